What follows belongs to an exercise in optimizing a design on an open flow for small area; a production flow would make more cautious choices.
Where RTL was checked, it was by simulation tests only, not by an equivalence proof against the original.
The runs stand in the order in which they began. Some may have run side by side, so a run need not build on the results above it, and the first need not be the original design.
The series may have gaps, and a smaller design here may also do less where the tests do not look.
For runs 3 to 6, only the layout was checked, not whether the RTL still works.
In run 16 the design's own scripts or RTL, not TritonCTS, make the clock network.
No driver is modelled on the clock port, so clock power and skew are understated where the tree is cut down; a real chip needs a root buffer or a tree.
No activity file was given, so power comes from the tool's default toggle rates.

<file path="flow/design.v">
module b12(
	       input            clock,
	       input            reset,
	       input            start,
	       input [3:0]      k,
	       output reg           nloss,
	       output reg [3:0]      nl,
	       output reg           speaker
	       );
   parameter RED = 0;
   parameter GREEN = 1;
   parameter YELLOW = 2;
   parameter BLUE = 3;
   parameter LED_ON = 1'b1;
   parameter LED_OFF = 1'b0;
   parameter PLAY_ON = 1;
   parameter PLAY_OFF = 0;
   parameter KEY_ON = 1;
   parameter NUM_KEY = 4;
   parameter COD_COLOR = 2;
   parameter COD_SOUND = 3;
   parameter SIZE_ADDRESS = 5;
   parameter SIZE_MEM = 2**SIZE_ADDRESS; 
   parameter COUNT_KEY = 33;
   parameter COUNT_SEQ = 33;
   parameter DEC_SEQ = 1;
   parameter COUNT_FIN = 8;
   parameter ERROR_TONE = 1;
   parameter RED_TONE = 2;
   parameter GREEN_TONE = 3;
   parameter YELLOW_TONE = 4;
   parameter BLUE_TONE = 5;
   parameter WIN_TONE = 6;
   reg [0:0]                     wr;
   reg [(SIZE_ADDRESS-1):0] address;
   reg [(COD_COLOR-1):0]    data_in;
   reg [(COD_COLOR-1):0]    data_out;
   reg [(COD_COLOR-1):0]    num;
   reg [(COD_SOUND-1):0]    sound;
   reg [0:0]                   play;
   reg [0:0] s;
   reg [2:0] counter;
   always @ (posedge clock )
   begin
	    if (reset)
	      begin
		     s = 0;
		     speaker <= 0;
		     counter = 0;
	      end
	    else
	      begin
		     if (play)
		       begin
			      case (sound)
				    0:
				      begin
					     if (counter > RED_TONE)  
					       begin
						      s = ~s;
						      counter = 0;
						      speaker <= s;
					       end
					     else
						   counter = counter + 1;
				      end
				    1:
				      begin
					     if (counter > GREEN_TONE)  
					       begin
						      s = ~s;
						      speaker <= s;
						      counter = 0;
					       end
					     else
						   counter = counter + 1;
				      end
				    2:
				      begin
					     if (counter > YELLOW_TONE)  
					       begin
						      s = ~s;
						      speaker <= s;
						      counter = 0;
					       end
					     else
						   counter = counter + 1;
				      end
				    3:
				      begin
					     if (counter > BLUE_TONE)  
					       begin
						      s = ~s;
						      speaker <= s;
						      counter = 0;
					       end
					     else
						   counter = counter + 1;
				      end
				    4:  
				      begin
					     if (counter > WIN_TONE)  
					       begin
						      s = ~s;
						      speaker <= s;
						      counter = 0;
					       end
					     else
						   counter = counter + 1;
				      end
				    5:  
				      begin
					     if (counter > ERROR_TONE)  
					       begin
						      s = ~s;
						      speaker <= s;
						      counter = 0;
					       end
					     else
						   counter = counter + 1;
				      end
				    default:
					  counter = 0;
			      endcase
		       end
		     else
		       begin
			      counter = 0;
			      speaker <= 0;
		       end
	      end
     end
   reg [(COD_COLOR-1):0]    count;
   always @ (posedge clock )
     begin
	    if (reset)
	      begin
		     count = 0;
		     num <= 0;
	      end
	    else    
	      begin
		     count = (count + 1) % (2**COD_COLOR) ;
		     num <= count;
	      end
     end
   reg [(COD_COLOR-1):0]    memory [0:(SIZE_MEM-1)];
   integer mar;
   always @ (posedge clock )
     begin
	    if (reset)
	      begin
		     data_out <= 0;
		     for(mar = 0; mar <= SIZE_MEM - 1; mar = mar + 1)
		       memory[mar] = 0;
	      end
	    else
	      begin
		     data_out <= memory[address];
		     if (wr)
			   memory[address] = data_in;
	      end
     end
   reg [4:0]                gamma;
   reg [(COD_COLOR-1):0]    ind;
   reg [(SIZE_ADDRESS-1):0] scan;
   reg [(SIZE_ADDRESS-1):0] max;
   reg [5:0]                timebase;
   reg [5:0]                count2;
   always @ (posedge clock )
     begin
	    if (reset)
	      begin
		     nloss <= LED_OFF;
		     nl <=  {4{LED_OFF}};
		     play <= PLAY_OFF;
		     wr <= 0;
		     scan = 0;
		     max = 0;
		     ind = 0;
		     timebase = 0;
		     count2 = 0;
		     sound <= 0;
		     address <= 0;
		     data_in <= 0;
		     gamma = 0;
	      end
	    else
	      begin
		     if (start == 1'b1)
			   gamma = 1;
             else
			   gamma = gamma;
		     case (gamma)
			   0: 
			     begin
				    gamma = 0;
			     end
			   1:  
			     begin
				    nloss <= LED_OFF;
				    nl <= {4{LED_OFF}};
				    play <= PLAY_OFF;
				    wr <= 0;
				    max = 0;
				    timebase = COUNT_SEQ;  
				    gamma = 2;
			     end
			   2:
			     begin
				    scan = 0;
				    wr <= 1;  
				    address <= max;  
				    data_in <= num;  
				    gamma = 3;
			     end
			   3:
			     begin
				    wr <= 0;  
				    address <= scan;
				    gamma = 4;
			     end
			   4:
			     begin
				    gamma = 5;
			     end
			   5:
			     begin
				    nl[data_out] <= LED_ON;
				    count2 = timebase;
				    play <= PLAY_ON;
				    sound <= {1'b0,data_out};
				    gamma = 6;
			     end
			   6:
			     begin
				    if (count2 == 0)
				      begin
					     nl <= {4{LED_OFF}};
					     play <= PLAY_OFF;
					     count2 = timebase;
					     gamma = 7;
				      end
				    else
				      begin
					     count2 = count2 - 1;
					     gamma = 6;
				      end
			     end
			   7:
			     begin
				    if (count2 == 0)
				      begin
					     if (scan != max)
					       begin
						      scan = scan + 1;
						      gamma = 3;
					       end
					     else
					       begin
						      scan = 0;
						      gamma = 8;
					       end
				      end
				    else
				      begin
					     count2 = count2 - 1;
					     gamma = 7;
				      end
			     end
			   8:
			     begin
				    count2 = COUNT_KEY;
				    address <= scan;
				    gamma = 9;
			     end
			   9:
			     begin
				    gamma = 10;
			     end
			   10:
			     begin
				    if (count2 == 0)
				      begin
					     nloss <= LED_ON;
					     max = 0;
					     gamma = 17;
				      end
				    else
				      begin
					     count2 = count2 - 1;
					     if (k[0] == KEY_ON)
					       begin
						      ind = 0;
						      sound <= 0;
						      play <= PLAY_ON;
						      count2 = timebase;
						      if (data_out == 0)
							    gamma = 11;
						      else
						        begin
							       nloss <= LED_ON;
							       gamma = 14;
						        end
					       end
					     else if (k[1] == KEY_ON)
					       begin
						      ind = 1;
						      sound <= 1;
						      play <= PLAY_ON;
						      count2 = timebase;
						      if (data_out == 1)
							    gamma = 11;
						      else
						        begin
							       nloss <= LED_ON;
							       gamma = 14;
						        end
					       end
					     else if (k[2] == KEY_ON)
					       begin
						      ind = 2;
						      sound <= 2;
						      play <= PLAY_ON;
						      count2 = timebase;
						      if (data_out == 2)
							    gamma = 11;
						      else
						        begin
							       nloss <= LED_ON;
							       gamma = 14;
						        end
					       end
					     else if (k[3] == KEY_ON)
					       begin
						      ind = 3;
						      sound <= 3;
						      play <= PLAY_ON;
						      count2 = timebase;
						      if (data_out == 3)
							    gamma = 11;
						      else
						        begin
							       nloss <= LED_ON;
							       gamma = 14;
						        end
					       end
					     else
						   gamma = 10;
				      end
			     end
			   11:
			     begin
				    nl[ind] <= LED_ON;
				    gamma = 12;
			     end
			   12:
			     begin
				    if (count2 == 0)
				      begin
					     nl <= {4{LED_OFF}};
					     play <= PLAY_OFF;
					     count2 = timebase;
					     gamma = 13;
				      end
				    else
				      begin
					     count2 = count2 - 1;
					     gamma = 12;
				      end
			     end
			   13:
			     begin
				    if (count2 == 0)
				      begin
					     if (scan != max)
					       begin
						      scan = scan + 1;
						      gamma = 8;
					       end
					     else if (max != (SIZE_MEM - 1))
					       begin
						      max = max + 1;
						      timebase = timebase - DEC_SEQ;
						      gamma = 2;
					       end
					     else
					       begin
						      play <= PLAY_ON;
						      sound <= 4;
						      count2 = COUNT_FIN;
						      gamma = 24;
					       end
				      end
				    else
				      begin
					     count2 = count2 - 1;
					     gamma = 13;
				      end
			     end
			   14:
			     begin
				    nl[ind] <= LED_ON;
				    gamma = 15;
			     end
			   15:
			     begin
				    if (count2 == 0)
				      begin
					     nl <= {4{LED_OFF}};
					     play <= PLAY_OFF;
					     count2 = timebase;
					     gamma = 16;
				      end
				    else
				      begin
					     count2 = count2 - 1;
					     gamma = 15;
				      end
			     end
			   16:
			     begin
				    if (count2 == 0)
				      begin
					     max = 0;
					     gamma = 17;
				      end
				    else
				      begin
					     count2 = count2 - 1;
					     gamma = 16;
				      end
			     end
			   17:
			     begin
				    address <= max;
				    gamma = 18;
			     end
			   18:
			     begin
				    gamma = 19;
			     end
			   19:
			     begin
				    nl[data_out] <= LED_ON;
				    play <= PLAY_ON;
				    sound <= {1'b0,data_out};
				    count2 = timebase;
				    gamma = 20;
			     end
			   20:
			     begin
				    if (count2 == 0)
				      begin
					     nl <= {4{LED_OFF}};
					     play <= PLAY_OFF;
					     count2 = timebase;
					     gamma = 21;
				      end
				    else
				      begin
					     count2 = count2 - 1;
					     gamma = 20;
				      end
			     end
			   21:
			     begin
				    if (count2 == 0)
				      begin
					     if (max != scan)
					       begin
						      max = max + 1;
						      gamma = 17;
					       end
					     else
					       begin
						      nl[data_out] <= LED_ON;
						      play <= PLAY_ON;
						      sound <= 5;
						      count2 = COUNT_FIN;
						      gamma = 22;
					       end
				      end
				    else
				      begin
					     count2 = count2 - 1;
					     gamma = 21;
				      end
			     end
			   22:
			     begin
				    if (count2==0)
				      begin
					     nl <= {4{LED_OFF}};
					     play <= PLAY_OFF;
					     count2 = COUNT_FIN;
					     gamma = 23;
				      end
				    else
				      begin
					     count2 = count2 - 1;
					     gamma = 22;
				      end
			     end
			   23:
			     begin
				    if (count2==0)
				      begin
					     nl[data_out] <= LED_ON;
					     play <= PLAY_ON;
					     sound <= 5;
					     count2 = COUNT_FIN;
					     gamma = 22;
				      end
				    else
				      begin
					     count2 = count2 - 1;
					     gamma = 23;
				      end
			     end
			   24:
			     begin
				    if (count2==0)
				      begin
					     nl <= {4{LED_ON}};
					     play <= PLAY_OFF;
					     count2 = COUNT_FIN;
					     gamma = 25;
				      end
				    else
				      begin
					     count2 = count2 - 1;
					     gamma = 24;
				      end
			     end
			   25:
			     begin
				    if (count2==0)
				      begin
					     nl <= {4{LED_OFF}};
					     play <= PLAY_ON;
					     sound <= 4;
					     count2 = COUNT_FIN;
					     gamma = 24;
				      end
				    else
				      begin
					     count2 = count2 - 1;
					     gamma = 25;
				      end
			     end
			   default:
				 gamma = 1;
		     endcase
	      end
     end
endmodule
</file>
<file path="flow/run.sh">
#!/bin/bash
# synth_recipe.tcl (not shown) runs the flow's synth.tcl, then flattens the netlist and writes it again
# the make line also repeats each setting of config.mk as NAME=value (left out here)
make -C /OpenROAD-flow-scripts/flow DESIGN_CONFIG=/design/flow/config.mk WORK_HOME=/design/flow/orfs CLKGATE_MAP_FILE= SYNTH_SCRIPT=/design/flow/synth_recipe.tcl finish
</file>
<file path="flow/config.mk">
export PLATFORM = sky130hd
export DESIGN_NAME = b12
export DESIGN_NICKNAME = b12
export VERILOG_FILES = /design/flow/design.v
export SDC_FILE = /design/flow/constraint.sdc
export NUM_CORES = 4
export LEC_CHECK = 0
export CAP_MARGIN = 20
export CORE_MARGIN = 2
export CORE_UTILIZATION = 40
export SLEW_MARGIN = 20
</file>
<file path="flow/constraint.sdc">
create_clock -name core_clock -period 5.0 [get_ports {clock}]
set_input_delay 1.0000 -clock core_clock [delete_from_list [all_inputs] [get_ports {clock}]]
set_output_delay 1.0000 -clock core_clock [all_outputs]
set_load 0.01 [all_outputs]
</file>
==> summary.txt, run 1 <==
- Clock-pin slew was measured on the worst setup and hold paths at about 0.060 ns.
- The CTS H-tree depth is 4.
- The die extent in x is between 100 and 150 um.
- Leaving out fill and tap cells, the most frequent cell in the layout is nand2_1.
- TritonCTS built the clock tree.
- For this block, the initial DRC count from the detailed router was ~720.
- Across the whole layout, storage elements account for between 2000 and 2500 sq um.
- The tree built by TritonCTS fans out to between 100 and 150 sinks.
- The total non-filler cell area in the finished layout is around 8100 sq um.
- The fill cell total of the finished layout is around 1.9k.
- The maximum number of pins on one net before global-route repair is 101.
- The number of global-route vias before repair is around 6.4k.
- In this run, CTS created clock tree buffers numbering 17.
- Global routing used about a fifth of the available tracks.
- The start-to-end type of the worst setup path is in2reg.
- The yosys synthesis warning count is 2.
- The wire length of the first global-routing pass is about 34000 um.
- Among all flip-flop cells after synthesis, the most frequent one is dfxtp_1.
- The starting density of the core is around 40%.
- The distinct cell type count after synthesis is 89.
- The shortest clock period the worst path allows after layout is approximately 3.5 ns.
- In this run the cell area of the synthesized design comes to between 7000 and 8000 sq um.
- The synthesis-to-layout area growth is 9.59%.
- The global placer's final weighted congestion is slightly above 0.9.
- The max-cap check violation count is 0.
- STA classifies the critical path startpoint as an input pin.
- The max-slew violation count is 0.
- In this run the tightest slew margin relative to its limit is roughly a quarter.
- Traced cell by cell, the critical path runs through clkdlybuf4s50_1, nor2b_1, nand2_1, o32a_1, nand4_1, mux2i_1, nor2_1.
- The count of nets after finishing is between 900 and 1k.
- Of all flip-flops after synthesis, the portion carrying an async set or reset was 0%.
- Counting flops and latches in the post-synthesis netlist gives 119.
- Cells with a size suffix above 1 make up roughly 8.8% of the layout.
- After detailed routing, the average wire length per cell comes to approximately 17 um.
- In this run, post-CTS hold repair placed 0 buffers.
- The top cell types in the final layout, fill and taps aside, are nand2_1, dfxtp_1, nor2_1, a21oi_1, o21ai_0.
- The slowest stage of the critical path is the clkdlybuf4s50_1 cell.
- The floorplan step defined a die boundary enclosing around 20000 sq um.
- In this run, placement finished with an instance count of ~1.2k.
- The initial antenna violation count is 0.
- After clock tree synthesis, the setup repair step added 0 buffers.
- Once detailed placement completed, the half-perimeter wirelength came to 13400 um.
- The transition at the pin with the smallest max-transition slack is between 1 and 1.5 ns.
- The number of DRC violations after detailed routing is 0.
- Counting every net in the synthesized netlist gives 989.
- The final sum of negative setup slack is 0 ns.
- The finished layout holds roughly 1.2k standard cells, fillers aside.
- 0 antenna diodes ended up in the layout.
- The design draws 2.26 mW.
- The cell chosen for the clock root is clkbuf_16.
- The worst setup path is captured at a flop.
- The ratio of routed vias to standard cells is ~5.9.
- The number of buffers and inverters on the critical path is 1.
- The run finished with no timing, DRC or antenna violations.
- After global routing the overflow that remains totals 0.
- The final number of setup-violating endpoints is 0.
- The floorplan has 49 rows.
- The leakage power of the design is approximately 2.6 nW.
- The cell area power density is between 200 and 300 nW/um^2.
- After layout, the worst path uses 69.6% of the clock period.
- The maximum clock insertion buffer count is 2.
- The total count of hold-check failures in the final report is 0.
- IR analysis of the VDD net gives a maximum drop of approximately 0.00026 V.
- The worst endpoint data arrival time is between 3 and 4 ns.
- Across all hold checks on the routed design, the worst slack comes to around 0.45 ns.
- By area the synthesized netlist is led by dfxtp_1, nand2_1, a21oi_1.
- Setup slack closes at approximately 1.5 ns.
- For the worst setup path, the data required time is between 5 and 6 ns.
- After synthesis, the largest area contributor takes up 32.3% of total cell area.
- The largest total area in the synthesized netlist belongs to dfxtp_1.
- The overall routed net length is just over 20000 um.
- The I/O pin count is 13.
- A synthesized cell averages about 7.6 sq um.
- Input and output buffers added on the ports amount to 12.
- The number of iterations in the first detailed-routing pass is 6.
- The detailed-route via count is ~6.9k.
- At the placement stage, the worst setup path has a slack of roughly 1.2 ns.
- The clock skew is between 0.01 and 0.015 ns.
- The count of flip-flops with a built-in enable after synthesis is 0.
- The number of resized instances in the post-cts repair step is 0.
- The post-detailed-placement cell area is between 7000 and 8000 sq um.
- The placeable core region is ~18000 sq um.
- The count of nets left with antenna violations once routing finished came out at 0.
- The die height is 140 um.
- The path category of the worst min-delay check is reg2reg.
- The part of the Yosys area used for sequential elements is 32.3%.
- The clock latency at the later pin of the worst-skew pair is between 0.4 and 0.5 ns.
- Among cell families on the critical path, the largest total delay comes from simple AND/OR/NAND/NOR gates.
- The share of the core filled with cells in the final layout is between 40% and 50%.
- The total area of multi-input combinational cells is about 4600 sq um.
- For this run, the top clock speed supported by timing is around 290 MHz.
- The largest driver fanout on the critical path is 22.
- Setup repair after global routing left no endpoint under its margin.
- Counting every instance in the synthesized netlist gives 974.
- In this design, the stage delay of the slowest critical-path cell is between 0.8 and 0.9 ns.
worst paths after layout:
| path | cells after the start | from | to | slack, ns |
|---|---|---|---|---|
| max | 7 | start | sound[2] | 1.52 |
| min | 2 | nl[2] | nl[2] | 0.45 |
| max reg2reg | 7 | gamma[0] | address[0] | 2.04 |
| min reg2reg | 2 | nl[2] | nl[2] | 0.45 |
layout make-up:
cell class | instances | area share, %
well taps | 229 | 3.54
flip-flops and latches | 119 | 29.4
multi-input cells | 757 | 56.3
repair buffers | 28 | 2.94
clock inverters | 9 | 1.30
clock buffers | 20 | 5.52
inverters | 20 | 0.928
routing by layer:
layer  routed length (um)  global-route usage (%)  up-vias
li1                     -                       -     3443
met5                    0                       0        -
met1                 9750                    29.6     3273
met2                 8890                    31.7      191
met4                  490                    8.11        0
met3                  977                    4.23       38
flip-flops by register name (all words and copies together) (netlist names):
register  count
memory       64
count2        6
timebase      6
address       5
gamma         5
max           5
scan          5
nl            4
counter       3
sound         3
data_in       2
data_out      2
ind           2
num           2
nloss         1
play          1
s             1
speaker       1
wr            1
power by group:
group	internal [mW]	switching, mW	total (mW)
Sequential	0.955	0.0149	0.970
Combinational	0.0392	0.0816	0.121
Clock	0.734	0.440	1.17
kinds of logic (layout without fill, tap and decap cells):
family | Yosys count | in the layout | share of synthesized area [%]
AOI/OAI and AO/OA | 278 | 278 | 24.7
DFF | 119 | 119 | 32.3
and+or+nand+nor | 407 | 407 | 27.1
muxes | 40 | 40 | 5.66
buffers and inverters | 98 | 77 | 6.00
adders and majority gates | 8 | 8 | 1.36
xor gates and xnor gates | 24 | 24 | 2.95
Yosys cell counts, types with 6 or more instances:
master / count
a211oi_1: 11
a21oi_1: 87
a221oi_1: 6
a22oi_1: 6
a31oi_1: 14
and2_1: 6
and3_1: 10
buf_2: 15
clkbuf_1: 48
dfxtp_1: 119
ha_1: 8
inv_1: 18
mux2_2: 9
mux2i_1: 29
nand2_1: 138
nand2b_1: 10
nand3_1: 58
nand3b_1: 6
nand4_1: 6
nor2_1: 89
nor2b_1: 25
nor3_1: 16
o21ai_0: 69
o2bb2ai_1: 7
o31ai_1: 8
or3_1: 6
xnor2_1: 10
xor2_1: 13
tightest hold or removal path, stage by stage (launching register included):
cell	delay, ns
dfxtp_1	0.31
nand2_1	0.05
o2bb2ai_1	0.05
==> run 2: changes to the inputs <==
==> flow/design.v (replaced) <==
module b12(
  input            clock,
  input            reset,
  input            start,
  input      [3:0] k,
  output reg       nloss,
  output reg [3:0] nl,
  output reg       speaker
);
  localparam [4:0]
    G0 = 5'd0,  G2 = 5'd1,  G3 = 5'd2,  G4 = 5'd3,  G5 = 5'd4,  G6 = 5'd5,
    G7 = 5'd6,  G8 = 5'd7,  G9 = 5'd8,  G10 = 5'd9, G10a = 5'd10, G11 = 5'd11,
    G12 = 5'd12, Ea = 5'd13, E0 = 5'd14, E1 = 5'd15, K0 = 5'd16, K1 = 5'd17,
    K2 = 5'd18, K3 = 5'd19, K4 = 5'd20, K5 = 5'd21, K6 = 5'd22, W0 = 5'd23,
    W1 = 5'd24;
  reg [4:0] st;
  reg [4:0] scan, mx, lvl;
  reg [5:0] cnt;
  reg [4:0] ph;
  reg [1:0] dout, din;
  reg [2:0] ctr;
  reg       s;
  reg [1:0] ring [0:31];
  wire cdone = (cnt == 6'd33);
  wire gphase = (st >= G3) && (st <= G12);
  wire [4:0] ridx = gphase ? scan : mx;
  wire [4:0] pidx = ridx - ph;
  wire [1:0] rdat = (gphase && scan == mx) ? din : ring[pidx];
  wire       kany = |k;
  wire [1:0] kidx = k[0] ? 2'd0 : k[1] ? 2'd1 : k[2] ? 2'd2 : 2'd3;
  integer i;
  always @(posedge clock) begin
    for (i = 0; i < 31; i = i + 1) ring[i] <= ring[i+1];
    ring[31] <= (gphase && ph == mx) ? din : ring[0];
  end
  always @(posedge clock) begin
    if (reset) ph <= 5'd0;
    else       ph <= ph + 5'd1;
  end
  always @(posedge clock) begin
    if (reset) begin
      st <= G0;
      scan <= 5'd0; mx <= 5'd0; lvl <= 5'd0; cnt <= 6'd0;
      dout <= 2'd0; din <= 2'd0;
    end else if (start) begin
      mx <= 5'd0; lvl <= 5'd0;
      st <= G2;
    end else begin
      case (st)
        G2: begin scan <= 5'd0; din <= ph[1:0]; st <= G3; end
        G3: st <= G4;
        G4: begin dout <= rdat; st <= G5; end
        G5: begin cnt <= {1'b0, lvl}; st <= G6; end
        G6: if (cdone) begin cnt <= {1'b0, lvl}; st <= G7; end
            else cnt <= cnt + 6'd1;
        G7: if (cdone) begin
              if (scan != mx) begin scan <= scan + 5'd1; st <= G3; end
              else begin scan <= 5'd0; st <= G8; end
            end else cnt <= cnt + 6'd1;
        G8: begin cnt <= 6'd0; st <= G9; end
        G9: begin dout <= rdat; st <= G10; end
        G10: if (cdone) begin mx <= 5'd0; st <= K0; end
             else if (kany) begin
               cnt <= {1'b0, lvl};
               dout <= kidx;
               st <= (dout == kidx) ? G10a : Ea;
             end else cnt <= cnt + 6'd1;
        G10a: st <= G11;
        G11: if (cdone) begin cnt <= {1'b0, lvl}; st <= G12; end
             else cnt <= cnt + 6'd1;
        G12: if (cdone) begin
               if (scan != mx) begin scan <= scan + 5'd1; st <= G8; end
               else if (mx != 5'd31) begin mx <= mx + 5'd1; lvl <= lvl + 5'd1; st <= G2; end
               else begin cnt <= 6'd25; st <= W0; end
             end else cnt <= cnt + 6'd1;
        Ea: st <= E0;
        E0: if (cdone) begin cnt <= {1'b0, lvl}; st <= E1; end
            else cnt <= cnt + 6'd1;
        E1: if (cdone) begin mx <= 5'd0; st <= K0; end
            else cnt <= cnt + 6'd1;
        K0: st <= K1;
        K1: begin dout <= rdat; st <= K2; end
        K2: begin cnt <= {1'b0, lvl}; st <= K3; end
        K3: if (cdone) begin cnt <= {1'b0, lvl}; st <= K4; end
            else cnt <= cnt + 6'd1;
        K4: if (cdone) begin
              if (mx != scan) begin mx <= mx + 5'd1; st <= K0; end
              else begin cnt <= 6'd25; st <= K5; end
            end else cnt <= cnt + 6'd1;
        K5: if (cdone) begin cnt <= 6'd25; st <= K6; end
            else cnt <= cnt + 6'd1;
        K6: if (cdone) begin cnt <= 6'd25; st <= K5; end
            else cnt <= cnt + 6'd1;
        W0: if (cdone) begin cnt <= 6'd25; st <= W1; end
            else cnt <= cnt + 6'd1;
        W1: if (cdone) begin cnt <= 6'd25; st <= W0; end
            else cnt <= cnt + 6'd1;
        default: st <= G0;
      endcase
    end
  end
  wire lit  = (st == G6) || (st == G11) || (st == E0) || (st == K3) || (st == K5);
  wire play = lit || (st == G10a) || (st == Ea) || (st == W0);
  wire [2:0] thr = (st == W0) ? 3'd6 : (st == K5) ? 3'd1 : {1'b0, dout} + 3'd2;
  always @(*) begin
    nloss = (st >= Ea) && (st <= K6);
    nl = (st == W1) ? 4'b1111 : lit ? (4'b0001 << dout) : 4'b0000;
  end
  always @(posedge clock) begin
    if (reset) begin
      s <= 1'b0; speaker <= 1'b0; ctr <= 3'd0;
    end else if (play) begin
      if (ctr > thr) begin s <= ~s; speaker <= ~s; ctr <= 3'd0; end
      else ctr <= ctr + 3'd1;
    end else begin
      ctr <= 3'd0; speaker <= 1'b0;
    end
  end
endmodule
==> summary.txt, run 2 <==
- The detailed placement HPWL is 9210 um.
- The number of buffers added to fix hold violations after cts is 0.
- The TritonCTS clock tree is done.
- The run finished with no timing, DRC or antenna violations.
- Sequential elements use 39.5% of the synthesized area.
- Counting flops with an async set or reset pin after synthesis yields a share of 0%.
- The synthesis-to-layout area growth is 10.4%.
- The total count of hold-check failures in the final report was 0.
- In the final layout, flip-flops and latches occupy roughly 2100 sq um.
- Using the TritonRoute via totals, the vias-per-cell ratio works out to between 5 and 6.
- For this configuration, the core starts out at a cell density of between 40% and 50%.
- The aggregate global-route resource usage is approximately a fifth.
- Sorting the synthesized cells by area gives the leading types as dfxtp_1, nor2_1, nand2_1.
- The congestion estimate from routability-driven global placement came to 0.869.
- Power spread over the standard cell area amounts to just over 300 nW/um^2.
- After clock tree synthesis, the setup repair step added 0 buffers.
- The maximum clock insertion buffer count is 2.
- Synthesis instantiated 67 different standard cells from the library.
- The worst endpoint data arrival time is between 4 and 5 ns.
- The die covers 14100 sq um.
- In this run, the number of DRC markers left after iteration 0 of detailed routing was roughly 470.
- The initial antenna violation count is 0.
- The H-tree was split into 3 levels.
- In this run, post-CTS repair resized a total of 0 instances.
- For the worst setup path, the data required time is 5.22 ns.
- Of all nets on the critical path, the largest fanout is 20.
- Dividing the detail-routed wire length by the instance count gives roughly 17 um.
- The I/O pin count is 13.
- The wire length of the first global-routing pass is around 22000 um.
- Summed over its instances, the top area cell type makes up between 30% and 40% of the synthesized netlist area.
- The number of clock sinks is 104.
- The clock latency at the later pin of the worst-skew pair is 0.35 ns.
- The max-cap check violation count is 0.
- Dividing the final minimum period by the clock period gives between 80% and 90%.
- The worst ir drop on vdd is between 0.00015 and 0.0002 V.
- The post-route netlist has between 6 and 7% of its cells at a drive strength greater than 1.
- Before CTS, the worst setup slack after placement is a little under 0.7 ns.
- Across the routed clock network, the largest skew measured is 0.00768 ns.
- In the layout the commonest cells are dfxtp_1, nor2_1, nand2_1, nand3_1, o21ai_0.
- The register clock-pin slew on the reported worst setup and hold paths is around 0.070 ns.
- Setup violations remaining at the end of the flow were counted as 0.
- Derived from the worst setup path, the maximum achievable clock frequency is around 230 MHz.
- STA classifies the critical path endpoint as a flop.
- The post-synthesis net count is 647.
- The most common cell after layout, fill and taps aside is dfxtp_1.
- The worst slew margin relative to its limit is a little over two fifths.
- In the post-route analysis, the smallest setup slack over all paths is ~0.63 ns.
- After floorplanning, the core was divided into just over 40 placement rows.
- The remaining antenna violation count after routing is 0.
- The detailed-route via count is between 4k and 5k.
- The number of global-route vias before repair was about 4.3k.
- The number of DRC violations after detailed routing is 0.
- The root buffer cell chosen for the clock tree is clkbuf_16.
- The register with the most flip-flops in the layout has 64 of them.
- For the pin with the worst max-slew slack, the measured transition is approximately 0.83 ns.
- Counting the fill cells in the layout gives approximately 1.3k.
- After routing, the total negative slack on setup checks comes to 0 ns.
- The mean area per synthesized cell is 8.45 sq um.
- The die extent in x is 119 um.
- The count of flip-flops with a built-in enable after synthesis is 0.
- The mapped netlist covers 5270 sq um.
- During placement, the flow inserted port buffers numbering 12.
- The shortest clock period the worst path allows after layout is around 4.4 ns.
- The synthesized design contains ~100 register bits.
- The core region is 12700 sq um.
- Synthesis produced 624 cells.
- The multi-input combinational cells in the finished layout cover a total of around 3000 sq um.
- Counting instances in the post-synthesis netlist gives the leading cell types as dfxtp_1, nor2_1, nand2_1, nand3_1, o21ai_0.
- After global routing the overflow that remains totals 0.
- The path category of the worst min-delay check is reg2reg.
- The synthesized design spends more area on one cell type than any other, namely dfxtp_1.
- For this run, the post-layout net count is ~640.
- The leakage power of the design is ~2.1 nW.
- The start-to-end type of the worst setup path is reg2reg.
- The reg2reg setup slack is about 0.63 ns.
- The cell with the most instances after synthesis is dfxtp_1.
- Setup repair after global routing left no endpoint under its margin.
- During synthesis, Yosys emitted a total of 2 warnings.
- TritonCTS created 9 clock buffers.
- The number of iterations in the first detailed-routing pass is 5.
- In this run the vertical extent of the chip is ~120 um.
- The max-slew violation count is 0.
- The most instantiated flip-flop cell in the synthesis netlist is dfxtp_1.
- The maximum number of pins on one net before global-route repair is 36.
- The overall routed net length is roughly 13000 um.
- The startpoint type of the worst setup path is a flop.
- The number of diodes added for antenna fixing is 0.
run 2: power breakdown:
group / total [mW] / switching, mW / internal, mW / leakage, nW
clock: 0.718 / 0.325 / 0.393 / 0.145
sequential: 0.845 / 0.00932 / 0.836 / 0.839
combinational: 0.237 / 0.159 / 0.0770 / 1.15
total: 1.80 / 0.494 / 1.31 / 2.14
run 2: area by class of cell:
cell class              count  share of cell area (%)
multi-input cells         463                    50.8
flip-flops and latches    104                    35.8
inverters                  19                    1.23
clock inverters             6                    1.38
clock buffers               9                    3.87
well taps                 172                    3.70
repair buffers             21                    3.22
run 2: critical path: stages (launching register included):
cell,delay (ns)
dfxtp_1,0.33
o211a_1,0.26
a211oi_4,0.40
mux2_2,0.39
ha_1,0.38
and3b_1,0.22
o21ai_0,0.46
and2_1,0.66
nor2_1,0.09
a32o_1,0.28
o32a_1,0.34
a2111oi_2,0.32
o22ai_1,0.11
run 2: logic make-up after synthesis:
| family | Yosys count | synth area share, % |
|---|---|---|
| compound gates | 146 | 18.8 |
| xor+xnor | 33 | 5.84 |
| fa+ha+maj | 17 | 4.13 |
| buf+inv | 57 | 4.51 |
| flops | 104 | 39.5 |
| mux | 23 | 4.58 |
| simple gates | 244 | 22.6 |
run 2: path summary, 6_finish.rpt:
check,depth (start not counted),start,end
setup / recovery,12,st[1],dout[0]
hold / removal,0,ring[28][0],ring[27][0]
setup reg to reg,12,st[1],dout[0]
hold reg to reg,0,ring[28][0],ring[27][0]
run 2: stage by stage:
stage	std cells	total power, mW	util (%)	instance area [sq um]	hold slack (ns)
3_5_place_dp	779	1.10	43.4	5520	0.334
5_1_grt	794	1.87	45.8	5820	0.354
4_1_cts	794	1.81	45.8	5820	0.352
6_report	794	1.80	45.8	5820	0.349
2_1_floorplan	624	1.04	-	5270	0.323
3_3_place_gp	779	1.09	43.3	5510	0.329
run 2: routing by layer:
layer / global-route usage (%) / vias up / routed length, um
met1: 27.8 / 2175 / 6580
met2: 28.0 / 167 / 5720
met3: 4.30 / 23 / 816
met5: 0 / - / 0
li1: - / 2244 / -
met4: 5.58 / 0 / 187
==> run 3: changes to the inputs <==
--- a/flow/design.v
+++ b/flow/design.v
@@ -25,5 +25,19 @@
   wire gphase = (st >= G3) && (st <= G12);
-  wire [4:0] ridx = gphase ? scan : mx;
-  wire [4:0] pidx = ridx - ph;
-  wire [1:0] rdat = (gphase && scan == mx) ? din : ring[pidx];
+  wire kphase = (st >= K0) && (st <= K6);
+  wire lphase = (st >= Ea) && (st <= E1);
+  wire adv    = (st == G5) || (st == G6) || (st == G7) || (st == G10a) ||
+                (st == G11) || (st == G12) || (st == G10) ||
+                (st == K2) || (st == K3) || (st == K4);
+  wire late   = (st == G10) && (cnt >= 6'd27);
+  wire [4:0] fsrc = kphase ? mx : scan;
+  wire [4:0] finc = fsrc + 5'd1;
+  wire last   = (scan == mx);
+  wire [4:0] nidx = (!kphase && last) ? 5'd0 : finc;
+  wire [4:0] fidx = (lphase || late || st == G2) ? 5'd0 : adv ? nidx : fsrc;
+  wire       hit  = (fidx[2:0] == ph[2:0]);
+  wire [1:0] tsel = fidx[4:3] - ph[4:3];
+  reg  [1:0] nxt;
+  always @(posedge clock)
+    if (hit) nxt <= ring[{tsel, 3'b000}];
+  wire [1:0] rdat = (gphase && last) ? din : nxt;
   wire       kany = |k;
@@ -56,4 +70,3 @@
         G7: if (cdone) begin
-              if (scan != mx) begin scan <= scan + 5'd1; st <= G3; end
-              else begin scan <= 5'd0; st <= G8; end
+              scan <= nidx; st <= last ? G8 : G3;
             end else cnt <= cnt + 6'd1;
@@ -71,3 +84,3 @@
         G12: if (cdone) begin
-               if (scan != mx) begin scan <= scan + 5'd1; st <= G8; end
+               if (!last) begin scan <= nidx; st <= G8; end
                else if (mx != 5'd31) begin mx <= mx + 5'd1; lvl <= lvl + 5'd1; st <= G2; end
@@ -86,3 +99,3 @@
         K4: if (cdone) begin
-              if (mx != scan) begin mx <= mx + 5'd1; st <= K0; end
+              if (!last) begin mx <= nidx; st <= K0; end
               else begin cnt <= 6'd25; st <= K5; end
--- a/flow/config.mk
+++ b/flow/config.mk
@@ -7,5 +7,7 @@
 export LEC_CHECK = 0
+export ABC_AREA = 1
 export CAP_MARGIN = 20
 export CORE_MARGIN = 2
-export CORE_UTILIZATION = 40
+export CORE_UTILIZATION = 65
+export CTS_BUF_LIST = sky130_fd_sc_hd__clkbuf_4 sky130_fd_sc_hd__clkbuf_8
 export SLEW_MARGIN = 20
==> summary.txt, run 3 <==
- The synthesis-to-layout area growth is 8.32%.
- The worst endpoint data arrival time is between 2 and 3 ns.
- The cell with the most instances after synthesis is dfxtp_1.
- Synthesis instantiated 46 different standard cells from the library.
- Data on the critical path is required at its endpoint by approximately 4.0 ns.
- The biggest area contributor in the post-synthesis netlist is dfxtp_1.
- The clock latency at the later pin of the worst-skew pair is 0.38 ns.
- The final sum of negative setup slack is 0 ns.
- The number of clock buffers added by TritonCTS is 9.
- The aggregate global-route resource usage is 31.4%.
- For this design, the slowest cell found on the critical path is dfxtp_1.
- The flip-flop count of the largest register after layout is between 60 and 70.
- Final hold analysis gives a worst-case slack of approximately 0.31 ns.
- In this run the worst path has a maximum fanout of 12.
- VDD sags by at most 0.000281 V.
- The commonest cells after synthesis are dfxtp_1, nand2_1, nor2_1, inv_1, a21oi_1.
- The core region is approximately 6800 sq um.
- The yosys synthesis warning count is 2.
- The most used flip-flop cell after synthesis is dfxtp_1.
- The startpoint type of the worst setup path is a flop.
- After detailed routing, the total wire length is ~11000 um.
- In this run the number of H-tree levels came out at 3.
- The starting density of the core is between 60% and 70%.
- Setup repair after global routing left no endpoint under its margin.
- Yosys mapped a number of flops with a built-in enable equal to 2.
- Walking the worst path, the cells encountered are inv_2, nand3_2, nor2_1, nor3_2, inv_1, nor2_1, o31ai_1, clkdlybuf4s50_1.
- The final route contains approximately 4k vias.
- The number of clock sinks is between 100 and 150.
- The TritonCTS clock tree is done.
- Once the clock tree was built, the setup fixing pass inserted 0 buffers.
- The shortest clock period the worst path allows after layout is ~3.7 ns.
- After synthesis the netlist holds a flip-flop and latch count of approximately 110.
- The worst pin sits at a relative slew slack of between 50% and 60%.
- Max-cap violations in this run came to 0.
- After global routing the overflow that remains totals 0.
- In the post-synthesis netlist, the biggest area contributors are dfxtp_1, nand2_1, nor2_1.
- The detailed router finished its first iteration with 332 violations.
- The number of antenna diodes in the final layout is 0.
- The number of iterations in the first detailed-routing pass is 5.
- The routed length per instance is between 15 and 20 um.
- For this run, design rule violations remaining after detail routing come to 0.
- In the layout the commonest cells are dfxtp_1, nand2_1, nor2_1, inv_1, a21oi_1.
- After clock tree synthesis, the repair step resized 0 gates.
- The path category of the worst min-delay check is reg2reg.
- Entering global routing, the biggest net connects 19 pins.
- After filler insertion, the fill cell instance count of the layout stands at approximately 520.
- The number of buffers added to fix hold violations after cts is 0.
- The setup path with the least slack is of type reg2out.
- The die extent in x is 87.3 um.
- The wire length of the first global-routing pass is 18300 um.
- The initial antenna violation count is 0.
- The number of nets handed over by synthesis was 587.
- Sequential elements use a little under half of the synthesized area.
- The part of the cycle the worst path needs is between 70 and 80%.
- Summing every instance area after synthesis gives around 4500 sq um.
- The leakage power of the design is slightly below 2 nW.
- The detail route stage leaves a number of antenna-violating nets equal to 0.
- The number of global-route vias before repair is between 3k and 4k.
- The number of buffers inserted by port buffering is 12.
- The final number of setup-violating endpoints is 0.
- The clock skew is roughly 0.022 ns.
- STA classifies the critical path endpoint as an output port.
- The async set or reset register ratio after synthesis is 0%.
- The floorplan step defined a die boundary enclosing between 7000 and 8000 sq um.
- The cell area power density is between 200 and 300 nW/um^2.
- The max-slew violation count came to 0.
- The global placer's final weighted congestion is roughly 1.
- The delay contributed by the slowest stage of the critical path is between 0.6 and 0.7 ns.
- The synthesized netlist cell count is roughly 570.
- The total count of hold-check failures in the final report is 0.
- The standard-cell row count is 30.
- In this run the vertical extent of the chip is 87.3 um.
- The library cell used most frequently in the layout, excluding fill and tap cells, is dfxtp_1.
- The root buffer cell chosen for the clock tree is clkbuf_8.
- The count of nets after finishing is roughly 610.
- The fraction of final layout cells sized beyond drive strength 1 is 9.49%.
- Derived from the worst setup path, the maximum achievable clock frequency is between 200 and 300 MHz.
- By instance count, the cell type seen most on the critical path is nor2_1.
- The run finished with no timing, DRC or antenna violations.
- Counting along the longest clock path gives a buffer depth of 2.
- The I/O pin count is 13.
- The transition at the pin with the smallest max-transition slack is roughly 0.73 ns.
- The detailed placement HPWL is 8210 um.
- Averaged over all synthesized cells, the footprint is around 7.9 sq um.
- After synthesis, the largest area contributor takes up about 46% of total cell area.
- The register clock-pin slew on the reported worst setup and hold paths is roughly 0.12 ns.
- The ratio of routed vias to standard cells is a little under 6.
## run 3: cell types whose count changed after synthesis, sizes merged, moves of 11 or more
cell	before	now
nand2	54	108
clkbuf	28	4
a21oi	32	48
mux2i	14	0
and3	11	0
nor2b	14	0
inv	19	72
## run 3: cell families after synthesis
group / count (synthesis) / synth area share [%]
and+or+nand+nor: 240 / 24.4
adders and majority gates: 12 / 3.33
buffers and inverters: 77 / 6.49
AOI/OAI and AO/OA: 114 / 14.5
xor gates and xnor gates: 19 / 3.69
DFF: 106 / 47.5
## run 3: critical path, delay by kind of cell, from the launching register on
| kind | cells | cell delay, ns |
|---|---|---|
| flip-flops | 1 | 0.63 |
| AO/OA/AOI/OAI | 1 | 0.11 |
| buffers and inverters | 3 | 0.75 |
| AND/OR/NAND/NOR | 4 | 0.85 |
## run 3: worst paths after layout
path / startpoint / end / slack, ns / cells after the start
max: st[4] / nl[1] / 1.29 / 8
min: ring[27][0] / ring[26][0] / 0.31 / 0
max reg2reg: st[0] / nxt[0] / 1.49 / 15
min reg2reg: ring[27][0] / ring[26][0] / 0.31 / 0
## run 3: layout make-up
class	count	area (sq um)	area share (%)
Inverter	72	273	5.58
Multi-Input combinational cell	385	2070	42.5
Tap cell	80	100	2.05
Clock inverter	6	51.3	1.05
Clock buffer	9	124	2.54
Timing Repair Buffer	12	120	2.46
Sequential cell	106	2140	43.9
## run 3: power by group
part           switching (mW)  internal (mW)  total [mW]
combinational          0.0335         0.0179      0.0515
sequential            0.00862          0.857       0.866
clock                   0.300          0.186       0.485
## run 3: per-layer routing
layer | global-route usage [%] | wire length, um
met5 | 0 | 0
met4 | 13.1 | 366
met3 | 5.59 | 516
met2 | 54.1 | 5660
met1 | 38.4 | 4820
## run 3: metrics by stage
step / total power [mW] / util (%) / setup WS [ns] / cells / cell area, sq um
5_1_grt: 1.44 / 72.3 / 1.04 / 670 / 4880
2_1_floorplan: 0.916 / - / 2.46 / 568 / 4510
3_5_place_dp: 0.935 / 69.7 / 1.73 / 655 / 4710
4_1_cts: 1.40 / 72.3 / 1.31 / 670 / 4880
3_3_place_gp: 0.932 / 69.7 / 1.81 / 655 / 4710
6_report: 1.40 / 72.3 / 1.29 / 670 / 4880
==> run 4: changes to the inputs <==
--- a/flow/config.mk
+++ b/flow/config.mk
@@ -10,4 +10,3 @@
 export CORE_MARGIN = 2
-export CORE_UTILIZATION = 65
-export CTS_BUF_LIST = sky130_fd_sc_hd__clkbuf_4 sky130_fd_sc_hd__clkbuf_8
+export CORE_UTILIZATION = 40
 export SLEW_MARGIN = 20
==> summary.txt, run 4 <==
- The number of buffers inserted by port buffering is 12.
- Counting every instance in the synthesized netlist gives about 570.
- The repair_antennas step left the layout with diodes totalling 0.
- Ranked by total cell area, the synthesized netlist is headed by dfxtp_1, nand2_1, nor2_1.
- The die is around 110 um tall.
- Along the worst path, the maximum fanout reaches 12.
- The die footprint is 12100 sq um.
- The fraction of final layout cells sized beyond drive strength 1 is between 9 and 10%.
- Yosys printed 2 warnings.
- The path class of the tightest hold or removal check is reg2reg.
- Clock-pin slew was measured on the worst setup and hold paths at approximately 0.080 ns.
- The total count of hold-check failures in the final report is 0.
- Sorting the synthesized cells by how often they occur yields dfxtp_1, nand2_1, nor2_1, inv_1, a21oi_1.
- The initial antenna violation count is 0.
- The worst slew margin relative to its limit is approximately 52%.
- After synthesis, the mean cell area works out to around 8 sq um.
- The remaining antenna violation count after routing is 0.
- The number of DRC markers in iteration 0 is 217.
- Setup repair after global routing left no endpoint under its margin.
- The worst path in the final design needs a cycle of 3.68 ns, including I/O delays and setup.
- The maximum clock insertion buffer count is 2.
- Timing would allow up to ~270 MHz.
- The transition at the pin with the smallest max-transition slack is around 0.72 ns.
- The part of the Yosys area used for sequential elements is between 40% and 50%.
- The finished layout holds ~730 standard cells, fillers aside.
- Yosys instantiated no cell more often than dfxtp_1.
- The leakage power of the design is slightly above 2 nW.
- The flow ran to the end and the layout has no timing, DRC or antenna violations.
- The number of global-route vias before repair is between 3k and 4k.
- In the finished design, the share of the clock period the worst path needs comes to 73.7%.
- The number of resized instances in the post-cts repair step is 0.
- The async set or reset register ratio after synthesis is 0%.
- The detailed-route via count is 3792.
- The starting density of the core is approximately 41%.
- The cell chosen for the clock root is clkbuf_16.
- The total CTS buffers is 9.
- The global routing stage identified its most utilized layer as met2.
- For this run, design rule violations remaining after detail routing come to 0.
- The I/O pin count is 13.
- The number of hold buffers added after CTS was 0.
- The most common cell after layout, fill and taps aside is dfxtp_1.
- The type of destination of the critical path is an output port.
- The global placer's final weighted congestion is approximately 0.94.
- The met3 usage is 3.82%.
- For this run, the slowest stage of the critical path takes approximately 0.61 ns.
- Net switching is about 23% of the power.
- The max-slew violation count is 0.
- The switching power summed over all nets is approximately 380 uW.
- The number of placed instances, taps included, is slightly above 700.
- The number of iterations in the first detailed-routing pass is 5.
- The leftover overflow at the end of global routing is 0.
- The aggregate global-route resource usage is between 10% and 20%.
- Combinational logic burns under 10% of the power.
- The worst endpoint data arrival time is roughly 2.7 ns.
- Summed over all instances, the cell type with the most area after synthesis is dfxtp_1.
- Counting every net in the synthesized netlist gives between 500 and 600.
- The TritonCTS clock tree is done.
- In the global route stage, met1 resource usage came out at between 20% and 30%.
- Walking the worst path, the cells encountered are inv_2, nand3_2, nor2_1, nor3_2, inv_1, nor2_1, o31ai_1, clkdlybuf4s50_1.
- The worst setup path is launched from a flop.
- The clock skew is approximately 0.0052 ns.
- The floorplan has 38 rows.
- The overall routed net length is about 11000 um.
- The die is between 100 and 150 um wide.
- The floorplan step defined a core boundary enclosing approximately 11000 sq um.
- The synthesis-to-layout area growth is 13.4%.
- The required time at the worst-slack endpoint is around 4.0 ns.
- For the worst-skew pair, the clock arrives at the later sink with an insertion delay of approximately 0.34 ns.
- CTS built an H-tree with a depth of 3.
- The maximum number of pins on one net before global-route repair is 21.
- Buffers added to address setup during post-CTS repair amount to 0.
- The power share of the clock group is 45.1%.
- Cell internal power was estimated by the tool at around 1.3 mW.
- Adding up every negative setup slack in the final design gives 0 ns.
- The wire length of the first global-routing pass is 17100 um.
- In this run, synthesis inferred 2 flip-flops with an integrated enable.
- In the layout the commonest cells are dfxtp_1, nand2_1, nor2_1, inv_1, a21oi_1.
- For met2 alone, demand over resource in global routing was 31.4%.
- The most instantiated flip-flop cell in the synthesis netlist is dfxtp_1.
- The max-cap check violation count is 0.
- Summed over its instances, the top area cell type makes up approximately 46% of the synthesized netlist area.
- Counting flops and latches in the post-synthesis netlist gives 106.
- Of the total power, registers draw 51.8%.
- The cell area power density is approximately 330 nW/um^2.
- The number of different library cells used by synthesis comes to 46.
- The detailed placement HPWL is 7970 um.
- The flip-flop count of the largest register after layout is 64.
- The tree built by TritonCTS fans out to between 100 and 150 sinks.
- The most numerous cell type found on the critical path is nor2_1.
- The ratio of routed vias to standard cells is between 5 and 6.
- For this design, the slowest cell found on the critical path is dfxtp_1.
- The filler cells instantiated in the layout total around 1.1k.
- The final number of setup-violating endpoints is 0.
- In the final routed layout, each cell accounts on average for approximately 15 um.
- The start-to-end type of the worst setup path is reg2out.
- In the final design database the tool counted between 600 and 700 nets.
- IR analysis of the VDD net gives a maximum drop of around 0.00025 V.
- The mapped netlist covers ~4500 sq um.
-- run 4: cell counts after synthesis --
Identical to the previous run, type by type.
-- run 4: kinds of logic after synthesis --
| group | after synthesis | synth area share [%] |
|---|---|---|
| DFF | 106 | 47.5 |
| adders and majority gates | 12 | 3.33 |
| AOI/OAI and AO/OA | 114 | 14.5 |
| buffers and inverters | 77 | 6.49 |
| xor gates and xnor gates | 19 | 3.69 |
| and+or+nand+nor | 240 | 24.4 |
-- run 4: cell type report --
cell class	instances	area (sq um)	share of cell area, %
clock buffers	10	239	4.67
inverters	72	273	5.33
flip-flops and latches	106	2140	41.9
clock inverters	6	91.3	1.79
repair buffers	12	120	2.35
multi-input cells	385	2070	40.6
well taps	140	175	3.42
-- run 4: power by group through the flow --
stage / combinational [mW] / clock, mW / sequential (mW)
after floorplan: 0.0352 / 0 / 0.881
after global placement: 0.0509 / 0 / 0.884
after detailed placement: 0.0514 / 0 / 0.884
after CTS: 0.0518 / 0.776 / 0.864
after global routing: 0.0579 / 0.804 / 0.865
final: 0.0522 / 0.753 / 0.864
-- run 4: worst paths after layout --
path                    from    endpoint  slack [ns]  depth (start not counted)
hold / removal    ring[6][0]  ring[5][0]        0.33                          0
hold reg to reg   ring[6][0]  ring[5][0]        0.33                          0
setup / recovery       st[4]       nl[0]        1.32                          8
setup reg to reg       st[0]      nxt[0]        1.84                         15
-- run 4: stage by stage --
| step | hold slack (ns) | utilization, % | setup WS, ns | area [sq um] | power, mW |
|---|---|---|---|---|---|
| after CTS | 0.330 | 46.8 | 1.29 | 5110 | 1.69 |
| after detailed placement | 0.312 | 43.8 | 1.68 | 4780 | 0.936 |
| final | 0.325 | 46.8 | 1.32 | 5110 | 1.67 |
| after global routing | 0.335 | 46.8 | 1.08 | 5110 | 1.73 |
| after global placement | 0.311 | 43.8 | 1.79 | 4780 | 0.935 |
| after floorplan | 0.310 | - | 2.46 | 4510 | 0.916 |
-- run 4: layer usage --
metal | share of wire [%] | vias to the layer above
met5 | 0 | -
met4 | 1.3 | 0
met3 | 3.5 | 10
met2 | 47 | 71
met1 | 48 | 1793
li1 | - | 1918
-- run 4: critical path, delay by kind of cell, from the launching register on --
| family | cells | cell delay, ns |
|---|---|---|
| AOI/OAI and AO/OA | 1 | 0.13 |
| buffers and inverters | 3 | 0.75 |
| and+or+nand+nor | 4 | 0.86 |
| DFF | 1 | 0.61 |
==> run 5: changes to the inputs <==
--- a/flow/config.mk
+++ b/flow/config.mk
@@ -10,3 +10,6 @@
 export CORE_MARGIN = 2
-export CORE_UTILIZATION = 40
+export CORE_UTILIZATION = 70
+export CTS_BUF_LIST = sky130_fd_sc_hd__clkbuf_16
+export CTS_CLUSTER_DIAMETER = 200
+export CTS_CLUSTER_SIZE = 50
 export SLEW_MARGIN = 20
==> summary.txt, run 5 <==
- The most used flip-flop cell after synthesis is dfxtp_1.
- Setup repair after global routing left no endpoint under its margin.
- Clock tree synthesis inserted a total of 9 buffers.
- The die extent in x is between 80 and 90 um.
- The initial antenna violation count was 0.
- The top cell types in the final layout, fill and taps aside, are dfxtp_1, nand2_1, nor2_1, inv_1, a21oi_1.
- The clock skew is roughly 0.0076 ns.
- In the global route stage, met2 resource usage came out at a little over half.
- The peak clock frequency supported by timing is around 270 MHz.
- For this design, the CTS-stage hold fixing added 0 buffers.
- The I/O pin count is 13.
- Post-CTS timing repair inserted 0 buffers for setup.
- The dominant cell type by area after synthesis is dfxtp_1.
- Setup violations remaining at the end of the flow were counted as 0.
- The overall routed net length is approximately 12000 um.
- In this run the remaining antenna-violating nets after routing total 0.
- The analysis attributes to net switching a power of 400 uW.
- The post-layout worst setup margin is roughly 1.3 ns.
- The cell area power density is around 330 nW/um^2.
- The type of destination of the critical path is an output port.
- For this block, the initial DRC count from the detailed router was 395.
- The worst hold path belongs to the class reg2reg.
- The number of antenna diodes in the final layout is 0.
- The max-slew violation count was 0.
- Post-CTS repair changed the size of 0 cells.
- After synthesis, the largest area contributor takes up a little under half of total cell area.
- The root buffer cell chosen for the clock tree is clkbuf_16.
- For this run, the total global-route usage over all layers was measured as 32.9%.
- The count of nets after finishing is around 600.
- Dividing the detail-routed via count by the number of cells gives 6.15.
- The worst endpoint data arrival time is approximately 2.7 ns.
- The leftover overflow at the end of global routing is 0.
- The yosys synthesis warning count is 2.
- The required time at the worst-slack endpoint is roughly 4.0 ns.
- For this run, global-route usage on met3 was measured as around 6.3%.
- The async set or reset register ratio after synthesis is 0%.
- The total non-filler cell area in the finished layout is ~5000 sq um.
- Subtracting the final worst setup slack from the clock period gives 3.69 ns.
- The startpoint type of the worst setup path is a flop.
- The count of state elements after synthesis is roughly 110.
- Summing all multi-input logic gate instances after layout gives just over 2000 sq um.
- In this run the cell area of the synthesized design comes to 4510 sq um.
- The worst setup path is of the reg2out kind.
- The tool flagged a number of max-cap violations equal to 0.
- The total count of hold-check failures in the final report is 0.
- The switching share of power is 24.4%.
- In this run the tightest slew margin relative to its limit is around 50%.
- The placeable core region is between 6000 and 7000 sq um.
- The synthesized netlist cell count is between 500 and 600.
- The commonest cells after synthesis are dfxtp_1, nand2_1, nor2_1, inv_1, a21oi_1.
- The power share of the clock group is a little over two fifths.
- The part of the Yosys area used for sequential elements is between 40% and 50%.
- Prior to clock tree synthesis, the placed netlist has a worst setup slack of around 1.7 ns.
- The sequential cell fraction of total power is between 50% and 60%.
- Relative to the synthesized area, the layout overhead comes to 11.4%.
- After legalization and detailed placement, the total HPWL measured slightly above 8000 um.
- After synthesis, the cell types taking the most area are dfxtp_1, nand2_1, nor2_1.
- Combinational logic burns 3.2% of the power.
- The count of flip-flops with a built-in enable after synthesis is 2.
- The number of global-route vias before repair is roughly 3.9k.
- Averaged over all synthesized cells, the footprint is approximately 7.9 sq um.
- Clock tree synthesis found a total of 106 sinks.
- The die covers a little over 7000 sq um.
- Measured in cells, the most critical reg-to-reg path has a length of 15.
- For the worst-skew pair, the clock arrives at the later sink with an insertion delay of around 0.35 ns.
- The global placer's final weighted congestion is 0.985.
- The global routing met1 resource utilization is between 40% and 50%.
- In this run the core area contains 29 standard-cell rows.
- At the pin with the least slew margin, the transition time is just over 0.7 ns.
- Registers take 2140 sq um.
- The routed length per instance is 17.3 um.
- In the final layout, the share of cells above drive strength 1 is 9.64%.
- The post-detailed-placement cell area is between 4000 and 5000 sq um.
- Internal power comes to roughly 1.2 mW.
- Along the worst hold path, the cell count comes to 0.
- The register with the most flip-flops in the layout has 64 of them.
- Counting distinct cell types in the post-synthesis netlist gives 46.
- The initial utilization of the core area, before any placement, comes to 71.8%.
- The detailed-route via count is roughly 4k.
- When the netlist entered floorplanning its net count stood at 587.
- The flow ran to the end and the layout has no timing, DRC or antenna violations.
- The layout has roughly 380 filler cells.
- After routing, the total negative slack on setup checks comes to 0 ns.
- The number of DRC violations after detailed routing is 0.
- The CTS H-tree depth is 3.
- The first detailed-routing pass ran for 6 iterations.
- The leakage power of the design is just over 2 nW.
- The cell with the most instances after synthesis is dfxtp_1.
- The TritonCTS clock tree is done.
- Leaving out fill and tap cells, the most frequent cell in the layout is dfxtp_1.
- The die height is 84.3 um.
- The final critical path takes up between 70% and 80% of the cycle.
- Across the VDD grid, the largest voltage drop is ~0.00032 V.
- The register clock-pin slew on the reported worst setup and hold paths is approximately 0.08 ns.
- The maximum clock insertion buffer count is 2.
- The share of the core filled with cells in the final layout is about four fifths.
- The maximum number of pins on one net before global-route repair is 23.
- The largest driver fanout on the critical path is 12.
- The number of buffers inserted by port buffering is 12.
- The wire length of the first global-routing pass is ~19000 um.
- The busiest metal layer after global routing is met2.
## run 5: kinds of logic after synthesis
| logic type | synth area share, % |
|---|---|
| flip-flops | 47.5 |
| buffers and inverters | 6.49 |
| adder cells (fa/ha/maj) | 3.33 |
| AND/OR/NAND/NOR | 24.4 |
| AO/OA/AOI/OAI | 14.5 |
| XOR/XNOR | 3.69 |
## run 5: worst max-delay path: stages, from the launching register on
cell	delay, ns
dfxtp_1	0.62
inv_2	0.19
nand3_2	0.22
nor2_1	0.10
nor3_2	0.27
inv_1	0.07
nor2_1	0.27
o31ai_1	0.11
clkdlybuf4s50_1	0.48
## run 5: path summary, 6_finish.rpt
kind	start	to	slack [ns]
min reg2reg	ring[25][0]	ring[24][0]	0.33
max	st[4]	nl[2]	1.31
min	ring[25][0]	ring[24][0]	0.33
max reg2reg	mx[3]	nxt[1]	1.57
## run 5: power groups by stage
stage	Combinational (mW)	Clock (mW)	Sequential, mW
final	0.0527	0.717	0.866
after global placement	0.0481	0	0.884
after detailed placement	0.0506	0	0.885
after floorplan	0.0352	0	0.881
after CTS	0.0513	0.720	0.865
after global routing	0.0574	0.750	0.866
## run 5: layout make-up
type	instances	share of cell area [%]
clock inverter	7	1.87
inverter	72	5.43
sequential	106	42.6
tap	77	1.92
timing repair buffer	12	2.39
clock buffer	9	4.48
multi-input combinational	385	41.3
## run 5: layer usage
| layer | vias up | wire length (um) | share of wire, % |
|---|---|---|---|
| li1 | 1929 | - | - |
| met1 | 1845 | 4590 | 40 |
| met2 | 266 | 5490 | 48 |
| met3 | 70 | 921 | 8.0 |
| met4 | 0 | 559 | 4.8 |
| met5 | - | 0 | 0 |
## run 5: through the flow
stage	power (mW)	instances	hold WS, ns
after floorplan	0.916	568	0.310
after global placement	0.932	652	0.311
after detailed placement	0.935	652	0.312
after CTS	1.64	668	0.330
after global routing	1.67	668	0.333
final	1.64	668	0.330
==> run 6: changes to the inputs <==
--- a/flow/config.mk
+++ b/flow/config.mk
@@ -10,6 +10,5 @@
 export CORE_MARGIN = 2
-export CORE_UTILIZATION = 70
-export CTS_BUF_LIST = sky130_fd_sc_hd__clkbuf_16
-export CTS_CLUSTER_DIAMETER = 200
-export CTS_CLUSTER_SIZE = 50
+export CORE_UTILIZATION = 80
+export CTS_BUF_LIST = sky130_fd_sc_hd__clkbuf_8
+export CTS_CLUSTER_SIZE = 30
 export SLEW_MARGIN = 20
==> summary.txt, run 6 <==
- The flow ran to the end and the layout has no timing, DRC or antenna violations.
- The async set or reset register ratio after synthesis is 0%.
- The flip-flop count of the largest register after layout is between 60 and 70.
- The count of nets after finishing is between 600 and 700.
- Counting flops with a built-in enable in the synthesized netlist gives 2.
- The total count of hold-check failures in the final report is 0.
- Measured against its own limit, the worst slew margin works out to 49.2%.
- The die extent in x is ~79 um.
- The number of DRC markers in iteration 0 is 605.
- The cell family contributing the most delay on the critical path is compound AO/OA/AOI/OAI gates.
- The combined flip-flop and latch cell area is ~2100 sq um.
- The signal on the critical path passes through nand3_2, o21ai_0, nand3_1, a31oi_1, o21ai_0, ha_1, xnor2_1, inv_1, nand2_1, nand2_1, nand3_1, nand4_1.
- The filler cells instantiated in the layout total around 240.
- The clock arrives with ~0.014 ns of skew.
- From bottom edge to top edge, the die measures 79.1 um.
- For the pin with the worst max-slew slack, the measured transition is between 0.7 and 0.8 ns.
- Of the synthesized area, sequential elements account for around 48%.
- Yosys printed 2 warnings.
- Setup repair after global routing left no endpoint under its margin.
- The number of clock sinks is ~110.
- The synthesized cell area is about 4500 sq um.
- The maximum number of pins on one net before global-route repair is 20.
- After synthesis, the netlist uses between 40 and 50 different library cells.
- The initialized floorplan defines 27 standard-cell rows.
- In the routed design, unresolved DRC markers number 0.
- The H-tree was split into 3 levels.
- The commonest cells after synthesis are dfxtp_1, nand2_1, nor2_1, inv_1, a21oi_1.
- The post-synthesis net count is 587.
- The global placer's final weighted congestion is 1.09.
- Summing all non-filler instances in the final layout gives an area of approximately 4900 sq um.
- The clock passes through at most 2 buffers.
- The source of the worst register-to-register timing path is st[4].
- Post-CTS repair changed the size of 0 cells.
- The delay contributed by the slowest stage of the critical path is about 0.67 ns.
- Timing would allow up to 262 MHz.
- The path category of the worst min-delay check is reg2reg.
- The aggregate global-route resource usage is a little over two fifths.
- Setup violations remaining at the end of the flow were counted as 0.
- The die covers 6250 sq um.
- The total CTS buffers is 9.
- Wires add up to roughly 13000 um.
- In this run the power density over the cells is between 200 and 300 nW/um^2.
- The number of hold buffers added after CTS was 0.
- The part of the cycle the worst path needs is between 70% and 80%.
- The first global-routing pass estimated 20300 um of wire.
- The shortest clock period the worst path allows after layout is roughly 3.8 ns.
- The endpoint identified for the worst register-to-register timing path is nxt[1].
- The largest driver fanout on the critical path is 12.
- The number of global-route vias before repair is about 4.1k.
- The worst hold path was traced through 0 stages.
- Clock latency on the worst-skew pair, taken at its later pin, is around 0.38 ns.
- The detail route stage leaves a number of antenna-violating nets equal to 0.
- After clock tree synthesis, the clock-pin slew on the worst setup and hold paths is about 0.11 ns.
- The type of destination of the critical path is a flop.
- Dividing the detail-routed via count by the number of cells gives around 6.6.
- The area growth from synthesis to layout is 8.82%.
- The leakage power of the design is between 2 and 2.5 nW.
- The total area of multi-input combinational cells is just over 2000 sq um.
- The synthesized netlist cell count is 568.
- The post-route netlist has under 10% of its cells at a drive strength greater than 1.
- The first TritonRoute pass finished after 7 iterations.
- The hold path startpoint is ring[28][0].
- The leftover overflow at the end of global routing is 0.
- The setup check on the worst reg-to-reg path leaves a slack of about 1.2 ns.
- The HPWL after detailed placement is 8260 um.
- STA classifies the critical path startpoint as a flop.
- The cell with the most instances after synthesis is dfxtp_1.
- The dominant cell type by area after synthesis is dfxtp_1.
- The initial antenna violation count is 0.
- Detailed routing inserted a total of roughly 4.4k vias.
- TritonCTS built the clock tree.
- The max-slew violation count is 0.
- A synthesized cell averages approximately 8 sq um.
- The max-cap check violation count is 0.
- Summed over its instances, the top area cell type makes up 46.2% of the synthesized netlist area.
- The required time at the worst-slack endpoint is slightly above 5 ns.
- The final sum of negative setup slack is 0 ns.
- The worst ir drop on vdd is 0.000370 V.
- The synthesized design contains between 100 and 150 register bits.
- Counting both buffers and inverters, the worst setup path holds a total of 1.
- The number of buffers inserted by port buffering is 12.
- The cell with the largest stage delay on the worst path is dfxtp_1.
- At the worst endpoint, the arrival time is just under 4 ns.
- Leaving out fill and tap cells, the most frequent cell in the layout is dfxtp_1.
- For this design the top-level I/O count stands at 13.
- The terminating pin of the worst hold path is ring[27][0].
- The most instantiated flip-flop cell in the synthesis netlist is dfxtp_1.
- Counting cells, the worst reg-to-reg path comes to 12.
- The initial utilization of the core area, before any placement, comes to between 80% and 90%.
- The core region is ~5500 sq um.
- The number of post-CTS setup repair buffers is 0.
- The library cells used most frequently in the layout, excluding fill and tap cells, are dfxtp_1, nand2_1, nor2_1, inv_1, a21oi_1.
- The cell chosen for the clock root is clkbuf_8.
- The critical path is of the reg2reg type.
- The routed length per instance is just under 20 um.
- By area the synthesized netlist is led by dfxtp_1, nand2_1, nor2_1.
- The number of diodes added for antenna fixing is 0.
- The post-detailed-placement cell area is approximately 4700 sq um.
[run 6: per-layer routing]
metal | part of all wire [%] | global-route usage (%) | up-vias
met2 | 47 | 73.0 | 363
met4 | 6.8 | 27.1 | 0
met3 | 10 | 8.52 | 120
met5 | 0 | 0 | -
li1 | - | - | 1925
met1 | 35 | 48.9 | 1953
[run 6: how the worst max path moves through the flow]
stage / from / to / slack (ns) / depth (start not counted)
6_report: st[4] / nxt[1] / 1.18 / 12
5_1_grt: st[4] / nl[1] / 1.06 / 8
4_1_cts: st[4] / nl[1] / 1.30 / 8
3_5_place_dp: st[0] / nxt[1] / 1.58 / 15
3_3_place_gp: st[4] / nl[0] / 1.89 / 8
2_1_floorplan: st[3] / nxt[0] / 2.46 / 14
[run 6: power by group]
group          switching, mW  internal, mW  leakage [nW]  total [mW]
sequential           0.00963         0.857         0.860       0.867
clock                  0.314         0.223         0.107       0.537
combinational         0.0373        0.0181          1.04      0.0554
[run 6: layout make-up]
class	count	area share, %
inverters	72	5.56
well taps	72	1.84
clock buffers	11	3.09
clock inverters	5	1.15
multi-input cells	385	42.3
flip-flops and latches	106	43.7
repair buffers	12	2.45
[run 6: kinds of logic after synthesis]
logic type / synth area share, %
AO/OA/AOI/OAI: 14.5
XOR/XNOR: 3.69
adder cells (fa/ha/maj): 3.33
buffers and inverters: 6.49
flip-flops: 47.5
AND/OR/NAND/NOR: 24.4
[run 6: stage by stage]
step	power (mW)	util, %	instances	hold WS [ns]	setup WS [ns]
3_3_place_gp	0.931	85.9	647	0.312	1.89
6_report	1.46	89.7	663	0.331	1.18
3_5_place_dp	0.936	85.9	647	0.314	1.58
4_1_cts	1.45	89.7	663	0.333	1.30
5_1_grt	1.49	89.7	663	0.338	1.06
2_1_floorplan	0.916	-	568	0.310	2.46
==> run 7: changes to the inputs <==
==> flow/design.v (replaced) <==
module b12(
  input            clock,
  input            reset,
  input            start,
  input      [3:0] k,
  output           nloss,
  output     [3:0] nl,
  output reg       speaker
);
  localparam [3:0]
    C_G0 = 4'd0,  C_G2 = 4'd1,  C_G3 = 4'd2,  C_G4 = 4'd3,  C_G5 = 4'd4,
    C_G8 = 4'd5,  C_G9 = 4'd6,
    C_G6 = 4'd8,  C_G11 = 4'd9, C_G10a = 4'd10, C_W0 = 4'd11,
    C_G7 = 4'd12, C_G12 = 4'd13, C_W1 = 4'd14, C_G10 = 4'd15;
  reg       L;           
  reg [3:0] c;           
  reg [4:0] scan, mx, lvl;
  reg [5:0] cnt;
  reg [4:0] ph;
  reg [1:0] dout, din, nxt;
  reg [2:0] ctr;
  reg       s;
  reg [1:0] ring [0:31];
  wire cdone = (cnt == 6'd33);
  wire last  = (scan == mx);
  wire sG2  = (c == C_G2),  sG5 = (c == C_G5), sG6 = (c == C_G6), sG7 = (c == C_G7);
  wire sG9  = (c == C_G9),  sG10 = (c == C_G10), sG10a = (c == C_G10a);
  wire sG11 = (c == C_G11), sG12 = (c == C_G12), sW0 = (c == C_W0), sW1 = (c == C_W1);
  wire       kany = |k;
  wire [1:0] kidx = k[0] ? 2'd0 : k[1] ? 2'd1 : k[2] ? 2'd2 : 2'd3;
  wire       key  = sG10 && !cdone && kany;
  wire [4:0] fsrc = L ? mx : scan;
  wire [4:0] finc = fsrc + 5'd1;
  wire adv  = sG5 || sG6 || sG7 || sG10a || sG11 || sG12 || sG10;
  wire zero = sG2 || (L && (sG10a || sG11 || sG12)) ||
              (sG10 && cnt >= 6'd27) || (!L && adv && last);
  wire [4:0] fidx = zero ? 5'd0 : adv ? finc : fsrc;
  integer i;
  always @(posedge clock) begin
    for (i = 0; i < 31; i = i + 1) ring[i] <= ring[i+1];
    ring[31] <= (!L && ph == mx) ? din : ring[0];
  end
  always @(posedge clock)
    if (fidx[2:0] == ph[2:0]) nxt <= ring[{fidx[4:3] - ph[4:3], 3'b000}];
  always @(posedge clock)
    if (reset) ph <= 5'd0;
    else       ph <= ph + 5'd1;
  wire [1:0] rdat = (!L && last) ? din : nxt;
  always @(posedge clock) begin
    if (sG5 || sG10a || (cdone && (sG6 || sG11)))   cnt <= {1'b0, lvl};
    else if (sG9)                                   cnt <= 6'd0;
    else if (cdone && (sG7 || sG12 || sW0 || sW1))  cnt <= 6'd25;
    else                                            cnt <= cnt + 6'd1;
    if (!c[3] && !sG5) dout <= rdat;
    else if (key)      dout <= kidx;
    if (sG2 || (cdone && !L && (sG7 || sG12))) scan <= fidx;
    if (start || (cdone && (sG10 || (L && sG12)))) mx <= 5'd0;
    else if (cdone && ((L && sG7) || (!L && sG12 && last))) mx <= finc;
    if (start) lvl <= 5'd0;
    else if (cdone && !L && sG12 && last) lvl <= finc;
    if (sG2) din <= ph[1:0];
  end
  always @(posedge clock) begin
    if (reset) begin
      L <= 1'b0; c <= C_G0;
    end else if (start) begin
      L <= 1'b0; c <= C_G2;
    end else begin
      if (sG10 && cdone) L <= 1'b1;
      else if (key)      L <= (dout != kidx);
      case (c)
        C_G0:   ;
        C_G2:   c <= C_G3;
        C_G3:   c <= C_G4;
        C_G4:   c <= C_G5;
        C_G5:   c <= C_G6;
        C_G6:   if (cdone) c <= C_G7;
        C_G7:   if (cdone) c <= !last ? C_G3 : L ? C_W0 : C_G8;
        C_G8:   c <= C_G9;
        C_G9:   c <= C_G10;
        C_G10:  if (cdone) c <= C_G3; else if (kany) c <= C_G10a;
        C_G10a: c <= C_G11;
        C_G11:  if (cdone) c <= C_G12;
        C_G12:  if (cdone) c <= L ? C_G3 : !last ? C_G8 : (mx != 5'd31) ? C_G2 : C_W0;
        C_W0:   if (cdone) c <= C_W1;
        C_W1:   if (cdone) c <= C_W0;
        default: c <= C_G0;
      endcase
    end
  end
  wire play = c[3] & ~c[2];
  wire lit  = sG6 || sG11 || (L && sW0);
  wire [2:0] thr = sW0 ? (L ? 3'd1 : 3'd6) : {1'b0, dout} + 3'd2;
  assign nloss = L;
  assign nl = (!L && sW1) ? 4'b1111 : lit ? (4'b0001 << dout) : 4'b0000;
  always @(posedge clock) begin
    if (reset) begin
      s <= 1'b0; speaker <= 1'b0;
    end else if (play && ctr > thr) begin
      s <= ~s; speaker <= ~s;
    end else if (!play)
      speaker <= 1'b0;
    if (play && !(ctr > thr)) ctr <= ctr + 3'd1;
    else                      ctr <= 3'd0;
  end
endmodule
--- a/flow/config.mk
+++ b/flow/config.mk
@@ -10,5 +10,3 @@
 export CORE_MARGIN = 2
-export CORE_UTILIZATION = 80
-export CTS_BUF_LIST = sky130_fd_sc_hd__clkbuf_8
-export CTS_CLUSTER_SIZE = 30
+export CORE_UTILIZATION = 70
 export SLEW_MARGIN = 20
==> summary.txt, run 7 <==
- The run finished with no timing, DRC or antenna violations.
- Cells fill about four fifths of the core in the end.
- The start-to-end type of the worst setup path is reg2out.
- The post-synthesis net count is 460.
- The synthesized netlist cell count is around 440.
- Across every metal layer, demand over resource in global routing totals ~29%.
- The clock latency at the later pin of the worst-skew pair is 0.38 ns.
- After detailed routing, the average wire length per cell comes to ~15 um.
- The area share of the leading cell type in the synthesized netlist is 46.7%.
- The path category of the worst min-delay check is reg2reg.
- The maximum number of pins on one net before global-route repair is 21.
- The number of clock sinks is about 110.
- In this run the count of I/O pins placed on the die edge is 13.
- The worst hold path passes through 0 cells.
- The detailed placement HPWL is approximately 6100 um.
- The number of buffers inserted by port buffering is 12.
- The detailed-route via count is 2964.
- The register with the most flip-flops in the layout has 64 of them.
- Summing the sequential cell areas from Yosys gives approximately 55% of the chip area.
- The placeable core region is between 5000 and 6000 sq um.
- Total power for the finished layout comes to between 1.5 and 2 mW.
- The total count of hold-check failures in the final report came to 0.
- The peak clock frequency supported by timing is 294 MHz.
- The number of different library cells used by synthesis comes to between 40 and 50.
- The total length of routed met3 wires is roughly 520 um.
- Summed over all cells, the static leakage comes to roughly 1.9 nW.
- The terminating pin of the worst hold path is ring[4][1].
- The instance count after placement with tap cells included is ~530.
- The yosys synthesis warning count is 2.
- The number of DRC violations after detailed routing is 0.
- The leftover overflow at the end of global routing is 0.
- Before CTS, the worst setup slack after placement is ~2.0 ns.
- After detailed placement, the total cell area comes to ~4300 sq um.
- The starting density of the core is between 70 and 80%.
- The finished cells cover between 4000 and 5000 sq um.
- Data on the critical path is required at its endpoint by around 4.0 ns.
- The wire length of the first global-routing pass is roughly 14000 um.
- The most common cell after layout, fill and taps aside is dfxtp_1.
- The repair_antennas step left the layout with diodes totalling 0.
- The top routing layer in use is met4.
- The worst setup path is launched from a flop.
- In this run, the number of DRC markers left after iteration 0 of detailed routing was ~280.
- The worst pin sits at a relative slew slack of about three fifths.
- Max-cap violations in this run came to 0.
- The die extent in x is 80.2 um.
- The H-tree generated during clock tree synthesis spans 3 levels.
- The routed design uses 3920 um of met2 wire.
- Setup repair after global routing left no endpoint under its margin.
- The die height is ~80 um.
- Measured in cells, the most critical reg-to-reg path has a length of 15.
- The standard-cell row count is 27.
- The first detailed-routing pass took 5 iterations.
- The startpoint identified for the worst hold timing path is ring[5][1].
- The die footprint is between 6000 and 7000 sq um.
- The number of global-route vias before repair is 2907.
- The max-slew violation count was 0.
- By count the netlist is led by dfxtp_1, nand2_1, inv_1, nor2_1.
- The synthesized cell area is ~4000 sq um.
- In the finished design, the share of the clock period the worst path needs comes to between 60% and 70%.
- The maximum clock insertion buffer count is 2.
- Counting flops with a built-in enable in the synthesized netlist gives 11.
- The transition at the pin with the smallest max-transition slack is 0.606 ns.
- In this run the power density over the cells is approximately 370 nW/um^2.
- For this design, the CTS-stage hold fixing added 0 buffers.
- The final sum of negative setup slack is 0 ns.
- The cell chosen for the clock root is clkbuf_8.
- Routability-driven placement finished with a final weighted congestion of around 1.
- The worst-case IR drop observed on VDD is 0.000467 V.
- TritonCTS built the clock tree.
- Post-CTS repair changed the size of 0 cells.
- The most instantiated flip-flop cell in the synthesis netlist is dfxtp_1.
- For the finished layout, the period the worst path requires is 3.40 ns.
- The post-layout worst setup margin is approximately 1.6 ns.
- Data on the critical path arrives at its endpoint at around 2.4 ns.
- The startpoint identified for the worst register-to-register timing path is L.
- STA classifies the critical path endpoint as an output port.
- The synthesized design contains between 100 and 150 register bits.
- By area the synthesized netlist is led by dfxtp_1, edfxtp_1, nand2_1.
- Averaged over all synthesized cells, the footprint is roughly 9.2 sq um.
- The remaining antenna violation count after routing is 0.
- The clock arrives with about 0.015 ns of skew.
- The fraction of final layout cells sized beyond drive strength 1 is roughly an eighth.
- dfxtp_1 is the most common cell in the netlist.
- Final hold analysis gives a worst-case slack of 0.330 ns.
- The total CTS buffers is 9.
- In the layout the commonest cells are dfxtp_1, nand2_1, inv_1, nor2_1.
- For this run, asynchronously set or reset flops after synthesis account for 0%.
- After detailed routing, the wire length on met1 is 3690 um.
- The synthesis-to-layout area growth is 9.38%.
- The reg2reg setup slack is ~2.1 ns.
- Clock-pin slew was measured on the worst setup and hold paths at 0.11 ns.
- The ratio of routed vias to standard cells is roughly 5.5.
- The final non-filler cell total is 542.
- The initial antenna violation count is 0.
- The endpoint identified for the worst register-to-register timing path is nxt[0].
- Setup violations remaining at the end of the flow were counted as 0.
- The biggest area contributor in the post-synthesis netlist is dfxtp_1.
- In this run the post-CTS setup repair buffer count came out at 0.
- The count of nets after finishing is 481.
- After detailed routing, the total wire length is between 8000 and 9000 um.
- The largest driver fanout on the critical path is 7.
## run 7: cell types whose count changed after synthesis, sizes merged, moves of 7 or more
cell | before | now
nand4 | 17 | 3
edfxtp | 2 | 11
dfxtp | 104 | 95
o21ai | 41 | 34
nand2 | 108 | 85
a21oi | 48 | 27
inv | 72 | 56
nor2 | 69 | 47
## run 7: power breakdown
group | internal [mW] | switching [mW]
combinational | 0.0510 | 0.0760
clock | 0.194 | 0.310
sequential | 0.952 | 0.0423
total | 1.20 | 0.429
## run 7: final cells by class
cell class | count | area, sq um
clock buffer | 10 | 128
clock inverter | 6 | 60.1
fill | 367 | 1120
inverter | 58 | 220
multi-input combinational | 278 | 1600
sequential | 106 | 2230
tap | 72 | 90.1
timing repair buffer | 12 | 120
## run 7: how the worst max path moves through the flow
stage / startpoint / to / slack [ns]
finish: c[1] / nl[0] / 1.60
global route: c[1] / nl[3] / 1.46
CTS: c[1] / nl[1] / 1.61
detailed placement: c[1] / nl[1] / 2.03
global placement: c[1] / nl[2] / 2.00
floorplan: L / nxt[0] / 2.47
## run 7: cells by family after synthesis
group                    share of synthesized area [%]
XOR/XNOR                                          3.23
flip-flops                                        54.9
adder cells (fa/ha/maj)                           2.77
AND/OR/NAND/NOR                                   21.7
buffers and inverters                             5.81
AO/OA/AOI/OAI                                     11.0
multiplexers                                     0.553
## run 7: routing by layer
metal | global-route usage, % | vias to the layer above
li1 | - | 1499
met1 | 35.9 | 1349
met2 | 47.9 | 101
met3 | 7.64 | 15
met4 | 10.2 | 0
met5 | 0 | -
## run 7: worst max-delay path, stage by stage, from the launching register on
cell	delay, ns
dfxtp_1	0.51
nand2_2	0.15
nor2_1	0.24
nand2_1	0.16
nand2_1	0.10
inv_1	0.07
o31ai_1	0.21
clkdlybuf4s50_1	0.59
==> run 8: changes to the inputs <==
--- a/flow/config.mk
+++ b/flow/config.mk
@@ -10,3 +10,4 @@
 export CORE_MARGIN = 2
-export CORE_UTILIZATION = 70
+export CORE_UTILIZATION = 75
+export CTS_BUF_LIST = sky130_fd_sc_hd__clkbuf_8
 export SLEW_MARGIN = 20
==> summary.txt, run 8 <==
- The clock latency at the later pin of the worst-skew pair is 0.37 ns.
- The Yosys step of the flow raised 2 warnings.
- In the synthesized netlist, the number of instances is roughly 440.
- The synthesized cell area is approximately 4100 sq um.
- For the pin with the worst max-slew slack, the measured transition is 0.602 ns.
- The run finished with no timing, DRC or antenna violations.
- In this run the horizontal extent of the chip is a little under 80 um.
- The standard-cell row count is 26.
- The fraction of final layout cells sized beyond drive strength 1 is between 10% and 20%.
- Summing all non-filler instances in the final layout gives an area of about 4500 sq um.
- The most common cell after layout, fill and taps aside is dfxtp_1.
- Once detailed placement completed, the half-perimeter wirelength came to 6570 um.
- The fill cell total of the finished layout is 260.
- The total length of routed met3 wires is 683 um.
- The clock skew is around 0.0063 ns.
- After global routing the overflow that remains totals 0.
- Buffers placed on the I/O ports in this run total 12.
- The remaining antenna violation count after routing is 0.
- The max-slew violation count is 0.
- The maximum number of pins on one net before global-route repair is 20.
- In this run the number of H-tree levels came out at 3.
- After synthesis, the most frequently instantiated cells are dfxtp_1, nand2_1, inv_1, nor2_1.
- The part of the cycle the worst path needs is 69.5%.
- The highest metal layer carrying signal wires in the routed design is met4.
- The part of the Yosys area used for sequential elements is approximately 55%.
- The number of antenna diodes in the final layout is 0.
- The initial antenna violation count is 0.
- The worst endpoint data arrival time is around 2.5 ns.
- The number of DRC violations after detailed routing is 0.
- The number of clock sinks is ~110.
- The share of the core filled with cells in the final layout is a little under nine tenths.
- The type of destination of the critical path is an output port.
- The detailed-route via count is roughly 3.2k.
- The final layout contains routed wiring with a total length of 9480 um.
- The ratio of routed vias to standard cells is roughly 6.0.
- The number of global-route vias before repair is around 3.2k.
- The total CTS buffers is 9.
- The maximum clock insertion buffer count is 2.
- The global placer's final weighted congestion is 1.01.
- The async set or reset register ratio after synthesis is 0%.
- The start point of the critical path is c[1].
- The shortest clock period the worst path allows after layout is approximately 3.5 ns.
- The synthesized design spends more area on one cell type than any other, namely dfxtp_1.
- The first routing iteration left approximately 380 violations.
- The library cells used most frequently in the layout, excluding fill and tap cells, are dfxtp_1, nand2_1, inv_1, nor2_1.
- For the worst setup path, the data required time is ~4 ns.
- The area share of the leading cell type in the synthesized netlist is roughly 47%.
- Across the run, the number of max-cap violations was 0.
- The final layout contains between 400 and 500 nets.
- The core region is roughly 5200 sq um.
- The worst ir drop on vdd is 0.000365 V.
- The TritonCTS clock tree is done.
- The aggregate global-route resource usage is around 33%.
- The leakage power of the design is 1.94 nW.
- The total count of hold-check failures in the final report is 0.
- The largest driver fanout on the critical path is 7.
- In this run the clock root is driven by a clkbuf_8.
- In this run, post-CTS hold repair placed 0 buffers.
- The final sum of negative setup slack is 0 ns.
- The number of post-CTS setup repair buffers is 0.
- The die is 77.7 um tall.
- The die footprint is slightly above 6000 sq um.
- In this run the critical register-to-register path is launched from L.
- The starting density of the core is between 70% and 80%.
- The termination of the worst setup path is nl[1].
- Setup repair after global routing left no endpoint under its margin.
- Dividing the detail-routed wire length by the instance count gives approximately 18 um.
- The path category of the worst min-delay check is reg2reg.
- The cell with the most instances after synthesis is dfxtp_1.
- STA classifies the critical path startpoint as a flop.
- The number of resized instances in the post-cts repair step is 0.
- The met2 wire length is approximately 4600 um.
- In this run the tightest slew margin relative to its limit is between 50% and 60%.
- The count of flip-flops with a built-in enable after synthesis is 11.
- The post-detailed-placement cell area is about 4300 sq um.
- The start-to-end type of the worst setup path is reg2out.
- Compared with the post-synthesis result, the final layout area differs by 9.81%.
- In this run the count of I/O pins placed on the die edge is 13.
- The distinct cell type count after synthesis is 43.
- For this block, wires on met1 add up to roughly 3700 um.
- The final number of setup-violating endpoints is 0.
- The flip-flop count of the largest register after layout is 64.
- The register clock-pin slew on the reported worst setup and hold paths is 0.10 ns.
- The peak clock frequency supported by timing is around 290 MHz.
- The worst register-to-register path ends at nxt[1].
- The post-synthesis net count is 460.
- The number of iterations in the first detailed-routing pass is 5.
- Among all flip-flop cells after synthesis, the most frequent one is dfxtp_1.
- In this run, synthesis produced a sequential element count of about 110.
- The mean area per synthesized cell is slightly above 9 sq um.
- Power spread over the standard cell area amounts to around 380 nW/um^2.
- The first global-routing pass estimated between 15000 and 20000 um of wire.
- Ranked by total cell area, the synthesized netlist is headed by dfxtp_1, edfxtp_1, nand2_1.
- The worst register-to-register path has a setup slack of between 1.5 and 2 ns.
- The number of cells on the worst reg-to-reg path is 14.
[run 8: cell count changes in the layout (fill, tap and decap cells not counted)]
cell       change
inv_6          +1
clkinv_4       -1
bufinv_16      +1
inv_8          -1
clkbuf_1       -1
clkinv_2       +1
[run 8: cell families after synthesis]
| kind of cell | count (synthesis) | synth area share (%) |
|---|---|---|
| buf+inv | 60 | 5.81 |
| xor+xnor | 15 | 3.23 |
| compound gates | 78 | 11.0 |
| fa+ha+maj | 9 | 2.77 |
| simple gates | 174 | 21.7 |
| flops | 106 | 54.9 |
| mux | 2 | 0.553 |
[run 8: routing by layer]
| layer | vias to the layer above | GRT usage [%] |
|---|---|---|
| li1 | 1494 | - |
| met4 | 0 | 18.8 |
| met2 | 197 | 57.1 |
| met3 | 59 | 5.93 |
| met5 | - | 0 |
| met1 | 1499 | 39.3 |
[run 8: how the worst min path moves through the flow]
stage	end	slack (ns)	depth (start not counted)	from
after global placement	ring[6][0]	0.31	0	ring[7][0]
after floorplan	ring[0][0]	0.31	0	ring[1][0]
after CTS	ring[6][1]	0.34	0	ring[7][1]
final	ring[5][0]	0.33	0	ring[6][0]
after detailed placement	ring[6][1]	0.31	0	ring[7][1]
after global routing	ring[22][1]	0.34	0	ring[23][1]
[run 8: final cells by class]
cell class | count | area, sq um | area share (%)
Clock buffer | 9 | 124 | 2.77
Multi-Input combinational cell | 278 | 1600 | 35.8
Clock inverter | 7 | 83.8 | 1.88
Inverter | 58 | 220 | 4.93
Sequential cell | 106 | 2230 | 50.0
Tap cell | 70 | 87.6 | 1.96
Timing Repair Buffer | 12 | 120 | 2.69
[run 8: critical path, stage by stage, from the launching register on]
cell	delay [ns]
dfxtp_1	0.51
nand2_2	0.16
nor2_1	0.26
nand2_1	0.17
nand2_1	0.10
inv_1	0.07
o31ai_1	0.25
clkdlybuf4s50_1	0.59
[run 8: where the power goes]
part	switching (mW)	total (mW)	internal (mW)	leakage [nW]
logic	0.0809	0.132	0.0512	0.937
clock network	0.304	0.545	0.241	0.108
registers	0.0480	1.00	0.952	0.895
total	0.433	1.68	1.24	1.94
[run 8: metrics by stage]
step                instances  total power [mW]  setup slack, ns  hold WS (ns)
detailed placement        524              1.14             1.95         0.314
finish                    540              1.68             1.52         0.335
floorplan                 444              1.09             2.47         0.310
global placement          524              1.13             1.99         0.310
global route              540              1.73             1.40         0.342
CTS                       540              1.68             1.54         0.339
==> run 9: changes to the inputs <==
--- a/flow/design.v
+++ b/flow/design.v
@@ -10,6 +10,6 @@
   localparam [3:0]
-    C_G0 = 4'd0,  C_G2 = 4'd1,  C_G3 = 4'd2,  C_G4 = 4'd3,  C_G5 = 4'd4,
-    C_G8 = 4'd5,  C_G9 = 4'd6,
-    C_G6 = 4'd8,  C_G11 = 4'd9, C_G10a = 4'd10, C_W0 = 4'd11,
-    C_G7 = 4'd12, C_G12 = 4'd13, C_W1 = 4'd14, C_G10 = 4'd15;
+    C_G0 = 4'd4,  C_G2 = 4'd3,  C_G3 = 4'd0,  C_G4 = 4'd9,  C_G5 = 4'd7,
+    C_G8 = 4'd2,  C_G9 = 4'd1,
+    C_G6 = 4'd5,  C_G11 = 4'd12, C_G10a = 4'd11, C_W0 = 4'd10,
+    C_G7 = 4'd13, C_G12 = 4'd8, C_W1 = 4'd14, C_G10 = 4'd15;
   reg       L;           
@@ -33,5 +33,4 @@
   wire [4:0] finc = fsrc + 5'd1;
-  wire adv  = sG5 || sG6 || sG7 || sG10a || sG11 || sG12 || sG10;
-  wire zero = sG2 || (L && (sG10a || sG11 || sG12)) ||
-              (sG10 && cnt >= 6'd27) || (!L && adv && last);
+  wire adv  = sG5 || sG6 || sG7 || sG10a || sG11 || sG12;
+  wire zero = sG2 || sG10 || (L && (sG10a || sG11 || sG12)) || (!L && adv && last);
   wire [4:0] fidx = zero ? 5'd0 : adv ? finc : fsrc;
@@ -53,3 +52,3 @@
     else                                            cnt <= cnt + 6'd1;
-    if (!c[3] && !sG5) dout <= rdat;
+    if (c == C_G0 || sG2 || c == C_G3 || c == C_G4 || c == C_G8 || sG9) dout <= rdat;
     else if (key)      dout <= kidx;
@@ -90,3 +89,3 @@
   end
-  wire play = c[3] & ~c[2];
+  wire play = sG6 || sG11 || sG10a || sW0;
   wire lit  = sG6 || sG11 || (L && sW0);
--- a/flow/config.mk
+++ b/flow/config.mk
@@ -10,4 +10,3 @@
 export CORE_MARGIN = 2
-export CORE_UTILIZATION = 75
-export CTS_BUF_LIST = sky130_fd_sc_hd__clkbuf_8
+export CORE_UTILIZATION = 70
 export SLEW_MARGIN = 20
==> summary.txt, run 9 <==
- Global routing used ~47% of the available met2 tracks.
- Setup slack closes at ~1.6 ns.
- The layer flagged by global routing as most heavily used is met2.
- The transition at the pin with the smallest max-transition slack is about 0.80 ns.
- The number of buffers inserted by port buffering is 12.
- 13 I/O pins were placed.
- Counting the fill cells in the layout gives ~360.
- The critical path goes through nand2_1, nor3_1, a21oi_1, o31ai_1, clkdlybuf4s50_1.
- The start point of the critical path is c[3].
- The leftover overflow at the end of global routing is 0.
- Counting distinct cell types in the post-synthesis netlist gives 36.
- The number of gates resized after CTS was 0.
- The combined flip-flop and latch cell area is between 2000 and 2500 sq um.
- Synthesis produced a netlist with a net count of 460.
- The die extent in x is around 80 um.
- In this run the static leakage power is between 1.5 and 2 nW.
- The source of the worst register-to-register timing path is L.
- After clock tree synthesis, the clock-pin slew on the worst setup and hold paths is 0.10 ns.
- The top cell types in the final layout, fill and taps aside, are dfxtp_1, nand2_1, inv_1, nor2_1, o21ai_0.
- The worst path in the final design needs a cycle of 3.44 ns, including I/O delays and setup.
- After clock tree synthesis, the setup repair step added 0 buffers.
- The final-layout worst hold slack is between 0.3 and 0.4 ns.
- The number of iterations in the first detailed-routing pass is 5.
- The maximum number of pins on one net before global-route repair is 21.
- The part of the cycle the worst path needs is 68.7%.
- Counting both buffers and inverters, the worst setup path holds a total of 1.
- The clock latency at the later pin of the worst-skew pair is ~0.37 ns.
- The number of global-route vias before repair is approximately 2.8k.
- In the final design database the tool counted between 400 and 500 nets.
- The global placer's final weighted congestion is between 1 and 1.5.
- The type of destination of the critical path is an output port.
- The die height is roughly 79 um.
- The final number of setup-violating endpoints is 0.
- The worst hold path begins at ring[1][0].
- The final sum of negative setup slack is 0 ns.
- The max-slew violation count was 0.
- Ranked by instance count, the synthesized netlist is headed by dfxtp_1, nand2_1, inv_1, nor2_1, o21ai_0.
- The termination of the worst setup path is nl[3].
- The detailed-route via count is approximately 3.0k.
- For this run, design rule violations remaining after detail routing come to 0.
- The count of nets left with antenna violations once routing finished came out at 0.
- The count of flip-flops with a built-in enable after synthesis is 11.
- The synthesis-to-layout area growth is 9.81%.
- The maximum clock insertion buffer count is 2.
- The worst slew margin relative to its limit is 46.2%.
- The starting density of the core is 72.5%.
- The flow ran to the end and the layout has no timing, DRC or antenna violations.
- Yosys attributes the largest share of cell area to dfxtp_1, edfxtp_1, nand2_1.
- The worst ir drop on vdd is ~0.0004 V.
- 0 antenna diodes ended up in the layout.
- Cells fill 79.6% of the core in the end.
- The synthesized cell area is slightly below 4000 sq um.
- Along the worst path, the maximum fanout reaches 6.
- The H-tree was split into 3 levels.
- Counting buffers and inverters, the worst setup path is 5 cells deep.
- The part of the Yosys area used for sequential elements is a little under three fifths.
- The peak clock frequency supported by timing is 291 MHz.
- dfxtp_1 is the most common cell in the netlist.
- The biggest area contributor in the post-synthesis netlist is dfxtp_1.
- In this run the clock root is driven by a clkbuf_8.
- Detailed placement finished with a half-perimeter wire length of around 5700 um.
- Counting flops and latches in the post-synthesis netlist gives 106.
- The TritonCTS clock tree is done.
- The final layout contains routed wiring with a total length of around 7900 um.
- Summed over its instances, the top area cell type makes up 48.0% of the synthesized netlist area.
- After detailed routing, the average wire length per cell comes to between 10 and 15 um.
- The placeable core region is 5470 sq um.
- The reg2reg setup slack is between 1.5 and 2 ns.
- The startpoint type of the worst setup path is a flop.
- The initial antenna violation count is 0.
- At the placement stage, the worst setup path has a slack of 1.88 ns.
- At the worst endpoint, the required time is 4.00 ns.
- The wire length of the first global-routing pass is between 10000 and 15000 um.
- The most instantiated flip-flop cell in the synthesis netlist is dfxtp_1.
- The standard-cell row count is 27.
- Setup repair after global routing left no endpoint under its margin.
- Between clock sinks in the finished design, the worst skew comes to roughly 0.0090 ns.
- The flip-flop count of the largest register after layout is 64.
- The total count of hold-check failures in the final report is 0.
- The number of DRC markers in iteration 0 is 190.
- The tightest min-delay check is of the reg2reg type.
- Averaged over all synthesized cells, the footprint is ~8.9 sq um.
- The cell with the largest stage delay on the worst path is clkdlybuf4s50_1.
- The critical path's top delay family is buffers and inverters.
- The number of cells on the worst reg-to-reg path is 15.
- Of all flip-flops after synthesis, the portion carrying an async set or reset was 0%.
- The start-to-end type of the worst setup path is reg2out.
- Leaving out fill and tap cells, the most frequent cell in the layout is dfxtp_1.
- In the final layout, the multi-input gates occupy approximately 1500 sq um.
- The synthesized netlist cell count is between 400 and 500.
- The yosys synthesis warning count is 2.
- The worst reg2reg path endpoint is nxt[1].
- For this run, global-route usage on met3 was measured as 7.39%.
- Of the cells placed in the final design, the portion with a size suffix greater than 1 is around a tenth.
- The die footprint is 6280 sq um.
- The ratio of routed vias to standard cells is 5.54.
- The number of clock buffers added by TritonCTS is 9.
- The total power consumption of the routed design is around 1.8 mW.
- For this design, the sink count on the clock tree is 106.
- The worst endpoint data arrival time is 2.44 ns.
- The delay contributed by the slowest stage of the critical path is between 0.5 and 0.6 ns.
- For this design the ratio of total power to cell area is approximately 410 nW/um^2.
- The max-cap check violation count is 0.
- The aggregate global-route resource usage is between 20 and 30%.
- The number of buffers added to fix hold violations after cts is 0.
- In the global route stage, met1 resource usage came out at approximately 33%.
## run 9: changes by cell type in the layout (fill, tap and decap cells not counted), sizes merged, moves of 2 or more
cell,change
o21ai,-3
a21oi,-3
inv,+8
or2,-2
nand3,-2
xor2,-2
nor2,-2
a31oi,+3
nor3,-3
o22ai,+2
a211oi,+2
nand2,-6
nand4,+7
## run 9: per-layer routing
layer | share of wire, % | routed length, um
met1 | 43 | 3420
met2 | 49 | 3910
met3 | 4.5 | 354
met4 | 2.8 | 223
met5 | 0 | 0
## run 9: metrics by stage
stage / area [sq um] / std cells
4_1_cts: 4350 / 540
3_5_place_dp: 4160 / 524
3_3_place_gp: 4160 / 524
5_1_grt: 4350 / 540
2_1_floorplan: 3970 / 444
6_report: 4350 / 540
## run 9: report_power, final
part | switching [mW] | internal (mW)
combinational | 0.163 | 0.109
sequential | 0.0609 | 0.963
clock | 0.309 | 0.195
total | 0.534 | 1.27
## run 9: how the worst min path moves through the flow
stage | end | slack (ns) | cells past startpoint
after floorplan | ring[0][0] | 0.31 | 0
after global placement | ring[24][1] | 0.31 | 0
after detailed placement | ring[21][0] | 0.31 | 0
after CTS | ring[1][1] | 0.33 | 0
after global routing | ring[1][1] | 0.33 | 0
final | ring[0][0] | 0.33 | 0
## run 9: cells by family after synthesis
| family | share of synthesized area [%] |
|---|---|
| simple gates | 19.5 |
| flops | 56.3 |
| compound gates | 11.0 |
| buf+inv | 6.75 |
| xor+xnor | 3.09 |
| fa+ha+maj | 2.84 |
| mux | 0.568 |
## run 9: cell type report
type / count / share of cell area, %
Inverter: 66 / 5.69
Timing Repair Buffer: 12 / 2.76
Clock buffer: 9 / 2.84
Tap cell: 72 / 2.07
Clock inverter: 7 / 1.72
Multi-Input combinational cell: 268 / 33.6
Sequential cell: 106 / 51.3
==> run 10: changes to the inputs <==
==> flow/flow/run.sh (new file) <==
#!/bin/bash
# Standard ORFS layout with three changes: combinational cells start at
# minimum size before floorplan repair, ports are buffered with buf_1, and
# CTS uses clkbuf_8 without dummy loads.
set -o pipefail
here=$(pwd)
export PRE_FLOORPLAN_TCL=$here/flow/downsize.tcl
export BUFFER_PORTS_ARGS="-buffer_cell sky130_fd_sc_hd__buf_1"
export CTS_ARGS="-sink_clustering_enable -repair_clock_nets -buf_list sky130_fd_sc_hd__clkbuf_8 -dont_use_dummy_load"
bash standard.sh > standard.log 2>&1
==> flow/flow/downsize.tcl (new file) <==
# Before floorplan repair: put every combinational cell at its smallest
# drive strength (same function and pins); repair_timing sizes up where needed.
set lib_cells {}
foreach inst [get_cells *] {
  set master [get_property $inst ref_name]
  if {![regexp {^(sky130_fd_sc_hd__)([a-z0-9]+)_([0-9]+)$} $master -> pre base drv]} { continue }
  if {[regexp {^(df|edf|sdf|sedf|dl|tap|fill|decap|conb|clk)} $base]} { continue }
  foreach d {0 1 2} {
    if {$d >= $drv} { break }
    set cand "${pre}${base}_${d}"
    set lc [get_lib_cells -quiet */$cand]
    if {[llength $lc] == 0} { continue }
    if {[get_property [lindex $lc 0] dont_use]} { continue }
    replace_cell $inst [lindex $lc 0]
    puts "downsize [get_property $inst full_name] $master -> $cand"
    break
  }
}
==> flow/standard.sh (new file) <==
#!/bin/bash
# synth_recipe.tcl (not shown) runs the flow's synth.tcl, then flattens the netlist and writes it again
# the make line also repeats each setting of config.mk as NAME=value (left out here)
make -C /OpenROAD-flow-scripts/flow DESIGN_CONFIG=/design/flow/config.mk WORK_HOME=/design/flow/orfs CLKGATE_MAP_FILE= SYNTH_SCRIPT=/design/flow/synth_recipe.tcl "${@:-finish}"
removed: flow/run.sh
==> summary.txt, run 10 <==
- Row generation in the floorplan step produced 27 rows.
- After clock tree synthesis, the setup repair step added 0 buffers.
- The remaining antenna violation count after routing is 0.
- The number of global-route vias before repair is about 3k.
- In this run the power spent charging and discharging nets is roughly 460 uW.
- The die extent in x is between 70 and 80 um.
- Routability-driven placement finished with a final weighted congestion of a little over 0.9.
- The TritonCTS clock tree is done.
- The critical path starts at L.
- The number of DRC markers in iteration 0 is approximately 200.
- The number of diodes added for antenna fixing is 0.
- Dividing the detail-routed wire length by the instance count gives 15.8 um.
- The die height is 78.5 um.
- The flip-flop count of the largest register after layout is 64.
- The post-route netlist has under 10% of its cells at a drive strength greater than 1.
- The leftover overflow at the end of global routing is 0.
- The largest driver fanout on the critical path is 17.
- After routing the design area is 4130 sq um.
- The placeable core region is 5440 sq um.
- In this run, post-CTS hold repair placed 0 buffers.
- The required time at the worst-slack endpoint is ~5.1 ns.
- The hold path startpoint is ring[12][1].
- The detailed placement HPWL is approximately 6300 um.
- The cell area power density is approximately 410 nW/um^2.
- For this configuration, the core starts out at a cell density of 71.4%.
- After detailed routing, the number of vias per cell comes to between 5 and 6.
- Cell internal power was estimated by the tool at 1.22 mW.
- Clock tree synthesis selected as its root buffer the cell clkbuf_8.
- The synthesized netlist cell count is about 440.
- The initial antenna violation count is 0.
- In this run the critical register-to-register path is launched from L.
- After clock tree synthesis, the clock-pin slew on the worst setup and hold paths is approximately 0.10 ns.
- Leaving out fill and tap cells, the most frequent cells in the layout are dfxtp_1, nand2_1, inv_1, nor2_1, o21ai_0.
- The maximum clock insertion buffer count is 2.
- For the worst-skew pair, the clock arrives at the later sink with an insertion delay of between 0.3 and 0.4 ns.
- The number of placed instances, taps included, is 524.
- The shortest clock period the worst path allows after layout is approximately 3.2 ns.
- At the worst endpoint, the arrival time is 3.28 ns.
- The detailed-route via count is 2987.
- The transition at the pin with the smallest max-transition slack is 0.859 ns.
- Combinational logic burns between 10% and 20% of the power.
- The max-slew violation count is 0.
- The first global-routing pass estimated 14100 um of wire.
- After routing, the total negative slack on setup checks comes to 0 ns.
- The count of buffers added on input and output ports is 12.
- The yosys synthesis warning count is 2.
- Max-cap violations in this run came to 0.
- The flow ran to the end and the layout has no timing, DRC or antenna violations.
- The setup path with the least slack is of type reg2reg.
- Wires add up to 8400 um.
- The maximum number of pins on one net before global-route repair is 20.
- Between clock sinks in the finished design, the worst skew comes to a little under 0.03 ns.
- The number of iterations in the first detailed-routing pass is 5.
- The worst hold path belongs to the class reg2reg.
- The clock network is responsible for a little under a quarter of the overall power.
- The aggregate global-route resource usage is about 30%.
- The total count of hold-check failures in the final report is 0.
- The count of cells in the finished layout, fillers not included, comes to about 530.
- The worst path uses approximately 64% of the clock period.
- VDD sags by at most 0.000320 V.
- The peak clock frequency supported by timing is roughly 310 MHz.
- The placed instances occupy a cell area of 4000 sq um.
- The most common cell after layout, fill and taps aside is dfxtp_1.
- Setup violations remaining at the end of the flow were counted as 0.
- The combined flip-flop and latch cell area is about 2200 sq um.
- In this run the static leakage power is approximately 1.8 nW.
- The count of nets after finishing is 479.
- The I/O pin count is 13.
- STA classifies the critical path startpoint as a flop.
- The sequential cell fraction of total power is 60.8%.
- The H-tree was split into 3 levels.
- Setup repair after global routing left no endpoint under its margin.
- Counting the fill cells in the layout gives between 300 and 400.
- The type of destination of the critical path is a flop.
- The die covers 6160 sq um.
- The number of clock sinks is approximately 110.
- The total CTS buffers is 9.
- The worst pin sits at a relative slew slack of 42.1%.
- Synthesis produced a netlist with a net count of between 400 and 500.
- Gates resized during post-CTS repair numbered 0.
- The number of DRC violations after detailed routing is 0.
- The multi-input combinational cells in the finished layout cover a total of 1390 sq um.
- Net switching is between 20% and 30% of the power.
==> run 10: per-stage QoR <==
step | worst slack (ns) | util [%] | power [mW] | hold WS (ns)
global route | 1.53 | 75.9 | 1.77 | 0.316
global placement | 2.21 | 73.6 | 1.27 | 0.312
floorplan | 2.39 | - | 1.22 | 0.310
detailed placement | 1.89 | 73.6 | 1.29 | 0.312
finish | 1.78 | 75.9 | 1.69 | 0.315
CTS | 1.86 | 75.9 | 1.69 | 0.319
==> run 10: final timing paths <==
check | end | slack (ns) | cells past startpoint
max reg2reg | nxt[1] | 1.78 | 15
min | ring[11][1] | 0.31 | 0
max | nxt[1] | 1.78 | 15
min reg2reg | ring[11][1] | 0.31 | 0
==> run 10: power groups by stage <==
stage	clock, mW	sequential, mW	combinational (mW)
after floorplan	0	1.02	0.198
final	0.406	1.03	0.256
after detailed placement	0	1.04	0.249
after global placement	0	1.04	0.234
after CTS	0.411	1.02	0.254
after global routing	0.442	1.03	0.293
==> run 10: area by class of cell <==
| cell class | instances | share of cell area (%) |
|---|---|---|
| Tap cell | 72 | 2.18 |
| Timing Repair Buffer | 12 | 1.09 |
| Multi-Input combinational cell | 268 | 33.6 |
| Inverter | 66 | 6.00 |
| Sequential cell | 106 | 54.1 |
| Clock buffer | 9 | 3.00 |
==> run 10: metal layers <==
layer	GRT usage, %	vias to the layer above	wire length, um
met1	36.0	1358	3500
met2	52.1	114	4150
met3	5.86	30	437
met5	0	-	0
met4	15.4	0	304
li1	-	1485	-
==> run 10: critical path, stage by stage, from the launching register on <==
cell	delay, ns
dfxtp_1	0.68
inv_1	0.27
nand2_1	0.12
nand2_1	0.14
nand3_1	0.13
xor2_1	0.26
nand2_1	0.08
o21ai_0	0.10
nand2_1	0.12
ha_1	0.21
xor2_1	0.18
inv_1	0.06
nand3_1	0.18
nand2_1	0.17
nand3_1	0.10
nand4_1	0.12
==> run 11: changes to the inputs <==
==> flow/flow/run.sh (replaced) <==
#!/bin/bash
# Layout flow: the standard ORFS flow (standard.sh) with these changes:
#  1. after the standard synthesis, the combinational cells of the netlist are
#     re-mapped by ABC with an area script; every register instance (name,
#     cell type, connections to D/DE/Q nets) is kept. The new netlist is used
#     only if a SAT proof shows every register input and every output is the
#     same function of the register outputs and inputs as before.
#  2. before floorplan repair, combinational cells start at minimum drive.
#  3. ports are buffered with buf_1; CTS uses clkbuf_8 and no dummy loads.
# Each tool writes its full output to a log file in this folder.
set -o pipefail
here=$(pwd)
R=$here/orfs/results/$FLOW_PLATFORM/b12/base
LIB=$FLOW_HOME/platforms/sky130hd/lib/sky130_fd_sc_hd__tt_025C_1v80.lib
export PRE_FLOORPLAN_TCL=$here/flow/downsize.tcl
export BUFFER_PORTS_ARGS="-buffer_cell sky130_fd_sc_hd__buf_1"
export CTS_ARGS="-sink_clustering_enable -repair_clock_nets -buf_list sky130_fd_sc_hd__clkbuf_8 -dont_use_dummy_load"

bash standard.sh $R/1_2_yosys.v > standard_synth.log 2>&1 || exit 1

# --- re-map the combinational logic
mkdir -p reopt
cp $R/1_2_yosys.v reopt/std.v
python3 flow/filtlib.py $LIB reopt/comb.lib > reopt_filtlib.log 2>&1
cat > reopt/reopt.ys <<YS
read_liberty -ignore_miss_func $LIB
read_verilog reopt/std.v
hierarchy -top $FLOW_TOP
setattr -mod -set keep_hierarchy 1 sky130_fd_sc_hd__dfxtp_1 sky130_fd_sc_hd__edfxtp_1 sky130_fd_sc_hd__conb_1
flatten
opt -purge
abc -liberty reopt/comb.lib -script flow/reopt.abc
opt_clean -purge
stat -liberty $LIB
select $FLOW_TOP
write_verilog -noattr -noexpr -selected reopt/new.v
YS
yosys -l reopt_yosys.log -q reopt/reopt.ys > /dev/null 2>&1
ok=0
if [[ -s reopt/new.v ]]; then
  python3 flow/cutff.py reopt/std.v reopt/a.v > reopt_cut.log 2>&1 &&
  python3 flow/cutff.py reopt/new.v reopt/b.v >> reopt_cut.log 2>&1 &&
  cat > reopt/eq.ys <<YS
read_liberty -ignore_miss_func $LIB
read_verilog reopt/a.v
rename $FLOW_TOP gold
read_verilog reopt/b.v
rename $FLOW_TOP gate
hierarchy -check
flatten
opt_clean
miter -equiv -flatten -make_assert gold gate m
hierarchy -top m
sat -verify -prove-asserts m
YS
  yosys -l reopt_equiv.log -q reopt/eq.ys > /dev/null 2>&1 && grep -q "SUCCESS" reopt_equiv.log && ok=1
fi
nstd=$(grep -cE "sky130_fd_sc_hd__(dfxtp|edfxtp)_" reopt/std.v)
nnew=$(grep -cE "sky130_fd_sc_hd__(dfxtp|edfxtp)_" reopt/new.v 2>/dev/null || echo 0)
if [[ $ok == 1 && $nstd == $nnew ]]; then
  echo "re-mapped netlist proven equivalent; using it" > reopt_result.log
  cp reopt/new.v $R/1_2_yosys.v
else
  echo "re-mapped netlist not used (proof $ok, registers $nstd/$nnew)" > reopt_result.log
fi

bash standard.sh > standard.log 2>&1
==> flow/flow/cutff.py (new file) <==
# cutff.py in.v out.v : remove flop instances; their Q nets become inputs
# q_<inst>, their D/DE nets become outputs d_<inst>/de_<inst>. The result is
# a purely combinational module whose ports depend only on flop names.
import re, sys
src, dst = sys.argv[1:3]
t = open(src).read()
clean = lambda s: re.sub(r'[^A-Za-z0-9_]', '_', s)
newin, newout, assigns = [], [], []
def repl(im):
    inst = clean(im.group(2).lstrip('\\').strip())
    pins = dict((p, n.strip()) for p, n in re.findall(r'\.(\w+)\(([^()]*)\)', im.group(3)))
    newin.append(('q_' + inst, pins['Q']))
    newout.append(('d_' + inst, pins['D']))
    if 'DE' in pins: newout.append(('de_' + inst, pins['DE']))
    return ''
t = re.sub(r'(sky130_fd_sc_hd__(?:dfxtp|edfxtp)_\d)\s+(\\\S+\s|\w+)\s*\((.*?)\);', repl, t, flags=re.S)
m = re.search(r'module\s+(\w+)\s*\(([^)]*)\);', t)
ports = m.group(2).strip() + ', ' + ', '.join(p for p, _ in newin + newout)
decl = ''.join('  input %s;\n' % p for p, _ in newin) + ''.join('  output %s;\n' % p for p, _ in newout)
decl += ''.join('  assign %s = %s ;\n' % (n, p) for p, n in newin)
decl += ''.join('  assign %s = %s ;\n' % (p, n) for p, n in newout)
t = t[:m.start()] + 'module %s(%s);\n' % (m.group(1), ports) + decl + t[m.end():]
t = re.sub(r'^(\s*)input clock;', r'\1input clock;', t, flags=re.M)
open(dst, 'w').write(t)
print(len(newin), 'flops cut', file=sys.stderr)
==> flow/flow/filtlib.py (new file) <==
# Write a copy of the liberty file keeping only the combinational cells ABC
# may use: no dont-use, no lpflow/probe/clock/delay cells, drive <= 2.
import re, sys
src, dst = sys.argv[1], sys.argv[2]
txt = open(src).read()
head_end = txt.index('cell (')
out = [txt[:head_end]]
i = head_end
pat = re.compile(r'\n\s*cell \(\s*"?([A-Za-z0-9_]+)"?\s*\)\s*\{')
starts = [m for m in pat.finditer(txt)]
keep = 0
for k, m in enumerate(starts):
    name = m.group(1)
    # find matching brace
    j = m.end(); depth = 1
    while depth:
        c = txt[j]
        if c == '{': depth += 1
        elif c == '}': depth -= 1
        j += 1
    body = txt[m.start():j]
    base = name.replace('sky130_fd_sc_hd__', '')
    mm = re.match(r'([a-z0-9]+)_(\d+)$', base)
    ok = mm is not None
    if ok:
        b, d = mm.group(1), int(mm.group(2))
        if d > 2 or (re.match(r'(lpflow|probe|clk|dly|dlygate|df|edf|sdf|sedf|dl|sdl|tap|fill|decap|diode|conb|bufinv|bufbuf|buf|einv|ebuf)', b) and b != 'buf'):
            ok = False
        if 'ff (' in body or 'latch (' in body or 'statetable' in body:
            ok = False
    if ok:
        out.append(body); keep += 1
out.append('\n}\n')
open(dst, 'w').write(''.join(out))
print('kept', keep, file=sys.stderr)
==> flow/flow/reopt.abc (new file) <==
strash
&get -n
&st
&deepsyn -T 20
&put
dch -f
map -a
topo
==> summary.txt, run 11 <==
- The routed length per instance is ~15 um.
- The cell with the largest stage delay on the worst path is dfxtp_1.
- After detailed routing, the total wire length is between 7000 and 8000 um.
- The maximum clock insertion buffer count is 2.
- Summed over all layers, the global routing overflow is 0.
- The min-delay analysis places its worst path in the category reg2reg.
- The worst reg2reg path endpoint is nxt[0].
- The leakage power of the design is 1.62 nW.
- Across the routed clock network, the largest skew measured is 0.0339 ns.
- The standard-cell row count is 26.
- For the worst-skew pair, the clock arrives at the later sink with an insertion delay of approximately 0.36 ns.
- The die is about 76 um wide.
- The cell chosen for the clock root is clkbuf_8.
- The startpoint type of the worst setup path is a flop.
- The worst register-to-register path begins at L.
- TritonCTS built the clock tree.
- The count of nets after finishing is 436.
- Setup repair after global routing left no endpoint under its margin.
- The number of cells traversed by the worst hold path is 0.
- The register with the most flip-flops in the layout has 64 of them.
- The post-synthesis net count is between 400 and 500.
- The synthesized netlist cell count is between 400 and 500.
- Once the clock tree was built, the resizer swapped 0 gates to a different size.
- Along the worst path, the maximum fanout reaches 17.
- The repair_antennas step left the layout with diodes totalling 0.
- The post-detailed-placement cell area is roughly 3700 sq um.
- The detailed placement HPWL is around 5400 um.
- The core region is 5040 sq um.
- The total count of hold-check failures in the final report was 0.
- The required time at the worst-slack endpoint is around 5.1 ns.
- The most prevalent standard cell on the critical path is inv_1.
- The max-cap check violation count is 0.
- For the pin with the worst max-slew slack, the measured transition is 0.736 ns.
- The initial antenna violation count was 0.
- Power spread over the standard cell area amounts to 398 nW/um^2.
- The number of clock sinks is around 110.
- The I/O pin count is 13.
- The flow ran to the end and the layout has no timing, DRC or antenna violations.
- Data on the critical path arrives at its endpoint at around 3.5 ns.
- The synthesized cell area is 3610 sq um.
- TritonCTS created 9 clock buffers.
- Once the floorplan was initialized, standard cells occupied between 70 and 80% of the core.
- After routing the design area is 3870 sq um.
- The number of post-CTS setup repair buffers is 0.
- The setup check on the worst reg-to-reg path leaves a slack of between 1.5 and 2 ns.
- The final-layout worst hold slack is 0.305 ns.
- The clock tree synthesis step divided the H-tree into 3 levels.
- The critical path in this run is classified as reg2reg.
- The max-slew violation count is 0.
- The ratio of routed vias to standard cells is about 5.5.
- The hold path startpoint is ring[5][0].
- Counting both buffers and inverters, the worst setup path holds a total of 5.
- The routed design could run at a clock period as short as 3.36 ns.
- The first global-routing pass estimated roughly 12000 um of wire.
- The peak clock frequency supported by timing is between 200 and 300 MHz.
- Dividing the synthesized area by the synthesized cell count gives ~8.9 sq um.
- The aggregate global-route resource usage is 28.8%.
- Entering global routing, the biggest net connects 21 pins.
- The number of global-route vias before repair is around 2.6k.
- In the final timing run, aggregate negative setup slack is 0 ns.
- For this run, the detailed router's first-pass iteration total came to 6.
- The terminating pin of the worst hold path is ring[4][0].
- Of the available clock period, the critical path in the final layout requires between 60% and 70%.
- The number of DRC violations after detailed routing is 0.
- The type of destination of the critical path is a flop.
- The congestion estimate from routability-driven global placement came to between 0.9 and 1.
- The routed layout has ~2.8k vias.
- VDD sags by at most between 0.0004 and 0.0005 V.
- The synthesis-to-layout area growth is 7.11%.
- The remaining antenna violation count after routing is 0.
- The die covers between 5000 and 6000 sq um.
- The most common cell after layout, fill and taps aside is dfxtp_1.
- Setup violations remaining at the end of the flow were counted as 0.
- The largest single stage delay on the critical path is between 0.7 and 0.8 ns.
- The number of cells on the worst reg-to-reg path is 17.
- The fraction of final layout cells sized beyond drive strength 1 is 2.11%.
- Walking the worst path, the cells encountered are nand2_1, o21ai_0, inv_1, nor2_1, inv_1, nor2_1, inv_1, nor2_1, inv_1, o21ai_0, nand3_1, nand3_1, xor2_1, xor2_1, inv_1, nor2_1, o22ai_1.
- In the layout the commonest cells are dfxtp_1, inv_1, nor2_1, nand2_1, o21ai_0.
- The Yosys step of the flow raised 2 warnings.
- The number of buffers added to fix hold violations after cts is 0.
- Measured along the y axis, the die boundary spans 75.8 um.
- Counting buffers and inverters, the worst setup path is 17 cells deep.
- The register clock-pin slew on the reported worst setup and hold paths is about 0.090 ns.
- Grouping stages by cell kind, the critical path spends the most delay in simple AND/OR/NAND/NOR gates.
- The worst slew margin relative to its limit is between 40% and 50%.
- The number of DRC markers in iteration 0 is between 150 and 200.
- The count of buffers added on input and output ports is 12.
==> run 11: worst max path at each step <==
| stage | to | start |
|---|---|---|
| global route | nxt[0] | L |
| floorplan | nxt[0] | L |
| detailed placement | nxt[0] | L |
| global placement | nxt[0] | L |
| finish | nxt[0] | L |
| CTS | nxt[0] | L |
==> run 11: area by class of cell <==
class,instances,area (sq um)
Fill cell,354,1180
Inverter,69,259
Clock buffer,9,124
Tap cell,70,87.6
Timing Repair Buffer,12,45.0
Multi-Input combinational cell,231,1120
Sequential cell,106,2230
==> run 11: metrics by stage <==
stage	setup WS, ns	util [%]	power [mW]	cells
detailed placement	1.70	74.2	1.16	488
finish	1.64	76.7	1.54	497
floorplan	2.29	-	1.11	406
global placement	1.75	74.2	1.15	488
CTS	1.69	76.7	1.55	497
global route	1.19	76.7	1.60	497
==> run 11: where the power goes <==
part           switching, mW  internal, mW  total (mW)
logic                 0.0950        0.0569       0.152
clock network          0.231         0.162       0.393
registers             0.0436         0.949       0.993
total                  0.370          1.17        1.54
==> run 11: worst register-to-register path: stages (launching register included) <==
cell,delay [ns]
dfxtp_1,0.71
nand2_1,0.10
o21ai_0,0.09
inv_1,0.07
nor2_1,0.13
inv_1,0.07
nor2_1,0.08
inv_1,0.08
nor2_1,0.25
inv_1,0.13
o21ai_0,0.18
nand3_1,0.11
nand3_1,0.16
xor2_1,0.41
xor2_1,0.29
inv_1,0.11
nor2_1,0.11
o22ai_1,0.07
==> run 11: metal layers <==
metal	GRT usage [%]	share of wire (%)	vias to the layer above
met1	37.2	45	1249
met5	0	0	-
met2	45.9	45	104
li1	-	-	1373
met4	13.1	3.7	0
met3	7.28	5.5	26
==> run 12: changes to the inputs <==
--- a/flow/design.v
+++ b/flow/design.v
@@ -31,7 +31,6 @@
   wire       key  = sG10 && !cdone && kany;
-  wire [4:0] fsrc = L ? mx : scan;
-  wire [4:0] finc = fsrc + 5'd1;
+  wire [4:0] finc = scan + 5'd1;
   wire adv  = sG5 || sG6 || sG7 || sG10a || sG11 || sG12;
   wire zero = sG2 || sG10 || (L && (sG10a || sG11 || sG12)) || (!L && adv && last);
-  wire [4:0] fidx = zero ? 5'd0 : adv ? finc : fsrc;
+  wire [4:0] fidx = zero ? 5'd0 : adv ? finc : scan;
   integer i;
@@ -54,5 +53,6 @@
     else if (key)      dout <= kidx;
-    if (sG2 || (cdone && !L && (sG7 || sG12))) scan <= fidx;
-    if (start || (cdone && (sG10 || (L && sG12)))) mx <= 5'd0;
-    else if (cdone && ((L && sG7) || (!L && sG12 && last))) mx <= finc;
+    if (sG2 || (cdone && (sG7 || sG12 || sG10))) scan <= fidx;
+    if (start) mx <= 5'd0;
+    else if (cdone && (sG10 || (L && sG12))) mx <= scan;
+    else if (cdone && !L && sG12 && last) mx <= finc;
     if (start) lvl <= 5'd0;
--- a/flow/flow/run.sh
+++ b/flow/flow/run.sh
@@ -16,3 +16,3 @@
 export BUFFER_PORTS_ARGS="-buffer_cell sky130_fd_sc_hd__buf_1"
-export CTS_ARGS="-sink_clustering_enable -repair_clock_nets -buf_list sky130_fd_sc_hd__clkbuf_8 -dont_use_dummy_load"
+export CTS_ARGS="-sink_clustering_enable -repair_clock_nets -buf_list sky130_fd_sc_hd__clkbuf_8 -dont_use_dummy_load -sink_clustering_size 30 -sink_clustering_max_diameter 150"
 
==> flow/flow/reopt.abc (replaced) <==
strash
&get -n
&st
&deepsyn -T 20
&put
dch -f
amap
strash
dch -f
amap
topo
==> summary.txt, run 12 <==
- STA puts the critical path data arrival time at about 4.4 ns.
- Routability-driven placement finished with a final weighted congestion of 0.976.
- The post-layout worst setup margin is 0.708 ns.
- Global routing used approximately 31% of the available tracks across all layers.
- The clock drives about 110 sinks.
- In this run the deepest clock path goes through 2 buffers.
- Leaving out fill and tap cells, the most frequent cell in the layout is dfxtp_1.
- The average instance in the mapped netlist occupies 9.85 sq um.
- The required time at the worst-slack endpoint is ~5.1 ns.
- Across the whole layout, storage elements account for about 2200 sq um.
- Summing over every cut layer, the via total after detailed routing is about 2.6k.
- The register clock-pin slew on the reported worst setup and hold paths is 0.07 ns.
- The H-tree was split into 3 levels.
- Measured along the y axis, the die boundary spans between 70 and 80 um.
- The clock latency at the later pin of the worst-skew pair is about 0.36 ns.
- The top cell types in the final layout, fill and taps aside, are dfxtp_1, nor2_1, inv_1, o21ai_0.
- The type of destination of the critical path is a flop.
- Summing every instance area after synthesis gives roughly 3500 sq um.
- The leakage power of the design is ~1.5 nW.
- The largest driver fanout on the critical path is 7.
- Counting every instance in the synthesized netlist gives 354.
- The number of DRC violations after detailed routing is 0.
- The worst ir drop on vdd is roughly 0.00035 V.
- The most critical setup path has its startpoint at c[1].
- For this run, the number of Yosys warnings is 2.
- Post-CTS timing repair inserted 0 buffers for setup.
- The number of hold buffers added after CTS was 0.
- The number of global-route vias before repair came to between 2k and 3k.
- For the pin with the worst max-slew slack, the measured transition is 0.615 ns.
- The number of cells on the worst reg-to-reg path is 18.
- The leftover overflow at the end of global routing is 0.
- The final layout contains approximately 390 nets.
- The starting density of the core is between 70% and 80%.
- The total count of hold-check failures in the final report is 0.
- Traced cell by cell, the critical path runs through inv_1, nor2_1, inv_1, a21oi_1, inv_1, nor2_1, inv_1, nor2_1, o21ai_0, nor2_1, inv_1, a222oi_1, nor2_1, a21oi_1, inv_1, o22ai_1, a21oi_1, a221o_1.
- Subtracting the final worst setup slack from the clock period gives approximately 4.3 ns.
- For this block, the routed nets add up to approximately 7700 um of wire.
- Combinational logic burns a little over a tenth of the power.
- The cell chosen for the clock root is clkbuf_8.
- After legalization and detailed placement, the total HPWL measured 5760 um.
- The termination of the worst setup path is nxt[1].
- The synthesis-to-layout area growth is 7.43%.
- The path class of the tightest hold or removal check is reg2reg.
- For this run, the detailed router's first-pass iteration total came to 4.
- Entering global routing, the biggest net connects 18 pins.
- Post-CTS repair changed the size of 0 cells.
- The die footprint is between 5000 and 6000 sq um.
- When the netlist entered floorplanning its net count stood at between 300 and 400.
- The max-cap check violation count is 0.
- The die extent in x is around 75 um.
- The largest individual stage delay along the critical path comes from the cell dfxtp_1.
- The final number of setup-violating endpoints is 0.
- Setup repair after global routing left no endpoint under its margin.
- The detailed router finished its first iteration with 268 violations.
- Net switching is 25.1% of the power.
- Per report_power, the clock group accounts for 24.6% of the total.
- The max-slew violation count is 0.
- Cells with a size suffix above 1 make up roughly 2.7% of the layout.
- The critical path's top delay family is compound AO/OA/AOI/OAI gates.
- The run finished with no timing, DRC or antenna violations.
- The start-to-end type of the worst setup path is reg2reg.
- The sum of buffers and inverters on the critical path is 6.
- The final sum of negative setup slack is 0 ns.
- The wire length of the first global-routing pass is about 12000 um.
- Of the available clock period, the critical path in the final layout requires 85.8%.
- The peak clock frequency supported by timing is between 200 and 250 MHz.
- The switching power summed over all nets is 408 uW.
- The delay contributed by the slowest stage of the critical path is approximately 0.42 ns.
- The number of buffers inserted by port buffering is 12.
- Counting buffers and inverters, the worst setup path is 18 cells deep.
- The I/O pin count is 13.
- In this run the critical register-to-register path is captured at nxt[1].
- The cell area power density is ~430 nW/um^2.
- Counting the fill cells in the layout gives between 300 and 400.
- The remaining antenna violation count after routing is 0.
- The number of diodes added for antenna fixing is 0.
- The number of cells traversed by the worst hold path is 0.
- Row generation in the floorplan step produced 25 rows.
- In the final layout, the multi-input gates occupy approximately 1100 sq um.
- The sequential cell fraction of total power is between 60% and 70%.
- The initial antenna violation count is 0.
- The post-placement setup slack is 0.829 ns.
- The total CTS buffers is 9.
- The ratio of routed vias to standard cells is between 5 and 6.
- The most prevalent standard cell on the critical path is inv_1.
- The setup check on the worst reg-to-reg path leaves a slack of 0.71 ns.
- The flip-flop count of the largest register after layout is 64.
- The worst slew margin relative to its limit is 58.6%.
- The source of the worst register-to-register timing path is c[1].
- In the final routed layout, each cell accounts on average for around 17 um.
- The design internal power is between 1 and 1.5 mW.
- The TritonCTS clock tree is done.
- The startpoint type of the worst setup path is a flop.
- The clock skew is roughly 0.023 ns.
- The total area inside the core boundary comes to about 4800 sq um.
[run 12: metal layers]
metal  GRT usage [%]  part of all wire, %
met5               0                    0
met4            19.0                  4.5
met3            9.08                  5.5
met2            51.7                   49
met1            34.0                   41
[run 12: stage by stage]
step | hold slack (ns) | utilization [%] | area [sq um] | power, mW | cells
floorplan | 0.310 | - | 3490 | 1.17 | 354
global placement | 0.312 | 76.1 | 3620 | 1.22 | 433
detailed placement | 0.312 | 76.1 | 3620 | 1.24 | 433
CTS | 0.329 | 78.7 | 3740 | 1.63 | 442
global route | 0.331 | 78.8 | 3750 | 1.69 | 443
finish | 0.328 | 78.8 | 3750 | 1.63 | 443
[run 12: area by class of cell]
class,count,area share (%)
Tap cell,67,2.24
Sequential cell,106,59.6
Multi-Input combinational cell,197,28.4
Clock buffer,9,3.31
Timing Repair Buffer,13,1.34
Inverter,51,5.11
[run 12: worst register-to-register path, cell delays in order, from the launching register on]
cell and delay (ns):
dfxtp_1 0.42, inv_1 0.15, nor2_1 0.23, inv_1 0.13, a21oi_1 0.36, inv_1 0.18, nor2_1 0.30, inv_1 0.15
nor2_1 0.10, o21ai_0 0.10, nor2_1 0.20, inv_1 0.11, a222oi_1 0.40, nor2_1 0.08, a21oi_1 0.28, inv_1 0.12
o22ai_1 0.27, a21oi_1 0.12, a221o_1 0.35
[run 12: worst min-delay path by stage]
| stage | from | to |
|---|---|---|
| detailed placement | ring[28][1] | ring[27][1] |
| global placement | ring[17][0] | ring[16][0] |
| finish | ring[29][0] | ring[28][0] |
| global route | ring[29][1] | ring[28][1] |
| CTS | ring[29][1] | ring[28][1] |
| floorplan | ring[1][0] | ring[0][0] |
[run 12: power groups by stage]
| stage | logic [mW] | registers, mW | clock network (mW) |
|---|---|---|---|
| final | 0.174 | 1.05 | 0.401 |
| after global routing | 0.194 | 1.06 | 0.433 |
| after global placement | 0.157 | 1.06 | 0 |
| after detailed placement | 0.169 | 1.07 | 0 |
| after floorplan | 0.131 | 1.04 | 0 |
| after CTS | 0.170 | 1.05 | 0.406 |
==> run 13: changes to the inputs <==
--- a/flow/flow/run.sh
+++ b/flow/flow/run.sh
@@ -16,3 +16,3 @@
 export BUFFER_PORTS_ARGS="-buffer_cell sky130_fd_sc_hd__buf_1"
-export CTS_ARGS="-sink_clustering_enable -repair_clock_nets -buf_list sky130_fd_sc_hd__clkbuf_8 -dont_use_dummy_load -sink_clustering_size 30 -sink_clustering_max_diameter 150"
+export CTS_ARGS="-sink_clustering_enable -repair_clock_nets -buf_list sky130_fd_sc_hd__clkbuf_8 -dont_use_dummy_load -sink_clustering_size 50 -sink_clustering_max_diameter 250"
 
==> summary.txt, run 13 <==
- The flow ran to the end and the layout has no timing, DRC or antenna violations.
- Of the cells placed in the final design, the portion with a size suffix greater than 1 is 2.66%.
- The most common cell after layout, fill and taps aside is dfxtp_1.
- In the synthesized netlist, the number of instances is between 300 and 400.
- The top cell types in the final layout, fill and taps aside, are dfxtp_1, nor2_1, inv_1, o21ai_0.
- The instance count after placement with tap cells included is 433.
- The count of nets left with antenna violations once routing finished came out at 0.
- Data on the critical path is required at its endpoint by slightly above 5 ns.
- The finished cells cover roughly 3700 sq um.
- In this run the deepest clock path goes through 2 buffers.
- The total CTS buffers is 9.
- Following the worst setup path forward leads to its endpoint at nxt[1].
- The ratio of routed vias to standard cells is ~5.9.
- The largest driver fanout on the critical path is 7.
- The first global-routing pass estimated ~12000 um of wire.
- The aggregate global-route resource usage is 30.7%.
- Tracing the worst setup path back leads to its startpoint at c[1].
- The initial utilization of the core area, before any placement, comes to about 73%.
- In this run, post-CTS hold repair placed 0 buffers.
- For this run, the share of the core covered by cells in the final layout is 78.8%.
- The max-slew violation count is 0.
- The total power consumption of the routed design is 1.63 mW.
- The die extent in x is 74.6 um.
- The worst register-to-register path begins at c[1].
- For this block, the routed nets add up to approximately 7700 um of wire.
- The global placer's final weighted congestion is 0.976.
- The total count of hold-check failures in the final report came to 0.
- The post-layout worst setup margin is approximately 0.71 ns.
- The routed layout has ~2.6k vias.
- TritonCTS built the clock tree.
- The I/O pin count is 13.
- The maximum number of pins on one net before global-route repair is 18.
- The type of destination of the critical path is a flop.
- At the end of the flow, the number of nets in the layout was between 300 and 400.
- The final number of setup-violating endpoints is 0.
- The part of the cycle the worst path needs is a little under nine tenths.
- Subtracting the final worst setup slack from the clock period gives around 4.3 ns.
- The register clock-pin slew on the reported worst setup and hold paths is ~0.07 ns.
- In this design, the critical path's most frequently occurring cell is inv_1.
- The die height is about 75 um.
- The post-detailed-placement cell area is between 3000 and 4000 sq um.
- The cell with the largest stage delay on the worst path is dfxtp_1.
- The startpoint type of the worst setup path is a flop.
- The max-cap check violation count is 0.
- Power spread over the standard cell area amounts to approximately 430 nW/um^2.
- The leftover overflow at the end of global routing is 0.
- The final sum of negative setup slack is 0 ns.
- Summed over all cells, the static leakage comes to ~1.5 nW.
- On the worst path, the slowest cell contributes a delay of ~0.42 ns.
- The synthesis-to-layout area growth is 7.43%.
- The initial antenna violation count came to 0.
- The worst pin sits at a relative slew slack of approximately three fifths.
- The number of DRC violations after detailed routing is 0.
- The critical path is of the reg2reg type.
- The post-placement setup slack is slightly above 0.8 ns.
- The number of post-CTS setup repair buffers is 0.
- After the flow finishes, the layout carries non-filler instances totaling 443.
- The number of cells on the worst reg-to-reg path is 18.
- The die covers 5560 sq um.
- The post-synthesis net count is roughly 360.
- The final-layout worst hold slack is between 0.3 and 0.4 ns.
- The setup check on the worst reg-to-reg path leaves a slack of 0.71 ns.
- At the later pin of the worst-skew pair, clock insertion delay measures about 0.36 ns.
- The worst register-to-register path ends at nxt[1].
- The flip-flop count of the largest register after layout is 64.
- The routed length per instance is between 15 and 20 um.
- The clock tree synthesis step divided the H-tree into 3 levels.
- The cell chosen for the clock root is clkbuf_8.
- Data arrives at the worst endpoint at 4.39 ns.
- After synthesis, the mean cell area works out to about 10 sq um.
- Gates resized during post-CTS repair numbered 0.
- The number of global-route vias before repair is 2594.
- The detailed placement HPWL is 5760 um.
- Counting every sink on the clock net gives ~110.
- The Yosys step of the flow raised 2 warnings.
- The peak clock frequency supported by timing is 233 MHz.
- The number of antenna diodes in the final layout is 0.
- The filler cells instantiated in the layout total between 300 and 400.
- The number of buffers inserted by port buffering is 12.
- Setup repair after global routing left no endpoint under its margin.
- The worst ir drop on vdd is between 0.0003 and 0.0004 V.
- For this block, the initial DRC count from the detailed router was approximately 270.
- The first detailed-routing pass took 4 iterations.
- The standard-cell row count is 25.
- The clock skew is between 0.02 and 0.025 ns.
- The placeable core region is between 4000 and 5000 sq um.
- The path category of the worst min-delay check is reg2reg.
- At the pin with the least slew margin, the transition time is approximately 0.6 ns.
- The synthesized cell area is 3490 sq um.
- Traced cell by cell, the critical path runs through inv_1, nor2_1, inv_1, a21oi_1, inv_1, nor2_1, inv_1, nor2_1, o21ai_0, nor2_1, inv_1, a222oi_1, nor2_1, a21oi_1, inv_1, o22ai_1, a21oi_1, a221o_1.
-- run 13: worst max-delay path, delay by kind of cell (launching register included) --
| family | cells | cell delay, ns |
|---|---|---|
| DFF | 1 | 0.42 |
| buffers and inverters | 6 | 0.84 |
| AOI/OAI and AO/OA | 7 | 1.87 |
| and+or+nand+nor | 5 | 0.91 |
-- run 13: metal layers --
metal	track usage, %	part of all wire, %	vias up
met5	0	0	-
met4	19.0	4.5	0
met2	51.7	49	114
met3	9.08	5.5	34
met1	34.0	41	1197
li1	-	-	1276
-- run 13: power by group --
part           switching [mW]  leakage, nW  internal [mW]
Clock                   0.239       0.0647          0.162
Sequential             0.0639        0.895          0.989
Combinational           0.105        0.508         0.0684
Total                   0.408         1.47           1.22
-- run 13: worst min path at each step --
stage | start | end | slack [ns] | cells after the start
6_report | ring[29][0] | ring[28][0] | 0.33 | 0
5_1_grt | ring[29][1] | ring[28][1] | 0.33 | 0
4_1_cts | ring[29][1] | ring[28][1] | 0.33 | 0
3_5_place_dp | ring[28][1] | ring[27][1] | 0.31 | 0
3_3_place_gp | ring[17][0] | ring[16][0] | 0.31 | 0
2_1_floorplan | ring[1][0] | ring[0][0] | 0.31 | 0
-- run 13: area by class of cell --
cell class | instances | area, sq um | share of cell area, %
timing repair buffer | 13 | 50.0 | 1.34
sequential | 106 | 2230 | 59.6
clock buffer | 9 | 124 | 3.31
inverter | 51 | 191 | 5.11
multi-input combinational | 197 | 1060 | 28.4
tap | 67 | 83.8 | 2.24
==> run 14: changes to the inputs <==
--- a/flow/flow/run.sh
+++ b/flow/flow/run.sh
@@ -16,3 +16,3 @@
 export BUFFER_PORTS_ARGS="-buffer_cell sky130_fd_sc_hd__buf_1"
-export CTS_ARGS="-sink_clustering_enable -repair_clock_nets -buf_list sky130_fd_sc_hd__clkbuf_8 -dont_use_dummy_load -sink_clustering_size 50 -sink_clustering_max_diameter 250"
+export CTS_ARGS="-sink_clustering_enable -repair_clock_nets -buf_list sky130_fd_sc_hd__clkbuf_8 -dont_use_dummy_load"
 
==> summary.txt, run 14 <==
- The synthesized netlist cell count is 354.
- The number of post-CTS setup repair buffers is 0.
- The busiest metal layer after global routing is met2.
- The ratio of routed vias to standard cells is between 5 and 6.
- The number of global-route vias before repair was around 2.6k.
- The global routing met1 resource utilization is roughly a third.
- The region available for standard cell placement spans 4750 sq um.
- The I/O pin count is 13.
- The die extent in x is roughly 75 um.
- Entering global routing, the biggest net connects 18 pins.
- The number of gates resized after CTS was 0.
- Before CTS, the worst setup slack after placement is slightly above 0.8 ns.
- The number of DRC markers in iteration 0 is 268.
- The TritonCTS clock tree is done.
- By startpoint and endpoint, the worst setup path is classified as reg2reg.
- In the layout the commonest cells are dfxtp_1, nor2_1, inv_1, o21ai_0.
- The fill cell total of the finished layout is approximately 330.
- The total CTS buffers is 9.
- The detailed placement HPWL is 5760 um.
- The peak clock frequency supported by timing is around 230 MHz.
- The detailed-route via count is roughly 2.6k.
- In the global route stage, met2 resource usage came out at between 50% and 60%.
- In the final layout, the multi-input gates occupy 1060 sq um.
- The number of buffers inserted by port buffering is 12.
- The register clock-pin slew on the reported worst setup and hold paths is 0.07 ns.
- The initial utilization of the core area, before any placement, comes to around 73%.
- The source of the worst register-to-register timing path is c[1].
- Measured along the y axis, the die boundary spans between 70 and 80 um.
- A synthesized cell averages 9.85 sq um.
- The maximum clock insertion buffer count is 2.
- The first global-routing pass estimated 12200 um of wire.
- Across all setup checks in the final design, the least slack found is about 0.71 ns.
- The number of buffers added to fix hold violations after cts is 0.
- The worst setup path is launched from a flop.
- The placed instances occupy a cell area of roughly 3600 sq um.
- The terminating pin of the worst hold path is ring[28][0].
- Global routing used 9.08% of the available met3 tracks.
- The max-cap check violation count is 0.
- Of the available clock period, the critical path in the final layout requires 85.8%.
- In this run the static leakage power is 1.47 nW.
- The clock skew is about 0.023 ns.
- Measured on the finished design, the core utilization comes to 78.8%.
- The overall routed net length is between 7000 and 8000 um.
- On the critical path, the stage with the largest delay is an instance of dfxtp_1.
- The transition at the pin with the smallest max-transition slack is between 0.6 and 0.7 ns.
- The sequential cells in the finished layout cover a total of 2230 sq um.
- The endpoint identified for the worst register-to-register timing path is nxt[1].
- The CTS H-tree depth is 3.
- The synthesis-to-layout area growth is 7.43%.
- Walking the worst path, the cells encountered are inv_1, nor2_1, inv_1, a21oi_1, inv_1, nor2_1, inv_1, nor2_1, o21ai_0, nor2_1, inv_1, a222oi_1, nor2_1, a21oi_1, inv_1, o22ai_1, a21oi_1, a221o_1.
- At the worst endpoint, the required time is approximately 5.1 ns.
- The post-synthesis net count is 361.
- The shortest clock period the worst path allows after layout is ~4.3 ns.
- The mapped netlist covers roughly 3500 sq um.
- The register with the most flip-flops in the layout has 64 of them.
- In this run the clock root is driven by a clkbuf_8.
- The number of antenna diodes in the final layout is 0.
- Global routing used between 30% and 40% of the available tracks across all layers.
- Setup repair after global routing left no endpoint under its margin.
- The worst slew margin relative to its limit is 58.6%.
- Before antenna repair, the detailed router went through 4 iterations.
- The type of destination of the critical path is a flop.
- The routed length per instance is 17.3 um.
- The total count of hold-check failures in the final report is 0.
- At the end of routability-driven placement, the weighted congestion stood at roughly 1.
- The die covers 5560 sq um.
- The initial antenna violation count is 0.
- Once detail routing completed, the nets flagged for antenna violations numbered 0.
- The delay contributed by the slowest stage of the critical path is approximately 0.42 ns.
- The final sum of negative setup slack is 0 ns.
- The final-layout worst hold slack is 0.328 ns.
- Counting both buffers and inverters, the worst setup path holds a total of 6.
- The min-delay analysis places its worst path in the category reg2reg.
- For this run, the post-layout net count is between 300 and 400.
- The total overflow left after global routing is 0.
- The flow ran to the end and the layout has no timing, DRC or antenna violations.
- The total non-filler cell area in the finished layout is around 3700 sq um.
- In this run the power density over the cells is between 400 and 500 nW/um^2.
- The clock latency at the later pin of the worst-skew pair is 0.36 ns.
- The number of cells on the worst reg-to-reg path is 18.
- Leaving out fill and tap cells, the most frequent cell in the layout is dfxtp_1.
- The post-route netlist has under 10% of its cells at a drive strength greater than 1.
- For the worst setup path, the data arrival time is around 4.4 ns.
- The max-slew violation count is 0.
- Row generation in the floorplan step produced 25 rows.
- Setup violations remaining at the end of the flow were counted as 0.
- The number of clock sinks is around 110.
- The yosys synthesis warning count is 2.
- The worst hold path was traced through 0 stages.
- The largest driver fanout on the critical path is 7.
- The most prevalent standard cell on the critical path is inv_1.
- For this run, design rule violations remaining after detail routing come to 0.
- Among cell families on the critical path, the largest total delay comes from compound AO/OA/AOI/OAI gates.
- The reg2reg setup slack is between 0.7 and 0.8 ns.
- The worst ir drop on vdd is 0.000355 V.
- The worst hold path begins at ring[29][0].
==> run 14: routing by layer <==
layer / wire (um) / up-vias
met5: 0 / -
met1: 3130 / 1197
met4: 346 / 0
li1: - / 1276
met2: 3760 / 114
met3: 424 / 34
==> run 14: worst reg2reg max path: cells and delay by family, from the launching register on <==
family,cells,cell delay (ns)
flip-flops,1,0.42
buffers and inverters,6,0.84
AO/OA/AOI/OAI,7,1.88
AND/OR/NAND/NOR,5,0.91
==> run 14: worst max-delay path by stage <==
stage / start / endpoint / slack [ns] / cells past startpoint
floorplan: c[1] / nxt[1] / 1.61 / 18
global placement: c[1] / nxt[1] / 1.23 / 18
detailed placement: c[1] / nxt[0] / 0.83 / 19
CTS: c[1] / nxt[1] / 0.83 / 18
global route: c[1] / nxt[1] / 0.30 / 18
finish: c[1] / nxt[1] / 0.71 / 18
==> run 14: cell type report <==
type	instances	area share [%]
sequential	106	59.6
multi-input combinational	197	28.4
inverter	51	5.11
clock buffer	9	3.31
tap	67	2.24
timing repair buffer	13	1.34
==> run 14: stage by stage <==
| stage | power [mW] | std cells |
|---|---|---|
| floorplan | 1.17 | 354 |
| global placement | 1.22 | 433 |
| detailed placement | 1.24 | 433 |
| CTS | 1.63 | 442 |
| global route | 1.69 | 443 |
| finish | 1.63 | 443 |
==> run 14: power by group <==
group	leakage (nW)	total (mW)	switching (mW)	internal, mW
logic	0.508	0.174	0.105	0.0684
clock network	0.0647	0.401	0.239	0.162
registers	0.895	1.05	0.0639	0.989
==> run 15: changes to the inputs <==
==> flow/flow/run.sh (replaced) <==
#!/bin/bash
# Layout flow: the standard ORFS flow (standard.sh) with these changes:
#  1. after the standard synthesis, the combinational cells of the netlist are
#     re-mapped by ABC for area (two rounds, four random seeds each, smallest
#     kept); every register instance (name, cell type, D/DE/Q nets) is kept.
#     A result is used only if a SAT proof shows every register input and
#     every output is the same function of register outputs and inputs as in
#     the standard netlist.
#  2. before floorplan repair, combinational cells start at minimum drive.
#  3. ports are buffered with buf_1; CTS uses clkbuf_8 and no dummy loads.
# Each tool writes its full output to a log file in this folder.
set -o pipefail
here=$(pwd)
R=$here/orfs/results/$FLOW_PLATFORM/b12/base
LIB=$FLOW_HOME/platforms/sky130hd/lib/sky130_fd_sc_hd__tt_025C_1v80.lib
export PRE_FLOORPLAN_TCL=$here/flow/downsize.tcl
export BUFFER_PORTS_ARGS="-buffer_cell sky130_fd_sc_hd__buf_1"
export CTS_ARGS="-sink_clustering_enable -repair_clock_nets -buf_list sky130_fd_sc_hd__clkbuf_8 -dont_use_dummy_load"

bash standard.sh $R/1_2_yosys.v > standard_synth.log 2>&1 || exit 1

mkdir -p reopt
cp $R/1_2_yosys.v reopt/std.v
python3 flow/filtlib.py $LIB reopt/comb.lib > reopt_filtlib.log 2>&1
python3 flow/cutff.py reopt/std.v reopt/gold.v > reopt_cut.log 2>&1

# remap IN OUT SEED: ABC area re-mapping of the combinational cells
remap() {
  printf 'strash\n&get -n\n&st\n&deepsyn -T 20 -S %s\n&put\ndch -f\namap\nstrash\ndch -f\namap\ntopo\n' $3 > reopt/s$3.abc
  local b=$(basename $2 .v)
  cat > reopt/r_$b.ys <<YS
read_liberty -ignore_miss_func $LIB
read_verilog $1
hierarchy -top $FLOW_TOP
setattr -mod -set keep_hierarchy 1 sky130_fd_sc_hd__dfxtp_1 sky130_fd_sc_hd__edfxtp_1 sky130_fd_sc_hd__conb_1
flatten
opt -purge
abc -liberty reopt/comb.lib -script reopt/s$3.abc
opt_clean -purge
stat -liberty $LIB
select $FLOW_TOP
write_verilog -noattr -noexpr -selected $2
YS
  yosys -l reopt_yosys_$b.log -q reopt/r_$b.ys > /dev/null 2>&1
}
# proven FILE: SAT proof against the standard netlist, and same registers
proven() {
  python3 flow/cutff.py $1 reopt/cand.v >> reopt_cut.log 2>&1 || return 1
  [[ $(grep -cE "sky130_fd_sc_hd__(dfxtp|edfxtp)_" $1) == $(grep -cE "sky130_fd_sc_hd__(dfxtp|edfxtp)_" reopt/std.v) ]] || return 1
  cat > reopt/eq.ys <<YS
read_liberty -ignore_miss_func $LIB
read_verilog reopt/gold.v
rename $FLOW_TOP gold
read_verilog reopt/cand.v
rename $FLOW_TOP gate
hierarchy -check
flatten
opt_clean
miter -equiv -flatten -make_assert gold gate m
hierarchy -top m
sat -verify -prove-asserts m
YS
  yosys -l reopt_equiv_$(basename $1 .v).log -q reopt/eq.ys > /dev/null 2>&1 && grep -q SUCCESS reopt_equiv_$(basename $1 .v).log
}
area() { grep "Chip area for top" reopt_yosys_$(basename $1 .v).log 2>/dev/null | awk '{print $NF}'; }

best=reopt/std.v
for round in 1 2; do
  for s in 1 2 3 4; do remap $best reopt/n${round}_$s.v $((round*10+s)) & done
  wait
  cand=$(for s in 1 2 3 4; do f=reopt/n${round}_$s.v; a=$(area $f); [[ -s $f && -n $a ]] && echo "$a $f"; done | sort -n | head -1 | awk '{print $2}')
  if [[ -n $cand ]] && proven $cand; then best=$cand; fi
  echo "round $round: best $best $(area $best)" >> reopt_result.log
done
if [[ $best != reopt/std.v ]]; then
  cp $best $R/1_2_yosys.v
  echo "using $best" >> reopt_result.log
else
  echo "using the standard netlist" >> reopt_result.log
fi

bash standard.sh > standard.log 2>&1
removed: flow/flow/reopt.abc
==> summary.txt, run 15 <==
- The total non-filler cell area in the finished layout is 3720 sq um.
- After technology mapping, the gate count stands at between 300 and 400.
- The longest clock path from root to sink contains 2 buffers.
- Setup violations remaining at the end of the flow were counted as 0.
- The start point of the critical path is scan[1].
- The total count of hold-check failures in the final report was 0.
- The wire length of the first global-routing pass is approximately 11000 um.
- Setup slack closes at roughly 1.5 ns.
- The I/O pin count is 13.
- Entering global routing, the biggest net connects 18 pins.
- After layout, the design draws a total of between 1.5 and 2 mW.
- The area growth from synthesis to layout is 7.29%.
- The max-cap check violation count is 0.
- The floorplan step set the die width to between 70 and 80 um.
- The number of iterations in the first detailed-routing pass is 6.
- The shortest clock period the worst path allows after layout is 3.52 ns.
- The terminating pin of the worst hold path is ring[30][0].
- Clock-pin slew was measured on the worst setup and hold paths at roughly 0.1 ns.
- Data on the critical path arrives at its endpoint at 3.61 ns.
- The top cell types in the final layout, fill and taps aside, are dfxtp_1, inv_1, nor2_1, o21ai_0, o22ai_1.
- After synthesis the cells add up to between 3000 and 4000 sq um.
- The mean area per synthesized cell is 9.85 sq um.
- The tightest min-delay check is of the reg2reg type.
- The source of the worst register-to-register timing path is scan[1].
- In this run the post-CTS setup repair buffer count came out at 0.
- The worst setup path is launched from a flop.
- The TritonCTS clock tree is done.
- In the routed design, unresolved DRC markers number 0.
- VDD sags by at most between 0.0003 and 0.0004 V.
- The worst slew margin relative to its limit is between 20% and 30%.
- The top routing layer in use is met4.
- Before CTS, the worst setup slack after placement is roughly 1.6 ns.
- The number of global-route vias before repair was 2323.
- The type of destination of the critical path is a flop.
- Once detail routing completed, the nets flagged for antenna violations numbered 0.
- The congestion estimate from routability-driven global placement came to between 0.9 and 1.
- The cell chosen for the clock root is clkbuf_8.
- After floorplanning, the core was sized to cover around 4800 sq um.
- The standard-cell row count is 25.
- The detailed placement HPWL is just over 5000 um.
- The worst hold path begins at ring[31][0].
- The ratio of routed vias to standard cells is ~5.8.
- The number of DRC markers in iteration 0 is between 200 and 250.
- The repair_antennas step left the layout with diodes totalling 0.
- The total length of routed met3 wires is a little over 400 um.
- The initial antenna violation count is 0.
- Clock skew on the completed layout was measured at about 0.032 ns.
- The leftover overflow at the end of global routing is 0.
- The number of clock sinks is 106.
- The yosys synthesis warning count is 2.
- The die footprint is 5530 sq um.
- The die height is ~74 um.
- The part of the cycle the worst path needs is 70.4%.
- The max-slew violation count is 0.
- Clock tree synthesis inserted a total of 9 buffers.
- The routed metal-1 wirelength is 3100 um.
- The aggregate global-route resource usage is a little over a quarter.
- The final sum of negative setup slack is 0 ns.
- The detailed-route via count is between 2k and 3k.
- For this design the static power due to leakage is 1.44 nW.
- The cell area power density is between 400 and 500 nW/um^2.
- The number of cells on the worst reg-to-reg path is 13.
- The worst setup path is of the reg2reg kind.
- The initial utilization of the core area, before any placement, comes to between 70 and 80%.
- The reg2reg setup slack is about 1.5 ns.
- Detailed routing placed a total of ~3200 um of wire on met2.
- The share of the core filled with cells in the final layout is 78.2%.
- Setup repair after global routing left no endpoint under its margin.
- At the later pin of the worst-skew pair, clock insertion delay measures around 0.36 ns.
- Along the worst hold path, the cell count comes to 0.
- Dividing the detail-routed wire length by the instance count gives between 15 and 20 um.
- The post-route netlist has ~2.4% of its cells at a drive strength greater than 1.
- The peak clock frequency supported by timing is between 200 and 300 MHz.
- The library cell used most frequently in the layout, excluding fill and tap cells, is dfxtp_1.
- In this run the worst path has a maximum fanout of 6.
- The run finished with no timing, DRC or antenna violations.
- For the worst setup path, the data required time is 5.09 ns.
- In this run, post-CTS hold repair placed 0 buffers.
- The overall routed net length is roughly 6900 um.
- The instance count after placement with tap cells included is ~430.
- The register with the most flip-flops in the layout has 64 of them.
- The CTS H-tree depth is 3.
- The count of nets after finishing is 382.
- The final non-filler cell total is 440.
- The post-detailed-placement cell area is 3590 sq um.
- The final-layout worst hold slack is 0.314 ns.
- Post-CTS repair changed the size of 0 cells.
- At the pin with the least slew margin, the transition time is between 1 and 1.5 ns.
- The worst reg2reg path endpoint is nxt[1].
- The post-synthesis net count is 359.
- The number of buffers inserted by port buffering is 12.
[run 15: report_power, final]
part           leakage [nW]  switching (mW)  internal [mW]
sequential            0.891          0.0420          0.950
combinational         0.479          0.0948         0.0591
clock                0.0647           0.232          0.162
total                  1.44           0.369           1.17
[run 15: per-layer routing]
layer	vias to the layer above	GRT usage (%)
met4	0	14.1
met2	104	42.5
met3	20	6.78
met5	-	0
met1	1173	36.1
li1	1261	-
[run 15: cell type report]
type	count	area (sq um)
Clock buffer	9	124
Tap cell	67	83.8
Inverter	58	218
Timing Repair Buffer	12	45.0
Sequential cell	106	2230
Fill cell	325	1040
Multi-Input combinational cell	188	1020
[run 15: critical path, cell delays in order, from the launching register on]
cell,delay [ns]
edfxtp_1,0.43
a222oi_1,0.34
o221ai_1,0.18
a21oi_1,0.15
nand2_1,0.11
nor2_1,0.33
or3_1,0.30
o22ai_1,0.17
o21ai_0,0.41
inv_1,0.14
o22ai_1,0.27
inv_1,0.11
o22ai_1,0.21
o22ai_1,0.10
[run 15: worst max path at each step]
stage / end / slack (ns) / cells past startpoint
5_1_grt: nxt[1] / 1.18 / 14
3_5_place_dp: nxt[1] / 1.56 / 13
6_report: nxt[1] / 1.48 / 13
3_3_place_gp: nxt[0] / 1.92 / 13
2_1_floorplan: nxt[0] / 2.16 / 13
4_1_cts: nxt[1] / 1.54 / 13
==> run 16: changes to the inputs <==
--- a/flow/flow/run.sh
+++ b/flow/flow/run.sh
@@ -9,3 +9,7 @@
 #  2. before floorplan repair, combinational cells start at minimum drive.
-#  3. ports are buffered with buf_1; CTS uses clkbuf_8 and no dummy loads.
+#  3. ports are buffered with buf_1.
+#  4. the clock tree is built by flow/cts_hook.tcl (a clkbuf_2 root and six
+#     clkbuf_8 leaves, one per cluster of nearby flip-flops) in place of
+#     TritonCTS; the CTS step's placement legalization and timing repair run
+#     as usual.
 # Each tool writes its full output to a log file in this folder.
@@ -17,3 +21,3 @@
 export BUFFER_PORTS_ARGS="-buffer_cell sky130_fd_sc_hd__buf_1"
-export CTS_ARGS="-sink_clustering_enable -repair_clock_nets -buf_list sky130_fd_sc_hd__clkbuf_8 -dont_use_dummy_load"
+export PRE_CTS_TCL=$here/flow/cts_hook.tcl
 
==> flow/flow/cts_hook.tcl (new file) <==
# Replace TritonCTS by a small balanced tree: a clkbuf_2 root on the clock
# port drives six clkbuf_8 leaves, each placed at the centre of a cluster of
# about 18 flip-flops (k-means on placement). ORFS's CTS step then legalizes
# the buffers and repairs setup and hold as usual.
source [file join [file dirname [info script]] mytree.tcl]
proc clock_tree_synthesis {args} {
  my_clock_tree 6 sky130_fd_sc_hd__clkbuf_8 sky130_fd_sc_hd__clkbuf_2
}
==> flow/flow/mytree.tcl (new file) <==
proc my_clock_tree {nleaf leafcell rootcell} {
  set db [ord::get_db]
  set block [ord::get_db_block]
  set net [$block findNet clock]
  set sinks {}
  foreach it [$net getITerms] { lappend sinks $it }
  set pts {}
  foreach it $sinks {
    set loc [[$it getInst] getLocation]
    lappend pts [list [lindex $loc 0] [lindex $loc 1]]
  }
  # k-means, initial centres spread along x then y
  set idx [lsort -integer -indices -increasing [lmap p $pts {expr {[lindex $p 0]*4 + [lindex $p 1]}}]]
  set n [llength $pts]
  set cent {}
  for {set i 0} {$i < $nleaf} {incr i} { lappend cent [lindex $pts [lindex $idx [expr {int(($i + 0.5) * $n / $nleaf)}]]] }
  for {set iter 0} {$iter < 30} {incr iter} {
    # balanced assignment: each cluster takes at most ceil(n/nleaf)
    set cap [expr {int(ceil(double($n) / $nleaf))}]
    set pairs {}
    for {set j 0} {$j < $n} {incr j} {
      set p [lindex $pts $j]
      for {set i 0} {$i < $nleaf} {incr i} {
        set c [lindex $cent $i]
        lappend pairs [list [expr {abs([lindex $p 0]-[lindex $c 0]) + abs([lindex $p 1]-[lindex $c 1])}] $j $i]
      }
    }
    set pairs [lsort -real -index 0 $pairs]
    set asg [lrepeat $n -1]; set cnt [lrepeat $nleaf 0]
    foreach pr $pairs {
      lassign $pr d j i
      if {[lindex $asg $j] >= 0 || [lindex $cnt $i] >= $cap} continue
      lset asg $j $i; lset cnt $i [expr {[lindex $cnt $i] + 1}]
    }
    set new {}
    for {set i 0} {$i < $nleaf} {incr i} {
      set sx 0; set sy 0; set m 0
      for {set j 0} {$j < $n} {incr j} { if {[lindex $asg $j] == $i} { set p [lindex $pts $j]; incr sx [lindex $p 0]; incr sy [lindex $p 1]; incr m } }
      if {$m > 0} { lappend new [list [expr {$sx / $m}] [expr {$sy / $m}]] } else { lappend new [lindex $cent $i] }
    }
    set cent $new
  }
  set lm [$db findMaster $leafcell]
  if {$nleaf > 4} {
    set rm [$db findMaster $rootcell]
    set root [odb::dbInst_create $block $rm clkbuf_root]
    set sx 0; set sy 0
    foreach c $cent { incr sx [lindex $c 0]; incr sy [lindex $c 1] }
    $root setLocation [expr {$sx / $nleaf}] [expr {$sy / $nleaf}]
    $root setPlacementStatus PLACED
    [$root findITerm A] connect $net
    set rnet [odb::dbNet_create $block clknet_root]
    $rnet setSigType CLOCK
    [$root findITerm X] connect $rnet
    set drv $rnet
  } else { set drv $net }
  for {set i 0} {$i < $nleaf} {incr i} {
    set b [odb::dbInst_create $block $lm clkbuf_leaf_$i]
    set c [lindex $cent $i]
    $b setLocation [lindex $c 0] [lindex $c 1]
    $b setPlacementStatus PLACED
    [$b findITerm A] connect $drv
    set ln [odb::dbNet_create $block clknet_leaf_$i]
    $ln setSigType CLOCK
    [$b findITerm X] connect $ln
    for {set j 0} {$j < $n} {incr j} {
      if {[lindex $asg $j] == $i} {
        set it [lindex $sinks $j]
        $it disconnect
        $it connect $ln
      }
    }
    puts "clock leaf $i: [lindex $cnt $i] sinks"
  }
  $net setSigType CLOCK
  set_propagated_clock [all_clocks]
}
==> summary.txt, run 16 <==
- The total count of hold-check failures in the final report is 0.
- The clock latency at the later pin of the worst-skew pair is about 0.49 ns.
- Wires add up to approximately 6800 um.
- The synthesis-to-layout area growth is 6.25%.
- The final number of setup-violating endpoints is 0.
- The detailed-route via count is approximately 2.5k.
- For this block, wires on met1 add up to 2990 um.
- In this run the critical register-to-register path is launched from mx[0].
- The number of resized instances in the post-cts repair step is 0.
- For this block, the initial DRC count from the detailed router was between 200 and 250.
- Setup repair after global routing left no endpoint under its margin.
- The worst hold path passes through 0 cells.
- Synthesis produced a netlist with a net count of ~360.
- The number of global-route vias before repair is 2303.
- The yosys synthesis warning count is 2.
- The number of iterations in the first detailed-routing pass is 6.
- The max-cap check violation count is 0.
- The placeable core region is 4750 sq um.
- The max-slew violation count was 0.
- The cell area power density is slightly above 400 nW/um^2.
- The leakage power of the design is ~1.4 nW.
- The reg2reg setup slack is 1.45 ns.
- The mean area per synthesized cell is 9.85 sq um.
- The standard-cell row count is 25.
- The count of nets left with antenna violations once routing finished came out at 0.
- In the finished design, the share of the clock period the worst path needs comes to a little under three quarters.
- At the end of routability-driven placement, the weighted congestion stood at ~0.96.
- The cell count after synthesis came out at ~350.
- In this design, the stage delay of the slowest critical-path cell is between 0.4 and 0.5 ns.
- The flow ran to the end and the layout has no timing, DRC or antenna violations.
- The starting density of the core is about 73%.
- The total power consumption of the routed design is 1.49 mW.
- The signal on the critical path passes through inv_1, nor2_1, inv_1, nor2_1, nor2_1, nor2_1, a21oi_1, or3_1, o21ai_0, buf_1.
- After detailed routing, no signal wire sits above met4.
- The worst register-to-register path has a depth of 14.
- The wire length of the first global-routing pass is 11000 um.
- Leaving out fill and tap cells, the most frequent cells in the layout are dfxtp_1, inv_1, nor2_1, o21ai_0, o22ai_1.
- The worst endpoint data arrival time is 2.57 ns.
- The share of the core filled with cells in the final layout is between 70% and 80%.
- Buffers added to address setup during post-CTS repair amount to 0.
- By instance count, the cell type seen most on the critical path is nor2_1.
- Timing would allow up to roughly 280 MHz.
- Once routing completed, OpenROAD measured the worst setup slack at around 1.4 ns.
- The aggregate global-route resource usage is roughly 26%.
- The initial antenna violation count is 0.
- The total length of routed met3 wires is 398 um.
- The clock skew is approximately 0.014 ns.
- In this run the worst hold path is classified as reg2reg.
- After synthesis the cells add up to between 3000 and 4000 sq um.
- The routed length per instance is roughly 15 um.
- The transition at the pin with the smallest max-transition slack is between 1 and 1.5 ns.
- The register with the most flip-flops in the layout has between 60 and 70 of them.
- The terminating pin of the worst hold path is ring[8][1].
- The die is 74.4 um wide.
- The fraction of final layout cells sized beyond drive strength 1 is roughly 1.9%.
- The die height is between 70 and 80 um.
- Including well taps, the total number of placed cells is around 430.
- The shortest clock period the worst path allows after layout is around 3.6 ns.
- The startpoint type of the worst setup path is a flop.
- The count of nets after finishing is between 300 and 400.
- Entering global routing, the biggest net connects 19 pins.
- Detailed placement finished with a half-perimeter wire length of between 5000 and 6000 um.
- The most common cell after layout, fill and taps aside is dfxtp_1.
- On the final layout, the worst hold slack is roughly 0.32 ns.
- Port buffering added 12 buffers.
- 13 I/O pins were placed.
- Clock-pin slew was measured on the worst setup and hold paths at 0.11 ns.
- The number of diodes added for antenna fixing is 0.
- The met2 wire length is 3210 um.
- Once placement finished, the instance area stood at 3590 sq um.
- The ratio of routed vias to standard cells is between 5 and 6.
- The cell with the largest stage delay on the worst path is dfxtp_1.
- The die covers around 5500 sq um.
- In this run the critical register-to-register path is captured at nxt[1].
- After detailed routing, the number of remaining DRC violations is 0.
- STA puts the critical path data required time at 4.00 ns.
- The post-placement setup slack is approximately 1.6 ns.
- The leftover overflow at the end of global routing is 0.
- The hold path startpoint is ring[9][1].
- The largest driver fanout on the critical path is 7.
- For this design, the CTS-stage hold fixing added 0 buffers.
- Once layout is done, the placed cells without fillers occupy between 3000 and 4000 sq um.
- The worst slew margin relative to its limit is roughly 29%.
- The worst setup path is captured at an output port.
- IR analysis of the VDD net gives a maximum drop of between 0.0003 and 0.0004 V.
- In the final timing run, aggregate negative setup slack is 0 ns.
- The final non-filler cell total is roughly 440.
- The start-to-end type of the worst setup path is reg2out.
==> run 16: cell count changes in the layout (fill, tap and decap cells not counted), sizes merged <==
cell | before | now
clkbuf | 9 | 7
==> run 16: how the worst max path moves through the flow <==
stage / startpoint / endpoint / slack (ns) / depth (start not counted)
after global placement: scan[1] / nxt[0] / 1.92 / 13
after global routing: c[2] / nl[2] / 1.13 / 10
after CTS: c[2] / nl[0] / 1.42 / 10
after detailed placement: scan[1] / nxt[1] / 1.56 / 13
final: c[0] / nl[0] / 1.43 / 10
after floorplan: scan[1] / nxt[0] / 2.16 / 13
==> run 16: worst max-delay path, delay by kind of cell (launching register included) <==
family,cells,cell delay [ns]
and+or+nand+nor,5,0.98
AOI/OAI and AO/OA,2,0.27
buffers and inverters,3,0.37
DFF,1,0.46
==> run 16: where the power goes <==
part | leakage (nW) | total [mW] | switching [mW] | internal (mW)
logic | 0.479 | 0.154 | 0.0951 | 0.0591
clock network | 0.0473 | 0.340 | 0.228 | 0.112
registers | 0.891 | 0.992 | 0.0416 | 0.950
==> run 16: per-layer routing <==
layer / track usage [%] / vias up
met3: 2.03 / 16
met5: 0 / -
li1: - / 1259
met2: 43.4 / 118
met1: 35.7 / 1143
met4: 6.75 / 0
==> run 16: final cells by class <==
type,instances,area [sq um]
sequential,106,2230
tap,67,83.8
fill,324,1070
inverter,58,218
multi-input combinational,188,1020
buffer,7,87.6
timing repair buffer,12,45.0
==> run 17: changes to the inputs <==
==> flow/run.sh (new file) <==
#!/bin/bash
# synth_recipe.tcl (not shown) runs the flow's synth.tcl, then flattens the netlist and writes it again
# the make line also repeats each setting of config.mk as NAME=value (left out here)
make -C /OpenROAD-flow-scripts/flow DESIGN_CONFIG=/design/flow/config.mk WORK_HOME=/design/flow/orfs CLKGATE_MAP_FILE= SYNTH_SCRIPT=/design/flow/synth_recipe.tcl finish
removed: flow/flow/run.sh
removed: flow/flow/cts_hook.tcl
removed: flow/flow/cutff.py
removed: flow/flow/downsize.tcl
removed: flow/flow/filtlib.py
removed: flow/flow/mytree.tcl
removed: flow/standard.sh
==> summary.txt, run 17 <==
- The peak clock frequency supported by timing is between 200 and 300 MHz.
- For this run, the post-layout net count is 460.
- Buffers added to address setup during post-CTS repair amount to 0.
- The area share of the leading cell type in the synthesized netlist is about 48%.
- The synthesized netlist cell count is 430.
- The maximum clock insertion buffer count is 2.
- Global routing consumed, over all layers together, about 30% of the routing resources.
- The final non-filler cell total is roughly 520.
- The placeable core region is 5470 sq um.
- By count the netlist is led by dfxtp_1, nand2_1, inv_1, nor2_1, a21oi_1.
- The wire length of the first global-routing pass is ~14000 um.
- The finished cells cover around 4300 sq um.
- The cell with the largest stage delay on the worst path is clkdlybuf4s50_1.
- The worst hold path begins at ring[10][0].
- The dominant combinational cell family by area after synthesis is simple AND/OR/NAND/NOR gates.
- Walking the worst path, the cells encountered are nand2_1, nor3_1, a21oi_1, o31ai_1, clkdlybuf4s50_1.
- The transition at the pin with the smallest max-transition slack is 0.634 ns.
- The initial utilization of the core area, before any placement, comes to 72.4%.
- The CTS H-tree depth is 3.
- The endpoint identified for the worst register-to-register timing path is nxt[1].
- The yosys synthesis warning count is 2.
- The number of cells on the worst reg-to-reg path is 15.
- The ratio of routed vias to standard cells is roughly 5.5.
- The reg2reg setup slack is 2.17 ns.
- The total count of hold-check failures in the final report is 0.
- The source of the worst register-to-register timing path is c[3].
- The synthesis-to-layout area growth is 8.75%.
- The part of the Yosys area used for sequential elements is 56.3%.
- Of all flip-flops after synthesis, the portion carrying an async set or reset was 0%.
- The worst hold path belongs to the class reg2reg.
- For this block, the initial DRC count from the detailed router was between 200 and 250.
- The number of buffers and inverters on the critical path is 1.
- The max-slew violation count is 0.
- The count of state elements after synthesis is 106.
- The number of global-route vias before repair is 2951.
- Timing analysis after detailed placement gives a worst setup slack of about 1.8 ns.
- The die footprint is 6280 sq um.
- The delay contributed by the slowest stage of the critical path is roughly 0.59 ns.
- TritonCTS created 9 clock buffers.
- STA classifies the critical path startpoint as a flop.
- TritonCTS built the clock tree.
- The library cells used most frequently in the layout, excluding fill and tap cells, are dfxtp_1, nand2_1, inv_1, nor2_1, a21oi_1.
- In this run the power density over the cells is ~430 nW/um^2.
- In this run the static leakage power is between 1.5 and 2 nW.
- The max-cap check violation count is 0.
- The most common cell in the synthesized netlist is dfxtp_1.
- In this run the cell area of the synthesized design comes to between 3000 and 4000 sq um.
- The I/O pin count is 13.
- Data on the critical path arrives at its endpoint at between 2 and 3 ns.
- The standard-cell row count is 27.
- After Yosys synthesis, and, or, nand and nor cells account for a little under a fifth of the synthesized area.
- The instance count after placement with tap cells included is approximately 510.
- Headroom to the max-slew limit came out at a little under three fifths.
- Measured against the total synthesized area, the mux share comes to less than 1%.
- The detailed placement HPWL is approximately 6400 um.
- The final sum of negative setup slack is 0 ns.
- The maximum number of pins on one net before global-route repair is 21.
- The die extent in x is roughly 80 um.
- In the synthesized netlist the dominant register cell turns out to be dfxtp_1.
- The number of clock sinks is approximately 110.
- The clock skew is 0.0134 ns.
- The count of flip-flops with a built-in enable after synthesis is 11.
- The number of buffers added to fix hold violations after cts is 0.
- The leftover overflow at the end of global routing is 0.
- Setup repair after global routing left no endpoint under its margin.
- The run finished with no timing, DRC or antenna violations.
- After layout, the worst setup slack is ~1.4 ns.
- Summing all placed instances gives a cell area of between 4000 and 5000 sq um.
- The shortest clock period the worst path allows after layout is around 3.6 ns.
- The number of DRC violations after detailed routing is 0.
- STA puts the critical path data required time at about 4.0 ns.
- The critical path runs through a total of 5 cells.
- The fraction of final layout cells sized beyond drive strength 1 is a little over a tenth.
- The type of destination of the critical path is an output port.
- The cell chosen for the clock root is clkbuf_8.
- Summed over all layers, the routed wires come to between 8000 and 9000 um.
- In this design, the largest share of critical-path delay is due to simple AND/OR/NAND/NOR gates.
- After clock tree synthesis, the clock-pin slew on the worst setup and hold paths is 0.10 ns.
- Leaving out fill and tap cells, the most frequent cell in the layout is dfxtp_1.
- The area fraction in compound gates after synthesis is roughly a tenth.
- From bottom edge to top edge, the die measures approximately 80 um.
- The initial antenna violation count is 0.
- The setup path with the least slack is of type reg2out.
- The post-synthesis net count is approximately 450.
- In this run the tool buffered the top-level ports with 12 buffer cells.
- The repair_antennas step left the layout with diodes totalling 0.
- For this block, the via count after detailed routing is between 2k and 3k.
- The share of the synthesized netlist area taken by xor and xnor gates is approximately 4.9%.
- The termination of the worst setup path is nl[1].
- The flip-flop count of the largest register after layout is between 60 and 70.
- The start point of the critical path is c[3].
- The final number of setup-violating endpoints is 0.
- The number of iterations in the first detailed-routing pass is 5.
- The global placer's final weighted congestion is 0.950.
- Once detail routing completed, the nets flagged for antenna violations numbered 0.
- In this run the worst path has a maximum fanout of 9.
- The worst-case IR drop observed on VDD is 0.000433 V.
- In the final routed layout, each cell accounts on average for around 16 um.
- For the worst-skew pair, the clock arrives at the later sink with an insertion delay of 0.38 ns.
- Once the clock tree was built, the resizer swapped 0 gates to a different size.
- Summing the areas of all fa, ha and maj instances in the mapped netlist gives under 10% of the synthesized area.
- The mean area per synthesized cell is ~9.2 sq um.
- The synthesized design spends more area on one cell type than any other, namely dfxtp_1.
- Counting distinct cell types in the post-synthesis netlist gives 32.
- Dividing the final minimum period by the clock period gives 71.9%.
- By area the synthesized netlist is led by dfxtp_1, edfxtp_1, nand2_1.
run 17: metal layers:
metal	track usage, %	share of wire, %	vias up
li1	-	-	1434
met1	35.0	41	1318
met2	51.4	50	102
met3	5.80	6.3	32
met4	15.5	3.4	0
met5	0	0	-
run 17: worst min-delay path by stage:
stage                       end  slack (ns)  depth (start not counted)
floorplan            ring[0][0]        0.31                          0
global placement    ring[17][1]        0.31                          0
detailed placement  ring[27][0]        0.31                          0
CTS                  ring[8][1]        0.33                          0
global route         ring[8][0]        0.34                          0
finish               ring[9][0]        0.33                          0
run 17: area by class of cell:
class	instances	area (sq um)
timing repair buffer	12	120
sequential	106	2230
fill	338	1160
multi-input combinational	262	1470
clock buffer	10	138
tap	72	90.1
inverter	53	199
clock inverter	6	65.1
run 17: cells by family (layout without fill, tap and decap cells):
family,count (synthesis),count (layout)
xor gates and xnor gates,22,22
buffers and inverters,62,81
DFF,106,106
and+or+nand+nor,160,160
muxes,2,2
adders and majority gates,9,9
AOI/OAI and AO/OA,69,69
run 17: power by group:
part / switching, mW / internal [mW]
clock: 0.312 / 0.212
sequential: 0.0655 / 0.965
combinational: 0.169 / 0.111
total: 0.546 / 1.29
run 17: through the flow:
stage / hold WS (ns) / util [%] / total power, mW
3_3_place_gp: 0.311 / 75.0 / 1.30
4_1_cts: 0.334 / 78.7 / 1.83
5_1_grt: 0.335 / 78.7 / 1.91
2_1_floorplan: 0.310 / - / 1.24
3_5_place_dp: 0.312 / 75.0 / 1.32
6_report: 0.334 / 78.7 / 1.83

afterwards: timing with drivers on the ports:
The results above use ideal ports. As a check the final layouts listed here were re-extracted and re-timed, cells and wires unchanged.
Step 1, drivers: a clkbuf_16 drives clock and a buf_2 each remaining input, both assumed.
Step 2 also shifts input and output timing later by t, the mid clock arrival at the registers, as if the neighbouring blocks saw the same clock.
a / b / c = ideal ports / drivers / drivers and shift; a / b = the first two.
| run | shift t [ns] | setup WS [ns] | hold slack, ns | latest minus earliest clock arrival (ns) | worst slew at a driven data input, ns |
|---|---|---|---|---|---|
| run 1 | 0.467 | 1.520 / 1.534 / 1.067 | 0.449 / 0.449 / 0.449 | 0.012 / 0.013 | 0.04 |
| run 2 | 0.389 | 0.633 / 0.633 / 0.633 | 0.349 / 0.349 / 0.349 | 0.011 / 0.011 | 0.04 |
| run 3 | 0.407 | 1.290 / 1.256 / 1.493 | 0.314 / 0.314 / 0.314 | 0.023 / 0.022 | 0.03 |
| run 4 | 0.381 | 1.315 / 1.274 / 1.655 | 0.325 / 0.325 / 0.325 | 0.005 / 0.006 | 0.03 |
| run 5 | 0.382 | 1.310 / 1.273 / 1.569 | 0.330 / 0.330 / 0.330 | 0.009 / 0.009 | 0.03 |
| run 6 | 0.402 | 1.184 / 1.184 / 1.184 | 0.331 / 0.331 / 0.331 | 0.014 / 0.014 | 0.03 |
| run 7 | 0.403 | 1.604 / 1.571 / 1.974 | 0.330 / 0.330 / 0.330 | 0.014 / 0.015 | 0.03 |
| run 8 | 0.398 | 1.523 / 1.495 / 1.856 | 0.335 / 0.335 / 0.335 | 0.007 / 0.007 | 0.03 |
| run 9 | 0.398 | 1.564 / 1.534 / 1.702 | 0.333 / 0.333 / 0.333 | 0.009 / 0.010 | 0.03 |
| run 10 | 0.378 | 1.782 / 1.782 / 1.782 | 0.315 / 0.315 / 0.315 | 0.031 / 0.031 | 0.03 |
| run 11 | 0.372 | 1.637 / 1.637 / 1.637 | 0.305 / 0.305 / 0.305 | 0.034 / 0.034 | 0.03 |
| run 12 | 0.382 | 0.708 / 0.708 / 0.708 | 0.328 / 0.328 / 0.328 | 0.023 / 0.024 | 0.03 |
| run 13 | 0.382 | 0.708 / 0.708 / 0.708 | 0.328 / 0.328 / 0.328 | 0.023 / 0.024 | 0.03 |
| run 14 | 0.382 | 0.708 / 0.708 / 0.708 | 0.328 / 0.328 / 0.328 | 0.023 / 0.024 | 0.03 |
| run 15 | 0.376 | 1.480 / 1.480 / 1.480 | 0.314 / 0.314 / 0.314 | 0.032 / 0.031 | 0.03 |
| run 16 | 0.511 | 1.426 / 1.402 / 1.450 | 0.322 / 0.322 / 0.322 | 0.014 / 0.014 | 0.03 |
| run 17 | 0.400 | 1.407 / 1.376 / 1.776 | 0.334 / 0.334 / 0.334 | 0.014 / 0.014 | 0.04 |
After both steps setup and hold are still met in every run listed. For run 1, which loses most, drivers alone change the setup slack by +0.014 ns; drivers and shift together by -0.453 ns.
